Background: an optimization exercise with open tools, aiming at a short achievable clock period and few clock cycles. Do not read the settings as production practice. Function was checked by simulation only, so behaviour that the tests miss may differ from the original. Runs are listed by start time; runs that overlapped did not see each other's results, and the first one shown may already differ from the original design. Not every run is shown, and edits may drop behaviour that the tests do not exercise. Power is estimated from default activity; no workload was simulated.

$ cat run.sh
#!/bin/bash
# synth_recipe.tcl (not shown) runs the flow's synth.tcl, then flattens the netlist and writes it again
# the make line also repeats each setting of config.mk as NAME=value (left out here)
make -C /OpenROAD-flow-scripts/flow DESIGN_CONFIG=/design/flow/config.mk WORK_HOME=/design/flow/orfs CLKGATE_MAP_FILE= SYNTH_SCRIPT=/design/flow/synth_recipe.tcl finish
$ cat design.v
module mul_s1 (input logic [32:0] a, input logic [32:0] b, output logic [243:0] rows);
  wire t0 = b[0] ^ 1'b0;
  wire t1 = (b[1] & ~b[0] & ~1'b0) | (~b[1] & b[0] & 1'b0);
  wire t2 = b[1];
  wire t3 = ((t0 & a[0]) | (t1 & 1'b0)) ^ t2;
  wire t4 = ((t0 & a[1]) | (t1 & a[0])) ^ t2;
  wire t5 = ((t0 & a[2]) | (t1 & a[1])) ^ t2;
  wire t6 = ((t0 & a[3]) | (t1 & a[2])) ^ t2;
  wire t7 = ((t0 & a[4]) | (t1 & a[3])) ^ t2;
  wire t8 = ((t0 & a[5]) | (t1 & a[4])) ^ t2;
  wire t9 = ((t0 & a[6]) | (t1 & a[5])) ^ t2;
  wire t10 = ((t0 & a[7]) | (t1 & a[6])) ^ t2;
  wire t11 = ((t0 & a[8]) | (t1 & a[7])) ^ t2;
  wire t12 = ((t0 & a[9]) | (t1 & a[8])) ^ t2;
  wire t13 = ((t0 & a[10]) | (t1 & a[9])) ^ t2;
  wire t14 = ((t0 & a[11]) | (t1 & a[10])) ^ t2;
  wire t15 = ((t0 & a[12]) | (t1 & a[11])) ^ t2;
  wire t16 = ((t0 & a[13]) | (t1 & a[12])) ^ t2;
  wire t17 = ((t0 & a[14]) | (t1 & a[13])) ^ t2;
  wire t18 = ((t0 & a[15]) | (t1 & a[14])) ^ t2;
  wire t19 = ((t0 & a[16]) | (t1 & a[15])) ^ t2;
  wire t20 = ((t0 & a[17]) | (t1 & a[16])) ^ t2;
  wire t21 = ((t0 & a[18]) | (t1 & a[17])) ^ t2;
  wire t22 = ((t0 & a[19]) | (t1 & a[18])) ^ t2;
  wire t23 = ((t0 & a[20]) | (t1 & a[19])) ^ t2;
  wire t24 = ((t0 & a[21]) | (t1 & a[20])) ^ t2;
  wire t25 = ((t0 & a[22]) | (t1 & a[21])) ^ t2;
  wire t26 = ((t0 & a[23]) | (t1 & a[22])) ^ t2;
  wire t27 = ((t0 & a[24]) | (t1 & a[23])) ^ t2;
  wire t28 = ((t0 & a[25]) | (t1 & a[24])) ^ t2;
  wire t29 = ((t0 & a[26]) | (t1 & a[25])) ^ t2;
  wire t30 = ((t0 & a[27]) | (t1 & a[26])) ^ t2;
  wire t31 = ((t0 & a[28]) | (t1 & a[27])) ^ t2;
  wire t32 = ((t0 & a[29]) | (t1 & a[28])) ^ t2;
  wire t33 = ((t0 & a[30]) | (t1 & a[29])) ^ t2;
  wire t34 = ((t0 & a[31]) | (t1 & a[30])) ^ t2;
  wire t35 = ((t0 & a[32]) | (t1 & a[31])) ^ t2;
  wire t36 = ((t0 & a[32]) | (t1 & a[32])) ^ t2;
  wire t37 = ~t36;
  wire t38 = b[2] ^ b[1];
  wire t39 = (b[3] & ~b[2] & ~b[1]) | (~b[3] & b[2] & b[1]);
  wire t40 = b[3];
  wire t41 = ((t38 & a[0]) | (t39 & 1'b0)) ^ t40;
  wire t42 = ((t38 & a[1]) | (t39 & a[0])) ^ t40;
  wire t43 = ((t38 & a[2]) | (t39 & a[1])) ^ t40;
  wire t44 = ((t38 & a[3]) | (t39 & a[2])) ^ t40;
  wire t45 = ((t38 & a[4]) | (t39 & a[3])) ^ t40;
  wire t46 = ((t38 & a[5]) | (t39 & a[4])) ^ t40;
  wire t47 = ((t38 & a[6]) | (t39 & a[5])) ^ t40;
  wire t48 = ((t38 & a[7]) | (t39 & a[6])) ^ t40;
  wire t49 = ((t38 & a[8]) | (t39 & a[7])) ^ t40;
  wire t50 = ((t38 & a[9]) | (t39 & a[8])) ^ t40;
  wire t51 = ((t38 & a[10]) | (t39 & a[9])) ^ t40;
  wire t52 = ((t38 & a[11]) | (t39 & a[10])) ^ t40;
  wire t53 = ((t38 & a[12]) | (t39 & a[11])) ^ t40;
  wire t54 = ((t38 & a[13]) | (t39 & a[12])) ^ t40;
  wire t55 = ((t38 & a[14]) | (t39 & a[13])) ^ t40;
  wire t56 = ((t38 & a[15]) | (t39 & a[14])) ^ t40;
  wire t57 = ((t38 & a[16]) | (t39 & a[15])) ^ t40;
  wire t58 = ((t38 & a[17]) | (t39 & a[16])) ^ t40;
  wire t59 = ((t38 & a[18]) | (t39 & a[17])) ^ t40;
  wire t60 = ((t38 & a[19]) | (t39 & a[18])) ^ t40;
  wire t61 = ((t38 & a[20]) | (t39 & a[19])) ^ t40;
  wire t62 = ((t38 & a[21]) | (t39 & a[20])) ^ t40;
  wire t63 = ((t38 & a[22]) | (t39 & a[21])) ^ t40;
  wire t64 = ((t38 & a[23]) | (t39 & a[22])) ^ t40;
  wire t65 = ((t38 & a[24]) | (t39 & a[23])) ^ t40;
  wire t66 = ((t38 & a[25]) | (t39 & a[24])) ^ t40;
  wire t67 = ((t38 & a[26]) | (t39 & a[25])) ^ t40;
  wire t68 = ((t38 & a[27]) | (t39 & a[26])) ^ t40;
  wire t69 = ((t38 & a[28]) | (t39 & a[27])) ^ t40;
  wire t70 = ((t38 & a[29]) | (t39 & a[28])) ^ t40;
  wire t71 = ((t38 & a[30]) | (t39 & a[29])) ^ t40;
  wire t72 = ((t38 & a[31]) | (t39 & a[30])) ^ t40;
  wire t73 = ((t38 & a[32]) | (t39 & a[31])) ^ t40;
  wire t74 = ((t38 & a[32]) | (t39 & a[32])) ^ t40;
  wire t75 = ~t74;
  wire t76 = b[4] ^ b[3];
  wire t77 = (b[5] & ~b[4] & ~b[3]) | (~b[5] & b[4] & b[3]);
  wire t78 = b[5];
  wire t79 = ((t76 & a[0]) | (t77 & 1'b0)) ^ t78;
  wire t80 = ((t76 & a[1]) | (t77 & a[0])) ^ t78;
  wire t81 = ((t76 & a[2]) | (t77 & a[1])) ^ t78;
  wire t82 = ((t76 & a[3]) | (t77 & a[2])) ^ t78;
  wire t83 = ((t76 & a[4]) | (t77 & a[3])) ^ t78;
  wire t84 = ((t76 & a[5]) | (t77 & a[4])) ^ t78;
  wire t85 = ((t76 & a[6]) | (t77 & a[5])) ^ t78;
  wire t86 = ((t76 & a[7]) | (t77 & a[6])) ^ t78;
  wire t87 = ((t76 & a[8]) | (t77 & a[7])) ^ t78;
  wire t88 = ((t76 & a[9]) | (t77 & a[8])) ^ t78;
  wire t89 = ((t76 & a[10]) | (t77 & a[9])) ^ t78;
  wire t90 = ((t76 & a[11]) | (t77 & a[10])) ^ t78;
  wire t91 = ((t76 & a[12]) | (t77 & a[11])) ^ t78;
  wire t92 = ((t76 & a[13]) | (t77 & a[12])) ^ t78;
  wire t93 = ((t76 & a[14]) | (t77 & a[13])) ^ t78;
  wire t94 = ((t76 & a[15]) | (t77 & a[14])) ^ t78;
  wire t95 = ((t76 & a[16]) | (t77 & a[15])) ^ t78;
  wire t96 = ((t76 & a[17]) | (t77 & a[16])) ^ t78;
  wire t97 = ((t76 & a[18]) | (t77 & a[17])) ^ t78;
  wire t98 = ((t76 & a[19]) | (t77 & a[18])) ^ t78;
  wire t99 = ((t76 & a[20]) | (t77 & a[19])) ^ t78;
  wire t100 = ((t76 & a[21]) | (t77 & a[20])) ^ t78;
  wire t101 = ((t76 & a[22]) | (t77 & a[21])) ^ t78;
  wire t102 = ((t76 & a[23]) | (t77 & a[22])) ^ t78;
  wire t103 = ((t76 & a[24]) | (t77 & a[23])) ^ t78;
  wire t104 = ((t76 & a[25]) | (t77 & a[24])) ^ t78;
  wire t105 = ((t76 & a[26]) | (t77 & a[25])) ^ t78;
  wire t106 = ((t76 & a[27]) | (t77 & a[26])) ^ t78;
  wire t107 = ((t76 & a[28]) | (t77 & a[27])) ^ t78;
  wire t108 = ((t76 & a[29]) | (t77 & a[28])) ^ t78;
  wire t109 = ((t76 & a[30]) | (t77 & a[29])) ^ t78;
  wire t110 = ((t76 & a[31]) | (t77 & a[30])) ^ t78;
  wire t111 = ((t76 & a[32]) | (t77 & a[31])) ^ t78;
  wire t112 = ((t76 & a[32]) | (t77 & a[32])) ^ t78;
  wire t113 = ~t112;
  wire t114 = b[6] ^ b[5];
  wire t115 = (b[7] & ~b[6] & ~b[5]) | (~b[7] & b[6] & b[5]);
  wire t116 = b[7];
  wire t117 = ((t114 & a[0]) | (t115 & 1'b0)) ^ t116;
  wire t118 = ((t114 & a[1]) | (t115 & a[0])) ^ t116;
  wire t119 = ((t114 & a[2]) | (t115 & a[1])) ^ t116;
  wire t120 = ((t114 & a[3]) | (t115 & a[2])) ^ t116;
  wire t121 = ((t114 & a[4]) | (t115 & a[3])) ^ t116;
  wire t122 = ((t114 & a[5]) | (t115 & a[4])) ^ t116;
  wire t123 = ((t114 & a[6]) | (t115 & a[5])) ^ t116;
  wire t124 = ((t114 & a[7]) | (t115 & a[6])) ^ t116;
  wire t125 = ((t114 & a[8]) | (t115 & a[7])) ^ t116;
  wire t126 = ((t114 & a[9]) | (t115 & a[8])) ^ t116;
  wire t127 = ((t114 & a[10]) | (t115 & a[9])) ^ t116;
  wire t128 = ((t114 & a[11]) | (t115 & a[10])) ^ t116;
  wire t129 = ((t114 & a[12]) | (t115 & a[11])) ^ t116;
  wire t130 = ((t114 & a[13]) | (t115 & a[12])) ^ t116;
  wire t131 = ((t114 & a[14]) | (t115 & a[13])) ^ t116;
  wire t132 = ((t114 & a[15]) | (t115 & a[14])) ^ t116;
  wire t133 = ((t114 & a[16]) | (t115 & a[15])) ^ t116;
  wire t134 = ((t114 & a[17]) | (t115 & a[16])) ^ t116;
  wire t135 = ((t114 & a[18]) | (t115 & a[17])) ^ t116;
  wire t136 = ((t114 & a[19]) | (t115 & a[18])) ^ t116;
  wire t137 = ((t114 & a[20]) | (t115 & a[19])) ^ t116;
  wire t138 = ((t114 & a[21]) | (t115 & a[20])) ^ t116;
  wire t139 = ((t114 & a[22]) | (t115 & a[21])) ^ t116;
  wire t140 = ((t114 & a[23]) | (t115 & a[22])) ^ t116;
  wire t141 = ((t114 & a[24]) | (t115 & a[23])) ^ t116;
  wire t142 = ((t114 & a[25]) | (t115 & a[24])) ^ t116;
  wire t143 = ((t114 & a[26]) | (t115 & a[25])) ^ t116;
  wire t144 = ((t114 & a[27]) | (t115 & a[26])) ^ t116;
  wire t145 = ((t114 & a[28]) | (t115 & a[27])) ^ t116;
  wire t146 = ((t114 & a[29]) | (t115 & a[28])) ^ t116;
  wire t147 = ((t114 & a[30]) | (t115 & a[29])) ^ t116;
  wire t148 = ((t114 & a[31]) | (t115 & a[30])) ^ t116;
  wire t149 = ((t114 & a[32]) | (t115 & a[31])) ^ t116;
  wire t150 = ((t114 & a[32]) | (t115 & a[32])) ^ t116;
  wire t151 = ~t150;
  wire t152 = b[8] ^ b[7];
  wire t153 = (b[9] & ~b[8] & ~b[7]) | (~b[9] & b[8] & b[7]);
  wire t154 = b[9];
  wire t155 = ((t152 & a[0]) | (t153 & 1'b0)) ^ t154;
  wire t156 = ((t152 & a[1]) | (t153 & a[0])) ^ t154;
  wire t157 = ((t152 & a[2]) | (t153 & a[1])) ^ t154;
  wire t158 = ((t152 & a[3]) | (t153 & a[2])) ^ t154;
  wire t159 = ((t152 & a[4]) | (t153 & a[3])) ^ t154;
  wire t160 = ((t152 & a[5]) | (t153 & a[4])) ^ t154;
  wire t161 = ((t152 & a[6]) | (t153 & a[5])) ^ t154;
  wire t162 = ((t152 & a[7]) | (t153 & a[6])) ^ t154;
  wire t163 = ((t152 & a[8]) | (t153 & a[7])) ^ t154;
  wire t164 = ((t152 & a[9]) | (t153 & a[8])) ^ t154;
  wire t165 = ((t152 & a[10]) | (t153 & a[9])) ^ t154;
  wire t166 = ((t152 & a[11]) | (t153 & a[10])) ^ t154;
  wire t167 = ((t152 & a[12]) | (t153 & a[11])) ^ t154;
  wire t168 = ((t152 & a[13]) | (t153 & a[12])) ^ t154;
  wire t169 = ((t152 & a[14]) | (t153 & a[13])) ^ t154;
  wire t170 = ((t152 & a[15]) | (t153 & a[14])) ^ t154;
  wire t171 = ((t152 & a[16]) | (t153 & a[15])) ^ t154;
  wire t172 = ((t152 & a[17]) | (t153 & a[16])) ^ t154;
  wire t173 = ((t152 & a[18]) | (t153 & a[17])) ^ t154;
  wire t174 = ((t152 & a[19]) | (t153 & a[18])) ^ t154;
  wire t175 = ((t152 & a[20]) | (t153 & a[19])) ^ t154;
  wire t176 = ((t152 & a[21]) | (t153 & a[20])) ^ t154;
  wire t177 = ((t152 & a[22]) | (t153 & a[21])) ^ t154;
  wire t178 = ((t152 & a[23]) | (t153 & a[22])) ^ t154;
  wire t179 = ((t152 & a[24]) | (t153 & a[23])) ^ t154;
  wire t180 = ((t152 & a[25]) | (t153 & a[24])) ^ t154;
  wire t181 = ((t152 & a[26]) | (t153 & a[25])) ^ t154;
  wire t182 = ((t152 & a[27]) | (t153 & a[26])) ^ t154;
  wire t183 = ((t152 & a[28]) | (t153 & a[27])) ^ t154;
  wire t184 = ((t152 & a[29]) | (t153 & a[28])) ^ t154;
  wire t185 = ((t152 & a[30]) | (t153 & a[29])) ^ t154;
  wire t186 = ((t152 & a[31]) | (t153 & a[30])) ^ t154;
  wire t187 = ((t152 & a[32]) | (t153 & a[31])) ^ t154;
  wire t188 = ((t152 & a[32]) | (t153 & a[32])) ^ t154;
  wire t189 = ~t188;
  wire t190 = b[10] ^ b[9];
  wire t191 = (b[11] & ~b[10] & ~b[9]) | (~b[11] & b[10] & b[9]);
  wire t192 = b[11];
  wire t193 = ((t190 & a[0]) | (t191 & 1'b0)) ^ t192;
  wire t194 = ((t190 & a[1]) | (t191 & a[0])) ^ t192;
  wire t195 = ((t190 & a[2]) | (t191 & a[1])) ^ t192;
  wire t196 = ((t190 & a[3]) | (t191 & a[2])) ^ t192;
  wire t197 = ((t190 & a[4]) | (t191 & a[3])) ^ t192;
  wire t198 = ((t190 & a[5]) | (t191 & a[4])) ^ t192;
  wire t199 = ((t190 & a[6]) | (t191 & a[5])) ^ t192;
  wire t200 = ((t190 & a[7]) | (t191 & a[6])) ^ t192;
  wire t201 = ((t190 & a[8]) | (t191 & a[7])) ^ t192;
  wire t202 = ((t190 & a[9]) | (t191 & a[8])) ^ t192;
  wire t203 = ((t190 & a[10]) | (t191 & a[9])) ^ t192;
  wire t204 = ((t190 & a[11]) | (t191 & a[10])) ^ t192;
  wire t205 = ((t190 & a[12]) | (t191 & a[11])) ^ t192;
  wire t206 = ((t190 & a[13]) | (t191 & a[12])) ^ t192;
  wire t207 = ((t190 & a[14]) | (t191 & a[13])) ^ t192;
  wire t208 = ((t190 & a[15]) | (t191 & a[14])) ^ t192;
  wire t209 = ((t190 & a[16]) | (t191 & a[15])) ^ t192;
  wire t210 = ((t190 & a[17]) | (t191 & a[16])) ^ t192;
  wire t211 = ((t190 & a[18]) | (t191 & a[17])) ^ t192;
  wire t212 = ((t190 & a[19]) | (t191 & a[18])) ^ t192;
  wire t213 = ((t190 & a[20]) | (t191 & a[19])) ^ t192;
  wire t214 = ((t190 & a[21]) | (t191 & a[20])) ^ t192;
  wire t215 = ((t190 & a[22]) | (t191 & a[21])) ^ t192;
  wire t216 = ((t190 & a[23]) | (t191 & a[22])) ^ t192;
  wire t217 = ((t190 & a[24]) | (t191 & a[23])) ^ t192;
  wire t218 = ((t190 & a[25]) | (t191 & a[24])) ^ t192;
  wire t219 = ((t190 & a[26]) | (t191 & a[25])) ^ t192;
  wire t220 = ((t190 & a[27]) | (t191 & a[26])) ^ t192;
  wire t221 = ((t190 & a[28]) | (t191 & a[27])) ^ t192;
  wire t222 = ((t190 & a[29]) | (t191 & a[28])) ^ t192;
  wire t223 = ((t190 & a[30]) | (t191 & a[29])) ^ t192;
  wire t224 = ((t190 & a[31]) | (t191 & a[30])) ^ t192;
  wire t225 = ((t190 & a[32]) | (t191 & a[31])) ^ t192;
  wire t226 = ((t190 & a[32]) | (t191 & a[32])) ^ t192;
  wire t227 = ~t226;
  wire t228 = b[12] ^ b[11];
  wire t229 = (b[13] & ~b[12] & ~b[11]) | (~b[13] & b[12] & b[11]);
  wire t230 = b[13];
  wire t231 = ((t228 & a[0]) | (t229 & 1'b0)) ^ t230;
  wire t232 = ((t228 & a[1]) | (t229 & a[0])) ^ t230;
  wire t233 = ((t228 & a[2]) | (t229 & a[1])) ^ t230;
  wire t234 = ((t228 & a[3]) | (t229 & a[2])) ^ t230;
  wire t235 = ((t228 & a[4]) | (t229 & a[3])) ^ t230;
  wire t236 = ((t228 & a[5]) | (t229 & a[4])) ^ t230;
  wire t237 = ((t228 & a[6]) | (t229 & a[5])) ^ t230;
  wire t238 = ((t228 & a[7]) | (t229 & a[6])) ^ t230;
  wire t239 = ((t228 & a[8]) | (t229 & a[7])) ^ t230;
  wire t240 = ((t228 & a[9]) | (t229 & a[8])) ^ t230;
  wire t241 = ((t228 & a[10]) | (t229 & a[9])) ^ t230;
  wire t242 = ((t228 & a[11]) | (t229 & a[10])) ^ t230;
  wire t243 = ((t228 & a[12]) | (t229 & a[11])) ^ t230;
  wire t244 = ((t228 & a[13]) | (t229 & a[12])) ^ t230;
  wire t245 = ((t228 & a[14]) | (t229 & a[13])) ^ t230;
  wire t246 = ((t228 & a[15]) | (t229 & a[14])) ^ t230;
  wire t247 = ((t228 & a[16]) | (t229 & a[15])) ^ t230;
  wire t248 = ((t228 & a[17]) | (t229 & a[16])) ^ t230;
  wire t249 = ((t228 & a[18]) | (t229 & a[17])) ^ t230;
  wire t250 = ((t228 & a[19]) | (t229 & a[18])) ^ t230;
  wire t251 = ((t228 & a[20]) | (t229 & a[19])) ^ t230;
  wire t252 = ((t228 & a[21]) | (t229 & a[20])) ^ t230;
  wire t253 = ((t228 & a[22]) | (t229 & a[21])) ^ t230;
  wire t254 = ((t228 & a[23]) | (t229 & a[22])) ^ t230;
  wire t255 = ((t228 & a[24]) | (t229 & a[23])) ^ t230;
  wire t256 = ((t228 & a[25]) | (t229 & a[24])) ^ t230;
  wire t257 = ((t228 & a[26]) | (t229 & a[25])) ^ t230;
  wire t258 = ((t228 & a[27]) | (t229 & a[26])) ^ t230;
  wire t259 = ((t228 & a[28]) | (t229 & a[27])) ^ t230;
  wire t260 = ((t228 & a[29]) | (t229 & a[28])) ^ t230;
  wire t261 = ((t228 & a[30]) | (t229 & a[29])) ^ t230;
  wire t262 = ((t228 & a[31]) | (t229 & a[30])) ^ t230;
  wire t263 = ((t228 & a[32]) | (t229 & a[31])) ^ t230;
  wire t264 = ((t228 & a[32]) | (t229 & a[32])) ^ t230;
  wire t265 = ~t264;
  wire t266 = b[14] ^ b[13];
  wire t267 = (b[15] & ~b[14] & ~b[13]) | (~b[15] & b[14] & b[13]);
  wire t268 = b[15];
  wire t269 = ((t266 & a[0]) | (t267 & 1'b0)) ^ t268;
  wire t270 = ((t266 & a[1]) | (t267 & a[0])) ^ t268;
  wire t271 = ((t266 & a[2]) | (t267 & a[1])) ^ t268;
  wire t272 = ((t266 & a[3]) | (t267 & a[2])) ^ t268;
  wire t273 = ((t266 & a[4]) | (t267 & a[3])) ^ t268;
  wire t274 = ((t266 & a[5]) | (t267 & a[4])) ^ t268;
  wire t275 = ((t266 & a[6]) | (t267 & a[5])) ^ t268;
  wire t276 = ((t266 & a[7]) | (t267 & a[6])) ^ t268;
  wire t277 = ((t266 & a[8]) | (t267 & a[7])) ^ t268;
  wire t278 = ((t266 & a[9]) | (t267 & a[8])) ^ t268;
  wire t279 = ((t266 & a[10]) | (t267 & a[9])) ^ t268;
  wire t280 = ((t266 & a[11]) | (t267 & a[10])) ^ t268;
  wire t281 = ((t266 & a[12]) | (t267 & a[11])) ^ t268;
  wire t282 = ((t266 & a[13]) | (t267 & a[12])) ^ t268;
  wire t283 = ((t266 & a[14]) | (t267 & a[13])) ^ t268;
  wire t284 = ((t266 & a[15]) | (t267 & a[14])) ^ t268;
  wire t285 = ((t266 & a[16]) | (t267 & a[15])) ^ t268;
  wire t286 = ((t266 & a[17]) | (t267 & a[16])) ^ t268;
  wire t287 = ((t266 & a[18]) | (t267 & a[17])) ^ t268;
  wire t288 = ((t266 & a[19]) | (t267 & a[18])) ^ t268;
  wire t289 = ((t266 & a[20]) | (t267 & a[19])) ^ t268;
  wire t290 = ((t266 & a[21]) | (t267 & a[20])) ^ t268;
  wire t291 = ((t266 & a[22]) | (t267 & a[21])) ^ t268;
  wire t292 = ((t266 & a[23]) | (t267 & a[22])) ^ t268;
  wire t293 = ((t266 & a[24]) | (t267 & a[23])) ^ t268;
  wire t294 = ((t266 & a[25]) | (t267 & a[24])) ^ t268;
  wire t295 = ((t266 & a[26]) | (t267 & a[25])) ^ t268;
  wire t296 = ((t266 & a[27]) | (t267 & a[26])) ^ t268;
  wire t297 = ((t266 & a[28]) | (t267 & a[27])) ^ t268;
  wire t298 = ((t266 & a[29]) | (t267 & a[28])) ^ t268;
  wire t299 = ((t266 & a[30]) | (t267 & a[29])) ^ t268;
  wire t300 = ((t266 & a[31]) | (t267 & a[30])) ^ t268;
  wire t301 = ((t266 & a[32]) | (t267 & a[31])) ^ t268;
  wire t302 = ((t266 & a[32]) | (t267 & a[32])) ^ t268;
  wire t303 = ~t302;
  wire t304 = b[16] ^ b[15];
  wire t305 = (b[17] & ~b[16] & ~b[15]) | (~b[17] & b[16] & b[15]);
  wire t306 = b[17];
  wire t307 = ((t304 & a[0]) | (t305 & 1'b0)) ^ t306;
  wire t308 = ((t304 & a[1]) | (t305 & a[0])) ^ t306;
  wire t309 = ((t304 & a[2]) | (t305 & a[1])) ^ t306;
  wire t310 = ((t304 & a[3]) | (t305 & a[2])) ^ t306;
  wire t311 = ((t304 & a[4]) | (t305 & a[3])) ^ t306;
  wire t312 = ((t304 & a[5]) | (t305 & a[4])) ^ t306;
  wire t313 = ((t304 & a[6]) | (t305 & a[5])) ^ t306;
  wire t314 = ((t304 & a[7]) | (t305 & a[6])) ^ t306;
  wire t315 = ((t304 & a[8]) | (t305 & a[7])) ^ t306;
  wire t316 = ((t304 & a[9]) | (t305 & a[8])) ^ t306;
  wire t317 = ((t304 & a[10]) | (t305 & a[9])) ^ t306;
  wire t318 = ((t304 & a[11]) | (t305 & a[10])) ^ t306;
  wire t319 = ((t304 & a[12]) | (t305 & a[11])) ^ t306;
  wire t320 = ((t304 & a[13]) | (t305 & a[12])) ^ t306;
  wire t321 = ((t304 & a[14]) | (t305 & a[13])) ^ t306;
  wire t322 = ((t304 & a[15]) | (t305 & a[14])) ^ t306;
  wire t323 = ((t304 & a[16]) | (t305 & a[15])) ^ t306;
  wire t324 = ((t304 & a[17]) | (t305 & a[16])) ^ t306;
  wire t325 = ((t304 & a[18]) | (t305 & a[17])) ^ t306;
  wire t326 = ((t304 & a[19]) | (t305 & a[18])) ^ t306;
  wire t327 = ((t304 & a[20]) | (t305 & a[19])) ^ t306;
  wire t328 = ((t304 & a[21]) | (t305 & a[20])) ^ t306;
  wire t329 = ((t304 & a[22]) | (t305 & a[21])) ^ t306;
  wire t330 = ((t304 & a[23]) | (t305 & a[22])) ^ t306;
  wire t331 = ((t304 & a[24]) | (t305 & a[23])) ^ t306;
  wire t332 = ((t304 & a[25]) | (t305 & a[24])) ^ t306;
  wire t333 = ((t304 & a[26]) | (t305 & a[25])) ^ t306;
  wire t334 = ((t304 & a[27]) | (t305 & a[26])) ^ t306;
  wire t335 = ((t304 & a[28]) | (t305 & a[27])) ^ t306;
  wire t336 = ((t304 & a[29]) | (t305 & a[28])) ^ t306;
  wire t337 = ((t304 & a[30]) | (t305 & a[29])) ^ t306;
  wire t338 = ((t304 & a[31]) | (t305 & a[30])) ^ t306;
  wire t339 = ((t304 & a[32]) | (t305 & a[31])) ^ t306;
  wire t340 = ((t304 & a[32]) | (t305 & a[32])) ^ t306;
  wire t341 = ~t340;
  wire t342 = b[18] ^ b[17];
  wire t343 = (b[19] & ~b[18] & ~b[17]) | (~b[19] & b[18] & b[17]);
  wire t344 = b[19];
  wire t345 = ((t342 & a[0]) | (t343 & 1'b0)) ^ t344;
  wire t346 = ((t342 & a[1]) | (t343 & a[0])) ^ t344;
  wire t347 = ((t342 & a[2]) | (t343 & a[1])) ^ t344;
  wire t348 = ((t342 & a[3]) | (t343 & a[2])) ^ t344;
  wire t349 = ((t342 & a[4]) | (t343 & a[3])) ^ t344;
  wire t350 = ((t342 & a[5]) | (t343 & a[4])) ^ t344;
  wire t351 = ((t342 & a[6]) | (t343 & a[5])) ^ t344;
  wire t352 = ((t342 & a[7]) | (t343 & a[6])) ^ t344;
  wire t353 = ((t342 & a[8]) | (t343 & a[7])) ^ t344;
  wire t354 = ((t342 & a[9]) | (t343 & a[8])) ^ t344;
  wire t355 = ((t342 & a[10]) | (t343 & a[9])) ^ t344;
  wire t356 = ((t342 & a[11]) | (t343 & a[10])) ^ t344;
  wire t357 = ((t342 & a[12]) | (t343 & a[11])) ^ t344;
  wire t358 = ((t342 & a[13]) | (t343 & a[12])) ^ t344;
  wire t359 = ((t342 & a[14]) | (t343 & a[13])) ^ t344;
  wire t360 = ((t342 & a[15]) | (t343 & a[14])) ^ t344;
  wire t361 = ((t342 & a[16]) | (t343 & a[15])) ^ t344;
  wire t362 = ((t342 & a[17]) | (t343 & a[16])) ^ t344;
  wire t363 = ((t342 & a[18]) | (t343 & a[17])) ^ t344;
  wire t364 = ((t342 & a[19]) | (t343 & a[18])) ^ t344;
  wire t365 = ((t342 & a[20]) | (t343 & a[19])) ^ t344;
  wire t366 = ((t342 & a[21]) | (t343 & a[20])) ^ t344;
  wire t367 = ((t342 & a[22]) | (t343 & a[21])) ^ t344;
  wire t368 = ((t342 & a[23]) | (t343 & a[22])) ^ t344;
  wire t369 = ((t342 & a[24]) | (t343 & a[23])) ^ t344;
  wire t370 = ((t342 & a[25]) | (t343 & a[24])) ^ t344;
  wire t371 = ((t342 & a[26]) | (t343 & a[25])) ^ t344;
  wire t372 = ((t342 & a[27]) | (t343 & a[26])) ^ t344;
  wire t373 = ((t342 & a[28]) | (t343 & a[27])) ^ t344;
  wire t374 = ((t342 & a[29]) | (t343 & a[28])) ^ t344;
  wire t375 = ((t342 & a[30]) | (t343 & a[29])) ^ t344;
  wire t376 = ((t342 & a[31]) | (t343 & a[30])) ^ t344;
  wire t377 = ((t342 & a[32]) | (t343 & a[31])) ^ t344;
  wire t378 = ((t342 & a[32]) | (t343 & a[32])) ^ t344;
  wire t379 = ~t378;
  wire t380 = b[20] ^ b[19];
  wire t381 = (b[21] & ~b[20] & ~b[19]) | (~b[21] & b[20] & b[19]);
  wire t382 = b[21];
  wire t383 = ((t380 & a[0]) | (t381 & 1'b0)) ^ t382;
  wire t384 = ((t380 & a[1]) | (t381 & a[0])) ^ t382;
  wire t385 = ((t380 & a[2]) | (t381 & a[1])) ^ t382;
  wire t386 = ((t380 & a[3]) | (t381 & a[2])) ^ t382;
  wire t387 = ((t380 & a[4]) | (t381 & a[3])) ^ t382;
  wire t388 = ((t380 & a[5]) | (t381 & a[4])) ^ t382;
  wire t389 = ((t380 & a[6]) | (t381 & a[5])) ^ t382;
  wire t390 = ((t380 & a[7]) | (t381 & a[6])) ^ t382;
  wire t391 = ((t380 & a[8]) | (t381 & a[7])) ^ t382;
  wire t392 = ((t380 & a[9]) | (t381 & a[8])) ^ t382;
  wire t393 = ((t380 & a[10]) | (t381 & a[9])) ^ t382;
  wire t394 = ((t380 & a[11]) | (t381 & a[10])) ^ t382;
  wire t395 = ((t380 & a[12]) | (t381 & a[11])) ^ t382;
  wire t396 = ((t380 & a[13]) | (t381 & a[12])) ^ t382;
  wire t397 = ((t380 & a[14]) | (t381 & a[13])) ^ t382;
  wire t398 = ((t380 & a[15]) | (t381 & a[14])) ^ t382;
  wire t399 = ((t380 & a[16]) | (t381 & a[15])) ^ t382;
  wire t400 = ((t380 & a[17]) | (t381 & a[16])) ^ t382;
  wire t401 = ((t380 & a[18]) | (t381 & a[17])) ^ t382;
  wire t402 = ((t380 & a[19]) | (t381 & a[18])) ^ t382;
  wire t403 = ((t380 & a[20]) | (t381 & a[19])) ^ t382;
  wire t404 = ((t380 & a[21]) | (t381 & a[20])) ^ t382;
  wire t405 = ((t380 & a[22]) | (t381 & a[21])) ^ t382;
  wire t406 = ((t380 & a[23]) | (t381 & a[22])) ^ t382;
  wire t407 = ((t380 & a[24]) | (t381 & a[23])) ^ t382;
  wire t408 = ((t380 & a[25]) | (t381 & a[24])) ^ t382;
  wire t409 = ((t380 & a[26]) | (t381 & a[25])) ^ t382;
  wire t410 = ((t380 & a[27]) | (t381 & a[26])) ^ t382;
  wire t411 = ((t380 & a[28]) | (t381 & a[27])) ^ t382;
  wire t412 = ((t380 & a[29]) | (t381 & a[28])) ^ t382;
  wire t413 = ((t380 & a[30]) | (t381 & a[29])) ^ t382;
  wire t414 = ((t380 & a[31]) | (t381 & a[30])) ^ t382;
  wire t415 = ((t380 & a[32]) | (t381 & a[31])) ^ t382;
  wire t416 = ((t380 & a[32]) | (t381 & a[32])) ^ t382;
  wire t417 = ~t416;
  wire t418 = b[22] ^ b[21];
  wire t419 = (b[23] & ~b[22] & ~b[21]) | (~b[23] & b[22] & b[21]);
  wire t420 = b[23];
  wire t421 = ((t418 & a[0]) | (t419 & 1'b0)) ^ t420;
  wire t422 = ((t418 & a[1]) | (t419 & a[0])) ^ t420;
  wire t423 = ((t418 & a[2]) | (t419 & a[1])) ^ t420;
  wire t424 = ((t418 & a[3]) | (t419 & a[2])) ^ t420;
  wire t425 = ((t418 & a[4]) | (t419 & a[3])) ^ t420;
  wire t426 = ((t418 & a[5]) | (t419 & a[4])) ^ t420;
  wire t427 = ((t418 & a[6]) | (t419 & a[5])) ^ t420;
  wire t428 = ((t418 & a[7]) | (t419 & a[6])) ^ t420;
  wire t429 = ((t418 & a[8]) | (t419 & a[7])) ^ t420;
  wire t430 = ((t418 & a[9]) | (t419 & a[8])) ^ t420;
  wire t431 = ((t418 & a[10]) | (t419 & a[9])) ^ t420;
  wire t432 = ((t418 & a[11]) | (t419 & a[10])) ^ t420;
  wire t433 = ((t418 & a[12]) | (t419 & a[11])) ^ t420;
  wire t434 = ((t418 & a[13]) | (t419 & a[12])) ^ t420;
  wire t435 = ((t418 & a[14]) | (t419 & a[13])) ^ t420;
  wire t436 = ((t418 & a[15]) | (t419 & a[14])) ^ t420;
  wire t437 = ((t418 & a[16]) | (t419 & a[15])) ^ t420;
  wire t438 = ((t418 & a[17]) | (t419 & a[16])) ^ t420;
  wire t439 = ((t418 & a[18]) | (t419 & a[17])) ^ t420;
  wire t440 = ((t418 & a[19]) | (t419 & a[18])) ^ t420;
  wire t441 = ((t418 & a[20]) | (t419 & a[19])) ^ t420;
  wire t442 = ((t418 & a[21]) | (t419 & a[20])) ^ t420;
  wire t443 = ((t418 & a[22]) | (t419 & a[21])) ^ t420;
  wire t444 = ((t418 & a[23]) | (t419 & a[22])) ^ t420;
  wire t445 = ((t418 & a[24]) | (t419 & a[23])) ^ t420;
  wire t446 = ((t418 & a[25]) | (t419 & a[24])) ^ t420;
  wire t447 = ((t418 & a[26]) | (t419 & a[25])) ^ t420;
  wire t448 = ((t418 & a[27]) | (t419 & a[26])) ^ t420;
  wire t449 = ((t418 & a[28]) | (t419 & a[27])) ^ t420;
  wire t450 = ((t418 & a[29]) | (t419 & a[28])) ^ t420;
  wire t451 = ((t418 & a[30]) | (t419 & a[29])) ^ t420;
  wire t452 = ((t418 & a[31]) | (t419 & a[30])) ^ t420;
  wire t453 = ((t418 & a[32]) | (t419 & a[31])) ^ t420;
  wire t454 = ((t418 & a[32]) | (t419 & a[32])) ^ t420;
  wire t455 = ~t454;
  wire t456 = b[24] ^ b[23];
  wire t457 = (b[25] & ~b[24] & ~b[23]) | (~b[25] & b[24] & b[23]);
  wire t458 = b[25];
  wire t459 = ((t456 & a[0]) | (t457 & 1'b0)) ^ t458;
  wire t460 = ((t456 & a[1]) | (t457 & a[0])) ^ t458;
  wire t461 = ((t456 & a[2]) | (t457 & a[1])) ^ t458;
  wire t462 = ((t456 & a[3]) | (t457 & a[2])) ^ t458;
  wire t463 = ((t456 & a[4]) | (t457 & a[3])) ^ t458;
  wire t464 = ((t456 & a[5]) | (t457 & a[4])) ^ t458;
  wire t465 = ((t456 & a[6]) | (t457 & a[5])) ^ t458;
  wire t466 = ((t456 & a[7]) | (t457 & a[6])) ^ t458;
  wire t467 = ((t456 & a[8]) | (t457 & a[7])) ^ t458;
  wire t468 = ((t456 & a[9]) | (t457 & a[8])) ^ t458;
  wire t469 = ((t456 & a[10]) | (t457 & a[9])) ^ t458;
  wire t470 = ((t456 & a[11]) | (t457 & a[10])) ^ t458;
  wire t471 = ((t456 & a[12]) | (t457 & a[11])) ^ t458;
  wire t472 = ((t456 & a[13]) | (t457 & a[12])) ^ t458;
  wire t473 = ((t456 & a[14]) | (t457 & a[13])) ^ t458;
  wire t474 = ((t456 & a[15]) | (t457 & a[14])) ^ t458;
  wire t475 = ((t456 & a[16]) | (t457 & a[15])) ^ t458;
  wire t476 = ((t456 & a[17]) | (t457 & a[16])) ^ t458;
  wire t477 = ((t456 & a[18]) | (t457 & a[17])) ^ t458;
  wire t478 = ((t456 & a[19]) | (t457 & a[18])) ^ t458;
  wire t479 = ((t456 & a[20]) | (t457 & a[19])) ^ t458;
  wire t480 = ((t456 & a[21]) | (t457 & a[20])) ^ t458;
  wire t481 = ((t456 & a[22]) | (t457 & a[21])) ^ t458;
  wire t482 = ((t456 & a[23]) | (t457 & a[22])) ^ t458;
  wire t483 = ((t456 & a[24]) | (t457 & a[23])) ^ t458;
  wire t484 = ((t456 & a[25]) | (t457 & a[24])) ^ t458;
  wire t485 = ((t456 & a[26]) | (t457 & a[25])) ^ t458;
  wire t486 = ((t456 & a[27]) | (t457 & a[26])) ^ t458;
  wire t487 = ((t456 & a[28]) | (t457 & a[27])) ^ t458;
  wire t488 = ((t456 & a[29]) | (t457 & a[28])) ^ t458;
  wire t489 = ((t456 & a[30]) | (t457 & a[29])) ^ t458;
  wire t490 = ((t456 & a[31]) | (t457 & a[30])) ^ t458;
  wire t491 = ((t456 & a[32]) | (t457 & a[31])) ^ t458;
  wire t492 = ((t456 & a[32]) | (t457 & a[32])) ^ t458;
  wire t493 = ~t492;
  wire t494 = b[26] ^ b[25];
  wire t495 = (b[27] & ~b[26] & ~b[25]) | (~b[27] & b[26] & b[25]);
  wire t496 = b[27];
  wire t497 = ((t494 & a[0]) | (t495 & 1'b0)) ^ t496;
  wire t498 = ((t494 & a[1]) | (t495 & a[0])) ^ t496;
  wire t499 = ((t494 & a[2]) | (t495 & a[1])) ^ t496;
  wire t500 = ((t494 & a[3]) | (t495 & a[2])) ^ t496;
  wire t501 = ((t494 & a[4]) | (t495 & a[3])) ^ t496;
  wire t502 = ((t494 & a[5]) | (t495 & a[4])) ^ t496;
  wire t503 = ((t494 & a[6]) | (t495 & a[5])) ^ t496;
  wire t504 = ((t494 & a[7]) | (t495 & a[6])) ^ t496;
  wire t505 = ((t494 & a[8]) | (t495 & a[7])) ^ t496;
  wire t506 = ((t494 & a[9]) | (t495 & a[8])) ^ t496;
  wire t507 = ((t494 & a[10]) | (t495 & a[9])) ^ t496;
  wire t508 = ((t494 & a[11]) | (t495 & a[10])) ^ t496;
  wire t509 = ((t494 & a[12]) | (t495 & a[11])) ^ t496;
  wire t510 = ((t494 & a[13]) | (t495 & a[12])) ^ t496;
  wire t511 = ((t494 & a[14]) | (t495 & a[13])) ^ t496;
  wire t512 = ((t494 & a[15]) | (t495 & a[14])) ^ t496;
  wire t513 = ((t494 & a[16]) | (t495 & a[15])) ^ t496;
  wire t514 = ((t494 & a[17]) | (t495 & a[16])) ^ t496;
  wire t515 = ((t494 & a[18]) | (t495 & a[17])) ^ t496;
  wire t516 = ((t494 & a[19]) | (t495 & a[18])) ^ t496;
  wire t517 = ((t494 & a[20]) | (t495 & a[19])) ^ t496;
  wire t518 = ((t494 & a[21]) | (t495 & a[20])) ^ t496;
  wire t519 = ((t494 & a[22]) | (t495 & a[21])) ^ t496;
  wire t520 = ((t494 & a[23]) | (t495 & a[22])) ^ t496;
  wire t521 = ((t494 & a[24]) | (t495 & a[23])) ^ t496;
  wire t522 = ((t494 & a[25]) | (t495 & a[24])) ^ t496;
  wire t523 = ((t494 & a[26]) | (t495 & a[25])) ^ t496;
  wire t524 = ((t494 & a[27]) | (t495 & a[26])) ^ t496;
  wire t525 = ((t494 & a[28]) | (t495 & a[27])) ^ t496;
  wire t526 = ((t494 & a[29]) | (t495 & a[28])) ^ t496;
  wire t527 = ((t494 & a[30]) | (t495 & a[29])) ^ t496;
  wire t528 = ((t494 & a[31]) | (t495 & a[30])) ^ t496;
  wire t529 = ((t494 & a[32]) | (t495 & a[31])) ^ t496;
  wire t530 = ((t494 & a[32]) | (t495 & a[32])) ^ t496;
  wire t531 = ~t530;
  wire t532 = b[28] ^ b[27];
  wire t533 = (b[29] & ~b[28] & ~b[27]) | (~b[29] & b[28] & b[27]);
  wire t534 = b[29];
  wire t535 = ((t532 & a[0]) | (t533 & 1'b0)) ^ t534;
  wire t536 = ((t532 & a[1]) | (t533 & a[0])) ^ t534;
  wire t537 = ((t532 & a[2]) | (t533 & a[1])) ^ t534;
  wire t538 = ((t532 & a[3]) | (t533 & a[2])) ^ t534;
  wire t539 = ((t532 & a[4]) | (t533 & a[3])) ^ t534;
  wire t540 = ((t532 & a[5]) | (t533 & a[4])) ^ t534;
  wire t541 = ((t532 & a[6]) | (t533 & a[5])) ^ t534;
  wire t542 = ((t532 & a[7]) | (t533 & a[6])) ^ t534;
  wire t543 = ((t532 & a[8]) | (t533 & a[7])) ^ t534;
  wire t544 = ((t532 & a[9]) | (t533 & a[8])) ^ t534;
  wire t545 = ((t532 & a[10]) | (t533 & a[9])) ^ t534;
  wire t546 = ((t532 & a[11]) | (t533 & a[10])) ^ t534;
  wire t547 = ((t532 & a[12]) | (t533 & a[11])) ^ t534;
  wire t548 = ((t532 & a[13]) | (t533 & a[12])) ^ t534;
  wire t549 = ((t532 & a[14]) | (t533 & a[13])) ^ t534;
  wire t550 = ((t532 & a[15]) | (t533 & a[14])) ^ t534;
  wire t551 = ((t532 & a[16]) | (t533 & a[15])) ^ t534;
  wire t552 = ((t532 & a[17]) | (t533 & a[16])) ^ t534;
  wire t553 = ((t532 & a[18]) | (t533 & a[17])) ^ t534;
  wire t554 = ((t532 & a[19]) | (t533 & a[18])) ^ t534;
  wire t555 = ((t532 & a[20]) | (t533 & a[19])) ^ t534;
  wire t556 = ((t532 & a[21]) | (t533 & a[20])) ^ t534;
  wire t557 = ((t532 & a[22]) | (t533 & a[21])) ^ t534;
  wire t558 = ((t532 & a[23]) | (t533 & a[22])) ^ t534;
  wire t559 = ((t532 & a[24]) | (t533 & a[23])) ^ t534;
  wire t560 = ((t532 & a[25]) | (t533 & a[24])) ^ t534;
  wire t561 = ((t532 & a[26]) | (t533 & a[25])) ^ t534;
  wire t562 = ((t532 & a[27]) | (t533 & a[26])) ^ t534;
  wire t563 = ((t532 & a[28]) | (t533 & a[27])) ^ t534;
  wire t564 = ((t532 & a[29]) | (t533 & a[28])) ^ t534;
  wire t565 = ((t532 & a[30]) | (t533 & a[29])) ^ t534;
  wire t566 = ((t532 & a[31]) | (t533 & a[30])) ^ t534;
  wire t567 = ((t532 & a[32]) | (t533 & a[31])) ^ t534;
  wire t568 = ((t532 & a[32]) | (t533 & a[32])) ^ t534;
  wire t569 = ~t568;
  wire t570 = b[30] ^ b[29];
  wire t571 = (b[31] & ~b[30] & ~b[29]) | (~b[31] & b[30] & b[29]);
  wire t572 = b[31];
  wire t573 = ((t570 & a[0]) | (t571 & 1'b0)) ^ t572;
  wire t574 = ((t570 & a[1]) | (t571 & a[0])) ^ t572;
  wire t575 = ((t570 & a[2]) | (t571 & a[1])) ^ t572;
  wire t576 = ((t570 & a[3]) | (t571 & a[2])) ^ t572;
  wire t577 = ((t570 & a[4]) | (t571 & a[3])) ^ t572;
  wire t578 = ((t570 & a[5]) | (t571 & a[4])) ^ t572;
  wire t579 = ((t570 & a[6]) | (t571 & a[5])) ^ t572;
  wire t580 = ((t570 & a[7]) | (t571 & a[6])) ^ t572;
  wire t581 = ((t570 & a[8]) | (t571 & a[7])) ^ t572;
  wire t582 = ((t570 & a[9]) | (t571 & a[8])) ^ t572;
  wire t583 = ((t570 & a[10]) | (t571 & a[9])) ^ t572;
  wire t584 = ((t570 & a[11]) | (t571 & a[10])) ^ t572;
  wire t585 = ((t570 & a[12]) | (t571 & a[11])) ^ t572;
  wire t586 = ((t570 & a[13]) | (t571 & a[12])) ^ t572;
  wire t587 = ((t570 & a[14]) | (t571 & a[13])) ^ t572;
  wire t588 = ((t570 & a[15]) | (t571 & a[14])) ^ t572;
  wire t589 = ((t570 & a[16]) | (t571 & a[15])) ^ t572;
  wire t590 = ((t570 & a[17]) | (t571 & a[16])) ^ t572;
  wire t591 = ((t570 & a[18]) | (t571 & a[17])) ^ t572;
  wire t592 = ((t570 & a[19]) | (t571 & a[18])) ^ t572;
  wire t593 = ((t570 & a[20]) | (t571 & a[19])) ^ t572;
  wire t594 = ((t570 & a[21]) | (t571 & a[20])) ^ t572;
  wire t595 = ((t570 & a[22]) | (t571 & a[21])) ^ t572;
  wire t596 = ((t570 & a[23]) | (t571 & a[22])) ^ t572;
  wire t597 = ((t570 & a[24]) | (t571 & a[23])) ^ t572;
  wire t598 = ((t570 & a[25]) | (t571 & a[24])) ^ t572;
  wire t599 = ((t570 & a[26]) | (t571 & a[25])) ^ t572;
  wire t600 = ((t570 & a[27]) | (t571 & a[26])) ^ t572;
  wire t601 = ((t570 & a[28]) | (t571 & a[27])) ^ t572;
  wire t602 = ((t570 & a[29]) | (t571 & a[28])) ^ t572;
  wire t603 = ((t570 & a[30]) | (t571 & a[29])) ^ t572;
  wire t604 = ((t570 & a[31]) | (t571 & a[30])) ^ t572;
  wire t605 = ((t570 & a[32]) | (t571 & a[31])) ^ t572;
  wire t606 = ((t570 & a[32]) | (t571 & a[32])) ^ t572;
  wire t607 = ~t606;
  wire t608 = b[32] ^ b[31];
  wire t609 = (b[32] & ~b[32] & ~b[31]) | (~b[32] & b[32] & b[31]);
  wire t610 = b[32];
  wire t611 = ((t608 & a[0]) | (t609 & 1'b0)) ^ t610;
  wire t612 = ((t608 & a[1]) | (t609 & a[0])) ^ t610;
  wire t613 = ((t608 & a[2]) | (t609 & a[1])) ^ t610;
  wire t614 = ((t608 & a[3]) | (t609 & a[2])) ^ t610;
  wire t615 = ((t608 & a[4]) | (t609 & a[3])) ^ t610;
  wire t616 = ((t608 & a[5]) | (t609 & a[4])) ^ t610;
  wire t617 = ((t608 & a[6]) | (t609 & a[5])) ^ t610;
  wire t618 = ((t608 & a[7]) | (t609 & a[6])) ^ t610;
  wire t619 = ((t608 & a[8]) | (t609 & a[7])) ^ t610;
  wire t620 = ((t608 & a[9]) | (t609 & a[8])) ^ t610;
  wire t621 = ((t608 & a[10]) | (t609 & a[9])) ^ t610;
  wire t622 = ((t608 & a[11]) | (t609 & a[10])) ^ t610;
  wire t623 = ((t608 & a[12]) | (t609 & a[11])) ^ t610;
  wire t624 = ((t608 & a[13]) | (t609 & a[12])) ^ t610;
  wire t625 = ((t608 & a[14]) | (t609 & a[13])) ^ t610;
  wire t626 = ((t608 & a[15]) | (t609 & a[14])) ^ t610;
  wire t627 = ((t608 & a[16]) | (t609 & a[15])) ^ t610;
  wire t628 = ((t608 & a[17]) | (t609 & a[16])) ^ t610;
  wire t629 = ((t608 & a[18]) | (t609 & a[17])) ^ t610;
  wire t630 = ((t608 & a[19]) | (t609 & a[18])) ^ t610;
  wire t631 = ((t608 & a[20]) | (t609 & a[19])) ^ t610;
  wire t632 = ((t608 & a[21]) | (t609 & a[20])) ^ t610;
  wire t633 = ((t608 & a[22]) | (t609 & a[21])) ^ t610;
  wire t634 = ((t608 & a[23]) | (t609 & a[22])) ^ t610;
  wire t635 = ((t608 & a[24]) | (t609 & a[23])) ^ t610;
  wire t636 = ((t608 & a[25]) | (t609 & a[24])) ^ t610;
  wire t637 = ((t608 & a[26]) | (t609 & a[25])) ^ t610;
  wire t638 = ((t608 & a[27]) | (t609 & a[26])) ^ t610;
  wire t639 = ((t608 & a[28]) | (t609 & a[27])) ^ t610;
  wire t640 = ((t608 & a[29]) | (t609 & a[28])) ^ t610;
  wire t641 = ((t608 & a[30]) | (t609 & a[29])) ^ t610;
  wire t642 = ((t608 & a[31]) | (t609 & a[30])) ^ t610;
  wire t643 = ((t608 & a[32]) | (t609 & a[31])) ^ t610;
  wire t644 = ((t608 & a[32]) | (t609 & a[32])) ^ t610;
  wire t645 = t27 ^ t63;
  wire t646 = t27 & t63;
  wire t647 = t28 ^ t64;
  wire t648 = t28 & t64;
  wire t649 = t29 ^ t65 ^ t101;
  wire t650 = (t29 & t65) | (t29 & t101) | (t65 & t101);
  wire t651 = t137 ^ t173;
  wire t652 = t137 & t173;
  wire t653 = t30 ^ t66 ^ t102;
  wire t654 = (t30 & t66) | (t30 & t102) | (t66 & t102);
  wire t655 = t138 ^ t174;
  wire t656 = t138 & t174;
  wire t657 = t31 ^ t67 ^ t103;
  wire t658 = (t31 & t67) | (t31 & t103) | (t67 & t103);
  wire t659 = t139 ^ t175 ^ t211;
  wire t660 = (t139 & t175) | (t139 & t211) | (t175 & t211);
  wire t661 = t247 ^ t283;
  wire t662 = t247 & t283;
  wire t663 = t32 ^ t68 ^ t104;
  wire t664 = (t32 & t68) | (t32 & t104) | (t68 & t104);
  wire t665 = t140 ^ t176 ^ t212;
  wire t666 = (t140 & t176) | (t140 & t212) | (t176 & t212);
  wire t667 = t248 ^ t284;
  wire t668 = t248 & t284;
  wire t669 = t33 ^ t69 ^ t105;
  wire t670 = (t33 & t69) | (t33 & t105) | (t69 & t105);
  wire t671 = t141 ^ t177 ^ t213;
  wire t672 = (t141 & t177) | (t141 & t213) | (t177 & t213);
  wire t673 = t249 ^ t285 ^ t321;
  wire t674 = (t249 & t285) | (t249 & t321) | (t285 & t321);
  wire t675 = t357 ^ t393;
  wire t676 = t357 & t393;
  wire t677 = t34 ^ t70 ^ t106;
  wire t678 = (t34 & t70) | (t34 & t106) | (t70 & t106);
  wire t679 = t142 ^ t178 ^ t214;
  wire t680 = (t142 & t178) | (t142 & t214) | (t178 & t214);
  wire t681 = t250 ^ t286 ^ t322;
  wire t682 = (t250 & t286) | (t250 & t322) | (t286 & t322);
  wire t683 = t358 ^ t394;
  wire t684 = t358 & t394;
  wire t685 = t35 ^ t71 ^ t107;
  wire t686 = (t35 & t71) | (t35 & t107) | (t71 & t107);
  wire t687 = t143 ^ t179 ^ t215;
  wire t688 = (t143 & t179) | (t143 & t215) | (t179 & t215);
  wire t689 = t251 ^ t287 ^ t323;
  wire t690 = (t251 & t287) | (t251 & t323) | (t287 & t323);
  wire t691 = t359 ^ t395 ^ t431;
  wire t692 = (t359 & t395) | (t359 & t431) | (t395 & t431);
  wire t693 = t467 ^ t503;
  wire t694 = t467 & t503;
  wire t695 = t37 ^ t72 ^ t108;
  wire t696 = (t37 & t72) | (t37 & t108) | (t72 & t108);
  wire t697 = t144 ^ t180 ^ t216;
  wire t698 = (t144 & t180) | (t144 & t216) | (t180 & t216);
  wire t699 = t252 ^ t288 ^ t324;
  wire t700 = (t252 & t288) | (t252 & t324) | (t288 & t324);
  wire t701 = t360 ^ t396 ^ t432;
  wire t702 = (t360 & t396) | (t360 & t432) | (t396 & t432);
  wire t703 = t468 ^ t504 ^ t540;
  wire t704 = (t468 & t504) | (t468 & t540) | (t504 & t540);
  wire t705 = t73 ^ t109 ^ t145;
  wire t706 = (t73 & t109) | (t73 & t145) | (t109 & t145);
  wire t707 = t181 ^ t217 ^ t253;
  wire t708 = (t181 & t217) | (t181 & t253) | (t217 & t253);
  wire t709 = t289 ^ t325 ^ t361;
  wire t710 = (t289 & t325) | (t289 & t361) | (t325 & t361);
  wire t711 = t397 ^ t433 ^ t469;
  wire t712 = (t397 & t433) | (t397 & t469) | (t433 & t469);
  wire t713 = t505 ^ t541;
  wire t714 = t505 & t541;
  wire t715 = t75 ^ t110 ^ t146;
  wire t716 = (t75 & t110) | (t75 & t146) | (t110 & t146);
  wire t717 = t182 ^ t218 ^ t254;
  wire t718 = (t182 & t218) | (t182 & t254) | (t218 & t254);
  wire t719 = t290 ^ t326 ^ t362;
  wire t720 = (t290 & t326) | (t290 & t362) | (t326 & t362);
  wire t721 = t398 ^ t434 ^ t470;
  wire t722 = (t398 & t434) | (t398 & t470) | (t434 & t470);
  wire t723 = t111 ^ t147 ^ t183;
  wire t724 = (t111 & t147) | (t111 & t183) | (t147 & t183);
  wire t725 = t219 ^ t255 ^ t291;
  wire t726 = (t219 & t255) | (t219 & t291) | (t255 & t291);
  wire t727 = t327 ^ t363 ^ t399;
  wire t728 = (t327 & t363) | (t327 & t399) | (t363 & t399);
  wire t729 = t435 ^ t471;
  wire t730 = t435 & t471;
  wire t731 = t113 ^ t148 ^ t184;
  wire t732 = (t113 & t148) | (t113 & t184) | (t148 & t184);
  wire t733 = t220 ^ t256 ^ t292;
  wire t734 = (t220 & t256) | (t220 & t292) | (t256 & t292);
  wire t735 = t328 ^ t364 ^ t400;
  wire t736 = (t328 & t364) | (t328 & t400) | (t364 & t400);
  wire t737 = t149 ^ t185 ^ t221;
  wire t738 = (t149 & t185) | (t149 & t221) | (t185 & t221);
  wire t739 = t257 ^ t293 ^ t329;
  wire t740 = (t257 & t293) | (t257 & t329) | (t293 & t329);
  wire t741 = t365 ^ t401;
  wire t742 = t365 & t401;
  wire t743 = t151 ^ t186 ^ t222;
  wire t744 = (t151 & t186) | (t151 & t222) | (t186 & t222);
  wire t745 = t258 ^ t294 ^ t330;
  wire t746 = (t258 & t294) | (t258 & t330) | (t294 & t330);
  wire t747 = t187 ^ t223 ^ t259;
  wire t748 = (t187 & t223) | (t187 & t259) | (t223 & t259);
  wire t749 = t295 ^ t331;
  wire t750 = t295 & t331;
  wire t751 = t189 ^ t224 ^ t260;
  wire t752 = (t189 & t224) | (t189 & t260) | (t224 & t260);
  wire t753 = t225 ^ t261;
  wire t754 = t225 & t261;
  wire t755 = t19 ^ t55;
  wire t756 = t19 & t55;
  wire t757 = t20 ^ t56;
  wire t758 = t20 & t56;
  wire t759 = t21 ^ t57 ^ t93;
  wire t760 = (t21 & t57) | (t21 & t93) | (t57 & t93);
  wire t761 = t129 ^ t165;
  wire t762 = t129 & t165;
  wire t763 = t22 ^ t58 ^ t94;
  wire t764 = (t22 & t58) | (t22 & t94) | (t58 & t94);
  wire t765 = t130 ^ t166;
  wire t766 = t130 & t166;
  wire t767 = t23 ^ t59 ^ t95;
  wire t768 = (t23 & t59) | (t23 & t95) | (t59 & t95);
  wire t769 = t131 ^ t167 ^ t203;
  wire t770 = (t131 & t167) | (t131 & t203) | (t167 & t203);
  wire t771 = t239 ^ t275;
  wire t772 = t239 & t275;
  wire t773 = t24 ^ t60 ^ t96;
  wire t774 = (t24 & t60) | (t24 & t96) | (t60 & t96);
  wire t775 = t132 ^ t168 ^ t204;
  wire t776 = (t132 & t168) | (t132 & t204) | (t168 & t204);
  wire t777 = t240 ^ t276;
  wire t778 = t240 & t276;
  wire t779 = t25 ^ t61 ^ t97;
  wire t780 = (t25 & t61) | (t25 & t97) | (t61 & t97);
  wire t781 = t133 ^ t169 ^ t205;
  wire t782 = (t133 & t169) | (t133 & t205) | (t169 & t205);
  wire t783 = t241 ^ t277 ^ t313;
  wire t784 = (t241 & t277) | (t241 & t313) | (t277 & t313);
  wire t785 = t349 ^ t385;
  wire t786 = t349 & t385;
  wire t787 = t26 ^ t62 ^ t98;
  wire t788 = (t26 & t62) | (t26 & t98) | (t62 & t98);
  wire t789 = t134 ^ t170 ^ t206;
  wire t790 = (t134 & t170) | (t134 & t206) | (t170 & t206);
  wire t791 = t242 ^ t278 ^ t314;
  wire t792 = (t242 & t278) | (t242 & t314) | (t278 & t314);
  wire t793 = t350 ^ t386;
  wire t794 = t350 & t386;
  wire t795 = t99 ^ t135 ^ t171;
  wire t796 = (t99 & t135) | (t99 & t171) | (t135 & t171);
  wire t797 = t207 ^ t243 ^ t279;
  wire t798 = (t207 & t243) | (t207 & t279) | (t243 & t279);
  wire t799 = t315 ^ t351 ^ t387;
  wire t800 = (t315 & t351) | (t315 & t387) | (t351 & t387);
  wire t801 = t423 ^ t459 ^ t458;
  wire t802 = (t423 & t459) | (t423 & t458) | (t459 & t458);
  wire t803 = t100 ^ t136 ^ t172;
  wire t804 = (t100 & t136) | (t100 & t172) | (t136 & t172);
  wire t805 = t208 ^ t244 ^ t280;
  wire t806 = (t208 & t244) | (t208 & t280) | (t244 & t280);
  wire t807 = t316 ^ t352 ^ t388;
  wire t808 = (t316 & t352) | (t316 & t388) | (t352 & t388);
  wire t809 = t424 ^ t460 ^ t646;
  wire t810 = (t424 & t460) | (t424 & t646) | (t460 & t646);
  wire t811 = t209 ^ t245 ^ t281;
  wire t812 = (t209 & t245) | (t209 & t281) | (t245 & t281);
  wire t813 = t317 ^ t353 ^ t389;
  wire t814 = (t317 & t353) | (t317 & t389) | (t353 & t389);
  wire t815 = t425 ^ t461 ^ t497;
  wire t816 = (t425 & t461) | (t425 & t497) | (t461 & t497);
  wire t817 = t496 ^ t648 ^ t649;
  wire t818 = (t496 & t648) | (t496 & t649) | (t648 & t649);
  wire t819 = t210 ^ t246 ^ t282;
  wire t820 = (t210 & t246) | (t210 & t282) | (t246 & t282);
  wire t821 = t318 ^ t354 ^ t390;
  wire t822 = (t318 & t354) | (t318 & t390) | (t354 & t390);
  wire t823 = t426 ^ t462 ^ t498;
  wire t824 = (t426 & t462) | (t426 & t498) | (t462 & t498);
  wire t825 = t650 ^ t652 ^ t653;
  wire t826 = (t650 & t652) | (t650 & t653) | (t652 & t653);
  wire t827 = t319 ^ t355 ^ t391;
  wire t828 = (t319 & t355) | (t319 & t391) | (t355 & t391);
  wire t829 = t427 ^ t463 ^ t499;
  wire t830 = (t427 & t463) | (t427 & t499) | (t463 & t499);
  wire t831 = t535 ^ t534 ^ t654;
  wire t832 = (t535 & t534) | (t535 & t654) | (t534 & t654);
  wire t833 = t656 ^ t657 ^ t659;
  wire t834 = (t656 & t657) | (t656 & t659) | (t657 & t659);
  wire t835 = t320 ^ t356 ^ t392;
  wire t836 = (t320 & t356) | (t320 & t392) | (t356 & t392);
  wire t837 = t428 ^ t464 ^ t500;
  wire t838 = (t428 & t464) | (t428 & t500) | (t464 & t500);
  wire t839 = t536 ^ t658 ^ t660;
  wire t840 = (t536 & t658) | (t536 & t660) | (t658 & t660);
  wire t841 = t662 ^ t663 ^ t665;
  wire t842 = (t662 & t663) | (t662 & t665) | (t663 & t665);
  wire t843 = t429 ^ t465 ^ t501;
  wire t844 = (t429 & t465) | (t429 & t501) | (t465 & t501);
  wire t845 = t537 ^ t573 ^ t572;
  wire t846 = (t537 & t573) | (t537 & t572) | (t573 & t572);
  wire t847 = t664 ^ t666 ^ t668;
  wire t848 = (t664 & t666) | (t664 & t668) | (t666 & t668);
  wire t849 = t669 ^ t671 ^ t673;
  wire t850 = (t669 & t671) | (t669 & t673) | (t671 & t673);
  wire t851 = t430 ^ t466 ^ t502;
  wire t852 = (t430 & t466) | (t430 & t502) | (t466 & t502);
  wire t853 = t538 ^ t574 ^ t670;
  wire t854 = (t538 & t574) | (t538 & t670) | (t574 & t670);
  wire t855 = t672 ^ t674 ^ t676;
  wire t856 = (t672 & t674) | (t672 & t676) | (t674 & t676);
  wire t857 = t677 ^ t679 ^ t681;
  wire t858 = (t677 & t679) | (t677 & t681) | (t679 & t681);
  wire t859 = t539 ^ t575 ^ t611;
  wire t860 = (t539 & t575) | (t539 & t611) | (t575 & t611);
  wire t861 = t610 ^ t678 ^ t680;
  wire t862 = (t610 & t678) | (t610 & t680) | (t678 & t680);
  wire t863 = t682 ^ t684 ^ t685;
  wire t864 = (t682 & t684) | (t682 & t685) | (t684 & t685);
  wire t865 = t687 ^ t689 ^ t691;
  wire t866 = (t687 & t689) | (t687 & t691) | (t689 & t691);
  wire t867 = t576 ^ t612 ^ 1'b1;
  wire t868 = (t576 & t612) | (t576 & 1'b1) | (t612 & 1'b1);
  wire t869 = t686 ^ t688 ^ t690;
  wire t870 = (t686 & t688) | (t686 & t690) | (t688 & t690);
  wire t871 = t692 ^ t694 ^ t695;
  wire t872 = (t692 & t694) | (t692 & t695) | (t694 & t695);
  wire t873 = t697 ^ t699 ^ t701;
  wire t874 = (t697 & t699) | (t697 & t701) | (t699 & t701);
  wire t875 = t577 ^ t613 ^ 1'b1;
  wire t876 = (t577 & t613) | (t577 & 1'b1) | (t613 & 1'b1);
  wire t877 = t696 ^ t698 ^ t700;
  wire t878 = (t696 & t698) | (t696 & t700) | (t698 & t700);
  wire t879 = t702 ^ t704 ^ t705;
  wire t880 = (t702 & t704) | (t702 & t705) | (t704 & t705);
  wire t881 = t707 ^ t709 ^ t711;
  wire t882 = (t707 & t709) | (t707 & t711) | (t709 & t711);
  wire t883 = t506 ^ t542 ^ t578;
  wire t884 = (t506 & t542) | (t506 & t578) | (t542 & t578);
  wire t885 = t614 ^ t706 ^ t708;
  wire t886 = (t614 & t706) | (t614 & t708) | (t706 & t708);
  wire t887 = t710 ^ t712 ^ t714;
  wire t888 = (t710 & t712) | (t710 & t714) | (t712 & t714);
  wire t889 = t715 ^ t717 ^ t719;
  wire t890 = (t715 & t717) | (t715 & t719) | (t717 & t719);
  wire t891 = t507 ^ t543 ^ t579;
  wire t892 = (t507 & t543) | (t507 & t579) | (t543 & t579);
  wire t893 = t615 ^ 1'b1 ^ t716;
  wire t894 = (t615 & 1'b1) | (t615 & t716) | (1'b1 & t716);
  wire t895 = t718 ^ t720 ^ t722;
  wire t896 = (t718 & t720) | (t718 & t722) | (t720 & t722);
  wire t897 = t723 ^ t725 ^ t727;
  wire t898 = (t723 & t725) | (t723 & t727) | (t725 & t727);
  wire t899 = t436 ^ t472 ^ t508;
  wire t900 = (t436 & t472) | (t436 & t508) | (t472 & t508);
  wire t901 = t544 ^ t580 ^ t616;
  wire t902 = (t544 & t580) | (t544 & t616) | (t580 & t616);
  wire t903 = t724 ^ t726 ^ t728;
  wire t904 = (t724 & t726) | (t724 & t728) | (t726 & t728);
  wire t905 = t730 ^ t731 ^ t733;
  wire t906 = (t730 & t731) | (t730 & t733) | (t731 & t733);
  wire t907 = t437 ^ t473 ^ t509;
  wire t908 = (t437 & t473) | (t437 & t509) | (t473 & t509);
  wire t909 = t545 ^ t581 ^ t617;
  wire t910 = (t545 & t581) | (t545 & t617) | (t581 & t617);
  wire t911 = 1'b1 ^ t732 ^ t734;
  wire t912 = (1'b1 & t732) | (1'b1 & t734) | (t732 & t734);
  wire t913 = t736 ^ t737 ^ t739;
  wire t914 = (t736 & t737) | (t736 & t739) | (t737 & t739);
  wire t915 = t366 ^ t402 ^ t438;
  wire t916 = (t366 & t402) | (t366 & t438) | (t402 & t438);
  wire t917 = t474 ^ t510 ^ t546;
  wire t918 = (t474 & t510) | (t474 & t546) | (t510 & t546);
  wire t919 = t582 ^ t618 ^ t738;
  wire t920 = (t582 & t618) | (t582 & t738) | (t618 & t738);
  wire t921 = t740 ^ t742 ^ t743;
  wire t922 = (t740 & t742) | (t740 & t743) | (t742 & t743);
  wire t923 = t367 ^ t403 ^ t439;
  wire t924 = (t367 & t403) | (t367 & t439) | (t403 & t439);
  wire t925 = t475 ^ t511 ^ t547;
  wire t926 = (t475 & t511) | (t475 & t547) | (t511 & t547);
  wire t927 = t583 ^ t619 ^ 1'b1;
  wire t928 = (t583 & t619) | (t583 & 1'b1) | (t619 & 1'b1);
  wire t929 = t744 ^ t746 ^ t747;
  wire t930 = (t744 & t746) | (t744 & t747) | (t746 & t747);
  wire t931 = t296 ^ t332 ^ t368;
  wire t932 = (t296 & t332) | (t296 & t368) | (t332 & t368);
  wire t933 = t404 ^ t440 ^ t476;
  wire t934 = (t404 & t440) | (t404 & t476) | (t440 & t476);
  wire t935 = t512 ^ t548 ^ t584;
  wire t936 = (t512 & t548) | (t512 & t584) | (t548 & t584);
  wire t937 = t620 ^ t748 ^ t750;
  wire t938 = (t620 & t748) | (t620 & t750) | (t748 & t750);
  wire t939 = t297 ^ t333 ^ t369;
  wire t940 = (t297 & t333) | (t297 & t369) | (t333 & t369);
  wire t941 = t405 ^ t441 ^ t477;
  wire t942 = (t405 & t441) | (t405 & t477) | (t441 & t477);
  wire t943 = t513 ^ t549 ^ t585;
  wire t944 = (t513 & t549) | (t513 & t585) | (t549 & t585);
  wire t945 = t621 ^ 1'b1 ^ t752;
  wire t946 = (t621 & 1'b1) | (t621 & t752) | (1'b1 & t752);
  wire t947 = t227 ^ t262 ^ t298;
  wire t948 = (t227 & t262) | (t227 & t298) | (t262 & t298);
  wire t949 = t334 ^ t370 ^ t406;
  wire t950 = (t334 & t370) | (t334 & t406) | (t370 & t406);
  wire t951 = t442 ^ t478 ^ t514;
  wire t952 = (t442 & t478) | (t442 & t514) | (t478 & t514);
  wire t953 = t550 ^ t586 ^ t622;
  wire t954 = (t550 & t586) | (t550 & t622) | (t586 & t622);
  wire t955 = t263 ^ t299 ^ t335;
  wire t956 = (t263 & t299) | (t263 & t335) | (t299 & t335);
  wire t957 = t371 ^ t407 ^ t443;
  wire t958 = (t371 & t407) | (t371 & t443) | (t407 & t443);
  wire t959 = t479 ^ t515 ^ t551;
  wire t960 = (t479 & t515) | (t479 & t551) | (t515 & t551);
  wire t961 = t587 ^ t623;
  wire t962 = t587 & t623;
  wire t963 = t265 ^ t300 ^ t336;
  wire t964 = (t265 & t300) | (t265 & t336) | (t300 & t336);
  wire t965 = t372 ^ t408 ^ t444;
  wire t966 = (t372 & t408) | (t372 & t444) | (t408 & t444);
  wire t967 = t480 ^ t516 ^ t552;
  wire t968 = (t480 & t516) | (t480 & t552) | (t516 & t552);
  wire t969 = t301 ^ t337 ^ t373;
  wire t970 = (t301 & t337) | (t301 & t373) | (t337 & t373);
  wire t971 = t409 ^ t445 ^ t481;
  wire t972 = (t409 & t445) | (t409 & t481) | (t445 & t481);
  wire t973 = t517 ^ t553;
  wire t974 = t517 & t553;
  wire t975 = t303 ^ t338 ^ t374;
  wire t976 = (t303 & t338) | (t303 & t374) | (t338 & t374);
  wire t977 = t410 ^ t446 ^ t482;
  wire t978 = (t410 & t446) | (t410 & t482) | (t446 & t482);
  wire t979 = t339 ^ t375 ^ t411;
  wire t980 = (t339 & t375) | (t339 & t411) | (t375 & t411);
  wire t981 = t447 ^ t483;
  wire t982 = t447 & t483;
  wire t983 = t341 ^ t376 ^ t412;
  wire t984 = (t341 & t376) | (t341 & t412) | (t376 & t412);
  wire t985 = t377 ^ t413;
  wire t986 = t377 & t413;
  wire t987 = t13 ^ t49;
  wire t988 = t13 & t49;
  wire t989 = t14 ^ t50;
  wire t990 = t14 & t50;
  wire t991 = t15 ^ t51 ^ t87;
  wire t992 = (t15 & t51) | (t15 & t87) | (t51 & t87);
  wire t993 = t123 ^ t159;
  wire t994 = t123 & t159;
  wire t995 = t16 ^ t52 ^ t88;
  wire t996 = (t16 & t52) | (t16 & t88) | (t52 & t88);
  wire t997 = t124 ^ t160;
  wire t998 = t124 & t160;
  wire t999 = t17 ^ t53 ^ t89;
  wire t1000 = (t17 & t53) | (t17 & t89) | (t53 & t89);
  wire t1001 = t125 ^ t161 ^ t197;
  wire t1002 = (t125 & t161) | (t125 & t197) | (t161 & t197);
  wire t1003 = t233 ^ t269;
  wire t1004 = t233 & t269;
  wire t1005 = t18 ^ t54 ^ t90;
  wire t1006 = (t18 & t54) | (t18 & t90) | (t54 & t90);
  wire t1007 = t126 ^ t162 ^ t198;
  wire t1008 = (t126 & t162) | (t126 & t198) | (t162 & t198);
  wire t1009 = t234 ^ t270;
  wire t1010 = t234 & t270;
  wire t1011 = t91 ^ t127 ^ t163;
  wire t1012 = (t91 & t127) | (t91 & t163) | (t127 & t163);
  wire t1013 = t199 ^ t235 ^ t271;
  wire t1014 = (t199 & t235) | (t199 & t271) | (t235 & t271);
  wire t1015 = t307 ^ t306 ^ t755;
  wire t1016 = (t307 & t306) | (t307 & t755) | (t306 & t755);
  wire t1017 = t92 ^ t128 ^ t164;
  wire t1018 = (t92 & t128) | (t92 & t164) | (t128 & t164);
  wire t1019 = t200 ^ t236 ^ t272;
  wire t1020 = (t200 & t236) | (t200 & t272) | (t236 & t272);
  wire t1021 = t308 ^ t756 ^ t757;
  wire t1022 = (t308 & t756) | (t308 & t757) | (t756 & t757);
  wire t1023 = t201 ^ t237 ^ t273;
  wire t1024 = (t201 & t237) | (t201 & t273) | (t237 & t273);
  wire t1025 = t309 ^ t345 ^ t344;
  wire t1026 = (t309 & t345) | (t309 & t344) | (t345 & t344);
  wire t1027 = t758 ^ t759 ^ t761;
  wire t1028 = (t758 & t759) | (t758 & t761) | (t759 & t761);
  wire t1029 = t202 ^ t238 ^ t274;
  wire t1030 = (t202 & t238) | (t202 & t274) | (t238 & t274);
  wire t1031 = t310 ^ t346 ^ t760;
  wire t1032 = (t310 & t346) | (t310 & t760) | (t346 & t760);
  wire t1033 = t762 ^ t763 ^ t765;
  wire t1034 = (t762 & t763) | (t762 & t765) | (t763 & t765);
  wire t1035 = t311 ^ t347 ^ t383;
  wire t1036 = (t311 & t347) | (t311 & t383) | (t347 & t383);
  wire t1037 = t382 ^ t764 ^ t766;
  wire t1038 = (t382 & t764) | (t382 & t766) | (t764 & t766);
  wire t1039 = t767 ^ t769 ^ t771;
  wire t1040 = (t767 & t769) | (t767 & t771) | (t769 & t771);
  wire t1041 = t312 ^ t348 ^ t384;
  wire t1042 = (t312 & t348) | (t312 & t384) | (t348 & t384);
  wire t1043 = t768 ^ t770 ^ t772;
  wire t1044 = (t768 & t770) | (t768 & t772) | (t770 & t772);
  wire t1045 = t773 ^ t775 ^ t777;
  wire t1046 = (t773 & t775) | (t773 & t777) | (t775 & t777);
  wire t1047 = t421 ^ t420 ^ t774;
  wire t1048 = (t421 & t420) | (t421 & t774) | (t420 & t774);
  wire t1049 = t776 ^ t778 ^ t779;
  wire t1050 = (t776 & t778) | (t776 & t779) | (t778 & t779);
  wire t1051 = t781 ^ t783 ^ t785;
  wire t1052 = (t781 & t783) | (t781 & t785) | (t783 & t785);
  wire t1053 = t422 ^ t780 ^ t782;
  wire t1054 = (t422 & t780) | (t422 & t782) | (t780 & t782);
  wire t1055 = t784 ^ t786 ^ t787;
  wire t1056 = (t784 & t786) | (t784 & t787) | (t786 & t787);
  wire t1057 = t789 ^ t791 ^ t793;
  wire t1058 = (t789 & t791) | (t789 & t793) | (t791 & t793);
  wire t1059 = t645 ^ t788 ^ t790;
  wire t1060 = (t645 & t788) | (t645 & t790) | (t788 & t790);
  wire t1061 = t792 ^ t794 ^ t795;
  wire t1062 = (t792 & t794) | (t792 & t795) | (t794 & t795);
  wire t1063 = t797 ^ t799 ^ t801;
  wire t1064 = (t797 & t799) | (t797 & t801) | (t799 & t801);
  wire t1065 = t647 ^ t796 ^ t798;
  wire t1066 = (t647 & t796) | (t647 & t798) | (t796 & t798);
  wire t1067 = t800 ^ t802 ^ t803;
  wire t1068 = (t800 & t802) | (t800 & t803) | (t802 & t803);
  wire t1069 = t805 ^ t807 ^ t809;
  wire t1070 = (t805 & t807) | (t805 & t809) | (t807 & t809);
  wire t1071 = t651 ^ t804 ^ t806;
  wire t1072 = (t651 & t804) | (t651 & t806) | (t804 & t806);
  wire t1073 = t808 ^ t810 ^ t811;
  wire t1074 = (t808 & t810) | (t808 & t811) | (t810 & t811);
  wire t1075 = t813 ^ t815 ^ t817;
  wire t1076 = (t813 & t815) | (t813 & t817) | (t815 & t817);
  wire t1077 = t655 ^ t812 ^ t814;
  wire t1078 = (t655 & t812) | (t655 & t814) | (t812 & t814);
  wire t1079 = t816 ^ t818 ^ t819;
  wire t1080 = (t816 & t818) | (t816 & t819) | (t818 & t819);
  wire t1081 = t821 ^ t823 ^ t825;
  wire t1082 = (t821 & t823) | (t821 & t825) | (t823 & t825);
  wire t1083 = t661 ^ t820 ^ t822;
  wire t1084 = (t661 & t820) | (t661 & t822) | (t820 & t822);
  wire t1085 = t824 ^ t826 ^ t827;
  wire t1086 = (t824 & t826) | (t824 & t827) | (t826 & t827);
  wire t1087 = t829 ^ t831 ^ t833;
  wire t1088 = (t829 & t831) | (t829 & t833) | (t831 & t833);
  wire t1089 = t667 ^ t828 ^ t830;
  wire t1090 = (t667 & t828) | (t667 & t830) | (t828 & t830);
  wire t1091 = t832 ^ t834 ^ t835;
  wire t1092 = (t832 & t834) | (t832 & t835) | (t834 & t835);
  wire t1093 = t837 ^ t839 ^ t841;
  wire t1094 = (t837 & t839) | (t837 & t841) | (t839 & t841);
  wire t1095 = t675 ^ t836 ^ t838;
  wire t1096 = (t675 & t836) | (t675 & t838) | (t836 & t838);
  wire t1097 = t840 ^ t842 ^ t843;
  wire t1098 = (t840 & t842) | (t840 & t843) | (t842 & t843);
  wire t1099 = t845 ^ t847 ^ t849;
  wire t1100 = (t845 & t847) | (t845 & t849) | (t847 & t849);
  wire t1101 = t683 ^ t844 ^ t846;
  wire t1102 = (t683 & t844) | (t683 & t846) | (t844 & t846);
  wire t1103 = t848 ^ t850 ^ t851;
  wire t1104 = (t848 & t850) | (t848 & t851) | (t850 & t851);
  wire t1105 = t853 ^ t855 ^ t857;
  wire t1106 = (t853 & t855) | (t853 & t857) | (t855 & t857);
  wire t1107 = t693 ^ t852 ^ t854;
  wire t1108 = (t693 & t852) | (t693 & t854) | (t852 & t854);
  wire t1109 = t856 ^ t858 ^ t859;
  wire t1110 = (t856 & t858) | (t856 & t859) | (t858 & t859);
  wire t1111 = t861 ^ t863 ^ t865;
  wire t1112 = (t861 & t863) | (t861 & t865) | (t863 & t865);
  wire t1113 = t703 ^ t860 ^ t862;
  wire t1114 = (t703 & t860) | (t703 & t862) | (t860 & t862);
  wire t1115 = t864 ^ t866 ^ t867;
  wire t1116 = (t864 & t866) | (t864 & t867) | (t866 & t867);
  wire t1117 = t869 ^ t871 ^ t873;
  wire t1118 = (t869 & t871) | (t869 & t873) | (t871 & t873);
  wire t1119 = t713 ^ t868 ^ t870;
  wire t1120 = (t713 & t868) | (t713 & t870) | (t868 & t870);
  wire t1121 = t872 ^ t874 ^ t875;
  wire t1122 = (t872 & t874) | (t872 & t875) | (t874 & t875);
  wire t1123 = t877 ^ t879 ^ t881;
  wire t1124 = (t877 & t879) | (t877 & t881) | (t879 & t881);
  wire t1125 = t721 ^ t876 ^ t878;
  wire t1126 = (t721 & t876) | (t721 & t878) | (t876 & t878);
  wire t1127 = t880 ^ t882 ^ t883;
  wire t1128 = (t880 & t882) | (t880 & t883) | (t882 & t883);
  wire t1129 = t885 ^ t887 ^ t889;
  wire t1130 = (t885 & t887) | (t885 & t889) | (t887 & t889);
  wire t1131 = t729 ^ t884 ^ t886;
  wire t1132 = (t729 & t884) | (t729 & t886) | (t884 & t886);
  wire t1133 = t888 ^ t890 ^ t891;
  wire t1134 = (t888 & t890) | (t888 & t891) | (t890 & t891);
  wire t1135 = t893 ^ t895 ^ t897;
  wire t1136 = (t893 & t895) | (t893 & t897) | (t895 & t897);
  wire t1137 = t735 ^ t892 ^ t894;
  wire t1138 = (t735 & t892) | (t735 & t894) | (t892 & t894);
  wire t1139 = t896 ^ t898 ^ t899;
  wire t1140 = (t896 & t898) | (t896 & t899) | (t898 & t899);
  wire t1141 = t901 ^ t903 ^ t905;
  wire t1142 = (t901 & t903) | (t901 & t905) | (t903 & t905);
  wire t1143 = t741 ^ t900 ^ t902;
  wire t1144 = (t741 & t900) | (t741 & t902) | (t900 & t902);
  wire t1145 = t904 ^ t906 ^ t907;
  wire t1146 = (t904 & t906) | (t904 & t907) | (t906 & t907);
  wire t1147 = t909 ^ t911 ^ t913;
  wire t1148 = (t909 & t911) | (t909 & t913) | (t911 & t913);
  wire t1149 = t745 ^ t908 ^ t910;
  wire t1150 = (t745 & t908) | (t745 & t910) | (t908 & t910);
  wire t1151 = t912 ^ t914 ^ t915;
  wire t1152 = (t912 & t914) | (t912 & t915) | (t914 & t915);
  wire t1153 = t917 ^ t919 ^ t921;
  wire t1154 = (t917 & t919) | (t917 & t921) | (t919 & t921);
  wire t1155 = t749 ^ t916 ^ t918;
  wire t1156 = (t749 & t916) | (t749 & t918) | (t916 & t918);
  wire t1157 = t920 ^ t922 ^ t923;
  wire t1158 = (t920 & t922) | (t920 & t923) | (t922 & t923);
  wire t1159 = t925 ^ t927 ^ t929;
  wire t1160 = (t925 & t927) | (t925 & t929) | (t927 & t929);
  wire t1161 = t751 ^ t924 ^ t926;
  wire t1162 = (t751 & t924) | (t751 & t926) | (t924 & t926);
  wire t1163 = t928 ^ t930 ^ t931;
  wire t1164 = (t928 & t930) | (t928 & t931) | (t930 & t931);
  wire t1165 = t933 ^ t935 ^ t937;
  wire t1166 = (t933 & t935) | (t933 & t937) | (t935 & t937);
  wire t1167 = t753 ^ t932 ^ t934;
  wire t1168 = (t753 & t932) | (t753 & t934) | (t932 & t934);
  wire t1169 = t936 ^ t938 ^ t939;
  wire t1170 = (t936 & t938) | (t936 & t939) | (t938 & t939);
  wire t1171 = t941 ^ t943 ^ t945;
  wire t1172 = (t941 & t943) | (t941 & t945) | (t943 & t945);
  wire t1173 = t754 ^ t940 ^ t942;
  wire t1174 = (t754 & t940) | (t754 & t942) | (t940 & t942);
  wire t1175 = t944 ^ t946 ^ t947;
  wire t1176 = (t944 & t946) | (t944 & t947) | (t946 & t947);
  wire t1177 = t949 ^ t951 ^ t953;
  wire t1178 = (t949 & t951) | (t949 & t953) | (t951 & t953);
  wire t1179 = 1'b1 ^ t948 ^ t950;
  wire t1180 = (1'b1 & t948) | (1'b1 & t950) | (t948 & t950);
  wire t1181 = t952 ^ t954 ^ t955;
  wire t1182 = (t952 & t954) | (t952 & t955) | (t954 & t955);
  wire t1183 = t957 ^ t959 ^ t961;
  wire t1184 = (t957 & t959) | (t957 & t961) | (t959 & t961);
  wire t1185 = t588 ^ t624 ^ t956;
  wire t1186 = (t588 & t624) | (t588 & t956) | (t624 & t956);
  wire t1187 = t958 ^ t960 ^ t962;
  wire t1188 = (t958 & t960) | (t958 & t962) | (t960 & t962);
  wire t1189 = t963 ^ t965 ^ t967;
  wire t1190 = (t963 & t965) | (t963 & t967) | (t965 & t967);
  wire t1191 = t589 ^ t625 ^ 1'b1;
  wire t1192 = (t589 & t625) | (t589 & 1'b1) | (t625 & 1'b1);
  wire t1193 = t964 ^ t966 ^ t968;
  wire t1194 = (t964 & t966) | (t964 & t968) | (t966 & t968);
  wire t1195 = t969 ^ t971 ^ t973;
  wire t1196 = (t969 & t971) | (t969 & t973) | (t971 & t973);
  wire t1197 = t518 ^ t554 ^ t590;
  wire t1198 = (t518 & t554) | (t518 & t590) | (t554 & t590);
  wire t1199 = t626 ^ t970 ^ t972;
  wire t1200 = (t626 & t970) | (t626 & t972) | (t970 & t972);
  wire t1201 = t974 ^ t975 ^ t977;
  wire t1202 = (t974 & t975) | (t974 & t977) | (t975 & t977);
  wire t1203 = t519 ^ t555 ^ t591;
  wire t1204 = (t519 & t555) | (t519 & t591) | (t555 & t591);
  wire t1205 = t627 ^ 1'b1 ^ t976;
  wire t1206 = (t627 & 1'b1) | (t627 & t976) | (1'b1 & t976);
  wire t1207 = t978 ^ t979 ^ t981;
  wire t1208 = (t978 & t979) | (t978 & t981) | (t979 & t981);
  wire t1209 = t448 ^ t484 ^ t520;
  wire t1210 = (t448 & t484) | (t448 & t520) | (t484 & t520);
  wire t1211 = t556 ^ t592 ^ t628;
  wire t1212 = (t556 & t592) | (t556 & t628) | (t592 & t628);
  wire t1213 = t980 ^ t982 ^ t983;
  wire t1214 = (t980 & t982) | (t980 & t983) | (t982 & t983);
  wire t1215 = t449 ^ t485 ^ t521;
  wire t1216 = (t449 & t485) | (t449 & t521) | (t485 & t521);
  wire t1217 = t557 ^ t593 ^ t629;
  wire t1218 = (t557 & t593) | (t557 & t629) | (t593 & t629);
  wire t1219 = 1'b1 ^ t984 ^ t985;
  wire t1220 = (1'b1 & t984) | (1'b1 & t985) | (t984 & t985);
  wire t1221 = t379 ^ t414 ^ t450;
  wire t1222 = (t379 & t414) | (t379 & t450) | (t414 & t450);
  wire t1223 = t486 ^ t522 ^ t558;
  wire t1224 = (t486 & t522) | (t486 & t558) | (t522 & t558);
  wire t1225 = t594 ^ t630 ^ t986;
  wire t1226 = (t594 & t630) | (t594 & t986) | (t630 & t986);
  wire t1227 = t415 ^ t451 ^ t487;
  wire t1228 = (t415 & t451) | (t415 & t487) | (t451 & t487);
  wire t1229 = t523 ^ t559 ^ t595;
  wire t1230 = (t523 & t559) | (t523 & t595) | (t559 & t595);
  wire t1231 = t631 ^ 1'b1;
  wire t1232 = t631 & 1'b1;
  wire t1233 = t417 ^ t452 ^ t488;
  wire t1234 = (t417 & t452) | (t417 & t488) | (t452 & t488);
  wire t1235 = t524 ^ t560 ^ t596;
  wire t1236 = (t524 & t560) | (t524 & t596) | (t560 & t596);
  wire t1237 = t453 ^ t489 ^ t525;
  wire t1238 = (t453 & t489) | (t453 & t525) | (t489 & t525);
  wire t1239 = t561 ^ t597;
  wire t1240 = t561 & t597;
  wire t1241 = t455 ^ t490 ^ t526;
  wire t1242 = (t455 & t490) | (t455 & t526) | (t490 & t526);
  wire t1243 = t491 ^ t527;
  wire t1244 = t491 & t527;
  wire t1245 = t9 ^ t45;
  wire t1246 = t9 & t45;
  wire t1247 = t10 ^ t46;
  wire t1248 = t10 & t46;
  wire t1249 = t11 ^ t47 ^ t83;
  wire t1250 = (t11 & t47) | (t11 & t83) | (t47 & t83);
  wire t1251 = t119 ^ t155;
  wire t1252 = t119 & t155;
  wire t1253 = t12 ^ t48 ^ t84;
  wire t1254 = (t12 & t48) | (t12 & t84) | (t48 & t84);
  wire t1255 = t120 ^ t156;
  wire t1256 = t120 & t156;
  wire t1257 = t85 ^ t121 ^ t157;
  wire t1258 = (t85 & t121) | (t85 & t157) | (t121 & t157);
  wire t1259 = t193 ^ t192 ^ t987;
  wire t1260 = (t193 & t192) | (t193 & t987) | (t192 & t987);
  wire t1261 = t86 ^ t122 ^ t158;
  wire t1262 = (t86 & t122) | (t86 & t158) | (t122 & t158);
  wire t1263 = t194 ^ t988 ^ t989;
  wire t1264 = (t194 & t988) | (t194 & t989) | (t988 & t989);
  wire t1265 = t195 ^ t231 ^ t230;
  wire t1266 = (t195 & t231) | (t195 & t230) | (t231 & t230);
  wire t1267 = t990 ^ t991 ^ t993;
  wire t1268 = (t990 & t991) | (t990 & t993) | (t991 & t993);
  wire t1269 = t196 ^ t232 ^ t992;
  wire t1270 = (t196 & t232) | (t196 & t992) | (t232 & t992);
  wire t1271 = t994 ^ t995 ^ t997;
  wire t1272 = (t994 & t995) | (t994 & t997) | (t995 & t997);
  wire t1273 = t268 ^ t996 ^ t998;
  wire t1274 = (t268 & t996) | (t268 & t998) | (t996 & t998);
  wire t1275 = t999 ^ t1001 ^ t1003;
  wire t1276 = (t999 & t1001) | (t999 & t1003) | (t1001 & t1003);
  wire t1277 = t1000 ^ t1002 ^ t1004;
  wire t1278 = (t1000 & t1002) | (t1000 & t1004) | (t1002 & t1004);
  wire t1279 = t1005 ^ t1007 ^ t1009;
  wire t1280 = (t1005 & t1007) | (t1005 & t1009) | (t1007 & t1009);
  wire t1281 = t1006 ^ t1008 ^ t1010;
  wire t1282 = (t1006 & t1008) | (t1006 & t1010) | (t1008 & t1010);
  wire t1283 = t1011 ^ t1013 ^ t1015;
  wire t1284 = (t1011 & t1013) | (t1011 & t1015) | (t1013 & t1015);
  wire t1285 = t1012 ^ t1014 ^ t1016;
  wire t1286 = (t1012 & t1014) | (t1012 & t1016) | (t1014 & t1016);
  wire t1287 = t1017 ^ t1019 ^ t1021;
  wire t1288 = (t1017 & t1019) | (t1017 & t1021) | (t1019 & t1021);
  wire t1289 = t1018 ^ t1020 ^ t1022;
  wire t1290 = (t1018 & t1020) | (t1018 & t1022) | (t1020 & t1022);
  wire t1291 = t1023 ^ t1025 ^ t1027;
  wire t1292 = (t1023 & t1025) | (t1023 & t1027) | (t1025 & t1027);
  wire t1293 = t1024 ^ t1026 ^ t1028;
  wire t1294 = (t1024 & t1026) | (t1024 & t1028) | (t1026 & t1028);
  wire t1295 = t1029 ^ t1031 ^ t1033;
  wire t1296 = (t1029 & t1031) | (t1029 & t1033) | (t1031 & t1033);
  wire t1297 = t1030 ^ t1032 ^ t1034;
  wire t1298 = (t1030 & t1032) | (t1030 & t1034) | (t1032 & t1034);
  wire t1299 = t1035 ^ t1037 ^ t1039;
  wire t1300 = (t1035 & t1037) | (t1035 & t1039) | (t1037 & t1039);
  wire t1301 = t1036 ^ t1038 ^ t1040;
  wire t1302 = (t1036 & t1038) | (t1036 & t1040) | (t1038 & t1040);
  wire t1303 = t1041 ^ t1043 ^ t1045;
  wire t1304 = (t1041 & t1043) | (t1041 & t1045) | (t1043 & t1045);
  wire t1305 = t1042 ^ t1044 ^ t1046;
  wire t1306 = (t1042 & t1044) | (t1042 & t1046) | (t1044 & t1046);
  wire t1307 = t1047 ^ t1049 ^ t1051;
  wire t1308 = (t1047 & t1049) | (t1047 & t1051) | (t1049 & t1051);
  wire t1309 = t1048 ^ t1050 ^ t1052;
  wire t1310 = (t1048 & t1050) | (t1048 & t1052) | (t1050 & t1052);
  wire t1311 = t1053 ^ t1055 ^ t1057;
  wire t1312 = (t1053 & t1055) | (t1053 & t1057) | (t1055 & t1057);
  wire t1313 = t1054 ^ t1056 ^ t1058;
  wire t1314 = (t1054 & t1056) | (t1054 & t1058) | (t1056 & t1058);
  wire t1315 = t1059 ^ t1061 ^ t1063;
  wire t1316 = (t1059 & t1061) | (t1059 & t1063) | (t1061 & t1063);
  wire t1317 = t1060 ^ t1062 ^ t1064;
  wire t1318 = (t1060 & t1062) | (t1060 & t1064) | (t1062 & t1064);
  wire t1319 = t1065 ^ t1067 ^ t1069;
  wire t1320 = (t1065 & t1067) | (t1065 & t1069) | (t1067 & t1069);
  wire t1321 = t1066 ^ t1068 ^ t1070;
  wire t1322 = (t1066 & t1068) | (t1066 & t1070) | (t1068 & t1070);
  wire t1323 = t1071 ^ t1073 ^ t1075;
  wire t1324 = (t1071 & t1073) | (t1071 & t1075) | (t1073 & t1075);
  wire t1325 = t1072 ^ t1074 ^ t1076;
  wire t1326 = (t1072 & t1074) | (t1072 & t1076) | (t1074 & t1076);
  wire t1327 = t1077 ^ t1079 ^ t1081;
  wire t1328 = (t1077 & t1079) | (t1077 & t1081) | (t1079 & t1081);
  wire t1329 = t1078 ^ t1080 ^ t1082;
  wire t1330 = (t1078 & t1080) | (t1078 & t1082) | (t1080 & t1082);
  wire t1331 = t1083 ^ t1085 ^ t1087;
  wire t1332 = (t1083 & t1085) | (t1083 & t1087) | (t1085 & t1087);
  wire t1333 = t1084 ^ t1086 ^ t1088;
  wire t1334 = (t1084 & t1086) | (t1084 & t1088) | (t1086 & t1088);
  wire t1335 = t1089 ^ t1091 ^ t1093;
  wire t1336 = (t1089 & t1091) | (t1089 & t1093) | (t1091 & t1093);
  wire t1337 = t1090 ^ t1092 ^ t1094;
  wire t1338 = (t1090 & t1092) | (t1090 & t1094) | (t1092 & t1094);
  wire t1339 = t1095 ^ t1097 ^ t1099;
  wire t1340 = (t1095 & t1097) | (t1095 & t1099) | (t1097 & t1099);
  wire t1341 = t1096 ^ t1098 ^ t1100;
  wire t1342 = (t1096 & t1098) | (t1096 & t1100) | (t1098 & t1100);
  wire t1343 = t1101 ^ t1103 ^ t1105;
  wire t1344 = (t1101 & t1103) | (t1101 & t1105) | (t1103 & t1105);
  wire t1345 = t1102 ^ t1104 ^ t1106;
  wire t1346 = (t1102 & t1104) | (t1102 & t1106) | (t1104 & t1106);
  wire t1347 = t1107 ^ t1109 ^ t1111;
  wire t1348 = (t1107 & t1109) | (t1107 & t1111) | (t1109 & t1111);
  wire t1349 = t1108 ^ t1110 ^ t1112;
  wire t1350 = (t1108 & t1110) | (t1108 & t1112) | (t1110 & t1112);
  wire t1351 = t1113 ^ t1115 ^ t1117;
  wire t1352 = (t1113 & t1115) | (t1113 & t1117) | (t1115 & t1117);
  wire t1353 = t1114 ^ t1116 ^ t1118;
  wire t1354 = (t1114 & t1116) | (t1114 & t1118) | (t1116 & t1118);
  wire t1355 = t1119 ^ t1121 ^ t1123;
  wire t1356 = (t1119 & t1121) | (t1119 & t1123) | (t1121 & t1123);
  wire t1357 = t1120 ^ t1122 ^ t1124;
  wire t1358 = (t1120 & t1122) | (t1120 & t1124) | (t1122 & t1124);
  wire t1359 = t1125 ^ t1127 ^ t1129;
  wire t1360 = (t1125 & t1127) | (t1125 & t1129) | (t1127 & t1129);
  wire t1361 = t1126 ^ t1128 ^ t1130;
  wire t1362 = (t1126 & t1128) | (t1126 & t1130) | (t1128 & t1130);
  wire t1363 = t1131 ^ t1133 ^ t1135;
  wire t1364 = (t1131 & t1133) | (t1131 & t1135) | (t1133 & t1135);
  wire t1365 = t1132 ^ t1134 ^ t1136;
  wire t1366 = (t1132 & t1134) | (t1132 & t1136) | (t1134 & t1136);
  wire t1367 = t1137 ^ t1139 ^ t1141;
  wire t1368 = (t1137 & t1139) | (t1137 & t1141) | (t1139 & t1141);
  wire t1369 = t1138 ^ t1140 ^ t1142;
  wire t1370 = (t1138 & t1140) | (t1138 & t1142) | (t1140 & t1142);
  wire t1371 = t1143 ^ t1145 ^ t1147;
  wire t1372 = (t1143 & t1145) | (t1143 & t1147) | (t1145 & t1147);
  wire t1373 = t1144 ^ t1146 ^ t1148;
  wire t1374 = (t1144 & t1146) | (t1144 & t1148) | (t1146 & t1148);
  wire t1375 = t1149 ^ t1151 ^ t1153;
  wire t1376 = (t1149 & t1151) | (t1149 & t1153) | (t1151 & t1153);
  wire t1377 = t1150 ^ t1152 ^ t1154;
  wire t1378 = (t1150 & t1152) | (t1150 & t1154) | (t1152 & t1154);
  wire t1379 = t1155 ^ t1157 ^ t1159;
  wire t1380 = (t1155 & t1157) | (t1155 & t1159) | (t1157 & t1159);
  wire t1381 = t1156 ^ t1158 ^ t1160;
  wire t1382 = (t1156 & t1158) | (t1156 & t1160) | (t1158 & t1160);
  wire t1383 = t1161 ^ t1163 ^ t1165;
  wire t1384 = (t1161 & t1163) | (t1161 & t1165) | (t1163 & t1165);
  wire t1385 = t1162 ^ t1164 ^ t1166;
  wire t1386 = (t1162 & t1164) | (t1162 & t1166) | (t1164 & t1166);
  wire t1387 = t1167 ^ t1169 ^ t1171;
  wire t1388 = (t1167 & t1169) | (t1167 & t1171) | (t1169 & t1171);
  wire t1389 = t1168 ^ t1170 ^ t1172;
  wire t1390 = (t1168 & t1170) | (t1168 & t1172) | (t1170 & t1172);
  wire t1391 = t1173 ^ t1175 ^ t1177;
  wire t1392 = (t1173 & t1175) | (t1173 & t1177) | (t1175 & t1177);
  wire t1393 = t1174 ^ t1176 ^ t1178;
  wire t1394 = (t1174 & t1176) | (t1174 & t1178) | (t1176 & t1178);
  wire t1395 = t1179 ^ t1181 ^ t1183;
  wire t1396 = (t1179 & t1181) | (t1179 & t1183) | (t1181 & t1183);
  wire t1397 = t1180 ^ t1182 ^ t1184;
  wire t1398 = (t1180 & t1182) | (t1180 & t1184) | (t1182 & t1184);
  wire t1399 = t1185 ^ t1187 ^ t1189;
  wire t1400 = (t1185 & t1187) | (t1185 & t1189) | (t1187 & t1189);
  wire t1401 = t1186 ^ t1188 ^ t1190;
  wire t1402 = (t1186 & t1188) | (t1186 & t1190) | (t1188 & t1190);
  wire t1403 = t1191 ^ t1193 ^ t1195;
  wire t1404 = (t1191 & t1193) | (t1191 & t1195) | (t1193 & t1195);
  wire t1405 = t1192 ^ t1194 ^ t1196;
  wire t1406 = (t1192 & t1194) | (t1192 & t1196) | (t1194 & t1196);
  wire t1407 = t1197 ^ t1199 ^ t1201;
  wire t1408 = (t1197 & t1199) | (t1197 & t1201) | (t1199 & t1201);
  wire t1409 = t1198 ^ t1200 ^ t1202;
  wire t1410 = (t1198 & t1200) | (t1198 & t1202) | (t1200 & t1202);
  wire t1411 = t1203 ^ t1205 ^ t1207;
  wire t1412 = (t1203 & t1205) | (t1203 & t1207) | (t1205 & t1207);
  wire t1413 = t1204 ^ t1206 ^ t1208;
  wire t1414 = (t1204 & t1206) | (t1204 & t1208) | (t1206 & t1208);
  wire t1415 = t1209 ^ t1211 ^ t1213;
  wire t1416 = (t1209 & t1211) | (t1209 & t1213) | (t1211 & t1213);
  wire t1417 = t1210 ^ t1212 ^ t1214;
  wire t1418 = (t1210 & t1212) | (t1210 & t1214) | (t1212 & t1214);
  wire t1419 = t1215 ^ t1217 ^ t1219;
  wire t1420 = (t1215 & t1217) | (t1215 & t1219) | (t1217 & t1219);
  wire t1421 = t1216 ^ t1218 ^ t1220;
  wire t1422 = (t1216 & t1218) | (t1216 & t1220) | (t1218 & t1220);
  wire t1423 = t1221 ^ t1223 ^ t1225;
  wire t1424 = (t1221 & t1223) | (t1221 & t1225) | (t1223 & t1225);
  wire t1425 = t1222 ^ t1224 ^ t1226;
  wire t1426 = (t1222 & t1224) | (t1222 & t1226) | (t1224 & t1226);
  wire t1427 = t1227 ^ t1229 ^ t1231;
  wire t1428 = (t1227 & t1229) | (t1227 & t1231) | (t1229 & t1231);
  wire t1429 = t632 ^ t1228 ^ t1230;
  wire t1430 = (t632 & t1228) | (t632 & t1230) | (t1228 & t1230);
  wire t1431 = t1232 ^ t1233 ^ t1235;
  wire t1432 = (t1232 & t1233) | (t1232 & t1235) | (t1233 & t1235);
  wire t1433 = t633 ^ 1'b1 ^ t1234;
  wire t1434 = (t633 & 1'b1) | (t633 & t1234) | (1'b1 & t1234);
  wire t1435 = t1236 ^ t1237 ^ t1239;
  wire t1436 = (t1236 & t1237) | (t1236 & t1239) | (t1237 & t1239);
  wire t1437 = t562 ^ t598 ^ t634;
  wire t1438 = (t562 & t598) | (t562 & t634) | (t598 & t634);
  wire t1439 = t1238 ^ t1240 ^ t1241;
  wire t1440 = (t1238 & t1240) | (t1238 & t1241) | (t1240 & t1241);
  wire t1441 = t563 ^ t599 ^ t635;
  wire t1442 = (t563 & t599) | (t563 & t635) | (t599 & t635);
  wire t1443 = 1'b1 ^ t1242 ^ t1243;
  wire t1444 = (1'b1 & t1242) | (1'b1 & t1243) | (t1242 & t1243);
  wire t1445 = t493 ^ t528 ^ t564;
  wire t1446 = (t493 & t528) | (t493 & t564) | (t528 & t564);
  wire t1447 = t600 ^ t636 ^ t1244;
  wire t1448 = (t600 & t636) | (t600 & t1244) | (t636 & t1244);
  wire t1449 = t529 ^ t565 ^ t601;
  wire t1450 = (t529 & t565) | (t529 & t601) | (t565 & t601);
  wire t1451 = t637 ^ 1'b1;
  wire t1452 = t637 & 1'b1;
  wire t1453 = t531 ^ t566 ^ t602;
  wire t1454 = (t531 & t566) | (t531 & t602) | (t566 & t602);
  wire t1455 = t567 ^ t603;
  wire t1456 = t567 & t603;
  assign rows[0] = t3;
  assign rows[1] = t2;
  assign rows[2] = t4;
  assign rows[3] = t5;
  assign rows[4] = t41;
  assign rows[5] = t40;
  assign rows[6] = t6;
  assign rows[7] = t42;
  assign rows[8] = t7;
  assign rows[9] = t43;
  assign rows[10] = t79;
  assign rows[11] = t78;
  assign rows[12] = t8;
  assign rows[13] = t44;
  assign rows[14] = t80;
  assign rows[15] = t81;
  assign rows[16] = t117;
  assign rows[17] = t116;
  assign rows[18] = t1245;
  assign rows[19] = t82;
  assign rows[20] = t118;
  assign rows[21] = t1246;
  assign rows[22] = t1247;
  assign rows[23] = t154;
  assign rows[24] = t1248;
  assign rows[25] = t1249;
  assign rows[26] = t1251;
  assign rows[27] = t1250;
  assign rows[28] = t1252;
  assign rows[29] = t1253;
  assign rows[30] = t1255;
  assign rows[31] = t1254;
  assign rows[32] = t1256;
  assign rows[33] = t1257;
  assign rows[34] = t1259;
  assign rows[35] = t1258;
  assign rows[36] = t1260;
  assign rows[37] = t1261;
  assign rows[38] = t1263;
  assign rows[39] = t1262;
  assign rows[40] = t1264;
  assign rows[41] = t1265;
  assign rows[42] = t1267;
  assign rows[43] = t1266;
  assign rows[44] = t1268;
  assign rows[45] = t1269;
  assign rows[46] = t1271;
  assign rows[47] = t1270;
  assign rows[48] = t1272;
  assign rows[49] = t1273;
  assign rows[50] = t1275;
  assign rows[51] = t1274;
  assign rows[52] = t1276;
  assign rows[53] = t1277;
  assign rows[54] = t1279;
  assign rows[55] = t1278;
  assign rows[56] = t1280;
  assign rows[57] = t1281;
  assign rows[58] = t1283;
  assign rows[59] = t1282;
  assign rows[60] = t1284;
  assign rows[61] = t1285;
  assign rows[62] = t1287;
  assign rows[63] = t1286;
  assign rows[64] = t1288;
  assign rows[65] = t1289;
  assign rows[66] = t1291;
  assign rows[67] = t1290;
  assign rows[68] = t1292;
  assign rows[69] = t1293;
  assign rows[70] = t1295;
  assign rows[71] = t1294;
  assign rows[72] = t1296;
  assign rows[73] = t1297;
  assign rows[74] = t1299;
  assign rows[75] = t1298;
  assign rows[76] = t1300;
  assign rows[77] = t1301;
  assign rows[78] = t1303;
  assign rows[79] = t1302;
  assign rows[80] = t1304;
  assign rows[81] = t1305;
  assign rows[82] = t1307;
  assign rows[83] = t1306;
  assign rows[84] = t1308;
  assign rows[85] = t1309;
  assign rows[86] = t1311;
  assign rows[87] = t1310;
  assign rows[88] = t1312;
  assign rows[89] = t1313;
  assign rows[90] = t1315;
  assign rows[91] = t1314;
  assign rows[92] = t1316;
  assign rows[93] = t1317;
  assign rows[94] = t1319;
  assign rows[95] = t1318;
  assign rows[96] = t1320;
  assign rows[97] = t1321;
  assign rows[98] = t1323;
  assign rows[99] = t1322;
  assign rows[100] = t1324;
  assign rows[101] = t1325;
  assign rows[102] = t1327;
  assign rows[103] = t1326;
  assign rows[104] = t1328;
  assign rows[105] = t1329;
  assign rows[106] = t1331;
  assign rows[107] = t1330;
  assign rows[108] = t1332;
  assign rows[109] = t1333;
  assign rows[110] = t1335;
  assign rows[111] = t1334;
  assign rows[112] = t1336;
  assign rows[113] = t1337;
  assign rows[114] = t1339;
  assign rows[115] = t1338;
  assign rows[116] = t1340;
  assign rows[117] = t1341;
  assign rows[118] = t1343;
  assign rows[119] = t1342;
  assign rows[120] = t1344;
  assign rows[121] = t1345;
  assign rows[122] = t1347;
  assign rows[123] = t1346;
  assign rows[124] = t1348;
  assign rows[125] = t1349;
  assign rows[126] = t1351;
  assign rows[127] = t1350;
  assign rows[128] = t1352;
  assign rows[129] = t1353;
  assign rows[130] = t1355;
  assign rows[131] = t1354;
  assign rows[132] = t1356;
  assign rows[133] = t1357;
  assign rows[134] = t1359;
  assign rows[135] = t1358;
  assign rows[136] = t1360;
  assign rows[137] = t1361;
  assign rows[138] = t1363;
  assign rows[139] = t1362;
  assign rows[140] = t1364;
  assign rows[141] = t1365;
  assign rows[142] = t1367;
  assign rows[143] = t1366;
  assign rows[144] = t1368;
  assign rows[145] = t1369;
  assign rows[146] = t1371;
  assign rows[147] = t1370;
  assign rows[148] = t1372;
  assign rows[149] = t1373;
  assign rows[150] = t1375;
  assign rows[151] = t1374;
  assign rows[152] = t1376;
  assign rows[153] = t1377;
  assign rows[154] = t1379;
  assign rows[155] = t1378;
  assign rows[156] = t1380;
  assign rows[157] = t1381;
  assign rows[158] = t1383;
  assign rows[159] = t1382;
  assign rows[160] = t1384;
  assign rows[161] = t1385;
  assign rows[162] = t1387;
  assign rows[163] = t1386;
  assign rows[164] = t1388;
  assign rows[165] = t1389;
  assign rows[166] = t1391;
  assign rows[167] = t1390;
  assign rows[168] = t1392;
  assign rows[169] = t1393;
  assign rows[170] = t1395;
  assign rows[171] = t1394;
  assign rows[172] = t1396;
  assign rows[173] = t1397;
  assign rows[174] = t1399;
  assign rows[175] = t1398;
  assign rows[176] = t1400;
  assign rows[177] = t1401;
  assign rows[178] = t1403;
  assign rows[179] = t1402;
  assign rows[180] = t1404;
  assign rows[181] = t1405;
  assign rows[182] = t1407;
  assign rows[183] = t1406;
  assign rows[184] = t1408;
  assign rows[185] = t1409;
  assign rows[186] = t1411;
  assign rows[187] = t1410;
  assign rows[188] = t1412;
  assign rows[189] = t1413;
  assign rows[190] = t1415;
  assign rows[191] = t1414;
  assign rows[192] = t1416;
  assign rows[193] = t1417;
  assign rows[194] = t1419;
  assign rows[195] = t1418;
  assign rows[196] = t1420;
  assign rows[197] = t1421;
  assign rows[198] = t1423;
  assign rows[199] = t1422;
  assign rows[200] = t1424;
  assign rows[201] = t1425;
  assign rows[202] = t1427;
  assign rows[203] = t1426;
  assign rows[204] = t1428;
  assign rows[205] = t1429;
  assign rows[206] = t1431;
  assign rows[207] = t1430;
  assign rows[208] = t1432;
  assign rows[209] = t1433;
  assign rows[210] = t1435;
  assign rows[211] = t1434;
  assign rows[212] = t1436;
  assign rows[213] = t1437;
  assign rows[214] = t1439;
  assign rows[215] = t1438;
  assign rows[216] = t1440;
  assign rows[217] = t1441;
  assign rows[218] = t1443;
  assign rows[219] = t1442;
  assign rows[220] = t1444;
  assign rows[221] = t1445;
  assign rows[222] = t1447;
  assign rows[223] = t1446;
  assign rows[224] = t1448;
  assign rows[225] = t1449;
  assign rows[226] = t1451;
  assign rows[227] = t638;
  assign rows[228] = t1450;
  assign rows[229] = t1452;
  assign rows[230] = t1453;
  assign rows[231] = t639;
  assign rows[232] = 1'b1;
  assign rows[233] = t1454;
  assign rows[234] = t1455;
  assign rows[235] = t569;
  assign rows[236] = t604;
  assign rows[237] = t640;
  assign rows[238] = t1456;
  assign rows[239] = t605;
  assign rows[240] = t641;
  assign rows[241] = 1'b1;
  assign rows[242] = t607;
  assign rows[243] = t642;
endmodule
module mul_s2 (input logic [243:0] rows, output logic [63:0] p);
  wire t0 = rows[8] ^ rows[9];
  wire t1 = rows[8] & rows[9];
  wire t2 = rows[12] ^ rows[13];
  wire t3 = rows[12] & rows[13];
  wire t4 = rows[15] ^ rows[16] ^ rows[17];
  wire t5 = (rows[15] & rows[16]) | (rows[15] & rows[17]) | (rows[16] & rows[17]);
  wire t6 = rows[19] ^ rows[20] ^ rows[21];
  wire t7 = (rows[19] & rows[20]) | (rows[19] & rows[21]) | (rows[20] & rows[21]);
  wire t8 = rows[23] ^ rows[24] ^ rows[25];
  wire t9 = (rows[23] & rows[24]) | (rows[23] & rows[25]) | (rows[24] & rows[25]);
  wire t10 = rows[27] ^ rows[28] ^ rows[29];
  wire t11 = (rows[27] & rows[28]) | (rows[27] & rows[29]) | (rows[28] & rows[29]);
  wire t12 = rows[31] ^ rows[32] ^ rows[33];
  wire t13 = (rows[31] & rows[32]) | (rows[31] & rows[33]) | (rows[32] & rows[33]);
  wire t14 = rows[35] ^ rows[36] ^ rows[37];
  wire t15 = (rows[35] & rows[36]) | (rows[35] & rows[37]) | (rows[36] & rows[37]);
  wire t16 = rows[39] ^ rows[40] ^ rows[41];
  wire t17 = (rows[39] & rows[40]) | (rows[39] & rows[41]) | (rows[40] & rows[41]);
  wire t18 = rows[43] ^ rows[44] ^ rows[45];
  wire t19 = (rows[43] & rows[44]) | (rows[43] & rows[45]) | (rows[44] & rows[45]);
  wire t20 = rows[47] ^ rows[48] ^ rows[49];
  wire t21 = (rows[47] & rows[48]) | (rows[47] & rows[49]) | (rows[48] & rows[49]);
  wire t22 = rows[51] ^ rows[52] ^ rows[53];
  wire t23 = (rows[51] & rows[52]) | (rows[51] & rows[53]) | (rows[52] & rows[53]);
  wire t24 = rows[55] ^ rows[56] ^ rows[57];
  wire t25 = (rows[55] & rows[56]) | (rows[55] & rows[57]) | (rows[56] & rows[57]);
  wire t26 = rows[59] ^ rows[60] ^ rows[61];
  wire t27 = (rows[59] & rows[60]) | (rows[59] & rows[61]) | (rows[60] & rows[61]);
  wire t28 = rows[63] ^ rows[64] ^ rows[65];
  wire t29 = (rows[63] & rows[64]) | (rows[63] & rows[65]) | (rows[64] & rows[65]);
  wire t30 = rows[67] ^ rows[68] ^ rows[69];
  wire t31 = (rows[67] & rows[68]) | (rows[67] & rows[69]) | (rows[68] & rows[69]);
  wire t32 = rows[71] ^ rows[72] ^ rows[73];
  wire t33 = (rows[71] & rows[72]) | (rows[71] & rows[73]) | (rows[72] & rows[73]);
  wire t34 = rows[75] ^ rows[76] ^ rows[77];
  wire t35 = (rows[75] & rows[76]) | (rows[75] & rows[77]) | (rows[76] & rows[77]);
  wire t36 = rows[79] ^ rows[80] ^ rows[81];
  wire t37 = (rows[79] & rows[80]) | (rows[79] & rows[81]) | (rows[80] & rows[81]);
  wire t38 = rows[83] ^ rows[84] ^ rows[85];
  wire t39 = (rows[83] & rows[84]) | (rows[83] & rows[85]) | (rows[84] & rows[85]);
  wire t40 = rows[87] ^ rows[88] ^ rows[89];
  wire t41 = (rows[87] & rows[88]) | (rows[87] & rows[89]) | (rows[88] & rows[89]);
  wire t42 = rows[91] ^ rows[92] ^ rows[93];
  wire t43 = (rows[91] & rows[92]) | (rows[91] & rows[93]) | (rows[92] & rows[93]);
  wire t44 = rows[95] ^ rows[96] ^ rows[97];
  wire t45 = (rows[95] & rows[96]) | (rows[95] & rows[97]) | (rows[96] & rows[97]);
  wire t46 = rows[99] ^ rows[100] ^ rows[101];
  wire t47 = (rows[99] & rows[100]) | (rows[99] & rows[101]) | (rows[100] & rows[101]);
  wire t48 = rows[103] ^ rows[104] ^ rows[105];
  wire t49 = (rows[103] & rows[104]) | (rows[103] & rows[105]) | (rows[104] & rows[105]);
  wire t50 = rows[107] ^ rows[108] ^ rows[109];
  wire t51 = (rows[107] & rows[108]) | (rows[107] & rows[109]) | (rows[108] & rows[109]);
  wire t52 = rows[111] ^ rows[112] ^ rows[113];
  wire t53 = (rows[111] & rows[112]) | (rows[111] & rows[113]) | (rows[112] & rows[113]);
  wire t54 = rows[115] ^ rows[116] ^ rows[117];
  wire t55 = (rows[115] & rows[116]) | (rows[115] & rows[117]) | (rows[116] & rows[117]);
  wire t56 = rows[119] ^ rows[120] ^ rows[121];
  wire t57 = (rows[119] & rows[120]) | (rows[119] & rows[121]) | (rows[120] & rows[121]);
  wire t58 = rows[123] ^ rows[124] ^ rows[125];
  wire t59 = (rows[123] & rows[124]) | (rows[123] & rows[125]) | (rows[124] & rows[125]);
  wire t60 = rows[127] ^ rows[128] ^ rows[129];
  wire t61 = (rows[127] & rows[128]) | (rows[127] & rows[129]) | (rows[128] & rows[129]);
  wire t62 = rows[131] ^ rows[132] ^ rows[133];
  wire t63 = (rows[131] & rows[132]) | (rows[131] & rows[133]) | (rows[132] & rows[133]);
  wire t64 = rows[135] ^ rows[136] ^ rows[137];
  wire t65 = (rows[135] & rows[136]) | (rows[135] & rows[137]) | (rows[136] & rows[137]);
  wire t66 = rows[139] ^ rows[140] ^ rows[141];
  wire t67 = (rows[139] & rows[140]) | (rows[139] & rows[141]) | (rows[140] & rows[141]);
  wire t68 = rows[143] ^ rows[144] ^ rows[145];
  wire t69 = (rows[143] & rows[144]) | (rows[143] & rows[145]) | (rows[144] & rows[145]);
  wire t70 = rows[147] ^ rows[148] ^ rows[149];
  wire t71 = (rows[147] & rows[148]) | (rows[147] & rows[149]) | (rows[148] & rows[149]);
  wire t72 = rows[151] ^ rows[152] ^ rows[153];
  wire t73 = (rows[151] & rows[152]) | (rows[151] & rows[153]) | (rows[152] & rows[153]);
  wire t74 = rows[155] ^ rows[156] ^ rows[157];
  wire t75 = (rows[155] & rows[156]) | (rows[155] & rows[157]) | (rows[156] & rows[157]);
  wire t76 = rows[159] ^ rows[160] ^ rows[161];
  wire t77 = (rows[159] & rows[160]) | (rows[159] & rows[161]) | (rows[160] & rows[161]);
  wire t78 = rows[163] ^ rows[164] ^ rows[165];
  wire t79 = (rows[163] & rows[164]) | (rows[163] & rows[165]) | (rows[164] & rows[165]);
  wire t80 = rows[167] ^ rows[168] ^ rows[169];
  wire t81 = (rows[167] & rows[168]) | (rows[167] & rows[169]) | (rows[168] & rows[169]);
  wire t82 = rows[171] ^ rows[172] ^ rows[173];
  wire t83 = (rows[171] & rows[172]) | (rows[171] & rows[173]) | (rows[172] & rows[173]);
  wire t84 = rows[175] ^ rows[176] ^ rows[177];
  wire t85 = (rows[175] & rows[176]) | (rows[175] & rows[177]) | (rows[176] & rows[177]);
  wire t86 = rows[179] ^ rows[180] ^ rows[181];
  wire t87 = (rows[179] & rows[180]) | (rows[179] & rows[181]) | (rows[180] & rows[181]);
  wire t88 = rows[183] ^ rows[184] ^ rows[185];
  wire t89 = (rows[183] & rows[184]) | (rows[183] & rows[185]) | (rows[184] & rows[185]);
  wire t90 = rows[187] ^ rows[188] ^ rows[189];
  wire t91 = (rows[187] & rows[188]) | (rows[187] & rows[189]) | (rows[188] & rows[189]);
  wire t92 = rows[191] ^ rows[192] ^ rows[193];
  wire t93 = (rows[191] & rows[192]) | (rows[191] & rows[193]) | (rows[192] & rows[193]);
  wire t94 = rows[195] ^ rows[196] ^ rows[197];
  wire t95 = (rows[195] & rows[196]) | (rows[195] & rows[197]) | (rows[196] & rows[197]);
  wire t96 = rows[199] ^ rows[200] ^ rows[201];
  wire t97 = (rows[199] & rows[200]) | (rows[199] & rows[201]) | (rows[200] & rows[201]);
  wire t98 = rows[203] ^ rows[204] ^ rows[205];
  wire t99 = (rows[203] & rows[204]) | (rows[203] & rows[205]) | (rows[204] & rows[205]);
  wire t100 = rows[207] ^ rows[208] ^ rows[209];
  wire t101 = (rows[207] & rows[208]) | (rows[207] & rows[209]) | (rows[208] & rows[209]);
  wire t102 = rows[211] ^ rows[212] ^ rows[213];
  wire t103 = (rows[211] & rows[212]) | (rows[211] & rows[213]) | (rows[212] & rows[213]);
  wire t104 = rows[215] ^ rows[216] ^ rows[217];
  wire t105 = (rows[215] & rows[216]) | (rows[215] & rows[217]) | (rows[216] & rows[217]);
  wire t106 = rows[219] ^ rows[220] ^ rows[221];
  wire t107 = (rows[219] & rows[220]) | (rows[219] & rows[221]) | (rows[220] & rows[221]);
  wire t108 = rows[223] ^ rows[224] ^ rows[225];
  wire t109 = (rows[223] & rows[224]) | (rows[223] & rows[225]) | (rows[224] & rows[225]);
  wire t110 = rows[227] ^ rows[228] ^ rows[229];
  wire t111 = (rows[227] & rows[228]) | (rows[227] & rows[229]) | (rows[228] & rows[229]);
  wire t112 = rows[231] ^ rows[232] ^ rows[233];
  wire t113 = (rows[231] & rows[232]) | (rows[231] & rows[233]) | (rows[232] & rows[233]);
  wire t114 = rows[235] ^ rows[236] ^ rows[237];
  wire t115 = (rows[235] & rows[236]) | (rows[235] & rows[237]) | (rows[236] & rows[237]);
  wire t116 = rows[239] ^ rows[240];
  wire t117 = rows[239] & rows[240];
  wire t118 = rows[3] ^ rows[4];
  wire t119 = rows[3] & rows[4];
  wire t120 = rows[6] ^ rows[7];
  wire t121 = rows[6] & rows[7];
  wire t122 = rows[10] ^ rows[11] ^ t0;
  wire t123 = (rows[10] & rows[11]) | (rows[10] & t0) | (rows[11] & t0);
  wire t124 = rows[14] ^ t1 ^ t2;
  wire t125 = (rows[14] & t1) | (rows[14] & t2) | (t1 & t2);
  wire t126 = rows[18] ^ t3 ^ t4;
  wire t127 = (rows[18] & t3) | (rows[18] & t4) | (t3 & t4);
  wire t128 = rows[22] ^ t5 ^ t6;
  wire t129 = (rows[22] & t5) | (rows[22] & t6) | (t5 & t6);
  wire t130 = rows[26] ^ t7 ^ t8;
  wire t131 = (rows[26] & t7) | (rows[26] & t8) | (t7 & t8);
  wire t132 = rows[30] ^ t9 ^ t10;
  wire t133 = (rows[30] & t9) | (rows[30] & t10) | (t9 & t10);
  wire t134 = rows[34] ^ t11 ^ t12;
  wire t135 = (rows[34] & t11) | (rows[34] & t12) | (t11 & t12);
  wire t136 = rows[38] ^ t13 ^ t14;
  wire t137 = (rows[38] & t13) | (rows[38] & t14) | (t13 & t14);
  wire t138 = rows[42] ^ t15 ^ t16;
  wire t139 = (rows[42] & t15) | (rows[42] & t16) | (t15 & t16);
  wire t140 = rows[46] ^ t17 ^ t18;
  wire t141 = (rows[46] & t17) | (rows[46] & t18) | (t17 & t18);
  wire t142 = rows[50] ^ t19 ^ t20;
  wire t143 = (rows[50] & t19) | (rows[50] & t20) | (t19 & t20);
  wire t144 = rows[54] ^ t21 ^ t22;
  wire t145 = (rows[54] & t21) | (rows[54] & t22) | (t21 & t22);
  wire t146 = rows[58] ^ t23 ^ t24;
  wire t147 = (rows[58] & t23) | (rows[58] & t24) | (t23 & t24);
  wire t148 = rows[62] ^ t25 ^ t26;
  wire t149 = (rows[62] & t25) | (rows[62] & t26) | (t25 & t26);
  wire t150 = rows[66] ^ t27 ^ t28;
  wire t151 = (rows[66] & t27) | (rows[66] & t28) | (t27 & t28);
  wire t152 = rows[70] ^ t29 ^ t30;
  wire t153 = (rows[70] & t29) | (rows[70] & t30) | (t29 & t30);
  wire t154 = rows[74] ^ t31 ^ t32;
  wire t155 = (rows[74] & t31) | (rows[74] & t32) | (t31 & t32);
  wire t156 = rows[78] ^ t33 ^ t34;
  wire t157 = (rows[78] & t33) | (rows[78] & t34) | (t33 & t34);
  wire t158 = rows[82] ^ t35 ^ t36;
  wire t159 = (rows[82] & t35) | (rows[82] & t36) | (t35 & t36);
  wire t160 = rows[86] ^ t37 ^ t38;
  wire t161 = (rows[86] & t37) | (rows[86] & t38) | (t37 & t38);
  wire t162 = rows[90] ^ t39 ^ t40;
  wire t163 = (rows[90] & t39) | (rows[90] & t40) | (t39 & t40);
  wire t164 = rows[94] ^ t41 ^ t42;
  wire t165 = (rows[94] & t41) | (rows[94] & t42) | (t41 & t42);
  wire t166 = rows[98] ^ t43 ^ t44;
  wire t167 = (rows[98] & t43) | (rows[98] & t44) | (t43 & t44);
  wire t168 = rows[102] ^ t45 ^ t46;
  wire t169 = (rows[102] & t45) | (rows[102] & t46) | (t45 & t46);
  wire t170 = rows[106] ^ t47 ^ t48;
  wire t171 = (rows[106] & t47) | (rows[106] & t48) | (t47 & t48);
  wire t172 = rows[110] ^ t49 ^ t50;
  wire t173 = (rows[110] & t49) | (rows[110] & t50) | (t49 & t50);
  wire t174 = rows[114] ^ t51 ^ t52;
  wire t175 = (rows[114] & t51) | (rows[114] & t52) | (t51 & t52);
  wire t176 = rows[118] ^ t53 ^ t54;
  wire t177 = (rows[118] & t53) | (rows[118] & t54) | (t53 & t54);
  wire t178 = rows[122] ^ t55 ^ t56;
  wire t179 = (rows[122] & t55) | (rows[122] & t56) | (t55 & t56);
  wire t180 = rows[126] ^ t57 ^ t58;
  wire t181 = (rows[126] & t57) | (rows[126] & t58) | (t57 & t58);
  wire t182 = rows[130] ^ t59 ^ t60;
  wire t183 = (rows[130] & t59) | (rows[130] & t60) | (t59 & t60);
  wire t184 = rows[134] ^ t61 ^ t62;
  wire t185 = (rows[134] & t61) | (rows[134] & t62) | (t61 & t62);
  wire t186 = rows[138] ^ t63 ^ t64;
  wire t187 = (rows[138] & t63) | (rows[138] & t64) | (t63 & t64);
  wire t188 = rows[142] ^ t65 ^ t66;
  wire t189 = (rows[142] & t65) | (rows[142] & t66) | (t65 & t66);
  wire t190 = rows[146] ^ t67 ^ t68;
  wire t191 = (rows[146] & t67) | (rows[146] & t68) | (t67 & t68);
  wire t192 = rows[150] ^ t69 ^ t70;
  wire t193 = (rows[150] & t69) | (rows[150] & t70) | (t69 & t70);
  wire t194 = rows[154] ^ t71 ^ t72;
  wire t195 = (rows[154] & t71) | (rows[154] & t72) | (t71 & t72);
  wire t196 = rows[158] ^ t73 ^ t74;
  wire t197 = (rows[158] & t73) | (rows[158] & t74) | (t73 & t74);
  wire t198 = rows[162] ^ t75 ^ t76;
  wire t199 = (rows[162] & t75) | (rows[162] & t76) | (t75 & t76);
  wire t200 = rows[166] ^ t77 ^ t78;
  wire t201 = (rows[166] & t77) | (rows[166] & t78) | (t77 & t78);
  wire t202 = rows[170] ^ t79 ^ t80;
  wire t203 = (rows[170] & t79) | (rows[170] & t80) | (t79 & t80);
  wire t204 = rows[174] ^ t81 ^ t82;
  wire t205 = (rows[174] & t81) | (rows[174] & t82) | (t81 & t82);
  wire t206 = rows[178] ^ t83 ^ t84;
  wire t207 = (rows[178] & t83) | (rows[178] & t84) | (t83 & t84);
  wire t208 = rows[182] ^ t85 ^ t86;
  wire t209 = (rows[182] & t85) | (rows[182] & t86) | (t85 & t86);
  wire t210 = rows[186] ^ t87 ^ t88;
  wire t211 = (rows[186] & t87) | (rows[186] & t88) | (t87 & t88);
  wire t212 = rows[190] ^ t89 ^ t90;
  wire t213 = (rows[190] & t89) | (rows[190] & t90) | (t89 & t90);
  wire t214 = rows[194] ^ t91 ^ t92;
  wire t215 = (rows[194] & t91) | (rows[194] & t92) | (t91 & t92);
  wire t216 = rows[198] ^ t93 ^ t94;
  wire t217 = (rows[198] & t93) | (rows[198] & t94) | (t93 & t94);
  wire t218 = rows[202] ^ t95 ^ t96;
  wire t219 = (rows[202] & t95) | (rows[202] & t96) | (t95 & t96);
  wire t220 = rows[206] ^ t97 ^ t98;
  wire t221 = (rows[206] & t97) | (rows[206] & t98) | (t97 & t98);
  wire t222 = rows[210] ^ t99 ^ t100;
  wire t223 = (rows[210] & t99) | (rows[210] & t100) | (t99 & t100);
  wire t224 = rows[214] ^ t101 ^ t102;
  wire t225 = (rows[214] & t101) | (rows[214] & t102) | (t101 & t102);
  wire t226 = rows[218] ^ t103 ^ t104;
  wire t227 = (rows[218] & t103) | (rows[218] & t104) | (t103 & t104);
  wire t228 = rows[222] ^ t105 ^ t106;
  wire t229 = (rows[222] & t105) | (rows[222] & t106) | (t105 & t106);
  wire t230 = rows[226] ^ t107 ^ t108;
  wire t231 = (rows[226] & t107) | (rows[226] & t108) | (t107 & t108);
  wire t232 = rows[230] ^ t109 ^ t110;
  wire t233 = (rows[230] & t109) | (rows[230] & t110) | (t109 & t110);
  wire t234 = rows[234] ^ t111 ^ t112;
  wire t235 = (rows[234] & t111) | (rows[234] & t112) | (t111 & t112);
  wire t236 = rows[238] ^ t113 ^ t114;
  wire t237 = (rows[238] & t113) | (rows[238] & t114) | (t113 & t114);
  wire t238 = rows[241] ^ t115 ^ t116;
  wire t239 = (rows[241] & t115) | (rows[241] & t116) | (t115 & t116);
  wire t240 = rows[242] ^ rows[243] ^ t117;
  wire t241 = (rows[242] & rows[243]) | (rows[242] & t117) | (rows[243] & t117);
  wire [63:0] s = {t239, t237, t235, t233, t231, t229, t227, t225, t223, t221, t219, t217, t215, t213, t211, t209, t207, t205, t203, t201, t199, t197, t195, t193, t191, t189, t187, t185, t183, t181, t179, t177, t175, t173, t171, t169, t167, t165, t163, t161, t159, t157, t155, t153, t151, t149, t147, t145, t143, t141, t139, t137, t135, t133, t131, t129, t127, t125, t123, t121, t119, rows[5], rows[2], rows[0]};
  wire [63:0] c = {t240, t238, t236, t234, t232, t230, t228, t226, t224, t222, t220, t218, t216, t214, t212, t210, t208, t206, t204, t202, t200, t198, t196, t194, t192, t190, t188, t186, t184, t182, t180, t178, t176, t174, t172, t170, t168, t166, t164, t162, t160, t158, t156, t154, t152, t150, t148, t146, t144, t142, t140, t138, t136, t134, t132, t130, t128, t126, t124, t122, t120, t118, 1'b0, rows[1]};
  assign p = s + c;
endmodule
module cpu
(
    input   logic           clk,
    input   logic           rst,
    output  logic   [31:0]  imem_addr,
    output  logic   [3:0]   imem_rmask,
    input   logic   [31:0]  imem_rdata,
    input   logic           imem_resp,
    output  logic   [31:0]  dmem_addr,
    output  logic   [3:0]   dmem_rmask,
    output  logic   [3:0]   dmem_wmask,
    input   logic   [31:0]  dmem_rdata,
    output  logic   [31:0]  dmem_wdata,
    input   logic           dmem_resp
);
localparam logic [31:0] RESET_PC = 32'h60000000;
logic [31:0] f_pc;
logic        a_valid;           
logic [31:0] a_pc;
logic        h_valid;           
logic [31:0] h_inst, h_pc;
logic        e_valid;
logic [31:0] e_pc;
logic [4:0]  e_rd;
logic        e_wen, e_isload, e_isstore, e_ismul, e_isbr, e_isjalr;
logic [31:0] e_a, e_b, e_imm, e_alt;
logic        e_fa_m, e_fa_w, e_fb_m, e_fb_w;
logic        e_pred;
logic [2:0]  e_f3;
logic        e_sel_add, e_sel_sub, e_sel_sll, e_sel_slt, e_sel_sltu, e_sel_xor,
             e_sel_srl, e_sel_sra, e_sel_or, e_sel_and, e_sel_b;
logic        e_mas, e_mbs;
logic        m_valid;
logic [31:0] m_pc;
logic [4:0]  m_rd;
logic        m_wen, m_isload, m_isstore, m_ismul, m_mulhi;
logic [31:0] m_res;
logic [31:0] m_addr, m_wdata;
logic [3:0]  m_rmask, m_wmask;
logic [2:0]  m_f3;
logic [1:0]  m_boff;
logic [243:0] m_rows;
logic        w_valid;
logic [31:0] w_pc;
logic [4:0]  w_rd;
logic        w_wen, w_isload, w_isstore;
logic [31:0] w_res;
logic [2:0]  w_f3;
logic [1:0]  w_boff;
logic [31:0] rf [1:31];
assign imem_addr  = f_pc;
assign imem_rmask = 4'b1111;
assign dmem_addr  = m_addr;
assign dmem_rmask = m_rmask;
assign dmem_wmask = m_wmask;
assign dmem_wdata = m_wdata;
logic [31:0] ld_val, w_wdata;
logic        w_fail, w_we;
always_comb begin
    logic [7:0]  by;
    logic [15:0] hw;
    by = dmem_rdata[8*w_boff +: 8];
    hw = w_boff[1] ? dmem_rdata[31:16] : dmem_rdata[15:0];
    unique case (w_f3)
        3'b000:  ld_val = {{24{by[7]}}, by};
        3'b001:  ld_val = {{16{hw[15]}}, hw};
        3'b100:  ld_val = {24'd0, by};
        3'b101:  ld_val = {16'd0, hw};
        default: ld_val = dmem_rdata;
    endcase
end
assign w_wdata = w_isload ? ld_val : w_res;
assign w_fail  = w_valid & (w_isload | w_isstore) & ~dmem_resp;
assign w_we    = w_valid & w_wen;         
logic        d_valid;
logic [31:0] d_inst, d_pc;
assign d_valid = h_valid | (a_valid & imem_resp);
assign d_inst  = h_valid ? h_inst : imem_rdata;
assign d_pc    = h_valid ? h_pc : a_pc;
logic [6:0] d_op;
logic [2:0] d_f3;
logic [4:0] d_rd, d_rs1, d_rs2;
logic d_lui, d_auipc, d_jal, d_jalr, d_br, d_load, d_store, d_opimm, d_opreg, d_mul;
assign d_op  = d_inst[6:0];
assign d_f3  = d_inst[14:12];
assign d_rd  = d_inst[11:7];
assign d_rs1 = d_inst[19:15];
assign d_rs2 = d_inst[24:20];
assign d_lui   = d_op == 7'b0110111;
assign d_auipc = d_op == 7'b0010111;
assign d_jal   = d_op == 7'b1101111;
assign d_jalr  = d_op == 7'b1100111;
assign d_br    = d_op == 7'b1100011;
assign d_load  = d_op == 7'b0000011;
assign d_store = d_op == 7'b0100011;
assign d_opimm = d_op == 7'b0010011;
assign d_opreg = d_op == 7'b0110011;
assign d_mul   = d_opreg & d_inst[25];
logic [31:0] i_imm, s_imm, b_imm, u_imm, j_imm;
assign i_imm = {{20{d_inst[31]}}, d_inst[31:20]};
assign s_imm = {{20{d_inst[31]}}, d_inst[31:25], d_inst[11:7]};
assign b_imm = {{19{d_inst[31]}}, d_inst[31], d_inst[7], d_inst[30:25], d_inst[11:8], 1'b0};
assign u_imm = {d_inst[31:12], 12'd0};
assign j_imm = {{11{d_inst[31]}}, d_inst[31], d_inst[19:12], d_inst[20], d_inst[30:21], 1'b0};
logic d_use1, d_use2, d_wen;
assign d_use1 = d_jalr | d_br | d_load | d_store | d_opimm | d_opreg;
assign d_use2 = d_br | d_store | d_opreg;
assign d_wen  = (d_rd != 5'd0) & (d_lui | d_auipc | d_jal | d_jalr | d_load | d_opimm | d_opreg);
logic [31:0] r1, r2;
always_comb begin
    r1 = (d_rs1 == 5'd0) ? 32'd0 : rf[d_rs1];
    r2 = (d_rs2 == 5'd0) ? 32'd0 : rf[d_rs2];
    if (w_we && w_rd == d_rs1) r1 = w_wdata;
    if (w_we && w_rd == d_rs2) r2 = w_wdata;
end
logic m1_e, m1_m, m2_e, m2_m;
assign m1_e = e_valid & e_wen & (e_rd == d_rs1);
assign m1_m = m_valid & m_wen & (m_rd == d_rs1);
assign m2_e = e_valid & e_wen & (e_rd == d_rs2);
assign m2_m = m_valid & m_wen & (m_rd == d_rs2);
logic hz1, hz2, stall_d;
assign hz1 = (m1_e & (e_isload | e_ismul)) | (~m1_e & m1_m & m_isload);
assign hz2 = (m2_e & (e_isload | e_ismul)) | (~m2_e & m2_m & m_isload);
assign stall_d = d_valid & ((d_use1 & hz1) | (d_use2 & hz2) |
                            (d_store & e_valid & (e_isload | e_isstore)));
logic        redirect_e;
logic [31:0] target_e;
logic        d_fire, d_redir;
logic [31:0] d_target;
assign d_fire   = d_valid & ~stall_d & ~redirect_e & ~w_fail;
assign d_redir  = d_jal | (d_br & d_inst[31]);
assign d_target = d_pc + (d_jal ? j_imm : b_imm);
logic [31:0] opa, opb;
assign opa = e_fa_m ? m_res : (e_fa_w ? w_res : e_a);
assign opb = e_fb_m ? m_res : (e_fb_w ? w_res : e_b);
logic signed [31:0] sopa, sopb;
assign sopa = opa;
assign sopb = opb;
logic [31:0] alu_out;
always_comb begin
    logic [31:0] r_add, r_sub, r_sll, r_srl, r_sra;
    r_add = opa + opb;
    r_sub = opa - opb;
    r_sll = opa << opb[4:0];
    r_srl = opa >> opb[4:0];
    r_sra = sopa >>> opb[4:0];
    alu_out = ({32{e_sel_add}}  & r_add)
            | ({32{e_sel_sub}}  & r_sub)
            | ({32{e_sel_sll}}  & r_sll)
            | ({32{e_sel_slt}}  & {31'd0, sopa < sopb})
            | ({32{e_sel_sltu}} & {31'd0, opa < opb})
            | ({32{e_sel_xor}}  & (opa ^ opb))
            | ({32{e_sel_srl}}  & r_srl)
            | ({32{e_sel_sra}}  & r_sra)
            | ({32{e_sel_or}}   & (opa | opb))
            | ({32{e_sel_and}}  & (opa & opb))
            | ({32{e_sel_b}}    & opb);
end
logic br_taken;
always_comb begin
    logic eq, lt, ltu;
    eq  = opa == opb;
    lt  = sopa < sopb;
    ltu = opa < opb;
    unique case (e_f3)
        3'b000:  br_taken = eq;
        3'b001:  br_taken = ~eq;
        3'b100:  br_taken = lt;
        3'b101:  br_taken = ~lt;
        3'b110:  br_taken = ltu;
        default: br_taken = ~ltu;
    endcase
end
logic [31:0] agu;
assign agu = opa + e_imm;
assign redirect_e = e_valid & ((e_isbr & (br_taken ^ e_pred)) | e_isjalr);
assign target_e   = e_isjalr ? {agu[31:1], 1'b0} : e_alt;
logic [243:0] mul_rows;
mul_s1 mul_s1_i (
    .a({e_mas & opa[31], opa}),
    .b({e_mbs & opb[31], opb}),
    .rows(mul_rows)
);
logic [3:0]  st_mask;
logic [31:0] st_data;
always_comb begin
    unique case (e_f3[1:0])
        2'b00:   begin st_mask = 4'b0001 << agu[1:0]; st_data = {4{opb[7:0]}}; end
        2'b01:   begin st_mask = agu[1] ? 4'b1100 : 4'b0011; st_data = {2{opb[15:0]}}; end
        default: begin st_mask = 4'b1111; st_data = opb; end
    endcase
end
logic [63:0] mul_p;
mul_s2 mul_s2_i (.rows(m_rows), .p(mul_p));
always_ff @(posedge clk) begin
    if (rst) begin
        f_pc    <= RESET_PC;
        a_valid <= 1'b0;
        h_valid <= 1'b0;
    end else if (w_fail) begin
        f_pc    <= w_pc;
        a_valid <= 1'b0;
        h_valid <= 1'b0;
    end else if (redirect_e) begin
        f_pc    <= target_e;
        a_valid <= 1'b0;
        h_valid <= 1'b0;
    end else if (stall_d) begin
        h_valid <= 1'b1;
        h_inst  <= d_inst;
        h_pc    <= d_pc;
        a_valid <= 1'b0;
    end else if (d_valid & d_redir) begin
        f_pc    <= d_target;
        a_valid <= 1'b0;
        h_valid <= 1'b0;
    end else if (a_valid & ~imem_resp & ~h_valid) begin
        f_pc    <= a_pc;
        a_valid <= 1'b0;
    end else begin
        f_pc    <= f_pc + 32'd4;
        a_valid <= 1'b1;
        a_pc    <= f_pc;
        h_valid <= 1'b0;
    end
end
always_ff @(posedge clk) begin
    if (rst) begin
        e_valid <= 1'b0;
    end else begin
        e_valid <= d_fire;
    end
    e_pc     <= d_pc;
    e_rd     <= d_rd;
    e_wen    <= d_wen;
    e_isload <= d_load;
    e_isstore<= d_store;
    e_ismul  <= d_mul;
    e_isbr   <= d_br;
    e_isjalr <= d_jalr;
    e_f3     <= d_f3;
    e_pred   <= d_inst[31];
    e_alt    <= d_inst[31] ? d_pc + 32'd4 : d_pc + b_imm;
    e_imm    <= d_store ? s_imm : i_imm;
    e_a      <= d_auipc ? d_pc : (d_lui ? 32'd0 : r1);
    e_b      <= (d_jal | d_jalr) ? d_pc + 32'd4 :
                d_lui | d_auipc ? u_imm :
                d_opimm ? i_imm : r2;
    e_fa_m   <= d_use1 & m1_e;
    e_fa_w   <= d_use1 & ~m1_e & m1_m;
    e_fb_m   <= d_use2 & m2_e;
    e_fb_w   <= d_use2 & ~m2_e & m2_m;
    e_mas    <= d_f3[1:0] == 2'b01 || d_f3[1:0] == 2'b10;
    e_mbs    <= d_f3[1:0] == 2'b01;
    e_sel_add  <= d_auipc | ((d_opimm | (d_opreg & ~d_inst[30])) & d_f3 == 3'b000);
    e_sel_sub  <= d_opreg & d_inst[30] & d_f3 == 3'b000;
    e_sel_sll  <= (d_opimm | d_opreg) & d_f3 == 3'b001;
    e_sel_slt  <= (d_opimm | d_opreg) & d_f3 == 3'b010;
    e_sel_sltu <= (d_opimm | d_opreg) & d_f3 == 3'b011;
    e_sel_xor  <= (d_opimm | d_opreg) & d_f3 == 3'b100;
    e_sel_srl  <= (d_opimm | d_opreg) & d_f3 == 3'b101 & ~d_inst[30];
    e_sel_sra  <= (d_opimm | d_opreg) & d_f3 == 3'b101 & d_inst[30];
    e_sel_or   <= (d_opimm | d_opreg) & d_f3 == 3'b110;
    e_sel_and  <= (d_opimm | d_opreg) & d_f3 == 3'b111;
    e_sel_b    <= d_lui | d_jal | d_jalr;
end
always_ff @(posedge clk) begin
    if (rst | w_fail) begin
        m_valid <= 1'b0;
        m_rmask <= 4'd0;
        m_wmask <= 4'd0;
    end else begin
        m_valid <= e_valid;
        m_rmask <= (e_valid & e_isload) ? 4'b1111 : 4'd0;
        m_wmask <= (e_valid & e_isstore) ? st_mask : 4'd0;
    end
    m_pc     <= e_pc;
    m_rd     <= e_rd;
    m_wen    <= e_wen;
    m_isload <= e_isload;
    m_isstore<= e_isstore;
    m_ismul  <= e_ismul;
    m_mulhi  <= e_f3[1:0] != 2'b00;
    m_res    <= alu_out;
    m_addr   <= {agu[31:2], 2'b00};
    m_wdata  <= st_data;
    m_f3     <= e_f3;
    m_boff   <= agu[1:0];
    m_rows   <= mul_rows;
end
always_ff @(posedge clk) begin
    if (rst | w_fail) begin
        w_valid <= 1'b0;
    end else begin
        w_valid <= m_valid;
    end
    w_pc     <= m_pc;
    w_rd     <= m_rd;
    w_wen    <= m_wen;
    w_isload <= m_isload;
    w_isstore<= m_isstore;
    w_res    <= m_ismul ? (m_mulhi ? mul_p[63:32] : mul_p[31:0]) : m_res;
    w_f3     <= m_f3;
    w_boff   <= m_boff;
end
always_ff @(posedge clk) begin
    if (rst) begin
        for (int i = 1; i < 32; i++) rf[i] <= 32'd0;
    end else if (w_we & ~w_fail) begin
        rf[w_rd] <= w_wdata;
    end
end
endmodule
$ cat config.mk
export PLATFORM = sky130hd
export DESIGN_NAME = cpu
export DESIGN_NICKNAME = cpu
export VERILOG_FILES = /design/flow/design.v
export SDC_FILE = /design/flow/constraint.sdc
export NUM_CORES = 4
export LEC_CHECK = 0
export CAP_MARGIN = 20
export CORE_MARGIN = 2
export CORE_UTILIZATION = 30
export PLACE_DENSITY = 0.5
export SLEW_MARGIN = 20
$ cat constraint.sdc
create_clock -name core_clock -period 10.0 [get_ports {clk}]
set_input_delay 2.0000 -clock core_clock [delete_from_list [all_inputs] [get_ports {clk}]]
set_output_delay 2.0000 -clock core_clock [all_outputs]
set_load 0.01 [all_outputs]
==> summary.txt, run 1 <==
Status
  • Run status: timing/DRC/antenna clean

Worst setup path
  • Nature of the critical path endpoint: flip-flop
  • Crit Path Class: flip-flop to flip-flop
  • Arr. time, crit path: around 7.9 ns
  • Max FO, Critical Path: 64
  • WP data required: approximately 11 ns
  • CP Launch Type: flip-flop

Logic synthesis
  • Synthesized area: roughly 120000 sq um
  • Synth warnings: 1
  • Mapped Cells: about 15000
  • EDFF count, synth: 1120
  • Primary FF master, synth: edfxtp_1
  • Synth unique cells: 96
  • Register area share after synthesis: 0.377
  • #FFs+latches synth: approximately 1800
  • Fraction of registers with async set/reset: 0
  • Syn Area/Cell: roughly 8 sq um

Clocking
  • Clk pin slew, worst setup/hold paths: around 0.070 ns
  • Post-CTS Hold Fix Bufs: 0
  • CTS Root Buffer Type: clkbuf_16
  • CTS resizes: 0
  • TritonCTS clock tree: yes
  • Clock latency (worst-skew pair): approximately 1 ns
  • Post-CTS setup buffers: 0
  • Clock buffer depth: 4
  • CTS H-tree lvls: 4
  • CTS buffer count: ~210
  • CTS sink cnt: about 1800

STA
  • Fin crit share: 0.737
  • Setup TNS: 0 ns
  • Skew final: ~0.12 ns
  • F_max: 136 MHz
  • Period minus WS final: around 7.4 ns
  • Unrepaired setup endpoints after global routing: no
  • Count of final setup violators: 0
  • Final-report hold violation count: 0
  • Final hold slack: approximately 0.32 ns
  • Max-slew headroom: 0.111
  • Measured slew at the worst slew-check pin: between 1 and 1.5 ns
  • Final max-slew violation count: 0

Final layout
  • Share of cells above drive strength 1: 0.0759
  • Fin nets: between 15000 and 20000
  • Max reg flops: 1024
  • Finished Core Util: 0.336
  • Largest regs: rf: 1024 flops, m_rows: 238 flops
  • Largest Register: rf
  • Synth-to-Final Area Change: 11.3%

Floorplan
  • Initial Utilization: 0.302
  • Die area: approximately 420000 sq um
  • # rows: 236
  • Chip width: between 600 and 700 um
  • Die H: 649 um
  • # IOs: about 180
  • Placeable core area: 413000 sq um

Drt
  • Avg WL per Cell: between 30 and 40 um
  • Vias: ~120k
  • Starting DRC count in detailed routing: 20200
  • Via/cell ratio: 6.19
  • WL final: between 600000 and 700000 um
  • # DRC: 0
  • Post-route ant nets: 0
  • DRT Pass-1 Iters: 9

Placement
  • # port buffers: between 150 and 200
  • DP HPWL: roughly 430000 um
  • Placer Congestion: just over 1

Min path
  • Hold/Removal Path Class: flip-flop to flip-flop

Power and ir drop
  • Total Power: 48100 uW
  • LEAKAGE: roughly 0.051 uW
  • VDD IR max: a little over 0.7 mV
  • Power per cell area: 347 nW/um^2

GRT
  • Initial antenna violation count: 48
  • Total gr overflow: 0
  • Pin count of the biggest net entering global routing: approximately 150
  • GRT Util Overall: 0.300
  • First-pass GRT wire length: around 910000 um
  • Number of global-route vias before repair: roughly 110k

Run
  • MaxCap Viol Count: 0
==> area by class of cell <==
cell class                      count  area [sq um]
Tap cell                         5474          6850
Multi-Input combinational cell  11200         70400
Clock inverter                    121          1290
Antenna cell                       36          90.1
Inverter                          553          2110
Timing Repair Buffer              618          5300
Clock buffer                      266          5640
Fill cell                       43400        275000
Sequential cell                  1788         47000
==> cells by family (layout without fill, tap and decap cells) <==
logic type	count (synthesis)	count (layout)	synth area share
multiplexers	288	288	0.0240
AO/OA/AOI/OAI	4208	4208	0.218
flip-flops	1788	1788	0.377
adder cells (fa/ha/maj)	761	761	0.104
XOR/XNOR	272	272	0.0191
AND/OR/NAND/NOR	5684	5684	0.192
other	2	42	0.0000602
buffers and inverters	2151	1558	0.0662
==> cells in the mapped netlist, types with 26 or more instances <==
cell type,number,area [sq um]
a21oi_1,1214,6080
nand4_1,49,307
o22ai_1,411,2570
dfxtp_1,668,13400
inv_1,515,1930
a21o_1,97,728
o21a_1,93,698
mux2i_1,234,2340
and2_1,37,231
a22oi_1,110,826
o31ai_1,39,293
xnor2_1,188,1650
or3_1,29,181
a311oi_1,392,3430
buf_1,176,661
and3_1,237,1480
ha_1,298,3730
mux2_2,50,563
clkinv_1,28,105
nor2b_1,32,200
a211o_1,32,280
a221oi_1,167,1460
o21bai_1,42,315
xor2_1,84,736
nand3_1,871,4360
a31oi_1,179,1120
edfxtp_1,1120,33600
fa_1,463,9270
buf_4,26,195
o21ai_0,824,4120
o211ai_1,61,458
clkbuf_1,1373,5150
nand2_1,2693,10100
a211oi_1,63,473
nor3_1,108,541
o221ai_1,310,2720
nand2b_1,32,200
nor2_1,1519,5700
==> metal layers <==
| metal | wire length, um | track usage |
|---|---|---|
| met1 | 254000 | 0.387 |
| met2 | 274000 | 0.434 |
| met3 | 84000 | 0.0939 |
| met4 | 48500 | 0.184 |
| met5 | 270 | 0.00204 |
==> report_power, final <==
group	switching, uW	total [uW]	leakage, uW	internal [uW]
registers	586	9410	0.0170	8820
clock network	3500	7980	0.00338	4480
logic	21900	30700	0.0307	8820
total	26000	48100	0.0511	22100
==> layout by cell type, fill, tap and decap left out, types with 97 or more instances in the layout <==
cell type / count
a31oi_1: 179
o22ai_1: 411
a311oi_1: 392
clkbuf_16: 211
nor2_1: 1508
a21oi_1: 1184
mux2i_1: 211
nand2_1: 2630
nor3_1: 107
dfxtp_1: 661
fa_1: 463
a22oi_1: 110
inv_1: 498
a221oi_1: 167
nand3_1: 869
o21ai_0: 823
buf_4: 429
a21o_1: 97
and3_1: 237
o221ai_1: 310
edfxtp_1: 1120
ha_1: 298
xnor2_1: 186
clkdlybuf4s50_1: 169
==> worst paths after layout <==
kind	slack [ns]	depth (start not counted)	from	end
worst min register to register	0.32	0	e_pc[26]	m_pc[26]
worst max register to register	2.63	16	e_fa_w	h_pc[2]
worst max-delay path	2.63	16	e_fa_w	h_pc[2]
worst min-delay path	0.32	0	e_pc[26]	m_pc[26]
==> per-stage QoR <==
step,std cells,instance area [sq um],setup WS [ns]
2_1_floorplan,15200,125000,0.774
3_3_place_gp,19600,132000,2.53
3_5_place_dp,19600,132000,2.61
4_1_cts,20000,139000,2.89
5_1_grt,20100,139000,2.41
6_report,20100,139000,2.63
==> worst max-delay path: stages (launching register included) <==
cell       delay [ns]
dfxtp_2          0.77
buf_4            0.40
mux2i_1          0.23
o21a_2           0.14
buf_4            0.75
ha_1             0.46
or3_1            0.49
nor3_1           0.23
o311ai_1         0.19
a31oi_1          0.41
o41a_1           0.29
o311ai_0         0.19
a32oi_1          0.34
o2111ai_2        0.41
and2_4           0.53
nor3_4           0.21
buf_4            0.79
Testbench counts, summed over its fixed seeds: cycles 62,514.
==> inputs of run 2 (changes only) <==
--- a/design.v
+++ b/design.v
@@ -1969,13 +1969,26 @@
 logic [31:0] a_pc;
 logic        h_valid;           
 logic [31:0] h_inst, h_pc;
+logic        a_hit, a_taken, h_hit, h_taken;
+logic [31:0] a_tgt, h_tgt;
+logic [1:0]  a_ctr, h_ctr;
+localparam int BTB_N = 32;
+logic [BTB_N-1:0] bt_valid;
+logic [24:0]      bt_tag  [BTB_N];
+logic [31:0]      bt_tgt  [BTB_N];
+logic [1:0]       bt_type [BTB_N];    
+logic [1:0]       bt_ctr  [BTB_N];
 logic        e_valid;
 logic [31:0] e_pc;
 logic [4:0]  e_rd;
 logic        e_wen, e_isload, e_isstore, e_ismul, e_isbr, e_isjalr;
 logic [31:0] e_a, e_b, e_imm, e_alt;
 logic        e_fa_m, e_fa_w, e_fb_m, e_fb_w;
-logic        e_pred;
+logic        e_mfa_m, e_mfa_w, e_mfb_m, e_mfb_w;
+logic        e_cfa_0, e_cfa_m, e_cfa_w, e_cfb_0, e_cfb_m, e_cfb_w;
+logic        e_pred, e_isjal, e_hit, e_jpred;
+logic [1:0]  e_ctr;
+logic [31:0] e_btgt, e_jk0, e_jk1;
 logic [2:0]  e_f3;
 logic        e_sel_add, e_sel_sub, e_sel_sll, e_sel_slt, e_sel_sltu, e_sel_xor,
              e_sel_srl, e_sel_sra, e_sel_or, e_sel_and, e_sel_b;
@@ -1994,15 +2007,19 @@
 logic [31:0] w_pc;
 logic [4:0]  w_rd;
 logic        w_wen, w_isload, w_isstore;
+logic        w_mem;             
 logic [31:0] w_res;
 logic [2:0]  w_f3;
 logic [1:0]  w_boff;
+logic        x_we;
+logic [4:0]  x_rd;
+logic [31:0] x_wdata;
 logic [31:0] rf [1:31];
 assign imem_addr  = f_pc;
 assign imem_rmask = 4'b1111;
 assign dmem_addr  = m_addr;
 assign dmem_rmask = m_rmask;
-assign dmem_wmask = m_wmask;
+assign dmem_wmask = m_wmask & {4{dmem_resp | ~w_mem}};
 assign dmem_wdata = m_wdata;
 logic [31:0] ld_val, w_wdata;
 logic        w_fail, w_we;
@@ -2020,13 +2037,20 @@
     endcase
 end
 assign w_wdata = w_isload ? ld_val : w_res;
-assign w_fail  = w_valid & (w_isload | w_isstore) & ~dmem_resp;
+assign w_fail  = w_mem & ~dmem_resp;
 assign w_we    = w_valid & w_wen;         
 logic        d_valid;
 logic [31:0] d_inst, d_pc;
 assign d_valid = h_valid | (a_valid & imem_resp);
 assign d_inst  = h_valid ? h_inst : imem_rdata;
 assign d_pc    = h_valid ? h_pc : a_pc;
+logic        d_hit, d_btaken;
+logic [31:0] d_btgt_p;
+logic [1:0]  d_ctr;
+assign d_hit    = h_valid ? h_hit : a_hit;
+assign d_btaken = h_valid ? h_taken : a_taken;
+assign d_btgt_p = h_valid ? h_tgt : a_tgt;
+assign d_ctr    = h_valid ? h_ctr : a_ctr;
 logic [6:0] d_op;
 logic [2:0] d_f3;
 logic [4:0] d_rd, d_rs1, d_rs2;
@@ -2052,7 +2076,8 @@
 assign b_imm = {{19{d_inst[31]}}, d_inst[31], d_inst[7], d_inst[30:25], d_inst[11:8], 1'b0};
 assign u_imm = {d_inst[31:12], 12'd0};
 assign j_imm = {{11{d_inst[31]}}, d_inst[31], d_inst[19:12], d_inst[20], d_inst[30:21], 1'b0};
-logic d_use1, d_use2, d_wen;
+logic d_use1, d_use2, d_wen, d_cuse1;
+assign d_cuse1 = d_br | d_jalr | d_load | d_store;
 assign d_use1 = d_jalr | d_br | d_load | d_store | d_opimm | d_opreg;
 assign d_use2 = d_br | d_store | d_opreg;
 assign d_wen  = (d_rd != 5'd0) & (d_lui | d_auipc | d_jal | d_jalr | d_load | d_opimm | d_opreg);
@@ -2060,6 +2085,8 @@
 always_comb begin
     r1 = (d_rs1 == 5'd0) ? 32'd0 : rf[d_rs1];
     r2 = (d_rs2 == 5'd0) ? 32'd0 : rf[d_rs2];
+    if (x_we && x_rd == d_rs1) r1 = x_wdata;
+    if (x_we && x_rd == d_rs2) r2 = x_wdata;
     if (w_we && w_rd == d_rs1) r1 = w_wdata;
     if (w_we && w_rd == d_rs2) r2 = w_wdata;
 end
@@ -2071,15 +2098,31 @@
 logic hz1, hz2, stall_d;
 assign hz1 = (m1_e & (e_isload | e_ismul)) | (~m1_e & m1_m & m_isload);
 assign hz2 = (m2_e & (e_isload | e_ismul)) | (~m2_e & m2_m & m_isload);
-assign stall_d = d_valid & ((d_use1 & hz1) | (d_use2 & hz2) |
-                            (d_store & e_valid & (e_isload | e_isstore)));
+assign stall_d = d_valid & ((d_use1 & hz1) | (d_use2 & hz2));
 logic        redirect_e;
 logic [31:0] target_e;
 logic        d_fire, d_redir;
 logic [31:0] d_target;
 assign d_fire   = d_valid & ~stall_d & ~redirect_e & ~w_fail;
-assign d_redir  = d_jal | (d_br & d_inst[31]);
-assign d_target = d_pc + (d_jal ? j_imm : b_imm);
+logic d_static;
+always_comb begin
+    if (d_rs1 == d_rs2)          d_static = d_f3 == 3'b000 || d_f3 == 3'b101 || d_f3 == 3'b111;
+    else if (d_f3 == 3'b001)     d_static = 1'b1;
+    else if (d_f3 == 3'b000)     d_static = 1'b0;
+    else                         d_static = d_inst[31];
+end
+logic d_pred;
+assign d_pred   = d_hit ? d_btaken : d_static;
+assign d_redir  = ~d_hit & (d_jal | (d_br & d_static));
+logic [31:0] n_tj, n_tb, n_target, h_tb, h_target, d_tb;
+logic [31:0] n_jimm, n_bimm;
+assign n_jimm   = {{11{imem_rdata[31]}}, imem_rdata[31], imem_rdata[19:12], imem_rdata[20], imem_rdata[30:21], 1'b0};
+assign n_bimm   = {{19{imem_rdata[31]}}, imem_rdata[31], imem_rdata[7], imem_rdata[30:25], imem_rdata[11:8], 1'b0};
+assign n_tj     = a_pc + n_jimm;
+assign n_tb     = a_pc + n_bimm;
+assign n_target = (imem_rdata[6:0] == 7'b1101111) ? n_tj : n_tb;
+assign d_target = h_valid ? h_target : n_target;
+assign d_tb     = h_valid ? h_tb : n_tb;
 logic [31:0] opa, opb;
 assign opa = e_fa_m ? m_res : (e_fa_w ? w_res : e_a);
 assign opb = e_fb_m ? m_res : (e_fb_w ? w_res : e_b);
@@ -2106,29 +2149,57 @@
             | ({32{e_sel_and}}  & (opa & opb))
             | ({32{e_sel_b}}    & opb);
 end
-logic br_taken;
-always_comb begin
+function automatic logic br_cond(input logic [2:0] f3, input logic [31:0] a, input logic [31:0] b);
     logic eq, lt, ltu;
-    eq  = opa == opb;
-    lt  = sopa < sopb;
-    ltu = opa < opb;
-    unique case (e_f3)
-        3'b000:  br_taken = eq;
-        3'b001:  br_taken = ~eq;
-        3'b100:  br_taken = lt;
-        3'b101:  br_taken = ~lt;
-        3'b110:  br_taken = ltu;
-        default: br_taken = ~ltu;
+    logic signed [31:0] sa, sb;
+    sa  = a;
+    sb  = b;
+    eq  = a == b;
+    lt  = sa < sb;
+    ltu = a < b;
+    unique case (f3)
+        3'b000:  br_cond = eq;
+        3'b001:  br_cond = ~eq;
+        3'b100:  br_cond = lt;
+        3'b101:  br_cond = ~lt;
+        3'b110:  br_cond = ltu;
+        default: br_cond = ~ltu;
     endcase
-end
+endfunction
+logic [31:0] asrc [3];
+logic [31:0] bsrc [3];
+logic [2:0]  asel, bsel;
+assign asrc[0] = e_a;
+assign asrc[1] = m_res;
+assign asrc[2] = w_res;
+assign bsrc[0] = e_b;
+assign bsrc[1] = m_res;
+assign bsrc[2] = w_res;
+assign asel = {e_cfa_w, e_cfa_m, e_cfa_0};
+assign bsel = {e_cfb_w, e_cfb_m, e_cfb_0};
+logic        br_taken, jalr_ok;
 logic [31:0] agu;
-assign agu = opa + e_imm;
-assign redirect_e = e_valid & ((e_isbr & (br_taken ^ e_pred)) | e_isjalr);
+always_comb begin
+    br_taken = 1'b0;
+    jalr_ok  = 1'b0;
+    agu      = 32'd0;
+    for (int i = 0; i < 3; i++) begin
+        for (int j = 0; j < 3; j++)
+            br_taken = br_taken | (asel[i] & bsel[j] & br_cond(e_f3, asrc[i], bsrc[j]));
+        jalr_ok = jalr_ok | (asel[i] & ((asrc[i] == e_jk0) | (asrc[i] == e_jk1)));
+        agu     = agu | ({32{asel[i]}} & (asrc[i] + e_imm));
+    end
+end
+assign redirect_e = e_valid & ((e_isbr & (br_taken ^ e_pred)) |
+                               (e_isjalr & ~(e_jpred & jalr_ok)));
 assign target_e   = e_isjalr ? {agu[31:1], 1'b0} : e_alt;
 logic [243:0] mul_rows;
+logic [31:0] mopa, mopb;
+assign mopa = e_mfa_m ? m_res : (e_mfa_w ? w_res : e_a);
+assign mopb = e_mfb_m ? m_res : (e_mfb_w ? w_res : e_b);
 mul_s1 mul_s1_i (
-    .a({e_mas & opa[31], opa}),
-    .b({e_mbs & opb[31], opb}),
+    .a({e_mas & mopa[31], mopa}),
+    .b({e_mbs & mopb[31], mopb}),
     .rows(mul_rows)
 );
 logic [3:0]  st_mask;
@@ -2142,39 +2213,106 @@
 end
 logic [63:0] mul_p;
 mul_s2 mul_s2_i (.rows(m_rows), .p(mul_p));
+logic [4:0]  f_idx;
+logic        f_hit, f_taken;
+logic [31:0] f_tgt, f_next;
+logic [1:0]  f_ctr;
+assign f_idx   = f_pc[6:2];
+assign f_hit   = bt_valid[f_idx] & (bt_tag[f_idx] == f_pc[31:7]);
+assign f_ctr   = bt_ctr[f_idx];
+assign f_tgt   = bt_tgt[f_idx];
+assign f_taken = f_hit & ((bt_type[f_idx] != 2'd0) | f_ctr[1]);
+assign f_next  = f_taken ? f_tgt : f_pc + 32'd4;
+logic        bw_valid;
+logic [4:0]  bw_idx;
+logic [24:0] bw_tag;
+logic [31:0] bw_tgt;
+logic [1:0]  bw_type, bw_ctr;
+logic        e_taken;
+logic [1:0]  e_ctr_up, e_ctr_dn;
+assign e_taken  = e_isbr ? br_taken : 1'b1;
+assign e_ctr_up = ~e_hit ? 2'b10 : ((e_ctr == 2'b11) ? 2'b11 : e_ctr + 2'd1);
+assign e_ctr_dn = ~e_hit ? 2'b01 : ((e_ctr == 2'b00) ? 2'b00 : e_ctr - 2'd1);
+always_ff @(posedge clk) begin
+    if (rst) begin
+        bw_valid <= 1'b0;
+    end else begin
+        bw_valid <= e_valid & (e_isbr | e_isjal | e_isjalr);
+    end
+    bw_idx  <= e_pc[6:2];
+    bw_tag  <= e_pc[31:7];
+    bw_tgt  <= e_isjalr ? {agu[31:1], 1'b0} : e_btgt;
+    bw_type <= e_isjalr ? 2'd2 : (e_isjal ? 2'd1 : 2'd0);
+    bw_ctr  <= e_taken ? e_ctr_up : e_ctr_dn;
+end
+always_ff @(posedge clk) begin
+    if (rst) begin
+        bt_valid <= '0;
+    end else if (bw_valid) begin
+        bt_valid[bw_idx] <= 1'b1;
+    end
+    if (bw_valid) begin
+        bt_tag[bw_idx]  <= bw_tag;
+        bt_tgt[bw_idx]  <= bw_tgt;
+        bt_type[bw_idx] <= bw_type;
+        bt_ctr[bw_idx]  <= bw_ctr;
+    end
+end
+logic [31:0] f_other;
+logic        f_sel_dt;
+always_comb begin
+    if (w_fail)                              f_other = w_pc;
+    else if (redirect_e)                     f_other = target_e;
+    else if (stall_d)                        f_other = f_pc;
+    else if (a_valid & ~imem_resp & ~h_valid) f_other = a_pc;
+    else                                     f_other = f_next;
+end
+assign f_sel_dt = d_valid & d_redir & ~stall_d & ~redirect_e & ~w_fail;
+always_ff @(posedge clk) begin
+    if (rst) begin
+        f_pc <= RESET_PC;
+    end else begin
+        f_pc <= f_sel_dt ? d_target : f_other;
+    end
+end
 always_ff @(posedge clk) begin
     if (rst) begin
-        f_pc    <= RESET_PC;
-        a_valid <= 1'b0;
-        h_valid <= 1'b0;
-    end else if (w_fail) begin
-        f_pc    <= w_pc;
         a_valid <= 1'b0;
         h_valid <= 1'b0;
-    end else if (redirect_e) begin
-        f_pc    <= target_e;
+    end else if (w_fail | redirect_e) begin
         a_valid <= 1'b0;
         h_valid <= 1'b0;
     end else if (stall_d) begin
         h_valid <= 1'b1;
-        h_inst  <= d_inst;
-        h_pc    <= d_pc;
         a_valid <= 1'b0;
     end else if (d_valid & d_redir) begin
-        f_pc    <= d_target;
         a_valid <= 1'b0;
         h_valid <= 1'b0;
     end else if (a_valid & ~imem_resp & ~h_valid) begin
-        f_pc    <= a_pc;
         a_valid <= 1'b0;
     end else begin
-        f_pc    <= f_pc + 32'd4;
         a_valid <= 1'b1;
-        a_pc    <= f_pc;
         h_valid <= 1'b0;
     end
 end
 always_ff @(posedge clk) begin
+    a_pc    <= f_pc;
+    a_hit   <= f_hit;
+    a_taken <= f_taken;
+    a_tgt   <= f_tgt;
+    a_ctr   <= f_ctr;
+    if (!h_valid) begin
+        h_inst  <= imem_rdata;
+        h_pc    <= a_pc;
+        h_target<= n_target;
+        h_tb    <= n_tb;
+        h_hit   <= a_hit;
+        h_taken <= a_taken;
+        h_tgt   <= a_tgt;
+        h_ctr   <= a_ctr;
+    end
+end
+always_ff @(posedge clk) begin
     if (rst) begin
         e_valid <= 1'b0;
     end else begin
@@ -2189,8 +2327,15 @@
     e_isbr   <= d_br;
     e_isjalr <= d_jalr;
     e_f3     <= d_f3;
-    e_pred   <= d_inst[31];
-    e_alt    <= d_inst[31] ? d_pc + 32'd4 : d_pc + b_imm;
+    e_pred   <= d_pred;
+    e_alt    <= d_pred ? d_pc + 32'd4 : d_tb;
+    e_isjal  <= d_jal;
+    e_hit    <= d_hit;
+    e_ctr    <= d_ctr;
+    e_jpred  <= d_hit;
+    e_jk0    <= d_btgt_p - i_imm;            
+    e_jk1    <= d_btgt_p - i_imm + 32'd1;    
+    e_btgt   <= d_target;
     e_imm    <= d_store ? s_imm : i_imm;
     e_a      <= d_auipc ? d_pc : (d_lui ? 32'd0 : r1);
     e_b      <= (d_jal | d_jalr) ? d_pc + 32'd4 :
@@ -2200,6 +2345,16 @@
     e_fa_w   <= d_use1 & ~m1_e & m1_m;
     e_fb_m   <= d_use2 & m2_e;
     e_fb_w   <= d_use2 & ~m2_e & m2_m;
+    e_mfa_m  <= d_mul & m1_e;
+    e_mfa_w  <= d_mul & ~m1_e & m1_m;
+    e_mfb_m  <= d_mul & m2_e;
+    e_mfb_w  <= d_mul & ~m2_e & m2_m;
+    e_cfa_m  <= d_cuse1 & m1_e;
+    e_cfa_w  <= d_cuse1 & ~m1_e & m1_m;
+    e_cfa_0  <= ~(d_cuse1 & (m1_e | m1_m));
+    e_cfb_m  <= d_br & m2_e;
+    e_cfb_w  <= d_br & ~m2_e & m2_m;
+    e_cfb_0  <= ~(d_br & (m2_e | m2_m));
     e_mas    <= d_f3[1:0] == 2'b01 || d_f3[1:0] == 2'b10;
     e_mbs    <= d_f3[1:0] == 2'b01;
     e_sel_add  <= d_auipc | ((d_opimm | (d_opreg & ~d_inst[30])) & d_f3 == 3'b000);
@@ -2241,8 +2396,10 @@
 always_ff @(posedge clk) begin
     if (rst | w_fail) begin
         w_valid <= 1'b0;
+        w_mem   <= 1'b0;
     end else begin
         w_valid <= m_valid;
+        w_mem   <= m_valid & (m_isload | m_isstore);
     end
     w_pc     <= m_pc;
     w_rd     <= m_rd;
@@ -2255,9 +2412,18 @@
 end
 always_ff @(posedge clk) begin
     if (rst) begin
+        x_we <= 1'b0;
+    end else begin
+        x_we <= w_we & ~w_fail;
+    end
+    x_rd    <= w_rd;
+    x_wdata <= w_wdata;
+end
+always_ff @(posedge clk) begin
+    if (rst) begin
         for (int i = 1; i < 32; i++) rf[i] <= 32'd0;
-    end else if (w_we & ~w_fail) begin
-        rf[w_rd] <= w_wdata;
+    end else if (x_we) begin
+        rf[x_rd] <= x_wdata;
     end
 end
 endmodule
--- a/config.mk
+++ b/config.mk
@@ -5,8 +5,11 @@
 export SDC_FILE = /design/flow/constraint.sdc
 export NUM_CORES = 4
 export LEC_CHECK = 0
+export ABC_CLOCK_PERIOD_IN_PS = 4000
 export CAP_MARGIN = 20
 export CORE_MARGIN = 2
 export CORE_UTILIZATION = 30
 export PLACE_DENSITY = 0.5
+export SETUP_SLACK_MARGIN = 5
 export SLEW_MARGIN = 20
+export TNS_END_PERCENT = 100
==> summary.txt, run 2 <==
Run
  • MaxCap Viol Count: 0 (unchanged)

Logic synthesis
  • Synthesized area: 224000 sq um (+80%)
  • #FFs+latches synth: 4022 (+120%)
  • Synth warnings: 3 (+2)
  • Syn Area/Cell: 10.5 sq um (+28%)
  • Synth cell count leaders: 3082 x nand2_1, 2978 x edfxtp_1, 1589 x clkbuf_1
  • Register area share after synthesis: 0.493 (+0.116)
  • Primary FF master, synth: edfxtp_1
  • Leading area contributor after synthesis: edfxtp_1
  • Top post-synthesis cells by area: edfxtp_1 40%, dfxtp_1 9.3%, mux4_2 5.2%, nand2_1 5.2%, fa_1 4.2%
  • Synth top area share: 0.399 (+0.130)
  • EDFF count, synth: 2978 (+170%)
  • Fraction of registers with async set/reset: 0 (unchanged)
  • Mapped Cells: 21300 (+41%)
  • Most frequent cell after synthesis: nand2_1
  • Synth unique cells: 98 (+2.1%)

Drt
  • Starting DRC count in detailed routing: 28800 (+43%)
  • Vias: 187000 (+50%)
  • Via/cell ratio: 5.97 (-3.6%)
  • # DRC: 0 (unchanged)
  • Post-route ant nets: 0 (unchanged)
  • DRT Pass-1 Iters: 14 (+5)
  • Avg WL per Cell: 33.9 um (+2.9%)
  • WL final: 1060000 um (+61%)

Power and ir drop
  • LEAKAGE: 0.0927 uW (+81%)
  • VDD IR max: 0.883 mV (+25%)
  • Power per cell area: 271 nW/um^2 (-22%)

GRT
  • First-pass GRT wire length: 1440000 um (+57%)
  • Initial antenna violation count: 119 (+150%)
  • GRT Util Overall: 0.268 (-0.0313)
  • Total gr overflow: 0 (unchanged)
  • Number of global-route vias before repair: 174000 (+52%)
  • Pin count of the biggest net entering global routing: 156 (+7.6%)

Floorplan
  • # IOs: 176 (unchanged)
  • Chip width: 868 um (+34%)
  • Placeable core area: 744000 sq um (+80%)
  • Die H: 868 um (+34%)
  • Die area: 753000 sq um (+79%)
  • # rows: 317 (+34%)
  • Initial Utilization: 0.301 (-0.000843)

Final layout
  • Finished Core Util: 0.349 (+0.0129)
  • Largest regs: bt_tgt: 1024 flops, rf: 1024 flops, bt_tag: 800 flops
  • Share of cells above drive strength 1: 0.137 (+0.0610)
  • Fin area: 259000 sq um (+87%)
  • Fin nets: 22100 (+45%)
  • Commonest non-fill, non-tap cell in the layout: nand2_1
  • Synth-to-Final Area Change: 15.9%
  • Most frequent cells in the layout: 3049 x nand2_1, 2978 x edfxtp_1, 1250 x a21oi_1

Status
  • Run status: timing/DRC/antenna clean

Worst setup path
  • Worst path buffer plus inverter count: 7 (+4)
  • Crit Path Class: flip-flop to flip-flop
  • Arr. time, crit path: 6.26 ns (-1.65 ns)
  • WP data required: 11.13 ns (+0.59 ns)
  • Crit-path cells: buf_12 -> buf_4 -> mux2i_1 -> o21ai_4 -> buf_6 -> inv_4 -> buf_6 -> nand2_2 -> o221ai_1 -> a22oi_1 -> fa_1 -> inv_1 -> fa_1 -> fa_1 -> inv_1 -> fa_1
  • Max FO, Critical Path: 35 (-45%)
  • Nature of the critical path endpoint: flip-flop
  • CP delay by family, top: adder cells
  • CP most frequent cell: fa_1
  • Crit-path max cell delay: 0.53 ns (-0.26 ns)
  • Slowest-stage cell, CP: mux2i_1
  • CP Launch Type: flip-flop

STA
  • Setup TNS: 0 ns (unchanged)
  • Unrepaired setup endpoints after global routing: yes
  • Skew final: 0.202 ns (+0.0865 ns)
  • Fin crit share: 0.513 (-0.224)
  • Period minus WS final: 5.13 ns (-2.24 ns)
  • Measured slew at the worst slew-check pin: 1.43 ns (+0.111 ns)
  • Max-slew headroom: 0.0425 (-0.0684)
  • Final max-slew violation count: 0 (unchanged)
  • Final-report hold violation count: 0 (unchanged)
  • Count of final setup violators: 0 (unchanged)
  • F_max: 195 MHz (+44%)

Clocking
  • Clock latency (worst-skew pair): 1.21 ns (+0.20 ns)
  • Clock buffer depth: 4 (unchanged)
  • CTS H-tree lvls: 5 (+1)
  • TritonCTS clock tree: yes
  • Post-CTS Hold Fix Bufs: 0 (unchanged)
  • CTS buffer count: 444 (+110%)
  • Clk pin slew, worst setup/hold paths: 0.07 ns (about the same)
  • CTS sink cnt: 4022 (+120%)
  • CTS Root Buffer Type: clkbuf_16

Placement
  • DP Area: 238000 sq um (+81%)
  • # port buffers: 169 (unchanged)
  • Placer Congestion: 1.00 (-1.8%)
  • DP HPWL: 678000 um (+57%)

Min path
  • Hold/Removal Path Class: flip-flop to flip-flop
-- run 2: kinds of logic (layout without fill, tap and decap cells) --
| logic type | after synthesis | after routing | share of synthesized area |
|---|---|---|---|
| xor gates and xnor gates | 651 | 651 | 0.0255 |
| AOI/OAI and AO/OA | 5111 | 5116 | 0.147 |
| adders and majority gates | 1088 | 1088 | 0.0764 |
| buffers and inverters | 2575 | 2608 | 0.0446 |
| DFF | 4022 | 4022 | 0.493 |
| other | 2 | 101 | 0.0000335 |
| and+or+nand+nor | 6963 | 6965 | 0.144 |
| muxes | 895 | 895 | 0.0694 |
-- run 2: routing by layer --
layer | global-route usage | wire, um
met5 | 0 | 741
met4 | 0.153 | 76000
met3 | 0.0713 | 125000
met1 | 0.352 | 409000
met2 | 0.399 | 451000
-- run 2: path summary, 6_finish.rpt --
path	from	slack [ns]	end	depth (start not counted)
worst max register to register	e_mfb_w	4.87	m_rows[130]	16
worst min register to register	m_pc[0]	0.30	w_pc[0]	0
worst max-delay path	e_mfb_w	4.87	m_rows[130]	16
worst min-delay path	m_pc[0]	0.30	w_pc[0]	0
-- run 2: area by class of cell --
type | instances | area, sq um
multi-input combinational | 14700 | 107000
inverter | 694 | 2730
timing repair buffer | 1082 | 11300
sequential | 4022 | 110000
clock inverter | 239 | 2620
clock buffer | 591 | 12300
timing repair inverter | 2 | 17.5
fill | 73400 | 485000
tap | 9889 | 12400
antenna | 95 | 238
-- run 2: power breakdown --
part           switching (uW)  internal (uW)  leakage, uW
Clock                    7320           9630      0.00728
Combinational           22100          11000       0.0481
Sequential               1140          19100       0.0373
Total                   30600          39700       0.0927
-- run 2: through the flow --
stage | std cells | hold WS [ns] | setup slack (ns) | power, uW
2_1_floorplan | 21300 | 0.310 | 3.69 | 35800
3_3_place_gp | 30200 | 0.313 | 2.48 | 49900
3_5_place_dp | 30200 | 0.312 | 2.44 | 50000
4_1_cts | 31100 | 0.305 | 4.86 | 68800
5_1_grt | 31300 | 0.311 | 4.87 | 72600
6_report | 31300 | 0.298 | 4.87 | 70300
-- run 2: what timing repair did --
action / in CTS / in global routing
endpoints found under the setup margin: 385 / 192
pin swaps: 52 / 68
cloned: 25 / 25
gates resized for setup: 524 / 323
buffers inserted: 93 / 84
hold endpoints to repair: 0 / 0
Testbench counts for the RTL of run 2, summed over its fixed seeds: cycles 53,925.

-- static timing again, ports no longer ideal --
No port has a modelled driver above. Below, the same layouts with a new extraction and two added sets of constraints. Step 1 assumes that a clkbuf_16 drives the clock port and a buf_2 every other input. Step 2 moves the port delays by t, midway between the first and last clock arrival at a register: inputs arrive t later, outputs are due t later. That takes back most of the time a late clock gives input paths. a / b / c = ideal ports / drivers / drivers and shift; a / b = the first two.
| run | t (ns) | setup WS [ns] | worst setup path at the end | slew at the worst register clock pin (ns) | pins driven straight from the clock port |
|---|---|---|---|---|---|
| run 1 | 1.054 | 2.630 / 2.630 / 2.354 | input to register | 0.07 / 0.07 | 1 |
| run 2 | 1.262 | 4.870 / 4.870 / 3.650 | input to register | 0.07 / 0.07 | 1 |
After both steps setup and hold are still met in every run listed. For run 2, which loses most, drivers alone change the setup slack by 0.000 ns; drivers and shift together by -1.220 ns.
